Background: an optimization exercise with open tools, aiming at small area and a short achievable clock period. Do not read the settings as production practice.
At most, simulation tests tie the RTL to the original design; equivalence was not proved.
Order is by start time. A run may have started before the one above it ended, and the first run may already hold edits.
The series may have gaps, and a smaller design here may also do less where the tests do not look.
Only the layout flow was run in runs 2 to 4, 7 and 9; the RTL was not checked for function there.
Power is estimated from default activity; no workload was simulated.

==> design.v <==
module Sync_FIFO
#(
	parameter data_width 		= 8		,	 
	parameter fifo_depth 		= 64		,	 
	parameter fifo_depth_bits	= 6			 
)
	(
		input  				clock			,
		input  				reset            	,
		input  				wr_req 			,
		input  [data_width-1:0] 	wr_data			,
		input  				rd_req            	,
		output reg [data_width-1:0]	rd_data			,
		output  			full            	,
		output  			empty            	,
		output  reg			overflow            	,
		input  				clear_overflow_request  ,
		output [fifo_depth_bits-1:0]	wr_index   		,
		output [fifo_depth_bits-1:0]	rd_index   
	);
	reg [data_width-1:0] memory [0:fifo_depth-1]			; 
	reg [fifo_depth_bits:0] 	wr_index_counter   		;  
	reg [fifo_depth_bits:0]  	rd_index_counter 		;
	wire full_sig  							;
	wire empty_sig 							;
	always @(posedge clock)
	begin
		if(reset == 1'b1) 
		begin
			wr_index_counter	<= {(fifo_depth_bits+1){1'b0}}	;
		end
		else if(wr_req == 1'b1 && full_sig == 1'b0) 
		begin
			memory[wr_index_counter[fifo_depth_bits-1:0]]	<=	wr_data		;
			wr_index_counter 	<=  wr_index_counter + 1'b1				;
		end 
	end 
	always @(posedge clock)
	begin
		if(reset == 1'b1)
		begin
			rd_index_counter	<= {(fifo_depth_bits+1){1'b0}}				;
			rd_data			<= {data_width{1'b0}}					;
		end	
		else if(rd_req == 1'b1 && empty_sig != 1'b1) 
		begin
			rd_data			<=	memory[rd_index_counter[fifo_depth_bits-1:0]]	;
			rd_index_counter	<=  rd_index_counter + 1'b1				; 
		end 
	end 
	assign full_sig 	= (wr_index_counter[fifo_depth_bits-1:0] == rd_index_counter[fifo_depth_bits-1:0]) && (wr_index_counter[fifo_depth_bits] != rd_index_counter[fifo_depth_bits]);
	assign empty_sig 	= (wr_index_counter == rd_index_counter)		;
	assign wr_index 	= wr_index_counter[fifo_depth_bits-1:0]			;
	assign rd_index 	= rd_index_counter[fifo_depth_bits-1:0]			;
	assign full 		= full_sig						;
	assign empty 		= empty_sig 						;
	always @(posedge clock)
	begin
		if(reset == 1'b1)  
			overflow <=	 1'b0 	;
		else if(clear_overflow_request == 1'b1)
			overflow <=	 1'b0 	;
		else if(full_sig == 1'b1 && wr_req == 1'b1) 
			overflow <=  1'b1	;
	end 
endmodule 
module I2C_Serial_Interface (clk, reset, SLAVE_ADDRESS_r,data_from_tx_fifo,tx_fifo_rd_en,control_reg,data_to_rx_fifo,rx_fifo_wr_en,i2c_sda_in,i2c_sda_out,i2c_scl,ref_clk_test, debug_port);
    	input   clk, reset;
	input [6:0]  	SLAVE_ADDRESS_r				;
	input [7:0] 	data_from_tx_fifo			;
	output 		tx_fifo_rd_en				;
	output reg [7:0]data_to_rx_fifo				;
	output		rx_fifo_wr_en				;
	 input [31:0] 	control_reg				;
    	input 	   	i2c_sda_in				;
    	output 	   	i2c_sda_out				;
    	output		i2c_scl					;
    	output 		ref_clk_test				;
    	output [47:0] debug_port				;
    	parameter IDLE	      			= 4'b0000	;
    	parameter I2C_START			= 4'b0001	;
    	parameter SEND_SLAVE_REG_ADDR_DATA 	= 4'b0010	;
    	parameter WAIT_STATE			= 4'b0011	;
    	parameter BUS_RELEASE			= 4'b0100	;
    	parameter ACK_CHECK		        = 4'b0101	;
    	parameter RD_DATA		        = 4'b0110	;
    	parameter RD_ACK_NACK			= 4'b0111	;
    	parameter STOP		       		= 4'b1000	;
    	reg [3:0] state						;
    	reg	  ref_clk					; 
	reg [7:0] ref_clk_counter				;
	wire 	  sda_in					;
	reg 	  release_bus					;
	reg       sda_change_flag				;
	reg 	  i2c_scl_cpy					;
	reg 	  sda_out					;
	wire [47:0] debug_port_ELA				;
	reg 		R_W_N					;
	reg 	[5:0]	BYTE_COUNT				;
	reg 		USE_REGISTER				;
	reg	[7:0] 	REGISTER				;
	reg 		USE_REPEATED_START			;
	reg		START					;
	reg 		TEST_OUT				;
	reg	[6:0] 	SLAVE_ADDRESS				;
	reg 		DEBUG_OUT				;
	reg	[7:0] 	RX_DATA					;
	 reg 		R_W_N_r					;
	 reg 	[5:0]	BYTE_COUNT_r				;
	 reg 		USE_REGISTER_r				;
	 reg	[7:0] 	REGISTER_r				;
	 reg 		USE_REPEATED_START_r			;
	 reg 	[7:0] 	Address_reg_data_I2C			;
	 reg  [2:0] 	shift_counter 				;
	 reg 	[1:0]	Addr_data_sel				; 
	 reg   		tx_fifo_rd_en_sig			; 
	 reg		tx_fifo_rd_en_sig_del			;
	 reg 		start_fsm				;
	 reg		clr_start_fsm				;
	 reg 	[2:0] 	dummy_counter				;
	 reg		ack_error				;
	 reg		Rd_data_flag				;
	 reg 		rx_fifo_wr_en_sig			;
	 reg		rx_fifo_wr_en_sig_del			;
	 reg 		BUSY					;
	always @ (posedge(clk))
	begin
		if (reset)
		begin
			ref_clk_counter <= 0			;
			ref_clk <= 1'b0				;
		end
		else if (ref_clk_counter < 125)
		begin
			ref_clk_counter <= ref_clk_counter + 1	;
			ref_clk <= 1'b0				;
		end
		else
		begin
			ref_clk_counter <= 0			;
			ref_clk <= 1				;
		end
	end
	assign ref_clk_test	=	ref_clk			;
	assign i2c_scl = i2c_scl_cpy				; 
	assign i2c_sda_out = sda_out				; 
	assign sda_in  = i2c_sda_in				; 
	always @(posedge clk)
	begin
		if(reset == 1'b1)
		begin
			START		<=	1'b0			;
			start_fsm	<=	1'b0			;
		end
		else
		begin
		START		<=	control_reg[17]		;
		if(clr_start_fsm == 1'b1)	
			start_fsm	<= 1'b0 		;
		else if((control_reg[17] && ~START) == 1'b1)	 
			start_fsm  <=  1'b1			;
		end
	end 
	always @(posedge clk)
	begin
		if(start_fsm == 1'b1)
		begin
			R_W_N				<=	control_reg[0]			;
			BYTE_COUNT			<=	control_reg[6:1]		;
			USE_REGISTER			<=	control_reg[7]			;
			REGISTER			<=	control_reg[15:8]		;
			USE_REPEATED_START		<=	control_reg[16]			;
			TEST_OUT			<=	control_reg[18]			;
			SLAVE_ADDRESS			<=	control_reg[25:19]		;
			DEBUG_OUT			<=	control_reg[31:26]		;
		end 
		else if(start_fsm == 1'b0)
		begin
			R_W_N				<=	1'b0				;
			BYTE_COUNT			<=	5'd0				;
			USE_REGISTER			<=	1'd0				;
			REGISTER			<=	8'd0				;
			USE_REPEATED_START		<=	1'b0				;
			TEST_OUT			<=	1'b0				;
			SLAVE_ADDRESS			<=	7'd0				;
			DEBUG_OUT			<=	13'd0				;
		end 
	end
	 always @(posedge clk)
	 begin
		if(reset == 1'b1)
			tx_fifo_rd_en_sig_del	<=	1'b0					;
		else
			tx_fifo_rd_en_sig_del	<=	tx_fifo_rd_en_sig			;
	 end 
	 assign tx_fifo_rd_en		=	tx_fifo_rd_en_sig & (~tx_fifo_rd_en_sig_del)	;
	always @(posedge clk)
	begin
		if(Addr_data_sel == 2'b00)									
			Address_reg_data_I2C	<=	{SLAVE_ADDRESS_r,1'b0}		; 
		else if(Addr_data_sel == 2'b01)								
			Address_reg_data_I2C	<=	{SLAVE_ADDRESS_r,1'b1}		; 
		else if(Addr_data_sel == 2'b10)
			Address_reg_data_I2C	<=	REGISTER_r			; 
		else 
			Address_reg_data_I2C	<=	data_from_tx_fifo		; 
	end 
	always @(posedge clk)
	begin
		if(reset == 1'b1)
			BUSY	<=	1'b0	;
		else if(start_fsm == 1'b1)
			BUSY	<=	1'b1	;
		else if(state == STOP && BYTE_COUNT_r == 6'd0)
			BUSY	<=	1'b0	;
	end 
   always @(posedge clk)
	begin
		if(reset==1'b1)
		begin
			i2c_scl_cpy						<= 1'b1							;
			sda_out							<= 1'b1							;
			R_W_N_r							<=	1'b0						;
			BYTE_COUNT_r						<=	5'd0						;
			USE_REGISTER_r						<=	1'd0						;
			REGISTER_r						<=	8'd0						;
			USE_REPEATED_START_r					<=	1'b0						;
			clr_start_fsm						<=	1'b0						;
			sda_change_flag						<=	1'b1						;
			sda_out								<= 1'b0						;
			Addr_data_sel						<=	2'b00						; 
			tx_fifo_rd_en_sig					<=	1'b0						;
			shift_counter						<=	3'b111						;
			ack_error						<=	1'b0						;
			rx_fifo_wr_en_sig					<=	1'b0						;
			Rd_data_flag						<=	1'b0						;
			state							<=	IDLE						;	
		end 
		else if(ref_clk == 1'b1 )
		begin
			case(state)
				IDLE:
				begin
					i2c_scl_cpy				<= 	1'b1						;	 
					sda_out					<= 	1'b1						;	 
					ack_error				<=	1'b0						;
					if(start_fsm == 1'b1 || Rd_data_flag == 1'b1)								 
					begin
						if(Rd_data_flag == 1'b1)
						begin
							state			<=	I2C_START					;	 
						end
						else
						begin
							R_W_N_r			<= R_W_N						;
							BYTE_COUNT_r		<= BYTE_COUNT						;
							USE_REGISTER_r		<= USE_REGISTER						;	
							REGISTER_r		<= REGISTER						;
							USE_REPEATED_START_r	<= USE_REPEATED_START					;
							state			<= I2C_START						;	
						end
					end 
					else
						state 				<=	IDLE						;
				end
				I2C_START:
				begin
					sda_change_flag				<=	1'b1						;	 
					sda_out					<= 1'b0							;	 
					shift_counter				<=	3'b111						;	 
					if(Rd_data_flag == 1'b1)			
						Addr_data_sel			<=	2'b01						;	 
					else			
					begin			
						clr_start_fsm			<=	1'b1						;	 
						Addr_data_sel			<=	2'b00						;	 
						if(R_W_N_r == 1'b0)			
							tx_fifo_rd_en_sig	<=	1'b1						;	 
					end 
					state	<=	SEND_SLAVE_REG_ADDR_DATA							;
				end
				SEND_SLAVE_REG_ADDR_DATA:
				begin
					tx_fifo_rd_en_sig			<=	1'b0						;	 
					if(sda_change_flag == 1'b1)
					begin
						shift_counter			<= 	shift_counter - 1'b1				;
						i2c_scl_cpy			<=	1'b0						;
						sda_out				<=	Address_reg_data_I2C[shift_counter]		;
						if(shift_counter == 3'b000)
						begin
							state			<=	WAIT_STATE					;
							if(Addr_data_sel == 2'b11)
								BYTE_COUNT_r	<=	BYTE_COUNT_r -1 				;
						end 
						else
							state			<=	SEND_SLAVE_REG_ADDR_DATA			;
							sda_change_flag		<= 	1'b0						;
					end
					else 
					begin
						sda_change_flag			<=	1'b1						;
						i2c_scl_cpy			<=	1'b1						;
						state				<=	SEND_SLAVE_REG_ADDR_DATA			;
					end
				end
				WAIT_STATE:												 
				begin
					i2c_scl_cpy				<=	1'b1						;
					state					<=	BUS_RELEASE					;
				end 
				BUS_RELEASE:												 
				begin
					i2c_scl_cpy				<=	1'b0						;
					sda_out					<=	1'b1						;							
					state					<=	ACK_CHECK					;
					if(Addr_data_sel == 2'b11 && BYTE_COUNT_r > 6'd0)
					begin
						tx_fifo_rd_en_sig		<=	1'b1 						; 
					end 
				end 
				ACK_CHECK:
				begin
					i2c_scl_cpy				<=	1'b1						;
					if(sda_in == 1'b0)
					begin
						sda_change_flag			<=	1'b1						;
						if(Addr_data_sel 	== 2'b00 && USE_REGISTER_r == 1'b1 )					 
						begin
							Addr_data_sel		<=  2'b10						;	 
							state			<=	SEND_SLAVE_REG_ADDR_DATA	;
						end 
						else if(Addr_data_sel != 2'b01 && R_W_N_r == 1'b0 && BYTE_COUNT_r > 6'd0)			 
						begin
							Addr_data_sel		<=  2'b11						;
							state			<=	SEND_SLAVE_REG_ADDR_DATA	;
						end 
						else if(Addr_data_sel != 2'b01 && R_W_N_r == 1'b0 && BYTE_COUNT_r == 6'd0)			 
						begin
							sda_out			<=	1'b0						;
							state			<=	STOP						;
						end 
						else if(R_W_N_r == 1'b1 && Rd_data_flag == 1'b0)						 
						begin
							Rd_data_flag		<=	1'b1						;
							sda_out			<=	1'b0						;
							state			<=	STOP						;
						end
						else
						begin												 
							Rd_data_flag		<=	1'b0						;
							sda_out			<=	1'b1						;
							state			<=	RD_DATA						;
						end 
					end 
					else
					begin
						ack_error			<=	1'b1						;
						state				<=	STOP						;
					end 
				end 
				RD_DATA:
				begin
					if(i2c_scl_cpy 		== 1'b1)
					begin
						sda_out				<=	1'b1						;
						i2c_scl_cpy			<=	1'b0						;
						state				<=	RD_DATA						;
					end
					else
					begin
						i2c_scl_cpy			<=	1'b1						;
						shift_counter			<= 	shift_counter - 1'b1				;
						RX_DATA[shift_counter]		<=	sda_in						;
						if(shift_counter == 3'b000)
						begin
							BYTE_COUNT_r		<=	BYTE_COUNT_r - 1'b1				;
							state			<=	RD_ACK_NACK					;
						end 
					end
				end 	
				RD_ACK_NACK:
				begin
					data_to_rx_fifo				<=	RX_DATA						;
					rx_fifo_wr_en_sig			<=	1'b1						;	 
					if(i2c_scl_cpy	==	1'b1)
					begin
						i2c_scl_cpy			<=	1'b0						;
						if(BYTE_COUNT_r > 6'd0)											
						begin
							sda_out			<=	1'b0						;	 
							state			<=	RD_ACK_NACK					;
						end 
						else
						begin
							sda_out			<=	1'b1						;	 
							state			<=	RD_ACK_NACK					;
						end
					end
					else	
					begin
						rx_fifo_wr_en_sig		<=	1'b0						;
						if(BYTE_COUNT_r > 6'd0)
						begin
							i2c_scl_cpy <= 1'b1								;
							state			<=	RD_DATA						;	 
						end 
						else
						begin
							i2c_scl_cpy <= 1'b1								;
							state			<=	STOP						;	 
						end
					end 
				end
				STOP:
				begin
					if(i2c_scl_cpy	== 1'b1)
					begin
						sda_out		 		<=	1'b0						;
						i2c_scl_cpy			<=	1'b0						;
						state 				<=	STOP						;
					end 
					else
					begin
						if(USE_REPEATED_START_r == 1'b1 && Rd_data_flag == 1'b1) 
						begin 	
							sda_out		 	<=	1'b1						;
							i2c_scl_cpy		<=	1'b1						;
							clr_start_fsm 		<=	1'b0						;
							state			<=	I2C_START					;
						end
						else
						begin
							sda_out		 	<=	1'b0						;
							i2c_scl_cpy		<=	1'b1						;
							clr_start_fsm 		<=	1'b0						;
							state			<=	IDLE						;
						end 
					end 
				end 
			endcase
		end
	end 
	always @(posedge clk)
	begin
		if(reset == 1'b1)
			rx_fifo_wr_en_sig_del	<=	1'b0			;
		else
			rx_fifo_wr_en_sig_del	<=	rx_fifo_wr_en_sig	;
	end 
	assign rx_fifo_wr_en	  = rx_fifo_wr_en_sig & ~rx_fifo_wr_en_sig_del	;
	assign debug_port_ELA = {4'd0,rx_fifo_wr_en,rx_fifo_wr_en_sig_del,BUSY,rx_fifo_wr_en_sig,data_to_rx_fifo,Rd_data_flag,data_from_tx_fifo,tx_fifo_rd_en_sig_del,tx_fifo_rd_en_sig,BYTE_COUNT_r,ack_error,start_fsm,sda_in,ref_clk,sda_out,i2c_scl_cpy,Addr_data_sel,state,shift_counter}	;
	assign debug_port	= debug_port_ELA	; 
endmodule
module I2C_Master (clk, reset, address, byteenable, chipselect, writedata, readdata, write, read,i2c_sda_in,i2c_sda_out,i2c_scl,ref_clk_test, debug_port);
    input   clk, reset;
    input             	read, write, chipselect	;
    input 	[1:0] 	address			;
    input 	[3:0]  	byteenable		;
    input 	[31:0] 	writedata		;
    output reg 	[31:0] 	readdata		;
    input 	       	i2c_sda_in		;
    output		i2c_sda_out		;
    output		i2c_scl			;
    output 		ref_clk_test		;
    output   	[14:0]  debug_port		;
    parameter ADDRESS           	= 2'b00	;
    parameter DATA              	= 2'b01	;
    parameter STATUS            	= 2'b10	;
    parameter CONTROL       		= 2'b11	;
    	reg [31:0] 	slave_address		;
    	reg  [31:0] 	tx_fifo_data_in		;
    	wire [31:0] 	tx_fifo_data_out	;
 	reg		tx_fifo_wr_req		;
	wire       	tx_fifo_rd_req		;
	wire		tx_fifo_full		;
	wire		tx_fifo_empty		;
	wire		tx_fifo_overflow	;
	wire		clr_tx_fifo_overflow	;
	wire [5:0] 	tx_fifo_wr_index	;
	wire [5:0] 	tx_fifo_rd_index	;
    	wire [31:0]	rx_fifo_data_in		;
	wire		rx_fifo_wr_req		;
	wire       	rx_fifo_rd_req		;
    	wire [7:0] 	rx_fifo_data_out	;
	wire		rx_fifo_full		;
	wire		rx_fifo_empty		;
	wire [5:0] 	rx_fifo_wr_index	;
	wire [5:0] 	rx_fifo_rd_index	;
	wire		rx_fifo_overflow	;
	wire		clr_rx_fifo_overflow	;
	wire[31:0] 	rx_tx_fifo_status		;
    	reg [31:0] 	rx_tx_fifo_status_service	;	 
    	reg [31:0] 	control_reg			;
	wire 		BUSY				;
	wire		ACK_ERROR			;
	reg 		chipselect_del			;
	wire		chipselect_rsg			;
	wire [47:0]  	debug_port_serial_interface	;
    always @ (*)
    begin
        if (read && chipselect)
            case (address)
                ADDRESS: 
                    readdata = slave_address		;
                DATA:
                    readdata = {24'b0, rx_fifo_data_out}	;
                STATUS: 
                    readdata = rx_tx_fifo_status	;
                CONTROL: 
                    readdata = control_reg		;
            endcase
        else
            readdata = 32'b0;
    end 
    always @ (posedge clk)
    begin
        if (reset)
        begin
    	    	slave_address 			<= 32'h0			;
    	    	tx_fifo_data_in	  		<= 32'h0			;
    	    	control_reg	  		<= 32'h0			;	
	 	tx_fifo_wr_req			<= 1'b0				; 
		rx_tx_fifo_status_service	<= 32'h0			; 
        end
        else
        begin
            if (write && chipselect)
            begin
                case (address)
                    ADDRESS: 
                        slave_address <= writedata				;
                    DATA:
			begin
                        	tx_fifo_data_in 	<= writedata		;
				tx_fifo_wr_req		<=	1'b1		;
			end 
                    STATUS: 
                        rx_tx_fifo_status_service 	<= writedata		;
                    CONTROL: 
                        control_reg 			<= writedata		;
                endcase
            end
	    else
	    begin
		tx_fifo_wr_req				<=	1'b0		; 
		rx_tx_fifo_status_service		<=	32'h00000000	; 
	    end 
        end
    end
	 always @(posedge clk)
	 begin
		if (reset)
			chipselect_del	<=	1'b0				;
		else
			chipselect_del	<=	chipselect			;
	 end 
	assign chipselect_rsg 		= chipselect & (~chipselect_del)	;	 
	assign rx_fifo_rd_req 		= ((chipselect_rsg == 1'b1)&& (read == 1'b1) && (address == DATA))?1'b1 :1'b0						; 
	assign clr_tx_fifo_overflow	= rx_tx_fifo_status_service[3]		;
	assign clr_rx_fifo_overflow	= rx_tx_fifo_status_service[0]		;
Sync_FIFO TX_FIFO_inst
(
	.clock(clk) 								,	 
	.reset(reset) 								,	 
	.wr_req(tx_fifo_wr_req) 						,	 
	.wr_data(tx_fifo_data_in[7:0])						,	 
	.rd_req(tx_fifo_rd_req) 						,	 
	.rd_data(tx_fifo_data_out[7:0]) 					,	 
	.full(tx_fifo_full) 							,	 
	.empty(tx_fifo_empty) 							,	 
	.overflow(tx_fifo_overflow) 						,	 
	.clear_overflow_request(clr_tx_fifo_overflow)				,	 
	.wr_index(tx_fifo_wr_index) 						,	 
	.rd_index(tx_fifo_rd_index) 							 
);
defparam TX_FIFO_inst.data_width = 8;
defparam TX_FIFO_inst.fifo_depth = 64;
defparam TX_FIFO_inst.fifo_depth_bits = 6;
Sync_FIFO RX_FIFO_inst
(
	.clock(clk) 								,	 
	.reset(reset) 								,	 
	.wr_req(rx_fifo_wr_req) 						,	 
	.wr_data(rx_fifo_data_in[7:0])						,	 
	.rd_req(rx_fifo_rd_req) 						,	 
	.rd_data(rx_fifo_data_out[7:0]) 					,	 
	.full(rx_fifo_full) 							,	 
	.empty(rx_fifo_empty) 							,	 
	.overflow(rx_fifo_overflow) 						,	 
	.clear_overflow_request(clr_rx_fifo_overflow)				,	 
	.wr_index(rx_fifo_wr_index) 						,	 
	.rd_index(rx_fifo_rd_index) 							 
);
defparam RX_FIFO_inst.data_width = 8;
defparam RX_FIFO_inst.fifo_depth = 64;
defparam RX_FIFO_inst.fifo_depth_bits = 6;
I2C_Serial_Interface I2C_Serial_Interface_inst
(
	.clk(clk) 								,	 
	.reset(reset) 								,	 
	.SLAVE_ADDRESS_r(slave_address[6:0])					,	 
	.data_from_tx_fifo(tx_fifo_data_out[7:0]) 				,	 
	.tx_fifo_rd_en(tx_fifo_rd_req) 						,	 
	.control_reg(control_reg) 						,	 
	.data_to_rx_fifo(rx_fifo_data_in[7:0]) 					,	 
	.rx_fifo_wr_en(rx_fifo_wr_req) 						,	 
	.i2c_sda_in(i2c_sda_in) 						,	 
	.i2c_sda_out(i2c_sda_out) 						,	 
	.i2c_scl(i2c_scl) 							,	 
	.ref_clk_test(ref_clk_test) 						,	 
	.debug_port(debug_port_serial_interface) 					 
);
assign ACK_ERROR 	= debug_port_serial_interface[14]	;
assign BUSY			= debug_port_serial_interface[41]	;
assign rx_tx_fifo_status  = {rx_fifo_rd_index,rx_fifo_wr_index,tx_fifo_rd_index,tx_fifo_wr_index,BUSY,ACK_ERROR,tx_fifo_empty,tx_fifo_full,tx_fifo_overflow,rx_fifo_empty,rx_fifo_full,rx_fifo_overflow}	;
assign debug_port = {rx_fifo_empty,rx_fifo_full,tx_fifo_full,rx_fifo_rd_index[2:0],rx_fifo_wr_index[2:0],tx_fifo_rd_index[2:0],tx_fifo_wr_index[2:0]}	;
endmodule
==> run.sh <==
#!/bin/bash
# synth_recipe.tcl (not shown) runs the flow's synth.tcl, then flattens the netlist and writes it again
# the make line also repeats each setting of config.mk as NAME=value (left out here)
make -C /OpenROAD-flow-scripts/flow DESIGN_CONFIG=/design/flow/config.mk WORK_HOME=/design/flow/orfs CLKGATE_MAP_FILE= SYNTH_SCRIPT=/design/flow/synth_recipe.tcl finish
==> config.mk <==
export PLATFORM = sky130hd
export DESIGN_NAME = I2C_Master
export DESIGN_NICKNAME = I2C_Master
export VERILOG_FILES = /design/flow/design.v
export SDC_FILE = /design/flow/constraint.sdc
export NUM_CORES = 4
export LEC_CHECK = 0
export CAP_MARGIN = 20
export CORE_MARGIN = 2
export CORE_UTILIZATION = 50
export PLACE_DENSITY = 0.65
export SLEW_MARGIN = 20
==> constraint.sdc <==
create_clock -name core_clock -period 4.5 [get_ports {clk}]
set_input_delay 0.9000 -clock core_clock [delete_from_list [all_inputs] [get_ports {clk}]]
set_output_delay 0.9000 -clock core_clock [all_outputs]
set_load 0.01 [all_outputs]
==> results of run 1 <==
## worst max-delay path, cell delays in order (launching register included)
cell and delay [ns]:
dfxtp_1 0.74, xor2_1 0.18, or2_2 0.35, nor3_1 0.30
mux4_2 0.29, nor2b_1 0.27, clkdlybuf4s50_1 0.61
## cells in the mapped netlist (all sizes together) (3+ instances only)
cell / number
a21oi: 131
o22ai: 13
o221ai: 11
a311oi: 6
a211o: 4
edfxtp: 1040
clkbuf: 108
or2: 13
and3: 10
a22oi: 126
nor3b: 5
or3b: 6
a31oi: 11
xnor2: 15
nand3b: 20
mux2i: 243
a2111oi: 3
a221oi: 11
mux4: 164
xor2: 29
nand4: 18
a41o: 3
nand2b: 11
mux2: 33
o211ai: 6
a211oi: 29
nand3: 70
nor3: 44
nor2: 273
nor4: 5
nor2b: 34
inv: 24
and4: 4
nand2: 228
or3: 6
dfxtp: 195
o21ai: 34
and2: 28
a22o: 8
buf: 99
ha: 13
or4: 4
## cell type report
class,count,area (sq um),share of cell area
Multi-Input combinational cell,1686,13400,0.239
Clock buffer,152,3180,0.0567
Timing Repair Buffer,198,1790,0.0319
Inverter,25,93.8,0.00168
Clock inverter,74,802,0.0143
Sequential cell,1235,35200,0.628
Tap cell,1287,1610,0.0287
## stage by stage
step | worst slack (ns) | std cells
floorplan | 1.34 | 3153
global placement | 0.723 | 4430
detailed placement | 0.707 | 4430
CTS | 0.132 | 4656
global route | 0.0862 | 4657
finish | 0.148 | 4657
## routing by layer
layer | track usage | vias to the layer above | part of all wire
li1 | - | 12400 | -
met1 | 0.326 | 14300 | 0.42
met2 | 0.370 | 1227 | 0.47
met3 | 0.0497 | 223 | 0.083
met4 | 0.0689 | 0 | 0.028
met5 | 0 | - | 0
## final timing paths
path,startpoint,endpoint,slack [ns],cells past startpoint
worst max register to register,RX_FIFO_inst.wr_index_counter[4],RX_FIFO_inst.memory[8][1],0.64,7
worst min register to register,rx_tx_fifo_status_service[0],RX_FIFO_inst.overflow,0.42,1
worst max-delay path,RX_FIFO_inst.wr_index_counter[4],readdata[2],0.15,6
worst min-delay path,rx_tx_fifo_status_service[0],RX_FIFO_inst.overflow,0.42,1
## power breakdown
| group | internal (mW) | switching (mW) |
|---|---|---|
| clock network | 5.75 | 4.33 |
| logic | 0.0718 | 0.146 |
| registers | 12.3 | 0.0187 |
## cells by family (layout without fill, tap and decap cells)
kind of cell,count (synthesis),in the layout
xor+xnor,44,44
buf+inv,232,449
compound gates,408,408
flops,1235,1235
mux,440,440
simple gates,781,781
fa+ha+maj,13,13
==> metrics.yaml, run 1 <==
power:
  pwr_density_cell_nw_per_um2: 403
  power_mw: 22.6
  irDropWorstVdd_uv: 368
  p_leak_nw: 17.2
timing:
  finalMaxSlewViolations: 0
  period_share: 0.967
  tightestPinTransition_ns: 0.948
  slew_headroom: 0.366
  fin_tns_setup_ns: 0
  worst_clock_skew_ns: 0.0595
  rsz0062_at_grt: "false"
  fmax_ghz: 0.230
  min_period_ns: 4.35
  fin_hold_ws_ns: 0.423
  finalSetupViolCount: 0
  finalHoldViolCount: 0
global_route:
  grt_use_total: 0.233
  grt_pass1_wl_um: 177000
  grt_max_degree: 98
  grt_pass1_vias: 27800
  antenna_found_initial: 2
  grt_overflow: 0
synth:
  synth_fa_ha_area_frac: 0.00328
  yosysUniqueCellTypes: 67
  ys_seq_elements: 1235
  synthXorXnorAreaFrac: 0.00807
  synth_area_leader_cell: "edfxtp_1"
  ys_warn_count: 3
  synth_top_family_by_area: "multiplexers"
  avgSynthCellArea_sq_um: 15.7
  ys_seq_area_frac: 0.708
  ys_async_sr_fraction: 0
  synth-edff-count: 1040
  synth_mux_area_frac: 0.131
  ys_top_cells_by_area: "edfxtp_1, dfxtp_1, mux4_2, mux2i_1, nor2_1"
  syn_nets: 3210
  synth_top_area_frac: 0.629
  yosys.area_share.simple: 0.0728
  synth_area_sq_um: 49600
  ys.flop_type: "edfxtp_1"
  synth_compound_area_frac: 0.0542
  netlist_instances: 3153
clock_network:
  cts_root_buf: "clkbuf_16"
  cts_tree: "built"
  cts_inserted_buffers: 121
  postCtsHoldBufs: 0
  cts.path.max_buffers: 3
  clk_pin_slew_ns: 0.06
  clock_latency_ns: 0.73
  htreeDepth: 3
  cts_resized: 0
  cts_setup_buffers: 0
  cts_sinks: 1235
detailed_routing:
  drt-total-wl_um: 120000
  drc: 0
  viasPerCell: 6.03
  wire_per_inst_um: 25.7
  dr.pass1.iters: 7
  drtIter0Drc: 3061
  postRouteAntennaNets: 0
  vias: 28100
die:
  core_area_sq_um: 98400
  chipHeight_um: 319
  rows: 115
  ios: 94
  start_util: 0.504
  die_w_um: 319
  dieArea_sq_um: 102000
place:
  globalplace.congestion: 0.879
  port-buffer-count: 89
  postPlaceCellArea_sq_um: 52000
  place_hpwl_um: 75700
worst_setup_path:
  crit_type: "reg -> out"
  cp-end-kind: "output port"
  path_max_fanout: 10
  critPathLaunchType: "register"
  arrival_ns: 3.45
  required_ns: 3.60
layout:
  fillerInstances: 7521
  final_cell_mix: "edfxtp_1, nor2_1, mux2i_1"
  final_nets: 3324
  fin_area_sq_um: 56000
  area_delta_synth_final_pct: 12.8
  utilization: 0.569
  drive_above_1_share: 0.157
  final_common_cell: "edfxtp_1"
  antenna_cells: 0
outcome:
  outcome: "no timing/DRC/antenna violations"
worst_hold_path:
  hold_class: "reg -> reg"
job:
  cap_violations: 0
==> run 2, diff against run 1 <==
==> design.v (replaced) <==
module Sync_FIFO
(
	input			clock,
	input			reset,
	input			wr_req,
	input	[7:0]		wr_data,
	input			rd_req,
	output reg [7:0]	rd_data,
	output reg		full,
	output reg		empty,
	output reg		overflow,
	input			clear_overflow_request,
	output reg [5:0]	wr_index,
	output reg [5:0]	rd_index
);
	reg [7:0] memory [0:63];
	wire push = wr_req & ~full;
	wire pop  = rd_req & ~empty;
	always @(posedge clock)
		if (push)
			memory[wr_index] <= wr_data;
	always @(posedge clock)
	begin
		if (reset)
		begin
			wr_index <= 6'd0;
			rd_index <= 6'd0;
			rd_data  <= 8'd0;
			full     <= 1'b0;
			empty    <= 1'b1;
		end
		else
		begin
			if (push)
				wr_index <= wr_index + 6'd1;
			if (pop)
			begin
				rd_index <= rd_index + 6'd1;
				rd_data  <= memory[rd_index];
			end
			if (push & ~pop)
			begin
				empty <= 1'b0;
				full  <= (wr_index + 6'd1 == rd_index);
			end
			if (pop & ~push)
			begin
				full  <= 1'b0;
				empty <= (rd_index + 6'd1 == wr_index);
			end
		end
	end
	always @(posedge clock)
	begin
		if (reset)
			overflow <= 1'b0;
		else if (clear_overflow_request)
			overflow <= 1'b0;
		else if (full & wr_req)
			overflow <= 1'b1;
	end
endmodule
module I2C_Serial_Interface
(
	input			clk,
	input			reset,
	input	[6:0]		SLAVE_ADDRESS_r,
	input	[7:0]		data_from_tx_fifo,
	output			tx_fifo_rd_en,
	input	[31:0]		control_reg,
	output reg [7:0]	RX_DATA,
	output			rx_fifo_wr_en,
	input			i2c_sda_in,
	output			i2c_sda_out,
	output			i2c_scl,
	output			ref_clk_test,
	output reg		BUSY,
	output reg		ack_error
);
	localparam IDLE				= 4'd0;
	localparam I2C_START			= 4'd1;
	localparam SEND_SLAVE_REG_ADDR_DATA	= 4'd2;
	localparam WAIT_STATE			= 4'd3;
	localparam BUS_RELEASE			= 4'd4;
	localparam ACK_CHECK			= 4'd5;
	localparam RD_DATA			= 4'd6;
	localparam RD_ACK_NACK			= 4'd7;
	localparam STOP				= 4'd8;
	reg [3:0]	state;
	reg		ref_clk;
	reg [6:0]	ref_clk_counter;
	reg		i2c_scl_cpy;
	reg		sda_out;
	reg		sda_change_flag;
	reg		START;
	reg		start_fsm;
	reg		clr_start_fsm;
	reg		R_W_N_r;
	reg [5:0]	BYTE_COUNT_r;
	reg		USE_REGISTER_r;
	reg [7:0]	REGISTER_r;
	reg		USE_REPEATED_START_r;
	reg [2:0]	shift_counter;
	reg [1:0]	Addr_data_sel;
	reg		tx_bit;		 
	reg		tx_fifo_rd_en_sig;
	reg		tx_fifo_rd_en_sig_del;
	reg		Rd_data_flag;
	reg		rx_fifo_wr_en_sig;
	reg		rx_fifo_wr_en_sig_del;
	wire pre_tick = (ref_clk_counter == 7'd125);
	always @(posedge clk)
	begin
		if (reset)
		begin
			ref_clk_counter	<= 7'd0;
			ref_clk		<= 1'b0;
		end
		else if (pre_tick)
		begin
			ref_clk_counter	<= 7'd0;
			ref_clk		<= 1'b1;
		end
		else
		begin
			ref_clk_counter	<= ref_clk_counter + 7'd1;
			ref_clk		<= 1'b0;
		end
	end
	assign ref_clk_test	= ref_clk;
	assign i2c_scl		= i2c_scl_cpy;
	assign i2c_sda_out	= sda_out;
	wire start_fsm_next = clr_start_fsm ? 1'b0 : ((control_reg[17] & ~START) ? 1'b1 : start_fsm);
	always @(posedge clk)
	begin
		if (reset)
		begin
			START		<= 1'b0;
			start_fsm	<= 1'b0;
		end
		else
		begin
			START		<= control_reg[17];
			start_fsm	<= start_fsm_next;
		end
	end
	wire load_cfg = ~reset & pre_tick & (state == IDLE) & ~Rd_data_flag & start_fsm_next;
	always @(posedge clk)
	begin
		if (load_cfg)
		begin
			R_W_N_r			<= start_fsm & control_reg[0];
			USE_REGISTER_r		<= start_fsm & control_reg[7];
			REGISTER_r		<= {8{start_fsm}} & control_reg[15:8];
			USE_REPEATED_START_r	<= start_fsm & control_reg[16];
		end
	end
	always @(posedge clk)
	begin
		if (reset)
			tx_fifo_rd_en_sig_del	<= 1'b0;
		else
			tx_fifo_rd_en_sig_del	<= tx_fifo_rd_en_sig;
	end
	assign tx_fifo_rd_en = tx_fifo_rd_en_sig & ~tx_fifo_rd_en_sig_del;
	reg [7:0] tx_byte;
	always @(*)
	begin
		case (Addr_data_sel)
			2'b00:   tx_byte = {SLAVE_ADDRESS_r, 1'b0};
			2'b01:   tx_byte = {SLAVE_ADDRESS_r, 1'b1};
			2'b10:   tx_byte = REGISTER_r;
			default: tx_byte = data_from_tx_fifo;
		endcase
	end
	always @(posedge clk)
		tx_bit <= tx_byte[shift_counter];
	always @(posedge clk)
	begin
		if (reset)
			BUSY <= 1'b0;
		else if (start_fsm)
			BUSY <= 1'b1;
		else if (state == STOP && BYTE_COUNT_r == 6'd0)
			BUSY <= 1'b0;
	end
	wire bc_nz = (BYTE_COUNT_r != 6'd0);
	always @(posedge clk)
	begin
		if (load_cfg)
			BYTE_COUNT_r <= {6{start_fsm}} & control_reg[6:1];
		else if (~reset & ref_clk)
		begin
			if ((state == SEND_SLAVE_REG_ADDR_DATA && sda_change_flag && shift_counter == 3'd0 && Addr_data_sel == 2'b11) ||
			    (state == RD_DATA && ~i2c_scl_cpy && shift_counter == 3'd0))
				BYTE_COUNT_r <= BYTE_COUNT_r - 6'd1;
		end
	end
	always @(posedge clk)
	begin
		if (reset)
		begin
			i2c_scl_cpy		<= 1'b1;
			sda_out			<= 1'b0;
			clr_start_fsm		<= 1'b0;
			sda_change_flag		<= 1'b1;
			Addr_data_sel		<= 2'b00;
			tx_fifo_rd_en_sig	<= 1'b0;
			shift_counter		<= 3'b111;
			ack_error		<= 1'b0;
			rx_fifo_wr_en_sig	<= 1'b0;
			Rd_data_flag		<= 1'b0;
			state			<= IDLE;
		end
		else if (ref_clk)
		begin
			case (state)
			IDLE:
			begin
				i2c_scl_cpy	<= 1'b1;
				sda_out		<= 1'b1;
				ack_error	<= 1'b0;
				if (start_fsm | Rd_data_flag)
					state	<= I2C_START;
			end
			I2C_START:
			begin
				sda_change_flag	<= 1'b1;
				sda_out		<= 1'b0;
				shift_counter	<= 3'b111;
				if (Rd_data_flag)
					Addr_data_sel	<= 2'b01;
				else
				begin
					clr_start_fsm	<= 1'b1;
					Addr_data_sel	<= 2'b00;
					if (~R_W_N_r)
						tx_fifo_rd_en_sig <= 1'b1;
				end
				state <= SEND_SLAVE_REG_ADDR_DATA;
			end
			SEND_SLAVE_REG_ADDR_DATA:
			begin
				tx_fifo_rd_en_sig <= 1'b0;
				if (sda_change_flag)
				begin
					shift_counter	<= shift_counter - 3'd1;
					i2c_scl_cpy	<= 1'b0;
					sda_out		<= tx_bit;
					sda_change_flag	<= 1'b0;
					if (shift_counter == 3'd0)
						state	<= WAIT_STATE;
				end
				else
				begin
					sda_change_flag	<= 1'b1;
					i2c_scl_cpy	<= 1'b1;
				end
			end
			WAIT_STATE:
			begin
				i2c_scl_cpy	<= 1'b1;
				state		<= BUS_RELEASE;
			end
			BUS_RELEASE:
			begin
				i2c_scl_cpy	<= 1'b0;
				sda_out		<= 1'b1;
				state		<= ACK_CHECK;
				if (Addr_data_sel == 2'b11 && bc_nz)
					tx_fifo_rd_en_sig <= 1'b1;
			end
			ACK_CHECK:
			begin
				i2c_scl_cpy	<= 1'b1;
				if (~i2c_sda_in)
				begin
					sda_change_flag	<= 1'b1;
					if (Addr_data_sel == 2'b00 && USE_REGISTER_r)
					begin
						Addr_data_sel	<= 2'b10;
						state		<= SEND_SLAVE_REG_ADDR_DATA;
					end
					else if (Addr_data_sel != 2'b01 && ~R_W_N_r && bc_nz)
					begin
						Addr_data_sel	<= 2'b11;
						state		<= SEND_SLAVE_REG_ADDR_DATA;
					end
					else if (Addr_data_sel != 2'b01 && ~R_W_N_r)
					begin
						sda_out		<= 1'b0;
						state		<= STOP;
					end
					else if (R_W_N_r && ~Rd_data_flag)
					begin
						Rd_data_flag	<= 1'b1;
						sda_out		<= 1'b0;
						state		<= STOP;
					end
					else
					begin
						Rd_data_flag	<= 1'b0;
						sda_out		<= 1'b1;
						state		<= RD_DATA;
					end
				end
				else
				begin
					ack_error	<= 1'b1;
					state		<= STOP;
				end
			end
			RD_DATA:
			begin
				if (i2c_scl_cpy)
				begin
					sda_out		<= 1'b1;
					i2c_scl_cpy	<= 1'b0;
				end
				else
				begin
					i2c_scl_cpy	<= 1'b1;
					shift_counter	<= shift_counter - 3'd1;
					if (shift_counter == 3'd0)
						state	<= RD_ACK_NACK;
				end
			end
			RD_ACK_NACK:
			begin
				if (i2c_scl_cpy)
				begin
					rx_fifo_wr_en_sig <= 1'b1;
					i2c_scl_cpy	<= 1'b0;
					sda_out		<= ~bc_nz;
				end
				else
				begin
					rx_fifo_wr_en_sig <= 1'b0;
					i2c_scl_cpy	<= 1'b1;
					state		<= bc_nz ? RD_DATA : STOP;
				end
			end
			STOP:
			begin
				if (i2c_scl_cpy)
				begin
					sda_out		<= 1'b0;
					i2c_scl_cpy	<= 1'b0;
				end
				else
				begin
					i2c_scl_cpy	<= 1'b1;
					clr_start_fsm	<= 1'b0;
					if (USE_REPEATED_START_r & Rd_data_flag)
					begin
						sda_out	<= 1'b1;
						state	<= I2C_START;
					end
					else
					begin
						sda_out	<= 1'b0;
						state	<= IDLE;
					end
				end
			end
			default: ;
			endcase
		end
	end
	always @(posedge clk)
		if (~reset & ref_clk & (state == RD_DATA) & ~i2c_scl_cpy)
			RX_DATA <= {RX_DATA[6:0], i2c_sda_in};
	always @(posedge clk)
	begin
		if (reset)
			rx_fifo_wr_en_sig_del	<= 1'b0;
		else
			rx_fifo_wr_en_sig_del	<= rx_fifo_wr_en_sig;
	end
	assign rx_fifo_wr_en = rx_fifo_wr_en_sig & ~rx_fifo_wr_en_sig_del;
endmodule
module I2C_Master (clk, reset, address, byteenable, chipselect, writedata, readdata, write, read, i2c_sda_in, i2c_sda_out, i2c_scl, ref_clk_test, debug_port);
	input		clk, reset;
	input		read, write, chipselect;
	input	[1:0]	address;
	input	[3:0]	byteenable;
	input	[31:0]	writedata;
	output reg [31:0] readdata;
	input		i2c_sda_in;
	output		i2c_sda_out;
	output		i2c_scl;
	output		ref_clk_test;
	output	[14:0]	debug_port;
	localparam ADDRESS	= 2'b00;
	localparam DATA		= 2'b01;
	localparam STATUS	= 2'b10;
	localparam CONTROL	= 2'b11;
	reg [31:0]	slave_address;
	reg [31:0]	control_reg;
	reg [7:0]	tx_fifo_data_in;
	reg		tx_fifo_wr_req;
	reg		clr_tx_fifo_overflow;
	reg		clr_rx_fifo_overflow;
	reg		chipselect_del;
	wire [7:0]	tx_fifo_data_out;
	wire		tx_fifo_rd_req;
	wire		tx_fifo_full, tx_fifo_empty, tx_fifo_overflow;
	wire [5:0]	tx_fifo_wr_index, tx_fifo_rd_index;
	wire [7:0]	rx_fifo_data_in;
	wire		rx_fifo_wr_req;
	wire		rx_fifo_rd_req;
	wire [7:0]	rx_fifo_data_out;
	wire		rx_fifo_full, rx_fifo_empty, rx_fifo_overflow;
	wire [5:0]	rx_fifo_wr_index, rx_fifo_rd_index;
	wire		BUSY, ACK_ERROR;
	wire [31:0]	status = {rx_fifo_rd_index, rx_fifo_wr_index, tx_fifo_rd_index, tx_fifo_wr_index,
				  BUSY, ACK_ERROR, tx_fifo_empty, tx_fifo_full, tx_fifo_overflow,
				  rx_fifo_empty, rx_fifo_full, rx_fifo_overflow};
	always @(*)
	begin
		if (read && chipselect)
			case (address)
				ADDRESS: readdata = slave_address;
				DATA:    readdata = {24'b0, rx_fifo_data_out};
				STATUS:  readdata = status;
				CONTROL: readdata = control_reg;
			endcase
		else
			readdata = 32'b0;
	end
	wire bus_write = write & chipselect;
	always @(posedge clk)
	begin
		if (reset)
		begin
			slave_address	<= 32'h0;
			control_reg	<= 32'h0;
		end
		else if (bus_write)
		begin
			if (address == ADDRESS)
				slave_address	<= writedata;
			if (address == CONTROL)
				control_reg	<= writedata;
		end
	end
	always @(posedge clk)
		if (bus_write && address == DATA)
			tx_fifo_data_in <= writedata[7:0];
	always @(posedge clk)
	begin
		if (reset)
		begin
			tx_fifo_wr_req		<= 1'b0;
			clr_tx_fifo_overflow	<= 1'b0;
			clr_rx_fifo_overflow	<= 1'b0;
		end
		else if (bus_write)
		begin
			if (address == DATA)
				tx_fifo_wr_req	<= 1'b1;
			if (address == STATUS)
			begin
				clr_tx_fifo_overflow	<= writedata[3];
				clr_rx_fifo_overflow	<= writedata[0];
			end
		end
		else
		begin
			tx_fifo_wr_req		<= 1'b0;
			clr_tx_fifo_overflow	<= 1'b0;
			clr_rx_fifo_overflow	<= 1'b0;
		end
	end
	always @(posedge clk)
	begin
		if (reset)
			chipselect_del	<= 1'b0;
		else
			chipselect_del	<= chipselect;
	end
	assign rx_fifo_rd_req = chipselect & ~chipselect_del & read & (address == DATA);
	Sync_FIFO TX_FIFO_inst
	(
		.clock(clk),
		.reset(reset),
		.wr_req(tx_fifo_wr_req),
		.wr_data(tx_fifo_data_in),
		.rd_req(tx_fifo_rd_req),
		.rd_data(tx_fifo_data_out),
		.full(tx_fifo_full),
		.empty(tx_fifo_empty),
		.overflow(tx_fifo_overflow),
		.clear_overflow_request(clr_tx_fifo_overflow),
		.wr_index(tx_fifo_wr_index),
		.rd_index(tx_fifo_rd_index)
	);
	Sync_FIFO RX_FIFO_inst
	(
		.clock(clk),
		.reset(reset),
		.wr_req(rx_fifo_wr_req),
		.wr_data(rx_fifo_data_in),
		.rd_req(rx_fifo_rd_req),
		.rd_data(rx_fifo_data_out),
		.full(rx_fifo_full),
		.empty(rx_fifo_empty),
		.overflow(rx_fifo_overflow),
		.clear_overflow_request(clr_rx_fifo_overflow),
		.wr_index(rx_fifo_wr_index),
		.rd_index(rx_fifo_rd_index)
	);
	I2C_Serial_Interface I2C_Serial_Interface_inst
	(
		.clk(clk),
		.reset(reset),
		.SLAVE_ADDRESS_r(slave_address[6:0]),
		.data_from_tx_fifo(tx_fifo_data_out),
		.tx_fifo_rd_en(tx_fifo_rd_req),
		.control_reg(control_reg),
		.RX_DATA(rx_fifo_data_in),
		.rx_fifo_wr_en(rx_fifo_wr_req),
		.i2c_sda_in(i2c_sda_in),
		.i2c_sda_out(i2c_sda_out),
		.i2c_scl(i2c_scl),
		.ref_clk_test(ref_clk_test),
		.BUSY(BUSY),
		.ack_error(ACK_ERROR)
	);
	assign debug_port = {rx_fifo_empty, rx_fifo_full, tx_fifo_full, rx_fifo_rd_index[2:0], rx_fifo_wr_index[2:0], tx_fifo_rd_index[2:0], tx_fifo_wr_index[2:0]};
endmodule
==> run 2 against run 1 <==
  * Area after synthesis decreased by 2.2%
  * Register-to-register slack better by 0.40 ns
  * Synthesized cell count down 6.8%
  * Largest cell class unchanged
  * Largest power group unchanged
==> metrics.yaml, run 2 <==
layout:
  final_cell_mix: "edfxtp_1, nor2_1, nand2_1"
  final_common_cell: "edfxtp_1"
  antenna_cells: 0  # unchanged
  area_delta_synth_final_pct: 12.1
  drive_above_1_share: 0.177  # +0.0202
  final_nets: 3071  # -7.6%
die:
  chipHeight_um: 316  # -1.1%
  ios: 94  # unchanged
  start_util: 0.503  # -0.00108
  dieArea_sq_um: 99600  # -2.2%
  rows: 114  # -0.87%
  die_w_um: 316  # -1.1%
  core_area_sq_um: 96400  # -2.0%
worst_setup_path:
  slowest_delay_ns: 0.59  # -0.15 ns
  endpoint: "readdata[20]"
  crit_cells: 5  # -1
  path_delay_family: "buffers and inverters"
  crit_top_cell: "clkdlybuf4s50_1"
  arrival_ns: 2.94  # -0.51 ns
  path_max_fanout: 21  # +11
  cp_cell_sequence: "clkdlybuf4s50_1 -> nand2_1 -> buf_4 -> nor2_1 -> clkdlybuf4s50_1"
  rr_endpoint: "RX_FIFO_inst.rd_data[2]"
  crit_buf_inv: 3  # +2
  critPathLaunchType: "primary input"
  required_ns: 3.60  # about the same
  rr_startpoint: "RX_FIFO_inst.rd_index[0]"
  cp-end-kind: "output port"
  regToRegSetupSlack_ns: 1.04  # +0.40 ns
  rr_worst_depth: 6  # -1
  crit_path_top_delay_cell: "clkdlybuf4s50_1"
  crit_type: "in -> out"
  cp-startpoint: "chipselect"
detailed_routing:
  postRouteAntennaNets: 0  # unchanged
  drc: 0  # unchanged
  drtIter0Drc: 3175  # +3.7%
  viasPerCell: 6.07  # +0.57%
  dr.pass1.iters: 8  # +1
  drt-total-wl_um: 112000  # -6.3%
  vias: 26600  # -5.3%
  wire_per_inst_um: 25.6  # -0.46%
timing:
  fmax_ghz: 0.261  # +13%
  finalSetupViolCount: 0  # unchanged
  period_share: 0.853  # -0.114
  finalMaxSlewViolations: 0  # unchanged
  rsz0062_at_grt: "false"
  min_period_ns: 3.84  # -0.515 ns
  fin_tns_setup_ns: 0  # unchanged
  setup_ws_ns: 0.663  # +0.515 ns
  fin_hold_ws_ns: 0.434  # +0.0103 ns
  tightestPinTransition_ns: 1.08  # +0.131 ns
  finalHoldViolCount: 0  # unchanged
  worst_clock_skew_ns: 0.0192  # -0.0403 ns
  slew_headroom: 0.280  # -0.0860
synth:
  ys_seq_elements: 1202  # -2.7%
  ys.flop_type: "edfxtp_1"
  yosys.area_share.simple: 0.0576  # -0.0152
  synth_compound_area_frac: 0.0568  # +0.00253
  synth-edff-count: 1057  # +1.6%
  avgSynthCellArea_sq_um: 16.5  # +4.9%
  synth_top_family_by_area: "multiplexers"
  synthXorXnorAreaFrac: 0.00776  # -0.000305
  ys_seq_area_frac: 0.714  # +0.00610
  synth_mux_area_frac: 0.140  # +0.00890
  synth_area_sq_um: 48500  # -2.2%
  synth_top_area_frac: 0.654  # +0.0249
  netlist_instances: 2939  # -6.8%
  yosysUniqueCellTypes: 64  # -4.5%
  ys_async_sr_fraction: 0  # unchanged
  syn_nets: 2997  # -6.6%
  ys_warn_count: 3  # unchanged
  yosysMostFrequentCell: "edfxtp_1"
  synth_area_leader_cell: "edfxtp_1"
  synth_top_cells_by_count: "edfxtp_1, nor2_1, nand2_1"
  ys_top_cells_by_area: "edfxtp_1, mux4_2, dfxtp_1, mux2i_1, mux2_2"
  synth_fa_ha_area_frac: 0.00361  # +0.000333
global_route:
  grt_pass1_wl_um: 168000  # -5.1%
  grt_use_total: 0.227  # -0.00591
  antenna_found_initial: 0  # -2
  grt_pass1_vias: 26500  # -4.7%
  grt_max_degree: 66  # -33%
  grt_overflow: 0  # unchanged
clock_network:
  htreeDepth: 3  # unchanged
  cts_root_buf: "clkbuf_16"
  cts_setup_buffers: 0  # unchanged
  cts_inserted_buffers: 114  # -5.8%
  postCtsHoldBufs: 0  # unchanged
  cts_resized: 0  # unchanged
  cts_tree: "built"
  cts_sinks: 1202  # -2.7%
  clock_latency_ns: 0.69  # -0.04 ns
  cts.path.max_buffers: 3  # unchanged
  clk_pin_slew_ns: 0.06  # about the same
power:
  p_leak_nw: 16.4  # -4.6%
  irDropWorstVdd_uv: 338  # -8.3%
  pwr_density_cell_nw_per_um2: 396  # -1.9%
  power_mw: 21.5  # -4.7%
place:
  port-buffer-count: 89  # unchanged
  globalplace.congestion: 0.881  # +0.28%
  place_hpwl_um: 72000  # -4.8%
  pre_cts_slack_ns: 0.701  # -0.00558 ns
job:
  cap_violations: 0  # unchanged
worst_hold_path:
  hold_class: "reg -> reg"
outcome:
  outcome: "no timing/DRC/antenna violations"
==> run 2: changes by cell type after synthesis, moves of 20 or more <==
cell | previous run | this run
a22oi_1 | 126 | 65
buf_4 | 40 | 17
dfxtp_1 | 195 | 145
mux2_2 | 33 | 82
mux2i_1 | 243 | 140
mux4_2 | 164 | 198
nand2_1 | 228 | 200
nand3_1 | 69 | 29
nor2_1 | 265 | 229
o22ai_1 | 13 | 33
==> run 2: logic make-up after synthesis <==
| family | after synthesis |
|---|---|
| compound gates | 413 |
| xor+xnor | 43 |
| fa+ha+maj | 14 |
| buf+inv | 226 |
| flops | 1202 |
| mux | 420 |
| simple gates | 621 |
==> run 2: layout make-up <==
type                            count  area [sq um]
Fill cell                        7289         42000
Sequential cell                  1202         34700
Multi-Input combinational cell   1511         12900
Clock buffer                      140          3010
Tap cell                         1276          1600
Timing Repair Buffer              161          1550
Clock inverter                     73           601
Inverter                           23          86.3
==> run 2: per-stage QoR <==
step           cell area (sq um)   util  instances
6_report                   54400  0.564       4386
3_5_place_dp               50800  0.527       4171
5_1_grt                    54400  0.564       4386
3_3_place_gp               50700  0.526       4167
2_1_floorplan              48500      -       2939
4_1_cts                    54400  0.564       4384
==> run 2: power by group <==
group          total [mW]  switching, mW  internal [mW]
Sequential           12.0         0.0157           12.0
Combinational       0.217          0.144         0.0733
Clock                9.29           4.04           5.24
==> run 2: layer usage <==
| layer | routed length (um) | GRT usage | up-vias |
|---|---|---|---|
| li1 | - | - | 11700 |
| met1 | 47500 | 0.329 | 13700 |
| met2 | 53000 | 0.354 | 1072 |
| met3 | 9550 | 0.0478 | 171 |
| met4 | 2380 | 0.0568 | 0 |
| met5 | 0 | 0 | - |
==> run 2: worst min path at each step <==
| stage | startpoint | to | slack, ns | cells past startpoint |
|---|---|---|---|---|
| 2_1_floorplan | clr_tx_fifo_overflow | TX_FIFO_inst.overflow | 0.40 | 1 |
| 3_3_place_gp | clr_tx_fifo_overflow | TX_FIFO_inst.overflow | 0.41 | 1 |
| 3_5_place_dp | clr_tx_fifo_overflow | TX_FIFO_inst.overflow | 0.43 | 1 |
| 4_1_cts | clr_tx_fifo_overflow | TX_FIFO_inst.overflow | 0.43 | 1 |
| 5_1_grt | clr_tx_fifo_overflow | TX_FIFO_inst.overflow | 0.46 | 1 |
| 6_report | clr_tx_fifo_overflow | TX_FIFO_inst.overflow | 0.43 | 1 |
==> run 3, diff against run 2 <==
--- a/config.mk
+++ b/config.mk
@@ -10,3 +10,4 @@
 export CORE_UTILIZATION = 50
 export PLACE_DENSITY = 0.65
+export SETUP_SLACK_MARGIN = 2.5
 export SLEW_MARGIN = 20
==> run 3 against run 2 <==
  * Count of clock-buffer cells in the layout decreased by 10
  * Worst hold slack got worse by 0.0034 ns
  * Sequential share of layout area decreased by 6.8 points
  * Combinational power increased by 47%
  * Largest power group unchanged
  * Design area increased by 12%
  * Maximum frequency increased by 29%
==> metrics.yaml, run 3 <==
global_route:
  grt_use_total: 0.255  # +0.0275
  grt_pass1_wl_um: 186000  # +11%
  grt_pass1_vias: 28100  # +6.0%
  antenna_found_initial: 0  # unchanged
  grt_overflow: 0  # unchanged
  grt_max_degree: 95  # +44%
timing:
  tightestPinTransition_ns: 1.07  # -0.0118 ns
  finalHoldViolCount: 0  # unchanged
  rsz0062_at_grt: "true"
  fin_tns_setup_ns: 0  # unchanged
  slew_headroom: 0.288  # +0.00884
  period_share: 0.660  # -0.192
  worst_clock_skew_ns: 0.0254  # +0.00626 ns
  finalMaxSlewViolations: 0  # unchanged
  setup_ws_ns: 1.53  # +0.866 ns
  min_period_ns: 2.97  # -0.866 ns
  fmax_ghz: 0.337  # +29%
  finalSetupViolCount: 0  # unchanged
  fin_hold_ws_ns: 0.430  # -0.00342 ns
layout:
  drive_above_1_share: 0.363  # +0.185
  final_cell_mix: "edfxtp_1, mux4_2, nand2_1"
  antenna_cells: 0  # unchanged
  final_common_cell: "edfxtp_1"
  area_delta_synth_final_pct: 25.9
  final_nets: 3331  # +8.5%
worst_setup_path:
  arrival_ns: 2.07  # -0.87 ns
  cp-startpoint: "address[0]"
  regToRegSetupSlack_ns: 1.86  # +0.82 ns
  path_max_fanout: 6  # -71%
  cp-end-kind: "output port"
  crit_type: "in -> out"
  critPathLaunchType: "primary input"
  required_ns: 3.60  # about the same
  crit_buf_inv: 5  # +2
  crit_path_top_delay_cell: "buf_2"
  slowest_delay_ns: 0.17  # -0.42 ns
  rr_startpoint: "TX_FIFO_inst.rd_index[0]"
  cp_cell_sequence: "buf_12 -> buf_12 -> nor2_4 -> buf_12 -> buf_16 -> a22oi_2 -> nor2_1 -> buf_2"
  crit_top_cell: "buf_12"
  path_delay_family: "buffers and inverters"
detailed_routing:
  viasPerCell: 6.16  # +1.5%
  drtIter0Drc: 3202  # +0.85%
  wire_per_inst_um: 27.9  # +9.0%
  drc: 0  # unchanged
  vias: 28600  # +7.6%
  dr.pass1.iters: 5  # -3
  drt-total-wl_um: 130000  # +16%
  postRouteAntennaNets: 0  # unchanged
clock_network:
  clock_latency_ns: 0.71  # +0.02 ns
  cts_root_buf: "clkbuf_16"
  htreeDepth: 3  # unchanged
  cts_tree: "built"
  cts_sinks: 1202  # unchanged
  cts_inserted_buffers: 117  # +2.6%
  clk_pin_slew_ns: 0.06  # about the same
  cts.path.max_buffers: 3  # unchanged
synth:
  synth_area_sq_um: 48500  # unchanged
  avgSynthCellArea_sq_um: 16.5  # unchanged
  synth_top_cells_by_count: "edfxtp_1, nor2_1, nand2_1"
  ys_seq_elements: 1202  # unchanged
  syn_nets: 2997  # unchanged
  ys.flop_type: "edfxtp_1"
  yosysUniqueCellTypes: 64  # unchanged
  ys_seq_area_frac: 0.714  # unchanged
  ys_async_sr_fraction: 0  # unchanged
  ys_top_cells_by_area: "edfxtp_1, mux4_2, dfxtp_1, mux2i_1, mux2_2"
  synth_area_leader_cell: "edfxtp_1"
  synth_top_area_frac: 0.654  # unchanged
  synth-edff-count: 1057  # unchanged
  netlist_instances: 2939  # unchanged
  ys_warn_count: 3  # unchanged
  yosysMostFrequentCell: "edfxtp_1"
die:
  chipHeight_um: 316  # unchanged
  ios: 94  # unchanged
  start_util: 0.503  # unchanged
  core_area_sq_um: 96400  # unchanged
  dieArea_sq_um: 99600  # unchanged
  rows: 114  # unchanged
  die_w_um: 316  # unchanged
worst_hold_path:
  min-delay-start: "clr_tx_fifo_overflow"
  hold_class: "reg -> reg"
place:
  pre_cts_slack_ns: 0.940  # +0.238 ns
  place_hpwl_um: 72200  # +0.22%
  port-buffer-count: 89  # unchanged
  globalplace.congestion: 0.896  # +1.7%
outcome:
  outcome: "no timing/DRC/antenna violations"
power:
  pwr_density_cell_nw_per_um2: 375  # -5.1%
  p_leak_nw: 19.0  # +16%
  irDropWorstVdd_uv: 313  # -7.2%
  power_mw: 22.9  # +6.5%
job:
  cap_violations: 0  # unchanged
run 3: changes by cell type in the layout (fill, tap and decap cells not counted), sizes merged:
| cell | change |
|---|---|
| inv | +6 |
| bufinv | +18 |
| clkinv | -10 |
| clkdlybuf4s50 | -52 |
| bufbuf | +3 |
| clkdlybuf4s15 | +1 |
| buf | +298 |
| clkinvlp | +5 |
| clkbuf | -4 |
run 3: cell type report:
type | instances | area (sq um)
multi-input combinational | 1511 | 15300
clock buffer | 130 | 2980
timing repair inverter | 1 | 6.26
inverter | 23 | 108
timing repair buffer | 417 | 5160
sequential | 1202 | 34800
fill | 6464 | 35300
clock inverter | 91 | 1200
tap | 1276 | 1600
run 3: worst reg2reg max path: cells and delay by family, from the launching register on:
family | cells | cell delay, ns
DFF | 1 | 0.38
muxes | 2 | 1.03
and+or+nand+nor | 1 | 0.07
AOI/OAI and AO/OA | 2 | 0.58
buffers and inverters | 3 | 0.44
run 3: what timing repair did:
item | CTS | global route
gates cloned | 19 | 5
setup endpoints to repair | 1196 | 1021
hold buffers | 0 | 0
buffers inserted | 157 | 81
endpoints found under the hold margin | 0 | 0
resized for setup | 797 | 152
pin swaps | 107 | 85
run 3: metrics by stage:
stage | std cells | instance area, sq um | utilization
after global placement | 4165 | 50900 | 0.527
after floorplan | 2939 | 48900 | -
after detailed placement | 4166 | 50900 | 0.528
after global routing | 4651 | 61100 | 0.634
final | 4651 | 61100 | 0.634
after CTS | 4563 | 59400 | 0.616
run 3: final timing paths:
check                       endpoint  cells after the start
max                     readdata[24]                      8
min reg2reg    TX_FIFO_inst.overflow                      1
max reg2reg  TX_FIFO_inst.rd_data[4]                      8
min            TX_FIFO_inst.overflow                      1
run 3: power by group:
group          total [mW]  switching, mW  internal (mW)
combinational       0.319          0.189          0.130
clock                10.6           4.26           6.33
sequential           12.0         0.0174           12.0
total                22.9           4.47           18.5
run 3: cells by family after synthesis:
| logic type | Yosys count | share of synthesized area |
|---|---|---|
| xor+xnor | 43 | 0.00776 |
| fa+ha+maj | 14 | 0.00361 |
| simple gates | 621 | 0.0576 |
| compound gates | 413 | 0.0568 |
| buf+inv | 226 | 0.0207 |
| mux | 420 | 0.140 |
| flops | 1202 | 0.714 |
run 3: layer usage:
| metal | global-route usage | vias up | wire (um) |
|---|---|---|---|
| met5 | 0 | - | 0 |
| met4 | 0.0874 | 0 | 4740 |
| met3 | 0.0397 | 260 | 10900 |
| met2 | 0.398 | 1333 | 61500 |
| met1 | 0.368 | 14800 | 52800 |
| li1 | - | 12200 | - |
==> run 4, diff against run 3 <==
--- a/config.mk
+++ b/config.mk
@@ -10,4 +10,4 @@
 export CORE_UTILIZATION = 50
 export PLACE_DENSITY = 0.65
-export SETUP_SLACK_MARGIN = 2.5
+export SETUP_SLACK_MARGIN = 1.5
 export SLEW_MARGIN = 20
==> run 4 against run 3 <==
  * Still clean on timing, DRC and antenna
  * Cell count is 5.4% lower
  * Sequential power barely moved
  * Register-to-register slack worse by 0.40 ns
  * Via count fell by 6.2%
  * Clock power fell by 7%
  * Core utilization shrank 6.2 points
  * Area after synthesis did not move
  * Critical endpoint is now TX_FIFO_inst.memory[14][0]
  * Largest cell class unchanged
  * Largest power group unchanged
==> metrics.yaml, run 4 <==
layout:
  finalNonFillerCells: 4401  # -5.4%
  antenna_cells: 0  # unchanged
  utilization: 0.571  # -0.0625
  final_nets: 3089  # -7.3%
  drive_above_1_share: 0.201  # -0.161
  area_delta_synth_final_pct: 13.5
  final_common_cell: "edfxtp_1"
  final_cell_mix: "edfxtp_1, nor2_1, nand2_1"
power:
  p_leak_nw: 16.8  # -11%
  irDropWorstVdd_uv: 317  # +0.97%
  pwr_density_cell_nw_per_um2: 401  # +6.9%
worst_setup_path:
  rr_startpoint: "TX_FIFO_inst.full"
  rr_worst_depth: 5  # -3
  path_max_fanout: 8  # +2
  rr_endpoint: "TX_FIFO_inst.memory[14][0]"
  cp_cell_sequence: "inv_1 -> nand2_1 -> clkinv_1 -> nand4b_1 -> nor2_1"
  arrival_ns: 3.36  # +1.29 ns
  crit_path_top_delay_cell: "nor2_1"
  cp-end-kind: "register"
  regToRegSetupSlack_ns: 1.46  # -0.40 ns
  required_ns: 4.82  # +1.22 ns
  path_delay_family: "simple AND/OR/NAND/NOR gates"
  crit_type: "reg -> reg"
  crit_buf_inv: 2  # -3
  slowest_delay_ns: 0.94  # +0.77 ns
  critPathLaunchType: "register"
clock_network:
  postCtsHoldBufs: 0  # unchanged
  cts_root_buf: "clkbuf_16"
  cts_tree: "built"
  htreeDepth: 3  # unchanged
  cts.path.max_buffers: 3  # unchanged
  clock_latency_ns: 0.71  # about the same
  cts_sinks: 1202  # unchanged
  cts_inserted_buffers: 117  # unchanged
  clk_pin_slew_ns: 0.06  # about the same
die:
  core_area_sq_um: 96400  # unchanged
  chipHeight_um: 316  # unchanged
  rows: 114  # unchanged
  dieArea_sq_um: 99600  # unchanged
  die_w_um: 316  # unchanged
  start_util: 0.503  # unchanged
  ios: 94  # unchanged
synth:
  ys_seq_area_frac: 0.714  # unchanged
  synth_top_cells_by_count: "edfxtp_1, nor2_1, nand2_1"
  ys_top_cells_by_area: "edfxtp_1, mux4_2, dfxtp_1, mux2i_1, mux2_2"
  ys_async_sr_fraction: 0  # unchanged
  yosysUniqueCellTypes: 64  # unchanged
  synth_area_sq_um: 48500  # unchanged
  synth_area_leader_cell: "edfxtp_1"
  syn_nets: 2997  # unchanged
  netlist_instances: 2939  # unchanged
  yosys.area_share.simple: 0.0576  # unchanged
  synthXorXnorAreaFrac: 0.00776  # unchanged
  synth_top_area_frac: 0.654  # unchanged
  synth_top_family_by_area: "multiplexers"
  ys_seq_elements: 1202  # unchanged
  synth_fa_ha_area_frac: 0.00361  # unchanged
  synth_mux_area_frac: 0.140  # unchanged
  ys_warn_count: 3  # unchanged
  synth-edff-count: 1057  # unchanged
  ys.flop_type: "edfxtp_1"
  avgSynthCellArea_sq_um: 16.5  # unchanged
  synth_compound_area_frac: 0.0568  # unchanged
  yosysMostFrequentCell: "edfxtp_1"
global_route:
  antenna_found_initial: 0  # unchanged
  grt_max_degree: 70  # -26%
  grt_pass1_vias: 26600  # -5.2%
  grt_use_total: 0.234  # -0.0201
  grt_overflow: 0  # unchanged
  grt_pass1_wl_um: 172000  # -7.6%
detailed_routing:
  postRouteAntennaNets: 0  # unchanged
  drc: 0  # unchanged
  vias: 26900  # -6.2%
  dr.pass1.iters: 5  # unchanged
  viasPerCell: 6.10  # -0.91%
  wire_per_inst_um: 26.5  # -5.3%
  drt-total-wl_um: 116000  # -10%
  drtIter0Drc: 3195  # -0.22%
timing:
  finalMaxSlewViolations: 0  # unchanged
  fin_tns_setup_ns: 0  # unchanged
  finalSetupViolCount: 0  # unchanged
  slew_headroom: 0.269  # -0.0198
  finalHoldViolCount: 0  # unchanged
  period_share: 0.677  # +0.0163
  fmax_ghz: 0.328  # -2.4%
  rsz0062_at_grt: "true"
  worst_clock_skew_ns: 0.0280  # +0.00252 ns
  fin_hold_ws_ns: 0.441  # +0.0102 ns
  min_period_ns: 3.04  # +0.0736 ns
  tightestPinTransition_ns: 1.09  # +0.0256 ns
outcome:
  outcome: "no timing/DRC/antenna violations"
worst_hold_path:
  min-delay-start: "clr_tx_fifo_overflow"
  hold_class: "reg -> reg"
  holdPathEnd: "TX_FIFO_inst.overflow"
  hold_depth: 1  # unchanged
place:
  place_hpwl_um: 71100  # -1.5%
  globalplace.congestion: 0.861  # -3.9%
  placed_cells: 4159  # -0.17%
  port-buffer-count: 89  # unchanged
job:
  cap_violations: 0  # unchanged
==> run 4: cell count changes in the layout (fill, tap and decap cells not counted), sizes merged <==
| cell | change |
|---|---|
| buf | -271 |
| bufbuf | -2 |
| bufinv | -12 |
| clkbuf | +10 |
| clkdlybuf4s15 | +3 |
| clkdlybuf4s50 | +15 |
| clkinv | +1 |
| clkinvlp | -6 |
| dlygate4sd2 | +16 |
| inv | -4 |
==> run 4: worst max-delay path by stage <==
stage | from | end | slack (ns) | cells past startpoint
4_1_cts | address[0] | readdata[5] | 1.48 | 6
5_1_grt | I2C_Serial_Interface_inst.rx_fifo_wr_en_sig | RX_FIFO_inst.memory[23][0] | 1.33 | 4
3_3_place_gp | chipselect | readdata[29] | 0.75 | 4
3_5_place_dp | chipselect | readdata[29] | 0.74 | 4
2_1_floorplan | address[1] | readdata[11] | 1.52 | 5
6_report | TX_FIFO_inst.full | TX_FIFO_inst.memory[14][0] | 1.46 | 5
==> run 4: cell families (layout without fill, tap and decap cells) <==
kind of cell / after synthesis / count (layout)
and+or+nand+nor: 621 / 621
AOI/OAI and AO/OA: 413 / 413
buffers and inverters: 226 / 412
DFF: 1202 / 1202
xor gates and xnor gates: 43 / 43
muxes: 420 / 420
adders and majority gates: 14 / 14
==> run 4: timing repair <==
item | CTS | global route
pin swaps | 7 | 1
gates resized for setup | 149 | 30
buffers inserted | 23 | 1
setup endpoints to repair | 57 | 117
cloned | 3 | 1
==> run 4: metrics by stage <==
| stage | area [sq um] | worst slack (ns) | power, mW |
|---|---|---|---|
| 2_1_floorplan | 48500 | 1.52 | 12.4 |
| 3_3_place_gp | 50600 | 0.752 | 12.5 |
| 3_5_place_dp | 50600 | 0.742 | 12.5 |
| 4_1_cts | 55000 | 1.48 | 22.2 |
| 5_1_grt | 55100 | 1.33 | 22.7 |
| 6_report | 55100 | 1.46 | 22.1 |
==> run 4: where the power goes <==
| part | internal [mW] | leakage (nW) | switching, mW |
|---|---|---|---|
| sequential | 12.0 | 10.7 | 0.0175 |
| combinational | 0.0951 | 4.26 | 0.160 |
| clock | 5.67 | 1.88 | 4.15 |
| total | 17.8 | 16.8 | 4.33 |
==> run 4: final cells by class <==
class | instances | area, sq um
timing repair buffer | 176 | 1810
clock inverter | 71 | 785
multi-input combinational | 1511 | 13100
sequential | 1202 | 34700
inverter | 23 | 86.3
fill | 7310 | 41400
tap | 1276 | 1600
clock buffer | 142 | 3040
==> run 4: metal layers <==
layer / vias to the layer above / global-route usage / routed length [um]
li1: 11700 / - / -
met1: 13900 / 0.334 / 49000
met2: 1074 / 0.368 / 54900
met3: 169 / 0.0516 / 10000
met4: 0 / 0.0643 / 2590
met5: - / 0 / 0
==> run 5, diff against run 4 <==
--- a/design.v
+++ b/design.v
@@ -17,7 +17,25 @@
 	wire push = wr_req & ~full;
 	wire pop  = rd_req & ~empty;
-	always @(posedge clock)
-		if (push)
-			memory[wr_index] <= wr_data;
+	wire [7:0] wr_hi = 8'd1 << wr_index[5:3];
+	wire [7:0] wr_lo = 8'd1 << wr_index[2:0];
+	wire [7:0] rd_hi = 8'd1 << rd_index[5:3];
+	wire [7:0] rd_lo = 8'd1 << rd_index[2:0];
+	reg  [7:0] rd_word;
+	integer k;
+	always @(*)
+	begin
+		rd_word = 8'd0;
+		for (k = 0; k < 64; k = k + 1)
+			rd_word = rd_word | (memory[k] & {8{rd_hi[k/8] & rd_lo[k%8]}});
+	end
+	genvar i;
+	generate
+		for (i = 0; i < 64; i = i + 1)
+		begin : row
+			always @(posedge clock)
+				if (push & wr_hi[i/8] & wr_lo[i%8])
+					memory[i] <= wr_data;
+		end
+	endgenerate
 	always @(posedge clock)
 	begin
@@ -37,5 +55,5 @@
 			begin
 				rd_index <= rd_index + 6'd1;
-				rd_data  <= memory[rd_index];
+				rd_data  <= rd_word;
 			end
 			if (push & ~pop)
@@ -152,6 +170,6 @@
 			R_W_N_r			<= start_fsm & control_reg[0];
 			USE_REGISTER_r		<= start_fsm & control_reg[7];
-			REGISTER_r		<= {8{start_fsm}} & control_reg[15:8];
-			USE_REPEATED_START_r	<= start_fsm & control_reg[16];
+			REGISTER_r		<= control_reg[15:8];
+			USE_REPEATED_START_r	<= control_reg[16];
 		end
 	end
@@ -417,16 +435,14 @@
 				  BUSY, ACK_ERROR, tx_fifo_empty, tx_fifo_full, tx_fifo_overflow,
 				  rx_fifo_empty, rx_fifo_full, rx_fifo_overflow};
+	wire rc = read & chipselect;
+	wire sel_address = rc & (address == ADDRESS);
+	wire sel_data    = rc & (address == DATA);
+	wire sel_status  = rc & (address == STATUS);
+	wire sel_control = rc & (address == CONTROL);
 	always @(*)
-	begin
-		if (read && chipselect)
-			case (address)
-				ADDRESS: readdata = slave_address;
-				DATA:    readdata = {24'b0, rx_fifo_data_out};
-				STATUS:  readdata = status;
-				CONTROL: readdata = control_reg;
-			endcase
-		else
-			readdata = 32'b0;
-	end
+		readdata = ({32{sel_address}} & slave_address)
+			 | ({32{sel_data}}    & {24'b0, rx_fifo_data_out})
+			 | ({32{sel_status}}  & status)
+			 | ({32{sel_control}} & control_reg);
 	wire bus_write = write & chipselect;
 	always @(posedge clk)
--- a/config.mk
+++ b/config.mk
@@ -8,6 +8,6 @@
 export CAP_MARGIN = 20
 export CORE_MARGIN = 2
-export CORE_UTILIZATION = 50
-export PLACE_DENSITY = 0.65
-export SETUP_SLACK_MARGIN = 1.5
+export CORE_UTILIZATION = 70
+export PLACE_DENSITY = 0.8
+export SETUP_SLACK_MARGIN = 1.8
 export SLEW_MARGIN = 20
==> run 5 against run 4 <==
  * Worst hold slack gained 0.0077 ns
  * Core utilization grew 27 points
  * First-iteration DRC count grew to 2.5 times the previous value
  * Still clean on timing, DRC and antenna
  * Sequential share of layout area shrank 2.7 points
  * Worst setup slack lost 0.092 ns
  * Total power shrank 1.3%
  * Clock skew grew 0.0061 ns
  * Synthesized cell count grew 17%
  * Count of clock-buffer cells in the layout grew 11
  * Die area shrank 28%
==> metrics.yaml, run 5 <==
worst_setup_path:
  rr_endpoint: "TX_FIFO_inst.rd_data[0]"
  regToRegSetupSlack_ns: 1.36  # -0.09 ns
  arrival_ns: 3.71  # +0.35 ns
  crit_type: "reg -> reg"
  cp-end-kind: "register"
  critPathLaunchType: "register"
  required_ns: 5.07  # +0.25 ns
  path_max_fanout: 12  # +4
  rr_worst_depth: 9  # +4
  rr_startpoint: "TX_FIFO_inst.rd_index[3]"
power:
  p_leak_nw: 18.8  # +12%
  pwr_density_cell_nw_per_um2: 378  # -5.8%
  power_mw: 21.8  # -1.3%
  irDropWorstVdd_uv: 334  # +5.6%
synth:
  ys_warn_count: 4  # +1
  ys_seq_area_frac: 0.716  # +0.00170
  ys.flop_type: "edfxtp_1"
  yosysMostFrequentCell: "edfxtp_1"
  avgSynthCellArea_sq_um: 14.0  # -15%
  ys_seq_elements: 1202  # unchanged
  ys_async_sr_fraction: 0  # unchanged
  yosysUniqueCellTypes: 77  # +20%
  synth-edff-count: 1057  # unchanged
  synth_top_area_frac: 0.656  # +0.00155
  synth_top_cells_by_count: "edfxtp_1, nor2_1, nand2_1"
  synth_area_sq_um: 48400  # -0.24%
  synth_area_leader_cell: "edfxtp_1"
  ys_top_cells_by_area: "edfxtp_1, dfxtp_1, a22oi_1, nor2_1, nand2_1"
  netlist_instances: 3448  # +17%
  syn_nets: 3525  # +18%
global_route:
  grt_pass1_wl_um: 253000  # +47%
  grt_overflow: 0  # unchanged
  grt_use_total: 0.511  # +0.277
  antenna_found_initial: 17  # +17
  grt_pass1_vias: 35200  # +32%
  grt_max_degree: 96  # +37%
timing:
  fin_tns_setup_ns: 0  # unchanged
  finalHoldViolCount: 0  # unchanged
  min_period_ns: 3.14  # +0.0918 ns
  finalMaxSlewViolations: 0  # unchanged
  period_share: 0.697  # +0.0204
  fmax_ghz: 0.319  # -2.9%
  slew_headroom: 0.281  # +0.0121
  rsz0062_at_grt: "true"
  tightestPinTransition_ns: 1.08  # -0.0142 ns
  worst_clock_skew_ns: 0.0341  # +0.00614 ns
  finalSetupViolCount: 0  # unchanged
die:
  start_util: 0.706  # +0.203
  ios: 94  # unchanged
  die_w_um: 267  # -15%
  rows: 96  # -16%
  chipHeight_um: 267  # -15%
  core_area_sq_um: 68600  # -29%
  dieArea_sq_um: 71300  # -28%
clock_network:
  cts_tree: "built"
  clk_pin_slew_ns: 0.07  # about the same
  cts_inserted_buffers: 113  # -3.4%
  cts_root_buf: "clkbuf_16"
  cts.path.max_buffers: 3  # unchanged
  htreeDepth: 3  # unchanged
  cts_sinks: 1202  # unchanged
  clock_latency_ns: 0.73  # +0.02 ns
layout:
  final_nets: 3847  # +25%
  fillerInstances: 3148  # -57%
  area_delta_synth_final_pct: 19.2
  drive_above_1_share: 0.237  # +0.0361
  final_common_cell: "edfxtp_1"
  final_cell_mix: "edfxtp_1, buf_4, nand2_1"
outcome:
  outcome: "no timing/DRC/antenna violations"
detailed_routing:
  drtIter0Drc: 8000  # +150%
  viasPerCell: 7.83  # +28%
  drc: 0  # unchanged
  vias: 37700  # +40%
  wire_per_inst_um: 39.0  # +47%
  postRouteAntennaNets: 0  # unchanged
  drt-total-wl_um: 188000  # +61%
  dr.pass1.iters: 9  # +4
job:
  cap_violations: 0  # unchanged
place:
  globalplace.congestion: 1.07  # +25%
  port-buffer-count: 89  # unchanged
  place_hpwl_um: 112000  # +58%
worst_hold_path:
  min-delay-start: "clr_rx_fifo_overflow"
  hold_depth: 1  # unchanged
  hold_class: "reg -> reg"
  holdPathEnd: "RX_FIFO_inst.overflow"
## run 5: cell count changes after synthesis, moves of 61 or more
cell     previous run  this run
nand3_1            29        96
nand2_1           200       261
mux4_2            198        15
nor2_1            229       342
a32oi_1             1        88
a22oi_1            65       202
## run 5: cell families after synthesis
kind of cell,share of synthesized area
xor gates and xnor gates,0.00832
muxes,0.0329
buffers and inverters,0.0243
AOI/OAI and AO/OA,0.108
DFF,0.716
adders and majority gates,0.00853
and+or+nand+nor,0.102
## run 5: per-stage QoR
stage	util	std cells	hold WS, ns	setup slack [ns]	cell area (sq um)
after floorplan	-	3448	0.401	1.81	48500
after global placement	0.742	4426	0.406	0.663	50900
after detailed placement	0.742	4428	0.424	0.522	50900
after CTS	0.819	4713	0.432	1.60	56200
after global routing	0.841	4799	0.473	1.37	57700
final	0.842	4811	0.448	1.36	57700
## run 5: timing repair
item	in CTS	in global routing
buffers inserted	65	81
setup endpoints to repair	542	561
pin swaps	26	49
hold buffers	0	0
gates resized for setup	431	206
gates cloned	8	2
## run 5: area by class of cell
type	instances	area (sq um)	area share
clock buffer	153	3040	0.0526
tap	931	1160	0.0202
sequential	1202	34800	0.602
antenna	13	32.5	0.000564
inverter	47	193	0.00334
timing repair buffer	428	4030	0.0698
clock inverter	59	558	0.00967
multi-input combinational	1978	13900	0.241
## run 5: worst max-delay path by stage
stage	cells after the start	slack, ns	startpoint	to
after floorplan	4	1.81	address[1]	readdata[6]
after global placement	7	0.66	address[0]	RX_FIFO_inst.rd_data[6]
after detailed placement	7	0.52	address[0]	RX_FIFO_inst.rd_data[6]
after CTS	4	1.60	I2C_Serial_Interface_inst.rx_fifo_wr_en_sig	RX_FIFO_inst.memory[19][6]
after global routing	9	1.37	TX_FIFO_inst.rd_index[3]	TX_FIFO_inst.rd_data[0]
final	9	1.36	TX_FIFO_inst.rd_index[3]	TX_FIFO_inst.rd_data[0]
## run 5: worst max-delay path: stages, from the launching register on
cell and delay [ns]:
dfxtp_4 0.42, buf_12 0.17, buf_4 0.19, and3_1 0.21, buf_4 0.19, and2_1 0.22, a221oi_1 0.56, nand3_1 0.27
a21oi_1 0.54, a311oi_1 0.18
## run 5: per-layer routing
layer | wire, um | track usage
met5 | 97 | 0
met2 | 79400 | 0.759
met1 | 53800 | 0.613
met3 | 31900 | 0.174
met4 | 22300 | 0.410
## run 5: report_power, final
| part | leakage (nW) | switching (mW) | internal, mW |
|---|---|---|---|
| Clock | 1.76 | 4.32 | 5.21 |
| Combinational | 6.38 | 0.178 | 0.102 |
| Sequential | 10.7 | 0.0188 | 12.0 |
==> run 6, diff against run 5 <==
--- a/design.v
+++ b/design.v
@@ -3,5 +3,6 @@
 	input			clock,
 	input			reset,
-	input			wr_req,
+	input			wr_req_next,	 
+	output reg		wr_req,		 
 	input	[7:0]		wr_data,
 	input			rd_req,
@@ -15,6 +16,12 @@
 );
 	reg [7:0] memory [0:63];
-	wire push = wr_req & ~full;
+	reg  push;
 	wire pop  = rd_req & ~empty;
+	wire full_next = (push & ~pop) ? (wr_index + 6'd1 == rd_index) : ((pop & ~push) ? 1'b0 : full);
+	always @(posedge clock)
+	begin
+		wr_req	<= ~reset & wr_req_next;
+		push	<= ~reset & wr_req_next & ~full_next;
+	end
 	wire [7:0] wr_hi = 8'd1 << wr_index[5:3];
 	wire [7:0] wr_lo = 8'd1 << wr_index[2:0];
@@ -57,14 +64,9 @@
 				rd_data  <= rd_word;
 			end
+			full <= full_next;
 			if (push & ~pop)
-			begin
 				empty <= 1'b0;
-				full  <= (wr_index + 6'd1 == rd_index);
-			end
 			if (pop & ~push)
-			begin
-				full  <= 1'b0;
 				empty <= (rd_index + 6'd1 == wr_index);
-			end
 		end
 	end
@@ -85,8 +87,8 @@
 	input	[6:0]		SLAVE_ADDRESS_r,
 	input	[7:0]		data_from_tx_fifo,
-	output			tx_fifo_rd_en,
+	output reg		tx_fifo_rd_en,
 	input	[31:0]		control_reg,
 	output reg [7:0]	RX_DATA,
-	output			rx_fifo_wr_en,
+	output			rx_fifo_wr_en_next,	 
 	input			i2c_sda_in,
 	output			i2c_sda_out,
@@ -123,8 +125,6 @@
 	reg		tx_bit;		 
 	reg		tx_fifo_rd_en_sig;
-	reg		tx_fifo_rd_en_sig_del;
 	reg		Rd_data_flag;
 	reg		rx_fifo_wr_en_sig;
-	reg		rx_fifo_wr_en_sig_del;
 	wire pre_tick = (ref_clk_counter == 7'd125);
 	always @(posedge clk)
@@ -174,12 +174,12 @@
 		end
 	end
+	wire tx_fifo_rd_en_sig_next =
+		~ref_clk ? tx_fifo_rd_en_sig :
+		(state == I2C_START) ? (tx_fifo_rd_en_sig | (~Rd_data_flag & ~R_W_N_r)) :
+		(state == SEND_SLAVE_REG_ADDR_DATA) ? 1'b0 :
+		(state == BUS_RELEASE) ? (tx_fifo_rd_en_sig | (Addr_data_sel == 2'b11 && BYTE_COUNT_r != 6'd0)) :
+		tx_fifo_rd_en_sig;
 	always @(posedge clk)
-	begin
-		if (reset)
-			tx_fifo_rd_en_sig_del	<= 1'b0;
-		else
-			tx_fifo_rd_en_sig_del	<= tx_fifo_rd_en_sig;
-	end
-	assign tx_fifo_rd_en = tx_fifo_rd_en_sig & ~tx_fifo_rd_en_sig_del;
+		tx_fifo_rd_en <= ~reset & tx_fifo_rd_en_sig_next & ~tx_fifo_rd_en_sig;
 	reg [7:0] tx_byte;
 	always @(*)
@@ -389,12 +389,6 @@
 		if (~reset & ref_clk & (state == RD_DATA) & ~i2c_scl_cpy)
 			RX_DATA <= {RX_DATA[6:0], i2c_sda_in};
-	always @(posedge clk)
-	begin
-		if (reset)
-			rx_fifo_wr_en_sig_del	<= 1'b0;
-		else
-			rx_fifo_wr_en_sig_del	<= rx_fifo_wr_en_sig;
-	end
-	assign rx_fifo_wr_en = rx_fifo_wr_en_sig & ~rx_fifo_wr_en_sig_del;
+	wire rx_fifo_wr_en_sig_next = (ref_clk & (state == RD_ACK_NACK)) ? i2c_scl_cpy : rx_fifo_wr_en_sig;
+	assign rx_fifo_wr_en_next = ~reset & rx_fifo_wr_en_sig_next & ~rx_fifo_wr_en_sig;
 endmodule
 module I2C_Master (clk, reset, address, byteenable, chipselect, writedata, readdata, write, read, i2c_sda_in, i2c_sda_out, i2c_scl, ref_clk_test, debug_port);
@@ -417,5 +411,7 @@
 	reg [31:0]	control_reg;
 	reg [7:0]	tx_fifo_data_in;
-	reg		tx_fifo_wr_req;
+	wire		tx_fifo_wr_req_next;
+	wire		tx_fifo_wr_req;
+	wire		rx_fifo_wr_req;
 	reg		clr_tx_fifo_overflow;
 	reg		clr_rx_fifo_overflow;
@@ -426,5 +422,5 @@
 	wire [5:0]	tx_fifo_wr_index, tx_fifo_rd_index;
 	wire [7:0]	rx_fifo_data_in;
-	wire		rx_fifo_wr_req;
+	wire		rx_fifo_wr_req_next;
 	wire		rx_fifo_rd_req;
 	wire [7:0]	rx_fifo_data_out;
@@ -464,9 +460,9 @@
 		if (bus_write && address == DATA)
 			tx_fifo_data_in <= writedata[7:0];
+	assign tx_fifo_wr_req_next = ~reset & bus_write & ((address == DATA) | tx_fifo_wr_req);
 	always @(posedge clk)
 	begin
 		if (reset)
 		begin
-			tx_fifo_wr_req		<= 1'b0;
 			clr_tx_fifo_overflow	<= 1'b0;
 			clr_rx_fifo_overflow	<= 1'b0;
@@ -474,6 +470,4 @@
 		else if (bus_write)
 		begin
-			if (address == DATA)
-				tx_fifo_wr_req	<= 1'b1;
 			if (address == STATUS)
 			begin
@@ -484,5 +478,4 @@
 		else
 		begin
-			tx_fifo_wr_req		<= 1'b0;
 			clr_tx_fifo_overflow	<= 1'b0;
 			clr_rx_fifo_overflow	<= 1'b0;
@@ -501,4 +494,5 @@
 		.clock(clk),
 		.reset(reset),
+		.wr_req_next(tx_fifo_wr_req_next),
 		.wr_req(tx_fifo_wr_req),
 		.wr_data(tx_fifo_data_in),
@@ -516,4 +510,5 @@
 		.clock(clk),
 		.reset(reset),
+		.wr_req_next(rx_fifo_wr_req_next),
 		.wr_req(rx_fifo_wr_req),
 		.wr_data(rx_fifo_data_in),
@@ -536,5 +531,5 @@
 		.control_reg(control_reg),
 		.RX_DATA(rx_fifo_data_in),
-		.rx_fifo_wr_en(rx_fifo_wr_req),
+		.rx_fifo_wr_en_next(rx_fifo_wr_req_next),
 		.i2c_sda_in(i2c_sda_in),
 		.i2c_sda_out(i2c_sda_out),
--- a/config.mk
+++ b/config.mk
@@ -8,6 +8,8 @@
 export CAP_MARGIN = 20
 export CORE_MARGIN = 2
-export CORE_UTILIZATION = 70
-export PLACE_DENSITY = 0.8
+export CORE_UTILIZATION = 50
+export CTS_BUF_LIST = sky130_fd_sc_hd__clkbuf_8
+export CTS_CLUSTER_SIZE = 30
+export PLACE_DENSITY = 0.65
 export SETUP_SLACK_MARGIN = 1.8
 export SLEW_MARGIN = 20
==> run 6 against run 5 <==
  * Sequential cell count rose by 2
  * Maximum frequency rose by 5.9%
  * Core utilization is 24 points lower
  * Wire length is 7.1% lower
  * Worst setup slack better by 0.18 ns
  * Clock skew up 0.038 ns
  * Via count down 6.7%
  * Register-to-register slack improved by 0.27 ns
==> metrics.yaml, run 6 <==
die:
  start_util: 0.503  # -0.203
  core_area_sq_um: 96400  # +41%
  dieArea_sq_um: 99500  # +40%
  chipHeight_um: 315  # +18%
  rows: 114  # +19%
  ios: 94  # unchanged
  die_w_um: 315  # +18%
synth:
  ys_seq_elements: 1204  # +0.17%
  ys_warn_count: 4  # unchanged
  synth_top_family_by_area: "compound AO/OA/AOI/OAI gates"
  synth_top_cells_by_count: "edfxtp_1, nor2_1, nand2_1"
  netlist_instances: 3440  # -0.23%
  synth-edff-count: 1057  # unchanged
  avgSynthCellArea_sq_um: 14.1  # +0.42%
  ys_async_sr_fraction: 0  # unchanged
  yosysMostFrequentCell: "edfxtp_1"
  ys.flop_type: "edfxtp_1"
  synth_area_leader_cell: "edfxtp_1"
  ys_seq_area_frac: 0.715  # about the same
  syn_nets: 3517  # -0.23%
  synth_area_sq_um: 48500  # +0.19%
  synth_compound_area_frac: 0.106  # -0.00242
  synth_mux_area_frac: 0.0313  # -0.00161
  synthXorXnorAreaFrac: 0.00885  # +0.000526
  ys_top_cells_by_area: "edfxtp_1, dfxtp_1, a32oi_1, nor2_1, a22oi_1"
  yosys.area_share.simple: 0.105  # +0.00329
  yosysUniqueCellTypes: 80  # +3.9%
  synth_top_area_frac: 0.654  # -0.00122
  synth_fa_ha_area_frac: 0.00851  # -0.0000158
worst_setup_path:
  crit_type: "reg -> out"
  regToRegSetupSlack_ns: 1.63  # +0.27 ns
  arrival_ns: 2.06  # -1.65 ns
  critPathLaunchType: "register"
  cp-startpoint: "RX_FIFO_inst.rd_data[5]"
  rr_worst_depth: 4  # -5
  rr_startpoint: "RX_FIFO_inst.push"
  slowest_delay_ns: 0.51  # -0.05 ns
  crit_path_top_delay_cell: "mux4_2"
  path_max_fanout: 2  # -10
  required_ns: 3.60  # -1.47 ns
  cp-end-kind: "output port"
  endpoint: "readdata[5]"
  cp_cell_sequence: "mux4_2 -> nor2b_4 -> buf_6"
  rr_endpoint: "RX_FIFO_inst.memory[18][4]"
clock_network:
  cts_inserted_buffers: 190  # +68%
  postCtsHoldBufs: 0  # unchanged
  cts_root_buf: "clkbuf_8"
  clock_latency_ns: 0.92  # +0.19 ns
  cts_sinks: 1204  # +0.17%
  clk_pin_slew_ns: 0.06  # about the same
  cts_tree: "built"
  cts.path.max_buffers: 3  # unchanged
  htreeDepth: 4  # +1
global_route:
  grt_pass1_vias: 32900  # -6.7%
  antenna_found_initial: 7  # -10
  grt_overflow: 0  # unchanged
  grt_use_total: 0.344  # -0.167
  grt_pass1_wl_um: 242000  # -4.7%
  grt_max_degree: 66  # -31%
layout:
  utilization: 0.598  # -0.244
  fillerInstances: 7521  # +140%
  multi_input_area_sq_um: 13900  # -0.49%
  area_delta_synth_final_pct: 18.8
  final_cell_mix: "edfxtp_1, buf_4, nand2_1"
  finalNonFillerCells: 5241  # +8.9%
  final_nets: 3882  # +0.91%
  drive_above_1_share: 0.241  # +0.00408
  final_common_cell: "edfxtp_1"
  seqCellArea_sq_um: 34800  # +0.12%
detailed_routing:
  dr.pass1.iters: 8  # -1
  postRouteAntennaNets: 0  # unchanged
  viasPerCell: 6.70  # -14%
  wire_per_inst_um: 33.2  # -15%
  vias: 35100  # -6.7%
  drtIter0Drc: 6179  # -23%
  drc: 0  # unchanged
  drt-total-wl_um: 174000  # -7.1%
place:
  placed_cells: 4765  # +7.6%
  port-buffer-count: 89  # unchanged
  place_hpwl_um: 110000  # -1.4%
  globalplace.congestion: 0.995  # -7.3%
  pre_cts_slack_ns: 0.580  # +0.0581 ns
timing:
  slew_headroom: 0.223  # -0.0574
  fin_tns_setup_ns: 0  # unchanged
  finalMaxSlewViolations: 0  # unchanged
  finalHoldViolCount: 0  # unchanged
  setup_ws_ns: 1.54  # +0.176 ns
  finalSetupViolCount: 0  # unchanged
  tightestPinTransition_ns: 1.16  # +0.0819 ns
  worst_clock_skew_ns: 0.0718  # +0.0377 ns
  fmax_ghz: 0.338  # +5.9%
  rsz0062_at_grt: "true"
  min_period_ns: 2.96  # -0.176 ns
  period_share: 0.658  # -0.0391
outcome:
  outcome: "no timing/DRC/antenna violations"
worst_hold_path:
  hold_class: "reg -> reg"
job:
  cap_violations: 0  # unchanged
run 6: cell count changes in the layout (fill, tap and decap cells not counted), sizes merged, moves of 27 or more:
cell and change:
clkbuf +50, nand3 +46, nor2 -27, inv +53, buf -28, clkinv +34
a22oi -58, a32oi +52
run 6: what timing repair did:
item | CTS | global route
cloned | 5 | 1
resized for setup | 455 | 137
pin swaps | 25 | 47
setup endpoints to repair | 178 | 329
setup buffers | 71 | 46
run 6: logic make-up after synthesis:
kind of cell,count (synthesis)
adder cells (fa/ha/maj),33
XOR/XNOR,49
AO/OA/AOI/OAI,693
multiplexers,132
buffers and inverters,272
flip-flops,1204
AND/OR/NAND/NOR,1057
run 6: worst min-delay path by stage:
stage,endpoint,depth (start not counted),slack (ns),startpoint
detailed placement,I2C_Serial_Interface_inst.tx_fifo_rd_en,1,0.42,I2C_Serial_Interface_inst.tx_fifo_rd_en_sig
CTS,RX_FIFO_inst.overflow,1,0.43,clr_rx_fifo_overflow
global route,I2C_Serial_Interface_inst.tx_fifo_rd_en,1,0.44,I2C_Serial_Interface_inst.tx_fifo_rd_en_sig
global placement,TX_FIFO_inst.overflow,1,0.41,clr_tx_fifo_overflow
finish,RX_FIFO_inst.overflow,1,0.42,clr_rx_fifo_overflow
floorplan,I2C_Serial_Interface_inst.tx_fifo_rd_en,1,0.39,I2C_Serial_Interface_inst.tx_fifo_rd_en_sig
run 6: cell type report:
cell class	count	area share
inverter	44	0.00319
timing repair buffer	400	0.0616
sequential	1204	0.604
clock buffer	206	0.0492
tap	1276	0.0277
antenna	6	0.000260
clock inverter	140	0.0135
multi-input combinational	1965	0.241
run 6: layer usage:
metal / GRT usage / routed length (um)
met3: 0.107 / 24500
met4: 0.181 / 11100
met5: 0 / 41
met2: 0.512 / 75800
met1: 0.456 / 62700
run 6: per-stage QoR:
step / hold WS, ns / cell area [sq um]
4_1_cts: 0.427 / 56700
2_1_floorplan: 0.394 / 48600
5_1_grt: 0.441 / 57600
3_5_place_dp: 0.415 / 51500
3_3_place_gp: 0.415 / 51400
6_report: 0.424 / 57600
run 6: critical path, delay by kind of cell (launching register included):
| kind | cells | cell delay (ns) |
|---|---|---|
| buf+inv | 1 | 0.11 |
| flops | 1 | 0.37 |
| mux | 1 | 0.51 |
| simple gates | 1 | 0.15 |
Power of run 6 is not shown: the default activity estimate is doubtful for this run.
==> run 7, diff against run 6 <==
--- a/design.v
+++ b/design.v
@@ -18,5 +18,10 @@
 	reg  push;
 	wire pop  = rd_req & ~empty;
-	wire full_next = (push & ~pop) ? (wr_index + 6'd1 == rd_index) : ((pop & ~push) ? 1'b0 : full);
+	wire [5:0] wr_inc = wr_index + 6'd1;
+	wire [5:0] rd_inc = rd_index + 6'd1;
+	wire fills    = (wr_inc == rd_index);	 
+	wire empties  = (rd_inc == wr_index);	 
+	wire full_next  = push ? (~pop & fills) : (~pop & full);
+	wire empty_next = pop ? (~push & empties) : (~push & empty);
 	always @(posedge clock)
 	begin
@@ -26,14 +31,4 @@
 	wire [7:0] wr_hi = 8'd1 << wr_index[5:3];
 	wire [7:0] wr_lo = 8'd1 << wr_index[2:0];
-	wire [7:0] rd_hi = 8'd1 << rd_index[5:3];
-	wire [7:0] rd_lo = 8'd1 << rd_index[2:0];
-	reg  [7:0] rd_word;
-	integer k;
-	always @(*)
-	begin
-		rd_word = 8'd0;
-		for (k = 0; k < 64; k = k + 1)
-			rd_word = rd_word | (memory[k] & {8{rd_hi[k/8] & rd_lo[k%8]}});
-	end
 	genvar i;
 	generate
@@ -58,15 +53,12 @@
 		begin
 			if (push)
-				wr_index <= wr_index + 6'd1;
+				wr_index <= wr_inc;
 			if (pop)
 			begin
-				rd_index <= rd_index + 6'd1;
-				rd_data  <= rd_word;
+				rd_index <= rd_inc;
+				rd_data  <= memory[rd_index];
 			end
-			full <= full_next;
-			if (push & ~pop)
-				empty <= 1'b0;
-			if (pop & ~push)
-				empty <= (rd_index + 6'd1 == wr_index);
+			full  <= full_next;
+			empty <= empty_next;
 		end
 	end
==> run 7 against run 6 <==
  * Design area up 2.1%
  * Still clean
  * Synthesized cell count is 2.3% higher
  * Wire length shrank 2.7%
  * Cell count increased by 2.6%
  * Die area is 0.16% higher
  * Global-route usage is 1.1 points lower
  * Sequential share of layout area shrank 1.3 points
  * Maximum frequency shrank 2.9%
  * Register-to-register slack got worse by 0.18 ns
  * Core utilization rose by 1.2 points
  * Via count increased by 2.2%
==> metrics.yaml, run 7 <==
timing:
  rsz0062_at_grt: "true"
  finalSetupViolCount: 0  # unchanged
  setup_ws_ns: 1.45  # -0.0873 ns
  slew_headroom: 0.199  # -0.0245
  tightestPinTransition_ns: 1.20  # +0.0366 ns
  fmax_ghz: 0.328  # -2.9%
  fin_hold_ws_ns: 0.407  # -0.0177 ns
  finalMaxSlewViolations: 0  # unchanged
  finalHoldViolCount: 0  # unchanged
  fin_tns_setup_ns: 0  # unchanged
  min_period_ns: 3.05  # +0.0873 ns
  period_share: 0.677  # +0.0194
  worst_clock_skew_ns: 0.0725  # +0.000660 ns
worst_setup_path:
  cp-end-kind: "register"
  crit_type: "reg -> reg"
  regToRegSetupSlack_ns: 1.45  # -0.18 ns
  rr_worst_depth: 11  # +7
  rr_endpoint: "TX_FIFO_inst.rd_data[5]"
  path_max_fanout: 6  # +4
  required_ns: 5.23  # +1.63 ns
  critPathLaunchType: "register"
  arrival_ns: 3.78  # +1.72 ns
  rr_startpoint: "TX_FIFO_inst.rd_index[0]"
clock_network:
  cts.path.max_buffers: 3  # unchanged
  cts_tree: "built"
  cts_root_buf: "clkbuf_8"
  cts_inserted_buffers: 190  # unchanged
  htreeDepth: 4  # unchanged
  clock_latency_ns: 0.90  # -0.02 ns
  cts_sinks: 1204  # unchanged
  clk_pin_slew_ns: 0.07  # about the same
worst_hold_path:
  holdPathEnd: "TX_FIFO_inst.wr_req"
  hold_class: "in -> reg"
  hold_depth: 4  # +3
  min-delay-start: "address[1]"
layout:
  fin_area_sq_um: 58900  # +2.1%
  area_delta_synth_final_pct: 21.1
  final_common_cell: "edfxtp_1"
  fillerInstances: 7215  # -4.1%
  final_cell_mix: "edfxtp_1, buf_4, nand2_1"
  drive_above_1_share: 0.247  # +0.00596
  final_nets: 4010  # +3.3%
global_route:
  grt_max_degree: 66  # unchanged
  grt_use_total: 0.333  # -0.0113
  antenna_found_initial: 3  # -4
  grt_pass1_vias: 33400  # +1.8%
  grt_pass1_wl_um: 237000  # -1.8%
  grt_overflow: 0  # unchanged
die:
  rows: 114  # unchanged
  chipHeight_um: 316  # about the same
  ios: 94  # unchanged
  die_w_um: 316  # about the same
  dieArea_sq_um: 99700  # +0.16%
  core_area_sq_um: 96600  # +0.15%
  start_util: 0.503  # about the same
detailed_routing:
  vias: 35900  # +2.2%
  viasPerCell: 6.68  # -0.39%
  drtIter0Drc: 6115  # -1.0%
  drt-total-wl_um: 170000  # -2.7%
  dr.pass1.iters: 10  # +2
  postRouteAntennaNets: 0  # unchanged
  wire_per_inst_um: 31.5  # -5.1%
  drc: 0  # unchanged
synth:
  ys_seq_elements: 1204  # unchanged
  synth_area_sq_um: 48600  # +0.16%
  ys_warn_count: 4  # unchanged
  synth_top_area_frac: 0.653  # -0.00106
  syn_nets: 3592  # +2.1%
  netlist_instances: 3520  # +2.3%
  ys.flop_type: "edfxtp_1"
  synth_top_cells_by_count: "edfxtp_1, nor2_1, nand2_1"
  synth-edff-count: 1057  # unchanged
  synth_area_leader_cell: "edfxtp_1"
  yosysMostFrequentCell: "edfxtp_1"
  ys_top_cells_by_area: "edfxtp_1, dfxtp_1, a32oi_1, nand3_1, a22oi_1"
  ys_async_sr_fraction: 0  # unchanged
  avgSynthCellArea_sq_um: 13.8  # -2.1%
  yosysUniqueCellTypes: 85  # +6.3%
  ys_seq_area_frac: 0.714  # -0.00116
place:
  port-buffer-count: 89  # unchanged
  pre_cts_slack_ns: 0.519  # -0.0612 ns
  globalplace.congestion: 1.03  # +3.9%
  place_hpwl_um: 106000  # -4.3%
  postPlaceCellArea_sq_um: 51300  # -0.28%
job:
  cap_violations: 0  # unchanged
outcome:
  outcome: "no timing/DRC/antenna violations"
==> run 7: changes by cell type after synthesis, moves of 23 or more <==
| cell | previous run | this run |
|---|---|---|
| clkbuf_1 | 138 | 161 |
| nor2_1 | 315 | 254 |
| inv_1 | 40 | 64 |
| mux2i_1 | 82 | 47 |
| mux2_2 | 38 | 1 |
| a222oi_1 | 5 | 32 |
| nand3_1 | 141 | 213 |
| nand4_1 | 70 | 95 |
==> run 7: worst max path at each step <==
stage,from,end,slack [ns],depth (start not counted)
2_1_floorplan,address[0],readdata[19],1.78,5
3_3_place_gp,address[0],readdata[9],0.56,7
3_5_place_dp,address[0],readdata[9],0.52,7
4_1_cts,RX_FIFO_inst.rd_index[0],readdata[26],1.55,4
5_1_grt,RX_FIFO_inst.rd_index[0],RX_FIFO_inst.rd_data[1],1.42,10
6_report,TX_FIFO_inst.rd_index[0],TX_FIFO_inst.rd_data[5],1.45,11
==> run 7: kinds of logic after synthesis <==
logic type | Yosys count | synth area share
xor+xnor | 48 | 0.00865
simple gates | 1130 | 0.117
compound gates | 735 | 0.113
buf+inv | 326 | 0.0300
fa+ha+maj | 28 | 0.00721
flops | 1204 | 0.714
mux | 49 | 0.0104
==> run 7: stage by stage <==
stage / instances / util
2_1_floorplan: 3520 / -
3_3_place_gp: 4790 / 0.531
3_5_place_dp: 4795 / 0.532
4_1_cts: 5290 / 0.595
5_1_grt: 5372 / 0.609
6_report: 5377 / 0.609
==> run 7: routing by layer <==
layer	global-route usage	wire length [um]	vias to the layer above
met2	0.494	73900	2910
met3	0.111	24100	612
li1	-	-	14700
met4	0.169	10200	2
met1	0.439	61300	17600
met5	0.00237	33	-
==> run 7: final cells by class <==
type	count	area (sq um)	area share
antenna	7	17.5	0.000298
clock buffer	200	2750	0.0468
clock inverter	148	686	0.0116
inverter	65	249	0.00423
multi-input combinational	1992	14200	0.241
sequential	1204	34800	0.591
tap	1276	1600	0.0271
timing repair buffer	485	4600	0.0782
==> run 7: critical path: stages (launching register included) <==
cell and delay, ns:
dfxtp_4 0.36, buf_6 0.13, ha_4 0.19, buf_4 0.14, buf_8 0.11, and4b_2 0.24, a32oi_4 0.25, nand4_1 0.34
or4_1 0.60, o311ai_1 0.25, buf_4 0.20, a31oi_1 0.08
==> run 7: timing repair <==
item                       CTS  global route
hold buffers                 0             0
setup endpoints to repair  246           361
pin swaps                  115           107
setup buffers              136            74
cloned                      11             3
gates resized for setup    584           168
Power of run 7 is not shown: the default activity estimate is doubtful for this run.
==> run 8, diff against run 7 <==
==> design.v: back to that of run 5 <==
--- a/config.mk
+++ b/config.mk
@@ -9,6 +9,4 @@
 export CORE_MARGIN = 2
 export CORE_UTILIZATION = 50
-export CTS_BUF_LIST = sky130_fd_sc_hd__clkbuf_8
-export CTS_CLUSTER_SIZE = 30
 export PLACE_DENSITY = 0.65
 export SETUP_SLACK_MARGIN = 1.8
==> run 8 against run 7 <==
  * Via count down 4.6%
  * Area after synthesis down 0.35%
  * Cell count down 4.9%
  * Clock skew down 0.030 ns
  * Worst setup slack better by 0.14 ns
  * Non-clock buffer count down 92
  * Core utilization down 0.94 points
  * Wire length up 0.62%
  * First-iteration DRC count down 11%
  * Largest cell class unchanged
==> metrics.yaml, run 8 <==
place:
  globalplace.congestion: 1.01  # -2.4%
  pre_cts_slack_ns: 0.433  # -0.0857 ns
  postPlaceCellArea_sq_um: 51400  # about the same
  place_hpwl_um: 110000  # +4.0%
  port-buffer-count: 89  # unchanged
global_route:
  antenna_found_initial: 4  # +1
  grt_overflow: 0  # unchanged
  grt_pass1_wl_um: 238000  # +0.22%
  grt_pass1_vias: 31900  # -4.5%
  grt_use_total: 0.339  # +0.00602
  grt_max_degree: 100  # +52%
power:
  comb_power_share: 0.014
  p_clk_frac: 0.435
  p_leak_nw: 18.6
  switching_share: 0.206
  pwr_density_cell_nw_per_um2: 378
  internal_power_mw: 17.3
  power_switching_mw: 4.49
  irDropWorstVdd_uv: 363
  pwr-share-seq: 0.551
detailed_routing:
  dr.pass1.iters: 6  # -4
  vias: 34300  # -4.6%
  viasPerCell: 6.70  # +0.27%
  drtIter0Drc: 5468  # -11%
  drc: 0  # unchanged
  drt-total-wl_um: 171000  # +0.62%
  postRouteAntennaNets: 0  # unchanged
  wire_per_inst_um: 33.3  # +5.8%
layout:
  drive_above_1_share: 0.224  # -0.0236
  final_common_cell: "edfxtp_1"
  fin_area_sq_um: 57800  # -1.8%
  area_delta_synth_final_pct: 19.3
  final_cell_mix: "edfxtp_1, nand2_1, buf_4"
  final_nets: 3817  # -4.8%
synth:
  ys_warn_count: 4  # unchanged
  synth_top_cells_by_count: "edfxtp_1, nor2_1, nand2_1"
  synth_compound_area_frac: 0.108  # -0.00477
  ys.flop_type: "edfxtp_1"
  netlist_instances: 3448  # -2.0%
  synth_fa_ha_area_frac: 0.00853  # +0.00132
  yosysUniqueCellTypes: 77  # -9.4%
  avgSynthCellArea_sq_um: 14.0  # +1.7%
  ys_seq_elements: 1202  # -0.17%
  synthXorXnorAreaFrac: 0.00832  # -0.000332
  syn_nets: 3525  # -1.9%
  ys_top_cells_by_area: "edfxtp_1, dfxtp_1, a22oi_1, nor2_1, nand2_1"
  yosys.area_share.simple: 0.102  # -0.0148
  synth_top_family_by_area: "compound AO/OA/AOI/OAI gates"
  synth_mux_area_frac: 0.0329  # +0.0225
  synth-edff-count: 1057  # unchanged
  synth_area_sq_um: 48400  # -0.35%
  ys_seq_area_frac: 0.716  # +0.00166
  yosysMostFrequentCell: "edfxtp_1"
  synth_area_leader_cell: "edfxtp_1"
  synth_top_area_frac: 0.656  # +0.00228
  ys_async_sr_fraction: 0  # unchanged
timing:
  fmax_ghz: 0.344  # +4.7%
  setup_ws_ns: 1.59  # +0.136 ns
  finalMaxSlewViolations: 0  # unchanged
  tightestPinTransition_ns: 1.02  # -0.179 ns
  period_share: 0.647  # -0.0303
  rsz0062_at_grt: "true"
  finalSetupViolCount: 0  # unchanged
  worst_clock_skew_ns: 0.0425  # -0.0300 ns
  fin_tns_setup_ns: 0  # unchanged
  finalHoldViolCount: 0  # unchanged
  min_period_ns: 2.91  # -0.136 ns
  slew_headroom: 0.318  # +0.120
outcome:
  outcome: "no timing/DRC/antenna violations"
clock_network:
  cts_sinks: 1202  # -0.17%
  clock_latency_ns: 0.74  # -0.16 ns
  cts_inserted_buffers: 118  # -38%
  cts.path.max_buffers: 3  # unchanged
  cts_tree: "built"
  cts_root_buf: "clkbuf_16"
  clk_pin_slew_ns: 0.06  # about the same
  postCtsHoldBufs: 0  # unchanged
  htreeDepth: 3  # -1
die:
  ios: 94  # unchanged
  dieArea_sq_um: 99300  # -0.34%
  die_w_um: 315  # -0.17%
  chipHeight_um: 315  # -0.17%
  rows: 114  # unchanged
  core_area_sq_um: 96300  # -0.30%
  start_util: 0.503  # about the same
worst_setup_path:
  crit_type: "in -> out"
  required_ns: 3.60  # -1.63 ns
  crit_path_top_delay_cell: "mux4_2"
  path_max_fanout: 5  # -1
  crit_top_cell: "buf_6"
  critPathLaunchType: "primary input"
  cp-end-kind: "output port"
  arrival_ns: 2.01  # -1.77 ns
  slowest_delay_ns: 0.53  # -0.07 ns
  cp_cell_sequence: "buf_16 -> buf_12 -> buf_6 -> mux4_2 -> nor2b_4 -> buf_6"
worst_hold_path:
  hold_class: "reg -> reg"
job:
  cap_violations: 0  # unchanged
[run 8: per-stage QoR]
stage | total power, mW | hold WS [ns] | cells | util
2_1_floorplan | 12.4 | 0.401 | 3448 | -
3_3_place_gp | 12.5 | 0.416 | 4771 | 0.533
3_5_place_dp | 12.5 | 0.415 | 4772 | 0.534
4_1_cts | 21.8 | 0.429 | 5067 | 0.589
5_1_grt | 22.3 | 0.452 | 5113 | 0.600
6_report | 21.8 | 0.426 | 5115 | 0.600
[run 8: cell families (layout without fill, tap and decap cells)]
logic type	Yosys count	in the layout
other cells	0	2
flops	1202	1202
fa+ha+maj	33	33
xor+xnor	46	46
simple gates	1039	1039
compound gates	724	724
mux	136	136
buf+inv	268	657
[run 8: final timing paths]
check	start	end	slack (ns)	cells past startpoint
hold / removal	clr_rx_fifo_overflow	RX_FIFO_inst.overflow	0.43	1
hold reg to reg	clr_rx_fifo_overflow	RX_FIFO_inst.overflow	0.43	1
setup / recovery	address[1]	readdata[5]	1.59	6
setup reg to reg	TX_FIFO_inst.full	TX_FIFO_inst.memory[4][5]	1.71	4
[run 8: power groups by stage]
stage / sequential [mW] / combinational, mW / clock, mW
after CTS: 12.0 / 0.286 / 9.50
after floorplan: 12.3 / 0.0968 / 0
after detailed placement: 12.3 / 0.224 / 0
final: 12.0 / 0.307 / 9.49
after global routing: 12.0 / 0.320 / 9.92
after global placement: 12.3 / 0.222 / 0
[run 8: critical path, delay by kind of cell]
family	cells	cell delay [ns]
mux	1	0.53
simple gates	1	0.15
buf+inv	4	0.42
[run 8: area by class of cell]
| class | instances | area, sq um |
|---|---|---|
| Tap cell | 1276 | 1600 |
| Sequential cell | 1202 | 34700 |
| Antenna cell | 2 | 5.00 |
| Timing Repair Buffer | 393 | 3750 |
| Fill cell | 7392 | 38500 |
| Clock inverter | 70 | 547 |
| Inverter | 47 | 184 |
| Multi-Input combinational cell | 1978 | 13900 |
| Clock buffer | 147 | 3080 |
[run 8: timing repair]
item,4_1_cts,5_1_grt
setup endpoints to repair,560,511
buffers inserted,70,46
gates cloned,8,0
pin swaps,35,62
gates resized for setup,418,177
[run 8: metal layers]
metal | track usage | part of all wire | vias up
met5 | 0 | 0.00016 | -
met4 | 0.181 | 0.069 | 4
met3 | 0.0804 | 0.12 | 562
met2 | 0.513 | 0.44 | 2716
met1 | 0.456 | 0.36 | 16900
li1 | - | - | 14000
==> run 9, diff against run 8 <==
==> design.v: back to that of run 7 <==
--- a/config.mk
+++ b/config.mk
@@ -10,4 +10,4 @@
 export CORE_UTILIZATION = 50
 export PLACE_DENSITY = 0.65
-export SETUP_SLACK_MARGIN = 1.8
+export SETUP_SLACK_MARGIN = 1.5
 export SLEW_MARGIN = 20
==> run 9 against run 8 <==
  * Critical path depth up 5
  * Die area up 0.34%
  * Global-route usage is 1.1 points lower
  * Maximum frequency decreased by 5.8%
  * Critical endpoint is now RX_FIFO_inst.rd_data[3]
  * Still clean on timing, DRC and antenna
  * Non-clock buffer count fell by 44
  * Wire length shrank 2.4%
  * Critical path type is now reg -> reg
  * Design area is 1.1% lower
==> metrics.yaml, run 9 <==
place:
  pre_cts_slack_ns: 0.465  # +0.0319 ns
  place_hpwl_um: 107000  # -2.3%
  globalplace.congestion: 0.998  # -1.1%
  postPlaceCellArea_sq_um: 51300  # about the same
  port-buffer-count: 89  # unchanged
global_route:
  grt_overflow: 0  # unchanged
  grt_max_degree: 72  # -28%
  grt_pass1_vias: 31800  # -0.31%
  grt_use_total: 0.328  # -0.0107
  antenna_found_initial: 2  # -2
  grt_pass1_wl_um: 234000  # -1.7%
synth:
  netlist_instances: 3520  # +2.1%
  ys_seq_area_frac: 0.714  # -0.00166
  ys_top_cells_by_area: "edfxtp_1, dfxtp_1, a32oi_1, nand3_1, a22oi_1"
  synth_area_leader_cell: "edfxtp_1"
  yosysMostFrequentCell: "edfxtp_1"
  ys_warn_count: 4  # unchanged
  yosysUniqueCellTypes: 85  # +10%
  syn_nets: 3592  # +1.9%
  synth_area_sq_um: 48600  # +0.35%
  synth_top_area_frac: 0.653  # -0.00228
  ys_seq_elements: 1204  # +0.17%
  synth_top_cells_by_count: "edfxtp_1, nor2_1, nand2_1"
  synth-edff-count: 1057  # unchanged
  ys.flop_type: "edfxtp_1"
  ys_async_sr_fraction: 0  # unchanged
  avgSynthCellArea_sq_um: 13.8  # -1.7%
clock_network:
  cts_root_buf: "clkbuf_16"
  cts_sinks: 1204  # +0.17%
  htreeDepth: 3  # unchanged
  clk_pin_slew_ns: 0.07  # about the same
  clock_latency_ns: 0.74  # about the same
  cts_tree: "built"
  cts.path.max_buffers: 3  # unchanged
  cts_inserted_buffers: 120  # +1.7%
  postCtsHoldBufs: 0  # unchanged
timing:
  finalSetupViolCount: 0  # unchanged
  period_share: 0.686  # +0.0395
  fin_tns_setup_ns: 0  # unchanged
  rsz0062_at_grt: "true"
  setup_ws_ns: 1.41  # -0.178 ns
  min_period_ns: 3.09  # +0.178 ns
  fmax_ghz: 0.324  # -5.8%
  finalMaxSlewViolations: 0  # unchanged
  finalHoldViolCount: 0  # unchanged
  fin_hold_ws_ns: 0.438  # +0.0116 ns
  tightestPinTransition_ns: 1.22  # +0.201 ns
  worst_clock_skew_ns: 0.0449  # +0.00244 ns
  slew_headroom: 0.184  # -0.135
die:
  die_w_um: 316  # +0.17%
  chipHeight_um: 316  # +0.17%
  ios: 94  # unchanged
  start_util: 0.503  # about the same
  rows: 114  # unchanged
  dieArea_sq_um: 99700  # +0.34%
  core_area_sq_um: 96600  # +0.30%
worst_setup_path:
  path_max_fanout: 11  # +6
  crit_cells: 11  # +5
  crit_top_cell: "buf_4"
  crit_type: "reg -> reg"
  crit_path_top_delay_cell: "a2111oi_2"
  rr_worst_depth: 11  # +7
  path_delay_family: "simple AND/OR/NAND/NOR gates"
  required_ns: 5.09  # +1.49 ns
  arrival_ns: 3.68  # +1.67 ns
  crit_buf_inv: 3  # -1
  slowest_delay_ns: 0.37  # -0.16 ns
  cp_cell_sequence: "inv_1 -> ha_4 -> buf_4 -> and3_4 -> and3_1 -> a2111oi_2 -> nand4_1 -> nor4_2 -> buf_4 -> nand3b_1 -> a32o_1"
  cp-end-kind: "register"
  critPathLaunchType: "register"
detailed_routing:
  drt-total-wl_um: 166000  # -2.4%
  vias: 34500  # +0.62%
  wire_per_inst_um: 32.6  # -2.2%
  postRouteAntennaNets: 0  # unchanged
  drc: 0  # unchanged
  dr.pass1.iters: 8  # +2
  drtIter0Drc: 5837  # +6.7%
  viasPerCell: 6.75  # +0.84%
worst_hold_path:
  hold_class: "reg -> reg"
  hold_depth: 1  # unchanged
layout:
  drive_above_1_share: 0.184  # -0.0402
  final_cell_mix: "edfxtp_1, nand2_1, buf_4"
  final_nets: 3803  # -0.37%
  area_delta_synth_final_pct: 17.6
  final_common_cell: "edfxtp_1"
  antenna_cells: 0  # -2
  fin_area_sq_um: 57100  # -1.1%
  fillerInstances: 7406  # +0.19%
job:
  cap_violations: 0  # unchanged
outcome:
  outcome: "no timing/DRC/antenna violations"
==> run 9: changes by cell type in the layout (fill, tap and decap cells not counted), moves of 26 or more <==
cell      change
mux2i_1      -35
nor2_4       -27
nand3_1     +119
mux2_2       -35
nor2_2       -51
a222oi_1     +27
and3_1       +31
a32oi_1      +42
nand4_1      +26
a22oi_1      -67
==> run 9: final cells by class <==
class / instances / area [sq um] / area share
clock inverters: 66 / 666 / 0.0117
inverters: 65 / 244 / 0.00427
multi-input cells: 1991 / 13500 / 0.237
repair buffers: 349 / 3120 / 0.0545
clock buffers: 153 / 3250 / 0.0569
well taps: 1276 / 1600 / 0.0279
flip-flops and latches: 1204 / 34700 / 0.608
==> run 9: routing by layer <==
metal / routed length (um) / up-vias / GRT usage
li1: - / 14300 / -
met1: 62300 / 17100 / 0.457
met2: 73800 / 2552 / 0.491
met3: 21100 / 512 / 0.0790
met4: 9280 / 2 / 0.151
met5: 11 / - / 0
==> run 9: final timing paths <==
path	from	end	slack (ns)
worst max-delay path	RX_FIFO_inst.rd_index[1]	RX_FIFO_inst.rd_data[3]	1.41
worst max register to register	RX_FIFO_inst.rd_index[1]	RX_FIFO_inst.rd_data[3]	1.41
worst min-delay path	clr_tx_fifo_overflow	TX_FIFO_inst.overflow	0.44
worst min register to register	clr_tx_fifo_overflow	TX_FIFO_inst.overflow	0.44
==> run 9: through the flow <==
step / std cells / utilization
after floorplan: 3520 / -
after global placement: 4796 / 0.531
after detailed placement: 4798 / 0.532
after CTS: 5061 / 0.583
after global routing: 5104 / 0.592
final: 5104 / 0.592
==> run 9: repair_timing <==
item                                    4_1_cts  5_1_grt
setup buffers                                39       37
gates resized for setup                     285      140
pin swaps                                    39       53
endpoints found under the setup margin       51       94
gates cloned                                  5        3
==> run 9: cell families after synthesis <==
kind of cell | synth area share
AOI/OAI and AO/OA | 0.113
adders and majority gates | 0.00721
and+or+nand+nor | 0.117
DFF | 0.714
muxes | 0.0104
xor gates and xnor gates | 0.00865
buffers and inverters | 0.0300
==> run 9: worst register-to-register path, delay by kind of cell, from the launching register on <==
kind                     cells  cell delay [ns]
AO/OA/AOI/OAI                2             0.63
adder cells (fa/ha/maj)      1             0.22
flip-flops                   1             0.35
buffers and inverters        3             0.50
AND/OR/NAND/NOR              5             1.24
Power of run 9 is not shown: the default activity estimate is doubtful for this run.
==> run 10, diff against run 9 <==
==> design.v: back to that of run 5 <==
--- a/config.mk
+++ b/config.mk
@@ -9,5 +9,8 @@
 export CORE_MARGIN = 2
 export CORE_UTILIZATION = 50
+export CTS_BUF_LIST = sky130_fd_sc_hd__clkbuf_16
+export CTS_CLUSTER_DIAMETER = 80
+export CTS_CLUSTER_SIZE = 30
 export PLACE_DENSITY = 0.65
-export SETUP_SLACK_MARGIN = 1.5
+export SETUP_SLACK_MARGIN = 1.8
 export SLEW_MARGIN = 20
==> run 10 against run 9 <==
  * First-iteration DRC count is 7.8% lower
  * Worst setup slack better by 0.17 ns
  * Clock skew up 0.028 ns
  * Wire length grew 1.2%
  * Count of clock-buffer cells in the layout decreased by 99
  * Critical path depth is 5 lower
  * Critical endpoint is now readdata[5]
==> metrics.yaml, run 10 <==
clock_network:
  clk_pin_slew_ns: 0.11  # +0.04 ns
  cts_root_buf: "clkbuf_16"
  cts_inserted_buffers: 52  # -57%
  postCtsHoldBufs: 0  # unchanged
  htreeDepth: 2  # -1
  cts.path.max_buffers: 3  # unchanged
  cts_sinks: 1202  # -0.17%
  clock_latency_ns: 0.73  # about the same
  cts_tree: "built"
detailed_routing:
  drt-total-wl_um: 168000  # +1.2%
  drtIter0Drc: 5380  # -7.8%
  drc: 0  # unchanged
  wire_per_inst_um: 33.8  # +3.7%
  postRouteAntennaNets: 0  # unchanged
  vias: 33700  # -2.4%
  viasPerCell: 6.76  # about the same
  dr.pass1.iters: 9  # +1
timing:
  min_period_ns: 2.92  # -0.168 ns
  worst_clock_skew_ns: 0.0733  # +0.0284 ns
  fin_hold_ws_ns: 0.437  # -0.000547 ns
  slew_headroom: 0.293  # +0.109
  fin_tns_setup_ns: 0  # unchanged
  period_share: 0.649  # -0.0374
  finalHoldViolCount: 0  # unchanged
  fmax_ghz: 0.342  # +5.8%
  tightestPinTransition_ns: 1.06  # -0.159 ns
  finalMaxSlewViolations: 0  # unchanged
  rsz0062_at_grt: "true"
  finalSetupViolCount: 0  # unchanged
layout:
  drive_above_1_share: 0.209  # +0.0256
  final_common_cell: "edfxtp_1"
  final_nets: 3750  # -1.4%
  final_cell_mix: "edfxtp_1, nand2_1, buf_4"
  fin_area_sq_um: 55800  # -2.4%
  utilization: 0.579  # -0.0123
  area_delta_synth_final_pct: 15.2
  finalNonFillerCells: 4982  # -2.4%
job:
  cap_violations: 0  # unchanged
die:
  ios: 94  # unchanged
  dieArea_sq_um: 99300  # -0.34%
  core_area_sq_um: 96300  # -0.30%
  die_w_um: 315  # -0.17%
  start_util: 0.503  # about the same
  rows: 114  # unchanged
  chipHeight_um: 315  # -0.17%
place:
  place_hpwl_um: 110000  # +2.3%
  placed_cells: 4772  # -0.54%
  globalplace.congestion: 1.01  # +1.1%
  postPlaceCellArea_sq_um: 51400  # about the same
  port-buffer-count: 89  # unchanged
synth:
  synth-edff-count: 1057  # unchanged
  synth_area_leader_cell: "edfxtp_1"
  ys_seq_elements: 1202  # -0.17%
  netlist_instances: 3448  # -2.0%
  syn_nets: 3525  # -1.9%
  ys.flop_type: "edfxtp_1"
  ys_async_sr_fraction: 0  # unchanged
  ys_top_cells_by_area: "edfxtp_1, dfxtp_1, a22oi_1, nor2_1, nand2_1"
  yosysMostFrequentCell: "edfxtp_1"
  synth_area_sq_um: 48400  # -0.35%
  ys_seq_area_frac: 0.716  # +0.00166
  synth_top_cells_by_count: "edfxtp_1, nor2_1, nand2_1"
  ys_warn_count: 4  # unchanged
  yosysUniqueCellTypes: 77  # -9.4%
  avgSynthCellArea_sq_um: 14.0  # +1.7%
  synth_top_area_frac: 0.656  # +0.00228
worst_setup_path:
  cp_cell_sequence: "buf_16 -> buf_12 -> buf_6 -> mux4_2 -> nor2b_4 -> buf_6"
  crit_type: "in -> out"
  required_ns: 3.60  # -1.49 ns
  crit_top_cell: "buf_6"
  cp-end-kind: "output port"
  path_delay_family: "multiplexers"
  arrival_ns: 2.02  # -1.66 ns
  critPathLaunchType: "primary input"
  crit_path_top_delay_cell: "mux4_2"
  slowest_delay_ns: 0.54  # +0.17 ns
  crit_buf_inv: 4  # +1
  path_max_fanout: 7  # -4
outcome:
  outcome: "no timing/DRC/antenna violations"
global_route:
  grt_use_total: 0.333  # +0.00511
  grt_overflow: 0  # unchanged
  grt_pass1_vias: 31100  # -2.3%
  grt_max_degree: 100  # +39%
  grt_pass1_wl_um: 233000  # about the same
  antenna_found_initial: 4  # +2
worst_hold_path:
  hold_class: "reg -> reg"
power:
  irDropWorstVdd_uv: 327
  p_leak_nw: 17.7
  pwr_density_cell_nw_per_um2: 328
## run 10: area by class of cell
cell class / count / area [sq um]
Antenna cell: 3 / 7.51
Clock buffer: 54 / 1350
Clock inverter: 30 / 314
Fill cell: 7562 / 40500
Inverter: 47 / 184
Multi-Input combinational cell: 1978 / 13800
Sequential cell: 1202 / 34800
Tap cell: 1276 / 1600
Timing Repair Buffer: 392 / 3740
## run 10: kinds of logic after synthesis
| group | share of synthesized area |
|---|---|
| AO/OA/AOI/OAI | 0.108 |
| XOR/XNOR | 0.00832 |
| adder cells (fa/ha/maj) | 0.00853 |
| buffers and inverters | 0.0243 |
| flip-flops | 0.716 |
| multiplexers | 0.0329 |
| AND/OR/NAND/NOR | 0.102 |
## run 10: worst paths after layout
path                                               startpoint  slack [ns]  depth (start not counted)                    endpoint
setup reg to reg  I2C_Serial_Interface_inst.rx_fifo_wr_en_sig        1.73                          4  RX_FIFO_inst.memory[44][3]
setup / recovery                                   address[1]        1.58                          6                 readdata[5]
hold / removal                           clr_tx_fifo_overflow        0.44                          1       TX_FIFO_inst.overflow
hold reg to reg                          clr_tx_fifo_overflow        0.44                          1       TX_FIFO_inst.overflow
## run 10: repair_timing
action	in CTS	in global routing
resized for setup	400	188
buffers inserted	71	45
setup endpoints to repair	522	510
cloned	6	0
pin swaps	24	56
## run 10: per-layer routing
layer / global-route usage / part of all wire
met5: 0.000484 / 0.00015
met4: 0.168 / 0.065
met3: 0.0787 / 0.13
met2: 0.510 / 0.45
met1: 0.448 / 0.36
## run 10: power by group
group / switching (mW) / internal, mW / leakage [nW]
Clock: 3.63 / 2.36 / 0.843
Combinational: 0.176 / 0.121 / 6.12
Sequential: 0.0165 / 12.0 / 10.7
Total: 3.82 / 14.5 / 17.7
## run 10: through the flow
| stage | worst slack (ns) | total power, mW |
|---|---|---|
| after floorplan | 1.81 | 12.4 |
| after global placement | 0.501 | 12.5 |
| after detailed placement | 0.433 | 12.5 |
| after CTS | 1.54 | 18.2 |
| after global routing | 1.57 | 18.6 |
| final | 1.58 | 18.3 |
==> run 11, diff against run 10 <==
--- a/config.mk
+++ b/config.mk
@@ -13,4 +13,4 @@
 export CTS_CLUSTER_SIZE = 30
 export PLACE_DENSITY = 0.65
-export SETUP_SLACK_MARGIN = 1.8
+export SETUP_SLACK_MARGIN = 2.0
 export SLEW_MARGIN = 20
==> run 11 against run 10 <==
  * Still clean on timing, DRC and antenna
  * Core utilization is 2.8 points higher
  * Sequential share of layout area fell by 2.8 points
  * Cell count increased by 2.0%
  * Worst setup slack better by 0.041 ns
  * Design area is 4.8% higher
  * Count of clock-buffer cells in the layout fell by 2
  * Sequential cell count unchanged
  * Non-clock buffer count is 106 higher
  * Global-route usage is 0.76 points higher
  * First-iteration DRC count grew 15%
  * Synthesized cell count unchanged
  * Critical path type unchanged
  * Highest routed layer unchanged
==> metrics.yaml, run 11 <==
clock_network:
  cts_root_buf: "clkbuf_16"
  htreeDepth: 2  # unchanged
  clock_latency_ns: 0.74  # about the same
  clk_pin_slew_ns: 0.11  # about the same
  cts.path.max_buffers: 3  # unchanged
  postCtsHoldBufs: 0  # unchanged
  cts_tree: "built"
  cts_inserted_buffers: 51  # -1.9%
  cts_sinks: 1202  # unchanged
detailed_routing:
  dr.pass1.iters: 6  # -3
  vias: 34600  # +3.0%
  postRouteAntennaNets: 0  # unchanged
  wire_per_inst_um: 34.2  # +1.0%
  drc: 0  # unchanged
  drt-total-wl_um: 174000  # +3.1%
  viasPerCell: 6.82  # +0.94%
  drtIter0Drc: 6183  # +15%
layout:
  final_cell_mix: "edfxtp_1, buf_4, nand2_1"
  final_common_cell: "edfxtp_1"
  area_delta_synth_final_pct: 20.8
  drive_above_1_share: 0.284  # +0.0749
  final_nets: 3856  # +2.8%
  finalNonFillerCells: 5081  # +2.0%
worst_hold_path:
  hold_class: "reg -> reg"
worst_setup_path:
  crit_buf_inv: 3  # -1
  cp_cell_sequence: "buf_16 -> buf_6 -> mux4_2 -> nor2b_4 -> buf_6"
  slowest_delay_ns: 0.57  # +0.03 ns
  path_delay_family: "multiplexers"
  required_ns: 3.60  # about the same
  cp-end-kind: "output port"
  arrival_ns: 1.98  # -0.04 ns
  crit_top_cell: "buf_6"
  critPathLaunchType: "primary input"
  path_max_fanout: 6  # -1
  crit_type: "in -> out"
  crit_path_top_delay_cell: "mux4_2"
synth:
  synth_top_area_frac: 0.656  # unchanged
  ys_warn_count: 4  # unchanged
  yosysMostFrequentCell: "edfxtp_1"
  avgSynthCellArea_sq_um: 14.0  # unchanged
  yosysUniqueCellTypes: 77  # unchanged
  synth_area_sq_um: 48400  # unchanged
  synth_area_leader_cell: "edfxtp_1"
  ys_seq_area_frac: 0.716  # unchanged
  ys_top_cells_by_area: "edfxtp_1, dfxtp_1, a22oi_1, nor2_1, nand2_1"
  synth-edff-count: 1057  # unchanged
  ys_seq_elements: 1202  # unchanged
  synth_top_cells_by_count: "edfxtp_1, nor2_1, nand2_1"
  ys.flop_type: "edfxtp_1"
  netlist_instances: 3448  # unchanged
  ys_async_sr_fraction: 0  # unchanged
  syn_nets: 3525  # unchanged
die:
  chipHeight_um: 315  # unchanged
  core_area_sq_um: 96300  # unchanged
  dieArea_sq_um: 99300  # unchanged
  die_w_um: 315  # unchanged
  rows: 114  # unchanged
  ios: 94  # unchanged
  start_util: 0.503  # unchanged
timing:
  slew_headroom: 0.257  # -0.0356
  rsz0062_at_grt: "true"
  worst_clock_skew_ns: 0.0698  # -0.00343 ns
  fmax_ghz: 0.347  # +1.4%
  fin_tns_setup_ns: 0  # unchanged
  finalSetupViolCount: 0  # unchanged
  tightestPinTransition_ns: 1.11  # +0.0534 ns
  finalMaxSlewViolations: 0  # unchanged
  finalHoldViolCount: 0  # unchanged
  period_share: 0.640  # -0.00918
  min_period_ns: 2.88  # -0.0413 ns
outcome:
  outcome: "no timing/DRC/antenna violations"
global_route:
  grt_pass1_vias: 32000  # +2.7%
  antenna_found_initial: 3  # -1
  grt_max_degree: 66  # -34%
  grt_overflow: 0  # unchanged
  grt.met3_usage: 0.0906  # +0.0119
  global_route.usage.met2: 0.516  # +0.00643
  grt_use_total: 0.341  # +0.00759
  top_usage_layer: "met2"
  use_met1: 0.454  # +0.00629
  grt_pass1_wl_um: 239000  # +2.5%
place:
  placed_cells: 4770  # -0.042%
  port-buffer-count: 89  # unchanged
  place_hpwl_um: 110000  # about the same
  globalplace.congestion: 1.03  # +1.8%
job:
  cap_violations: 0  # unchanged
[run 11: cell counts after synthesis]
No cell type changed its count.
[run 11: area by class of cell]
type	instances	area (sq um)
Sequential cell	1202	34800
Fill cell	7219	37800
Clock inverter	26	284
Antenna cell	1	2.50
Tap cell	1276	1600
Timing Repair Buffer	498	4820
Multi-Input combinational cell	1979	15500
Inverter	47	194
Clock buffer	52	1300
[run 11: timing repair]
| item | in CTS | in global routing |
|---|---|---|
| gates resized for setup | 730 | 276 |
| pin swaps | 102 | 156 |
| setup endpoints to repair | 857 | 430 |
| cloned | 11 | 2 |
| setup buffers | 137 | 82 |
[run 11: kinds of logic (layout without fill, tap and decap cells)]
kind of cell	after synthesis	count (layout)	share of synthesized area
DFF	1202	1202	0.716
and+or+nand+nor	1039	1040	0.102
AOI/OAI and AO/OA	724	724	0.108
buffers and inverters	268	623	0.0243
muxes	136	136	0.0329
xor gates and xnor gates	46	46	0.00832
adders and majority gates	33	33	0.00853
other	0	1	0
[run 11: per-stage QoR]
| stage | hold WS (ns) | util | setup WS, ns | instance area (sq um) |
|---|---|---|---|---|
| floorplan | 0.401 | - | 1.84 | 48600 |
| global placement | 0.419 | 0.533 | 0.663 | 51400 |
| detailed placement | 0.420 | 0.534 | 0.592 | 51400 |
| CTS | 0.436 | 0.586 | 1.58 | 56500 |
| global route | 0.446 | 0.607 | 1.60 | 58500 |
| finish | 0.437 | 0.607 | 1.62 | 58500 |
[run 11: metal layers]
metal	routed length [um]	up-vias
li1	-	14000
met1	62400	17200
met2	76400	2782
met3	23000	627
met4	11800	2
met5	9	-
[run 11: final timing paths]
check                                              start                       to  slack, ns  cells past startpoint
worst min-delay path                clr_tx_fifo_overflow    TX_FIFO_inst.overflow       0.44                      1
worst min register to register      clr_tx_fifo_overflow    TX_FIFO_inst.overflow       0.44                      1
worst max register to register  TX_FIFO_inst.rd_index[0]  TX_FIFO_inst.rd_data[5]       1.70                      9
worst max-delay path                          address[1]              readdata[2]       1.62                      5
Power of run 11 is not shown: the default activity estimate is doubtful for this run.
==> run 12, diff against run 11 <==
--- a/config.mk
+++ b/config.mk
@@ -10,7 +10,7 @@
 export CORE_UTILIZATION = 50
 export CTS_BUF_LIST = sky130_fd_sc_hd__clkbuf_16
-export CTS_CLUSTER_DIAMETER = 80
-export CTS_CLUSTER_SIZE = 30
+export CTS_CLUSTER_DIAMETER = 60
+export CTS_CLUSTER_SIZE = 24
 export PLACE_DENSITY = 0.65
-export SETUP_SLACK_MARGIN = 2.0
+export SETUP_SLACK_MARGIN = 1.8
 export SLEW_MARGIN = 20
==> run 12 against run 11 <==
  * Worst setup slack worse by 0.035 ns
  * Die area stayed put
  * Core utilization decreased by 1.7 points
  * Wire length fell by 1.9%
  * Sequential share of layout area rose by 1.7 points
  * Register-to-register slack hardly changed
  * Clock skew down 0.026 ns
  * Count of clock-buffer cells in the layout increased by 31
  * Worst hold slack got worse by 0.0096 ns
  * Cell count shrank 0.81%
  * Critical path type unchanged
  * Sequential cell count stayed put
==> metrics.yaml, run 12 <==
outcome:
  outcome: "no timing/DRC/antenna violations"
global_route:
  grt_overflow: 0  # unchanged
  antenna_found_initial: 3  # unchanged
  grt_use_total: 0.338  # -0.00352
  grt_pass1_vias: 31700  # -0.99%
  grt_pass1_wl_um: 236000  # -1.3%
  grt_max_degree: 100  # +52%
place:
  pre_cts_slack_ns: 0.433  # -0.159 ns
  placed_cells: 4772  # +0.042%
  place_hpwl_um: 110000  # about the same
  port-buffer-count: 89  # unchanged
  postPlaceCellArea_sq_um: 51400  # about the same
  globalplace.congestion: 1.01  # -1.7%
layout:
  area_delta_synth_final_pct: 17.3
  fillerInstances: 7467  # +3.4%
  final_common_cell: "edfxtp_1"
  final_nets: 3770  # -2.2%
  fin_area_sq_um: 56800  # -2.9%
  final_cell_mix: "edfxtp_1, nand2_1, buf_4"
  utilization: 0.590  # -0.0175
  drive_above_1_share: 0.218  # -0.0659
  finalNonFillerCells: 5040  # -0.81%
timing:
  fmax_ghz: 0.343  # -1.2%
  finalSetupViolCount: 0  # unchanged
  min_period_ns: 2.91  # +0.0345 ns
  tightestPinTransition_ns: 1.07  # -0.0445 ns
  rsz0062_at_grt: "true"
  fin_tns_setup_ns: 0  # unchanged
  period_share: 0.647  # +0.00767
  fin_hold_ws_ns: 0.427  # -0.00963 ns
  setup_ws_ns: 1.59  # -0.0345 ns
  finalHoldViolCount: 0  # unchanged
  worst_clock_skew_ns: 0.0438  # -0.0260 ns
  slew_headroom: 0.287  # +0.0296
  finalMaxSlewViolations: 0  # unchanged
worst_setup_path:
  cp_cell_sequence: "buf_16 -> buf_12 -> buf_6 -> mux4_2 -> nor2b_4 -> buf_6"
  arrival_ns: 2.01  # +0.03 ns
  crit_type: "in -> out"
  crit_path_top_delay_cell: "mux4_2"
  critPathLaunchType: "primary input"
  rr_worst_depth: 8  # -1
  cp-end-kind: "output port"
  slowest_delay_ns: 0.53  # -0.04 ns
  path_max_fanout: 5  # -1
  required_ns: 3.60  # about the same
  crit_top_cell: "buf_6"
die:
  core_area_sq_um: 96300  # unchanged
  dieArea_sq_um: 99300  # unchanged
  ios: 94  # unchanged
  start_util: 0.503  # unchanged
  chipHeight_um: 315  # unchanged
  rows: 114  # unchanged
  die_w_um: 315  # unchanged
synth:
  ys_top_cells_by_area: "edfxtp_1, dfxtp_1, a22oi_1, nor2_1, nand2_1"
  ys_seq_area_frac: 0.716  # unchanged
  netlist_instances: 3448  # unchanged
  avgSynthCellArea_sq_um: 14.0  # unchanged
  synth_top_cells_by_count: "edfxtp_1, nor2_1, nand2_1"
  synth_area_leader_cell: "edfxtp_1"
  ys_warn_count: 4  # unchanged
  yosysMostFrequentCell: "edfxtp_1"
  synth_top_area_frac: 0.656  # unchanged
  ys.flop_type: "edfxtp_1"
  yosysUniqueCellTypes: 77  # unchanged
  synth-edff-count: 1057  # unchanged
  syn_nets: 3525  # unchanged
  ys_async_sr_fraction: 0  # unchanged
  synth_area_sq_um: 48400  # unchanged
  ys_seq_elements: 1202  # unchanged
detailed_routing:
  drc: 0  # unchanged
  drt-total-wl_um: 170000  # -1.9%
  vias: 34000  # -1.9%
  drtIter0Drc: 5518  # -11%
  wire_per_inst_um: 33.8  # -1.1%
  viasPerCell: 6.74  # -1.1%
  postRouteAntennaNets: 0  # unchanged
  dr.pass1.iters: 7  # +1
clock_network:
  clock_latency_ns: 0.72  # -0.02 ns
  cts_tree: "built"
  cts_root_buf: "clkbuf_16"
  cts_inserted_buffers: 83  # +63%
  clk_pin_slew_ns: 0.08  # -0.03 ns
  postCtsHoldBufs: 0  # unchanged
  htreeDepth: 3  # +1
  cts_sinks: 1202  # unchanged
  cts.path.max_buffers: 3  # unchanged
worst_hold_path:
  hold_depth: 1  # unchanged
  hold_class: "reg -> reg"
power:
  power_mw: 20.4
  p_leak_nw: 18.2
  pwr_density_cell_nw_per_um2: 360
  irDropWorstVdd_uv: 337
job:
  cap_violations: 0  # unchanged
==> run 12: cell counts after synthesis <==
Identical to the previous run, type by type.
==> run 12: report_power, final <==
part / internal, mW / leakage (nW) / switching [mW]
Combinational: 0.121 / 6.06 / 0.175
Clock: 3.73 / 1.40 / 4.43
Sequential: 12.0 / 10.7 / 0.0171
==> run 12: worst max-delay path: cells and delay by family <==
family                 cells  cell delay, ns
multiplexers               1            0.53
buffers and inverters      4            0.43
AND/OR/NAND/NOR            1            0.15
==> run 12: path summary, 6_finish.rpt <==
kind,startpoint,to,slack [ns]
worst max-delay path,address[1],readdata[5],1.59
worst min-delay path,clr_rx_fifo_overflow,RX_FIFO_inst.overflow,0.43
worst max register to register,TX_FIFO_inst.rd_index[1],TX_FIFO_inst.rd_data[4],1.70
worst min register to register,clr_rx_fifo_overflow,RX_FIFO_inst.overflow,0.43
==> run 12: layer usage <==
layer	up-vias	GRT usage	part of all wire
met5	-	0	0.00015
met4	4	0.182	0.069
met3	577	0.0891	0.13
met2	2665	0.509	0.44
met1	16800	0.448	0.36
li1	13900	-	-
==> run 12: logic make-up (layout without fill, tap and decap cells) <==
group | count (synthesis) | in the layout | share of synthesized area
DFF | 1202 | 1202 | 0.716
and+or+nand+nor | 1039 | 1039 | 0.102
AOI/OAI and AO/OA | 724 | 724 | 0.108
buffers and inverters | 268 | 581 | 0.0243
muxes | 136 | 136 | 0.0329
xor gates and xnor gates | 46 | 46 | 0.00832
adders and majority gates | 33 | 33 | 0.00853
other | 0 | 3 | 0
==> run 12: final cells by class <==
type | instances | area, sq um | area share
clock buffer | 83 | 2080 | 0.0366
sequential | 1202 | 34800 | 0.612
multi-input combinational | 1978 | 13800 | 0.242
tap | 1276 | 1600 | 0.0281
timing repair buffer | 381 | 3590 | 0.0633
clock inverter | 70 | 816 | 0.0144
inverter | 47 | 180 | 0.00317
antenna | 3 | 7.51 | 0.000132
==> run 12: timing repair <==
item / CTS / global route
cloned: 8 / 1
endpoints found under the setup margin: 550 / 513
pin swaps: 26 / 55
resized for setup: 382 / 179
setup buffers: 68 / 33
==> run 13, diff against run 12 <==
--- a/config.mk
+++ b/config.mk
@@ -10,7 +10,7 @@
 export CORE_UTILIZATION = 50
 export CTS_BUF_LIST = sky130_fd_sc_hd__clkbuf_16
-export CTS_CLUSTER_DIAMETER = 60
-export CTS_CLUSTER_SIZE = 24
-export PLACE_DENSITY = 0.65
+export CTS_CLUSTER_DIAMETER = 70
+export CTS_CLUSTER_SIZE = 27
+export PLACE_DENSITY = 0.75
 export SETUP_SLACK_MARGIN = 1.8
 export SLEW_MARGIN = 20
==> run 13 against run 12 <==
  * Critical path type is now reg -> reg
  * Still clean on timing, DRC and antenna
  * Non-clock buffer count is 14 lower
  * Via count is 2.1% higher
  * Worst setup slack worse by 0.064 ns
  * Synthesized cell count stayed put
  * Sequential share of layout area is 0.66 points higher
  * Global-route usage is 1.1 points higher
==> metrics.yaml, run 13 <==
outcome:
  outcome: "no timing/DRC/antenna violations"
clock_network:
  cts.path.max_buffers: 3  # unchanged
  postCtsHoldBufs: 0  # unchanged
  cts_tree: "built"
  clock_latency_ns: 0.70  # -0.02 ns
  cts_inserted_buffers: 59  # -29%
  cts_root_buf: "clkbuf_16"
  htreeDepth: 2  # -1
  clk_pin_slew_ns: 0.09  # about the same
  cts_sinks: 1202  # unchanged
die:
  start_util: 0.503  # unchanged
  rows: 114  # unchanged
  chipHeight_um: 315  # unchanged
  core_area_sq_um: 96300  # unchanged
  die_w_um: 315  # unchanged
  ios: 94  # unchanged
  dieArea_sq_um: 99300  # unchanged
synth:
  ys.flop_type: "edfxtp_1"
  ys_seq_elements: 1202  # unchanged
  syn_nets: 3525  # unchanged
  avgSynthCellArea_sq_um: 14.0  # unchanged
  synth_top_cells_by_count: "edfxtp_1, nor2_1, nand2_1"
  synth_top_area_frac: 0.656  # unchanged
  synth_area_sq_um: 48400  # unchanged
  ys_seq_area_frac: 0.716  # unchanged
  synth_area_leader_cell: "edfxtp_1"
  netlist_instances: 3448  # unchanged
  ys_warn_count: 4  # unchanged
  ys_top_cells_by_area: "edfxtp_1, dfxtp_1, a22oi_1, nor2_1, nand2_1"
  yosysUniqueCellTypes: 77  # unchanged
  yosysMostFrequentCell: "edfxtp_1"
  synth-edff-count: 1057  # unchanged
  ys_async_sr_fraction: 0  # unchanged
detailed_routing:
  wire_per_inst_um: 35.4  # +4.8%
  postRouteAntennaNets: 0  # unchanged
  drc: 0  # unchanged
  route.met2.wl_um: 75800  # +0.17%
  top_layer: "met5"
  drt-met1-wl_um: 58700  # -4.2%
  met3_length_um: 26500  # +22%
  viasPerCell: 6.97  # +3.3%
  drt-total-wl_um: 176000  # +3.5%
  vias: 34700  # +2.1%
  dr.pass1.iters: 7  # unchanged
  drtIter0Drc: 6140  # +11%
global_route:
  grt_max_degree: 79  # -21%
  grt_pass1_wl_um: 242000  # +2.5%
  antenna_found_initial: 12  # +9
  grt_pass1_vias: 31900  # +0.83%
  grt_use_total: 0.348  # +0.0106
  grt_overflow: 0  # unchanged
timing:
  finalSetupViolCount: 0  # unchanged
  tightestPinTransition_ns: 1.14  # +0.0723 ns
  worst_clock_skew_ns: 0.0403  # -0.00357 ns
  setup_ws_ns: 1.52  # -0.0638 ns
  finalMaxSlewViolations: 0  # unchanged
  min_period_ns: 2.98  # +0.0638 ns
  finalHoldViolCount: 0  # unchanged
  slew_headroom: 0.236  # -0.0510
  fin_tns_setup_ns: 0  # unchanged
  rsz0062_at_grt: "true"
  period_share: 0.662  # +0.0142
  fmax_ghz: 0.336  # -2.1%
power:
  power_mw: 18.8  # -8.2%
  pwr_density_cell_nw_per_um2: 335  # -7.1%
  internal_power_mw: 14.8  # -6.8%
  switching_share: 0.214  # -0.0115
  pwr-share-seq: 0.639  # +0.052
  irDropWorstVdd_uv: 357  # +6.1%
  power_switching_mw: 4.02  # -13%
  comb_power_share: 0.018  # +0.004
  p_leak_nw: 17.7  # -2.4%
  p_clk_frac: 0.343  # -0.056
place:
  place_hpwl_um: 112000  # +2.2%
  port-buffer-count: 89  # unchanged
  pre_cts_slack_ns: 0.571  # +0.138 ns
  globalplace.congestion: 1.06  # +5.4%
layout:
  final_cell_mix: "edfxtp_1, nand2_1, buf_4"
  final_common_cell: "edfxtp_1"
  final_nets: 3732  # -1.0%
  area_delta_synth_final_pct: 15.9
  seqCellArea_sq_um: 34700  # -0.10%
  fillerInstances: 7332  # -1.8%
  drive_above_1_share: 0.212  # -0.00592
  multi_input_area_sq_um: 14200  # +3.2%
worst_hold_path:
  hold_class: "reg -> reg"
worst_setup_path:
  cp-end-kind: "register"
  path_max_fanout: 27  # +22
  arrival_ns: 3.51  # +1.50 ns
  required_ns: 5.03  # +1.43 ns
  crit_type: "reg -> reg"
  critPathLaunchType: "register"
job:
  cap_violations: 0  # unchanged
-- run 13: cell counts after synthesis --
No cell type changed its count.
-- run 13: logic make-up after synthesis --
logic type | after synthesis | share of synthesized area
AND/OR/NAND/NOR | 1039 | 0.102
buffers and inverters | 268 | 0.0243
XOR/XNOR | 46 | 0.00832
adder cells (fa/ha/maj) | 33 | 0.00853
flip-flops | 1202 | 0.716
multiplexers | 136 | 0.0329
AO/OA/AOI/OAI | 724 | 0.108
-- run 13: routing by layer --
metal  up-vias  GRT usage
met4        18      0.221
met5         -          0
li1      13800          -
met1     16900      0.437
met3       759      0.117
met2      3194      0.518
-- run 13: cell type report --
cell class | count | share of cell area
Tap cell | 1276 | 0.0284
Inverter | 47 | 0.00334
Antenna cell | 2 | 0.0000892
Sequential cell | 1202 | 0.619
Multi-Input combinational cell | 1978 | 0.253
Clock buffer | 59 | 0.0263
Timing Repair Buffer | 367 | 0.0620
Clock inverter | 48 | 0.00818
-- run 13: repair_timing --
item                       CTS  global route
pin swaps                   46            56
setup endpoints to repair  579           475
gates cloned                 9             0
setup buffers               71            30
resized for setup          487           162
-- run 13: worst paths after layout --
path	start	to	slack [ns]	cells after the start
max	RX_FIFO_inst.rd_index[4]	RX_FIFO_inst.rd_data[4]	1.52	7
min	clr_tx_fifo_overflow	TX_FIFO_inst.overflow	0.43	1
max reg2reg	RX_FIFO_inst.rd_index[4]	RX_FIFO_inst.rd_data[4]	1.52	7
min reg2reg	clr_tx_fifo_overflow	TX_FIFO_inst.overflow	0.43	1
-- run 13: through the flow --
stage | std cells | hold slack [ns] | utilization | instance area, sq um
after CTS | 4947 | 0.438 | 0.573 | 55100
after global placement | 4760 | 0.418 | 0.532 | 51200
final | 4979 | 0.434 | 0.583 | 56100
after global routing | 4977 | 0.447 | 0.583 | 56100
after detailed placement | 4760 | 0.424 | 0.532 | 51200
after floorplan | 3448 | 0.401 | - | 48500
-- run 13: power groups by stage --
stage / clock [mW] / combinational [mW] / sequential [mW]
final: 6.44 / 0.337 / 12.0
after global routing: 6.75 / 0.344 / 12.0
after CTS: 6.37 / 0.310 / 12.0
after detailed placement: 0 / 0.234 / 12.3
after global placement: 0 / 0.230 / 12.3
after floorplan: 0 / 0.0968 / 12.3
-- run 13: worst max-delay path, stage by stage, from the launching register on --
cell and delay, ns:
dfxtp_4 0.37, buf_16 0.19, inv_1 0.59, o21ai_0 0.31
a22oi_1 0.28, o2111ai_1 0.42, nor4_1 0.47, a211oi_1 0.15
==> run 14, diff against run 13 <==
==> design.v: back to that of run 6 <==
--- a/config.mk
+++ b/config.mk
@@ -10,7 +10,7 @@
 export CORE_UTILIZATION = 50
 export CTS_BUF_LIST = sky130_fd_sc_hd__clkbuf_16
-export CTS_CLUSTER_DIAMETER = 70
-export CTS_CLUSTER_SIZE = 27
-export PLACE_DENSITY = 0.75
+export CTS_CLUSTER_DIAMETER = 80
+export CTS_CLUSTER_SIZE = 30
+export PLACE_DENSITY = 0.65
 export SETUP_SLACK_MARGIN = 1.8
 export SLEW_MARGIN = 20
==> run 14 against run 13 <==
  * Cell count fell by 0.12%
  * Maximum frequency up 6.9%
  * Combinational power fell by 14%
  * Sequential power about the same
  * Worst hold slack got worse by 0.015 ns
  * Clock skew is 0.013 ns lower
  * Sequential share of layout area grew 0.49 points
  * First-iteration DRC count decreased by 4.6%
  * Count of clock-buffer cells in the layout is 6 lower
  * Wire length decreased by 2.9%
  * Highest routed layer unchanged
==> metrics.yaml, run 14 <==
place:
  port-buffer-count: 89  # unchanged
  postPlaceCellArea_sq_um: 51500  # +0.48%
  globalplace.congestion: 0.995  # -6.4%
  placed_cells: 4765  # +0.11%
  place_hpwl_um: 110000  # -1.7%
layout:
  drive_above_1_share: 0.212  # about the same
  area_delta_synth_final_pct: 15.1
  final_nets: 3743  # +0.29%
  final_common_cell: "edfxtp_1"
  fillerInstances: 7640  # +4.2%
  fin_area_sq_um: 55800  # -0.52%
  final_cell_mix: "edfxtp_1, nand2_1, buf_4"
  finalNonFillerCells: 4973  # -0.12%
worst_setup_path:
  critPathLaunchType: "register"
  arrival_ns: 3.37  # -0.14 ns
  required_ns: 5.08  # +0.05 ns
  rr_worst_depth: 8  # +1
  rr_startpoint: "RX_FIFO_inst.rd_index[2]"
  path_max_fanout: 28  # +3.7%
  regToRegSetupSlack_ns: 1.71  # +0.19 ns
  crit_type: "reg -> reg"
  cp-end-kind: "register"
  rr_endpoint: "RX_FIFO_inst.rd_data[3]"
global_route:
  grt_pass1_vias: 31200  # -2.4%
  grt_use_total: 0.336  # -0.0122
  antenna_found_initial: 5  # -7
  grt_pass1_wl_um: 236000  # -2.6%
  grt_overflow: 0  # unchanged
  grt_max_degree: 66  # -16%
synth:
  ys_warn_count: 4  # unchanged
  synth_area_sq_um: 48500  # +0.19%
  yosysUniqueCellTypes: 80  # +3.9%
  ys.flop_type: "edfxtp_1"
  ys_seq_area_frac: 0.715  # about the same
  synth-edff-count: 1057  # unchanged
  ys_async_sr_fraction: 0  # unchanged
  synth_top_cells_by_count: "edfxtp_1, nor2_1, nand2_1"
  ys_seq_elements: 1204  # +0.17%
  ys_top_cells_by_area: "edfxtp_1, dfxtp_1, a32oi_1, nor2_1, a22oi_1"
  synth_top_area_frac: 0.654  # -0.00122
  yosysMostFrequentCell: "edfxtp_1"
  syn_nets: 3517  # -0.23%
  avgSynthCellArea_sq_um: 14.1  # +0.42%
  synth_area_leader_cell: "edfxtp_1"
  netlist_instances: 3440  # -0.23%
timing:
  finalSetupViolCount: 0  # unchanged
  min_period_ns: 2.79  # -0.192 ns
  fin_tns_setup_ns: 0  # unchanged
  period_share: 0.619  # -0.0427
  finalHoldViolCount: 0  # unchanged
  tightestPinTransition_ns: 1.19  # +0.0527 ns
  rsz0062_at_grt: "true"
  fmax_ghz: 0.359  # +6.9%
  finalMaxSlewViolations: 0  # unchanged
  slew_headroom: 0.201  # -0.0353
  worst_clock_skew_ns: 0.0277  # -0.0125 ns
power:
  irDropWorstVdd_uv: 331  # -7.5%
  p_leak_nw: 17.8  # +0.49%
  pwr_density_cell_nw_per_um2: 328  # -2.0%
detailed_routing:
  wire_per_inst_um: 34.4  # -2.8%
  drtIter0Drc: 5858  # -4.6%
  vias: 34200  # -1.5%
  drc: 0  # unchanged
  postRouteAntennaNets: 0  # unchanged
  dr.pass1.iters: 6  # -1
  drt-total-wl_um: 171000  # -2.9%
  viasPerCell: 6.87  # -1.4%
clock_network:
  cts_tree: "built"
  postCtsHoldBufs: 0  # unchanged
  cts_inserted_buffers: 51  # -14%
  cts_root_buf: "clkbuf_16"
  clk_pin_slew_ns: 0.12  # +0.03 ns
  cts.path.max_buffers: 3  # unchanged
  cts_sinks: 1204  # +0.17%
  htreeDepth: 2  # unchanged
  clock_latency_ns: 0.71  # about the same
worst_hold_path:
  hold_depth: 1  # unchanged
  min-delay-start: "clr_rx_fifo_overflow"
  hold_class: "reg -> reg"
  holdPathEnd: "RX_FIFO_inst.overflow"
die:
  chipHeight_um: 315  # about the same
  ios: 94  # unchanged
  die_w_um: 315  # about the same
  dieArea_sq_um: 99500  # +0.18%
  start_util: 0.503  # about the same
  rows: 114  # unchanged
  core_area_sq_um: 96400  # +0.15%
job:
  cap_violations: 0  # unchanged
outcome:
  outcome: "no timing/DRC/antenna violations"
-- run 14: changes by cell type in the layout (fill, tap and decap cells not counted), moves of 8 or more --
cell,previous run,this run
a21oi_4,11,3
a22oi_1,188,132
a32oi_1,80,132
buf_4,220,247
buf_8,6,16
dfxtp_1,118,101
dfxtp_2,10,18
dfxtp_4,17,28
inv_1,60,43
nand2_1,258,248
nand3_1,89,134
nor2_2,95,82
nor2_4,34,18
o21ai_0,54,46
-- run 14: how the worst max path moves through the flow --
stage,to,from,cells after the start
3_5_place_dp,RX_FIFO_inst.rd_data[3],chipselect,9
3_3_place_gp,RX_FIFO_inst.rd_data[3],chipselect,9
4_1_cts,RX_FIFO_inst.memory[50][5],RX_FIFO_inst.push,4
2_1_floorplan,readdata[17],address[0],6
5_1_grt,RX_FIFO_inst.memory[17][1],RX_FIFO_inst.push,4
6_report,RX_FIFO_inst.rd_data[3],RX_FIFO_inst.rd_index[2],8
-- run 14: metrics by stage --
step	setup slack (ns)	power (mW)	utilization	hold WS, ns
6_report	1.71	18.3	0.579	0.419
5_1_grt	1.66	18.6	0.579	0.432
4_1_cts	1.61	18.3	0.567	0.412
3_5_place_dp	0.580	12.5	0.534	0.415
3_3_place_gp	0.608	12.5	0.533	0.415
2_1_floorplan	1.80	12.4	-	0.394
-- run 14: area by class of cell --
cell class,count,area (sq um),share of cell area
Sequential cell,1204,34800,0.624
Multi-Input combinational cell,1965,13800,0.248
Timing Repair Buffer,400,3750,0.0671
Tap cell,1276,1600,0.0286
Clock buffer,53,1330,0.0238
Clock inverter,28,317,0.00567
Inverter,44,184,0.00329
Antenna cell,3,7.51,0.000134
-- run 14: kinds of logic after synthesis --
kind of cell,Yosys count,share of synthesized area
flip-flops,1204,0.715
AND/OR/NAND/NOR,1057,0.105
AO/OA/AOI/OAI,693,0.106
buffers and inverters,272,0.0250
multiplexers,132,0.0313
XOR/XNOR,49,0.00885
adder cells (fa/ha/maj),33,0.00851
-- run 14: critical path, stage by stage, from the launching register on --
cell	delay (ns)
dfxtp_4	0.38
buf_12	0.13
nor2b_2	0.15
buf_4	0.27
and3_1	0.42
a32oi_1	0.43
nand4_1	0.23
nor4_2	0.51
a211oi_2	0.13
-- run 14: repair_timing --
| action | 4_1_cts | 5_1_grt |
|---|---|---|
| buffers inserted | 53 | 58 |
| endpoints found under the setup margin | 190 | 365 |
| hold endpoints to repair | 0 | 0 |
| pin swaps | 25 | 58 |
| cloned | 10 | 2 |
| gates resized for setup | 417 | 174 |
-- run 14: per-layer routing --
metal,routed length [um],global-route usage
met1,62400,0.461
met2,75400,0.504
met3,22700,0.0828
met4,10500,0.163
met5,41,0
-- run 14: report_power, final --
group	switching (mW)	internal, mW	leakage, nW
registers	0.0173	12.0	10.7
logic	0.174	0.117	6.27
clock network	3.60	2.41	0.824
total	3.80	14.5	17.8
==> run 15, diff against run 14 <==
--- a/config.mk
+++ b/config.mk
@@ -10,6 +10,6 @@
 export CORE_UTILIZATION = 50
 export CTS_BUF_LIST = sky130_fd_sc_hd__clkbuf_16
-export CTS_CLUSTER_DIAMETER = 80
-export CTS_CLUSTER_SIZE = 30
+export CTS_CLUSTER_DIAMETER = 60
+export CTS_CLUSTER_SIZE = 24
 export PLACE_DENSITY = 0.65
 export SETUP_SLACK_MARGIN = 1.8
==> run 15 against run 14 <==
  * Non-clock buffer count down 28
  * First-iteration DRC count up 4.5%
  * Combinational power about the same
  * Clock skew up 0.023 ns
  * Wire length up 0.49%
  * Sequential share of layout area down 1.2 points
  * Cell count up 1.1%
  * Via count up 0.38%
  * Critical endpoint is now RX_FIFO_inst.rd_data[2]
==> metrics.yaml, run 15 <==
die:
  die_w_um: 315  # unchanged
  start_util: 0.503  # unchanged
  dieArea_sq_um: 99500  # unchanged
  rows: 114  # unchanged
  chipHeight_um: 315  # unchanged
  core_area_sq_um: 96400  # unchanged
  ios: 94  # unchanged
layout:
  multi_input_area_sq_um: 13800  # -0.28%
  area_delta_synth_final_pct: 17.4
  seqCellArea_sq_um: 34800  # about the same
  utilization: 0.590  # +0.0114
  final_common_cell: "edfxtp_1"
  fillerInstances: 7520  # -1.6%
  final_cell_mix: "edfxtp_1, nand2_1, buf_4"
  drive_above_1_share: 0.219  # +0.00666
  fin_area_sq_um: 56900  # +2.0%
  final_nets: 3752  # +0.24%
detailed_routing:
  drc: 0  # unchanged
  drtIter0Drc: 6123  # +4.5%
  viasPerCell: 6.82  # -0.68%
  postRouteAntennaNets: 0  # unchanged
  wire_per_inst_um: 34.2  # -0.57%
  dr.pass1.iters: 8  # +2
  vias: 34300  # +0.38%
  drt-total-wl_um: 172000  # +0.49%
worst_setup_path:
  cp_cell_sequence: "buf_6 -> ha_1 -> nor3b_2 -> and2_0 -> a22oi_2 -> nand4_1 -> nor4_4 -> a311oi_1"
  crit_type: "reg -> reg"
  critPathLaunchType: "register"
  required_ns: 5.06  # -0.02 ns
  cp-end-kind: "register"
  crit_path_top_delay_cell: "nor4_4"
  arrival_ns: 3.39  # +0.02 ns
  path_max_fanout: 8  # -71%
  slowest_delay_ns: 0.53  # +0.02 ns
clock_network:
  cts_root_buf: "clkbuf_16"
  cts_inserted_buffers: 88  # +73%
  cts_sinks: 1204  # unchanged
  htreeDepth: 3  # +1
  cts.path.max_buffers: 3  # unchanged
  clock_latency_ns: 0.72  # about the same
  clk_pin_slew_ns: 0.09  # -0.03 ns
  cts_tree: "built"
global_route:
  grt_pass1_wl_um: 238000  # +0.84%
  grt_use_total: 0.339  # +0.00334
  grt_overflow: 0  # unchanged
  grt_pass1_vias: 31600  # +1.2%
  grt_max_degree: 66  # unchanged
  antenna_found_initial: 5  # unchanged
synth:
  synth_top_cells_by_count: "edfxtp_1, nor2_1, nand2_1"
  synth-edff-count: 1057  # unchanged
  ys_seq_elements: 1204  # unchanged
  ys_warn_count: 4  # unchanged
  ys_seq_area_frac: 0.715  # unchanged
  yosysUniqueCellTypes: 80  # unchanged
  syn_nets: 3517  # unchanged
  ys.flop_type: "edfxtp_1"
  yosysMostFrequentCell: "edfxtp_1"
  netlist_instances: 3440  # unchanged
  synth_area_sq_um: 48500  # unchanged
  ys_top_cells_by_area: "edfxtp_1, dfxtp_1, a32oi_1, nor2_1, a22oi_1"
  avgSynthCellArea_sq_um: 14.1  # unchanged
  ys_async_sr_fraction: 0  # unchanged
  synth_area_leader_cell: "edfxtp_1"
  synth_top_area_frac: 0.654  # unchanged
timing:
  slew_headroom: 0.166  # -0.0348
  worst_clock_skew_ns: 0.0503  # +0.0225 ns
  period_share: 0.630  # +0.0108
  tightestPinTransition_ns: 1.25  # +0.0520 ns
  fin_tns_setup_ns: 0  # unchanged
  setup_ws_ns: 1.67  # -0.0486 ns
  min_period_ns: 2.83  # +0.0486 ns
  fin_hold_ws_ns: 0.426  # +0.00738 ns
  finalMaxSlewViolations: 0  # unchanged
  finalSetupViolCount: 0  # unchanged
  finalHoldViolCount: 0  # unchanged
  rsz0062_at_grt: "true"
  fmax_ghz: 0.353  # -1.7%
power:
  p_leak_nw: 18.3  # +2.8%
  irDropWorstVdd_uv: 396  # +20%
  pwr_density_cell_nw_per_um2: 368  # +12%
place:
  port-buffer-count: 89  # unchanged
  pre_cts_slack_ns: 0.580  # unchanged
  postPlaceCellArea_sq_um: 51500  # unchanged
  place_hpwl_um: 110000  # unchanged
  globalplace.congestion: 0.995  # unchanged
job:
  cap_violations: 0  # unchanged
outcome:
  outcome: "no timing/DRC/antenna violations"
worst_hold_path:
  hold_class: "reg -> reg"
==> run 15: cell counts after synthesis <==
No cell type changed its count.
==> run 15: layer usage <==
layer	GRT usage	routed length [um]	vias up
met4	0.169	10700	10
li1	-	-	13900
met5	0	68	-
met3	0.0902	22900	592
met1	0.460	62600	17000
met2	0.508	75800	2807
==> run 15: through the flow <==
stage | instances | power [mW]
floorplan | 3440 | 12.4
global placement | 4759 | 12.5
detailed placement | 4765 | 12.5
CTS | 4983 | 20.9
global route | 5022 | 21.3
finish | 5026 | 20.9
==> run 15: worst paths after layout <==
check,start,end,slack [ns],cells after the start
worst max-delay path,RX_FIFO_inst.rd_index[0],RX_FIFO_inst.rd_data[2],1.67,8
worst min-delay path,clr_rx_fifo_overflow,RX_FIFO_inst.overflow,0.43,1
worst max register to register,RX_FIFO_inst.rd_index[0],RX_FIFO_inst.rd_data[2],1.67,8
worst min register to register,clr_rx_fifo_overflow,RX_FIFO_inst.overflow,0.43,1
==> run 15: final cells by class <==
type | instances | area share
multi-input combinational | 1965 | 0.242
clock inverter | 72 | 0.0153
sequential | 1204 | 0.611
inverter | 44 | 0.00323
tap | 1276 | 0.0280
timing repair buffer | 372 | 0.0604
clock buffer | 89 | 0.0391
antenna | 4 | 0.000176
==> run 15: cells by family after synthesis <==
group	share of synthesized area
flops	0.715
fa+ha+maj	0.00851
compound gates	0.106
mux	0.0313
simple gates	0.105
xor+xnor	0.00885
buf+inv	0.0250
==> run 15: worst max-delay path, delay by kind of cell, from the launching register on <==
| family | cells | cell delay [ns] |
|---|---|---|
| AOI/OAI and AO/OA | 2 | 0.53 |
| adders and majority gates | 1 | 0.21 |
| buffers and inverters | 1 | 0.14 |
| DFF | 1 | 0.32 |
| and+or+nand+nor | 4 | 1.49 |
==> run 15: power breakdown <==
part | switching [mW] | internal (mW)
combinational | 0.174 | 0.116
sequential | 0.0178 | 12.0
clock | 4.54 | 4.09
total | 4.73 | 16.2
==> run 15: what timing repair did <==
action | 4_1_cts | 5_1_grt
gates cloned | 9 | 0
resized for setup | 386 | 162
hold buffers | 0 | 0
buffers inserted | 48 | 39
endpoints found under the setup margin | 182 | 284
pin swaps | 27 | 55
==> run 16, diff against run 15 <==
--- a/design.v
+++ b/design.v
@@ -19,10 +19,12 @@
 	wire pop  = rd_req & ~empty;
 	wire full_next = (push & ~pop) ? (wr_index + 6'd1 == rd_index) : ((pop & ~push) ? 1'b0 : full);
+	reg  [7:0] push_hi;
+	wire [5:0] wr_index_next = push ? wr_index + 6'd1 : wr_index;
 	always @(posedge clock)
 	begin
 		wr_req	<= ~reset & wr_req_next;
 		push	<= ~reset & wr_req_next & ~full_next;
+		push_hi	<= {8{~reset & wr_req_next & ~full_next}} & (8'd1 << wr_index_next[5:3]);
 	end
-	wire [7:0] wr_hi = 8'd1 << wr_index[5:3];
 	wire [7:0] wr_lo = 8'd1 << wr_index[2:0];
 	wire [7:0] rd_hi = 8'd1 << rd_index[5:3];
@@ -41,5 +43,5 @@
 		begin : row
 			always @(posedge clock)
-				if (push & wr_hi[i/8] & wr_lo[i%8])
+				if (push_hi[i/8] & wr_lo[i%8])
 					memory[i] <= wr_data;
 		end
==> run 16 against run 15 <==
  * Still clean
  * Area after synthesis rose by 1.0%
  * Clock power fell by 5.6%
  * First-iteration DRC count shrank 6.9%
  * Design area shrank 1.2%
  * Via count decreased by 1.3%
  * Sequential power hardly changed
  * Clock skew fell by 0.017 ns
  * Largest power group unchanged
==> metrics.yaml, run 16 <==
detailed_routing:
  wire_per_inst_um: 34.5  # +0.80%
  viasPerCell: 6.84  # +0.15%
  dr.pass1.iters: 8  # unchanged
  drc: 0  # unchanged
  drtIter0Drc: 5700  # -6.9%
  vias: 33900  # -1.3%
  drt-total-wl_um: 171000  # -0.66%
  postRouteAntennaNets: 0  # unchanged
synth:
  synthXorXnorAreaFrac: 0.00876  # -0.0000904
  synth-edff-count: 1057  # unchanged
  avgSynthCellArea_sq_um: 14.2  # +0.45%
  synth_fa_ha_area_frac: 0.00843  # -0.0000869
  yosysUniqueCellTypes: 75  # -6.3%
  syn_nets: 3537  # +0.57%
  synth_area_sq_um: 49000  # +1.0%
  synth_top_family_by_area: "simple AND/OR/NAND/NOR gates"
  ys_warn_count: 4  # unchanged
  synth_top_area_frac: 0.648  # -0.00668
  yosysMostFrequentCell: "edfxtp_1"
  ys_async_sr_fraction: 0  # unchanged
  yosys.area_share.simple: 0.109  # +0.00370
  synth_mux_area_frac: 0.0277  # -0.00359
  ys_seq_elements: 1220  # +1.3%
  synth_top_cells_by_count: "edfxtp_1, nand2_1, a22oi_1"
  ys_seq_area_frac: 0.714  # -0.000766
  ys_top_cells_by_area: "edfxtp_1, dfxtp_1, a22oi_1, nand2_1, a32oi_1"
  netlist_instances: 3460  # +0.58%
  synth_compound_area_frac: 0.108  # +0.00267
  synth_area_leader_cell: "edfxtp_1"
  ys.flop_type: "edfxtp_1"
worst_setup_path:
  crit_top_cell: "buf_4"
  rr_startpoint: "TX_FIFO_inst.rd_index[5]"
  cp_cell_sequence: "buf_4 -> and2_1 -> buf_4 -> and3_1 -> a2111oi_4 -> nand3_1 -> or4_4 -> o31a_1"
  required_ns: 5.06  # about the same
  cp-end-kind: "register"
  path_max_fanout: 14  # +6
  slowest_delay_ns: 0.58  # +0.05 ns
  cp-startpoint: "TX_FIFO_inst.rd_index[5]"
  endpoint: "TX_FIFO_inst.rd_data[7]"
  crit_path_top_delay_cell: "or4_4"
  rr_worst_depth: 8  # unchanged
  arrival_ns: 3.36  # -0.03 ns
  rr_endpoint: "TX_FIFO_inst.rd_data[7]"
  regToRegSetupSlack_ns: 1.71  # +0.04 ns
  crit_type: "reg -> reg"
  critPathLaunchType: "register"
global_route:
  grt_max_degree: 66  # unchanged
  grt_pass1_vias: 31400  # -0.56%
  grt_pass1_wl_um: 238000  # about the same
  grt_overflow: 0  # unchanged
  grt_use_total: 0.336  # -0.00284
  antenna_found_initial: 5  # unchanged
timing:
  worst_clock_skew_ns: 0.0337  # -0.0165 ns
  finalHoldViolCount: 0  # unchanged
  slew_headroom: 0.246  # +0.0795
  tightestPinTransition_ns: 1.13  # -0.115 ns
  fmax_ghz: 0.358  # +1.5%
  min_period_ns: 2.79  # -0.0408 ns
  rsz0062_at_grt: "true"
  setup_ws_ns: 1.71  # +0.0408 ns
  period_share: 0.621  # -0.00908
  fin_tns_setup_ns: 0  # unchanged
  finalMaxSlewViolations: 0  # unchanged
  finalSetupViolCount: 0  # unchanged
clock_network:
  postCtsHoldBufs: 0  # unchanged
  clk_pin_slew_ns: 0.09  # about the same
  cts_tree: "built"
  htreeDepth: 3  # unchanged
  cts_inserted_buffers: 83  # -5.7%
  cts_root_buf: "clkbuf_16"
  cts_sinks: 1220  # +1.3%
  clock_latency_ns: 0.69  # -0.03 ns
  cts.path.max_buffers: 3  # unchanged
die:
  die_w_um: 317  # +0.51%
  ios: 94  # unchanged
  rows: 114  # unchanged
  dieArea_sq_um: 101000  # +1.0%
  chipHeight_um: 317  # +0.51%
  start_util: 0.506  # +0.00294
  core_area_sq_um: 96900  # +0.44%
place:
  port-buffer-count: 89  # unchanged
  globalplace.congestion: 1.02  # +2.2%
  place_hpwl_um: 111000  # +0.49%
  postPlaceCellArea_sq_um: 51600  # +0.14%
  pre_cts_slack_ns: 0.738  # +0.158 ns
layout:
  final_cell_mix: "edfxtp_1, nand2_1, a22oi_1"
  utilization: 0.581  # -0.00966
  drive_above_1_share: 0.175  # -0.0439
  area_delta_synth_final_pct: 14.8
  fin_area_sq_um: 56200  # -1.2%
  fillerInstances: 7510  # -0.13%
  final_common_cell: "edfxtp_1"
  final_nets: 3685  # -1.8%
power:
  irDropWorstVdd_uv: 355  # -10%
  p_leak_nw: 18.3  # +0.22%
  power_mw: 20.6  # -1.7%
  pwr_density_cell_nw_per_um2: 366  # -0.52%
outcome:
  outcome: "no timing/DRC/antenna violations"
worst_hold_path:
  hold_class: "reg -> reg"
  min-delay-start: "clr_rx_fifo_overflow"
job:
  cap_violations: 0  # unchanged
[run 16: repair_timing]
| item | 4_1_cts | 5_1_grt |
|---|---|---|
| setup endpoints to repair | 73 | 54 |
| gates resized for setup | 365 | 105 |
| pin swaps | 18 | 31 |
| cloned | 6 | 1 |
| buffers inserted | 51 | 18 |
[run 16: worst min path at each step]
| stage | to | slack [ns] | cells past startpoint |
|---|---|---|---|
| 6_report | RX_FIFO_inst.overflow | 0.43 | 1 |
| 5_1_grt | RX_FIFO_inst.overflow | 0.44 | 1 |
| 4_1_cts | TX_FIFO_inst.overflow | 0.43 | 1 |
| 3_5_place_dp | TX_FIFO_inst.overflow | 0.41 | 1 |
| 3_3_place_gp | RX_FIFO_inst.overflow | 0.42 | 1 |
| 2_1_floorplan | TX_FIFO_inst.overflow | 0.40 | 1 |
[run 16: where the power goes]
group          switching [mW]  internal, mW  total, mW  leakage, nW
registers              0.0183          12.1       12.2         10.8
logic                   0.165         0.104      0.268         6.08
clock network            4.37          3.77       8.14         1.42
[run 16: cell families after synthesis]
| logic type | Yosys count |
|---|---|
| flip-flops | 1220 |
| AND/OR/NAND/NOR | 1039 |
| AO/OA/AOI/OAI | 737 |
| buffers and inverters | 266 |
| multiplexers | 116 |
| XOR/XNOR | 49 |
| adder cells (fa/ha/maj) | 33 |
[run 16: through the flow]
stage	std cells	hold slack, ns
finish	4953	0.425
global route	4951	0.442
CTS	4932	0.430
detailed placement	4723	0.410
global placement	4723	0.416
floorplan	3460	0.401
[run 16: per-layer routing]
layer,up-vias,GRT usage,part of all wire
met3,600,0.0737,0.12
met5,-,0,0.00027
li1,13800,-,-
met4,8,0.182,0.071
met2,2652,0.517,0.44
met1,16800,0.449,0.36
[run 16: worst max-delay path, delay by kind of cell (launching register included)]
family	cells	cell delay [ns]
buf+inv	2	0.40
compound gates	2	0.74
simple gates	4	1.08
flops	1	0.45
[run 16: cell type report]
cell class                      count  area, sq um  share of cell area
Clock buffer                       85         2130              0.0378
Timing Repair Buffer              296         2830              0.0503
Inverter                           33          124             0.00220
Antenna cell                        2         5.00           0.0000890
Multi-Input combinational cell   1974        13700               0.244
Tap cell                         1276         1600              0.0284
Clock inverter                     67          734              0.0131
Sequential cell                  1220        35100               0.624
==> run 17, diff against run 16 <==
--- a/config.mk
+++ b/config.mk
@@ -10,6 +10,6 @@
 export CORE_UTILIZATION = 50
 export CTS_BUF_LIST = sky130_fd_sc_hd__clkbuf_16
-export CTS_CLUSTER_DIAMETER = 60
-export CTS_CLUSTER_SIZE = 24
+export CTS_CLUSTER_DIAMETER = 80
+export CTS_CLUSTER_SIZE = 30
 export PLACE_DENSITY = 0.65
 export SETUP_SLACK_MARGIN = 1.8
==> run 17 against run 16 <==
  * Maximum frequency is 0.15% lower
  * Worst hold slack improved by 0.0051 ns
  * Global-route usage rose by 0.070 points
  * Via count down 0.30%
  * Clock skew grew 0.019 ns
  * Non-clock buffer count grew 36
  * Count of clock-buffer cells in the layout is 31 lower
  * Area after synthesis did not move
  * Worst setup slack worse by 0.0043 ns
  * Critical endpoint is now RX_FIFO_inst.rd_data[5]
  * Largest power group unchanged
==> metrics.yaml, run 17 <==
timing:
  fin_tns_setup_ns: 0  # unchanged
  period_share: 0.622  # +0.000947
  setup_ws_ns: 1.70  # -0.00426 ns
  tightestPinTransition_ns: 1.18  # +0.0444 ns
  slew_headroom: 0.216  # -0.0296
  fmax_ghz: 0.357  # -0.15%
  rsz0062_at_grt: "true"
  worst_clock_skew_ns: 0.0525  # +0.0187 ns
  finalHoldViolCount: 0  # unchanged
  finalMaxSlewViolations: 0  # unchanged
  min_period_ns: 2.80  # +0.00426 ns
  finalSetupViolCount: 0  # unchanged
place:
  pre_cts_slack_ns: 0.738  # unchanged
  globalplace.congestion: 1.02  # unchanged
  postPlaceCellArea_sq_um: 51600  # unchanged
  port-buffer-count: 89  # unchanged
  placed_cells: 4723  # unchanged
  place_hpwl_um: 111000  # unchanged
synth:
  yosysUniqueCellTypes: 75  # unchanged
  synth_top_cells_by_count: "edfxtp_1, nand2_1, a22oi_1"
  yosysMostFrequentCell: "edfxtp_1"
  netlist_instances: 3460  # unchanged
  ys_seq_elements: 1220  # unchanged
  synth-edff-count: 1057  # unchanged
  synth_top_area_frac: 0.648  # unchanged
  avgSynthCellArea_sq_um: 14.2  # unchanged
  syn_nets: 3537  # unchanged
  ys_warn_count: 4  # unchanged
  ys.flop_type: "edfxtp_1"
  synth_area_sq_um: 49000  # unchanged
  ys_async_sr_fraction: 0  # unchanged
  ys_top_cells_by_area: "edfxtp_1, dfxtp_1, a22oi_1, nand2_1, a32oi_1"
  synth_area_leader_cell: "edfxtp_1"
  ys_seq_area_frac: 0.714  # unchanged
job:
  cap_violations: 0  # unchanged
die:
  die_w_um: 317  # unchanged
  core_area_sq_um: 96900  # unchanged
  start_util: 0.506  # unchanged
  rows: 114  # unchanged
  ios: 94  # unchanged
  chipHeight_um: 317  # unchanged
  dieArea_sq_um: 101000  # unchanged
layout:
  final_cell_mix: "edfxtp_1, nand2_1, a22oi_1"
  final_common_cell: "edfxtp_1"
  drive_above_1_share: 0.175  # -0.000433
  fin_area_sq_um: 55400  # -1.4%
  final_nets: 3690  # +0.14%
  area_delta_synth_final_pct: 13.1
  utilization: 0.572  # -0.00827
  finalNonFillerCells: 4925  # -0.57%
clock_network:
  clock_latency_ns: 0.70  # about the same
  clk_pin_slew_ns: 0.11  # +0.02 ns
  htreeDepth: 2  # -1
  cts_sinks: 1220  # unchanged
  cts.path.max_buffers: 3  # unchanged
  cts_root_buf: "clkbuf_16"
  postCtsHoldBufs: 0  # unchanged
  cts_inserted_buffers: 52  # -37%
  cts_tree: "built"
global_route:
  grt_overflow: 0  # unchanged
  grt_pass1_vias: 31200  # -0.63%
  grt_pass1_wl_um: 238000  # +0.14%
  antenna_found_initial: 5  # unchanged
  grt_max_degree: 66  # unchanged
  grt_use_total: 0.337  # +0.000697
detailed_routing:
  wire_per_inst_um: 34.9  # +1.2%
  dr.pass1.iters: 6  # -2
  vias: 33800  # -0.30%
  viasPerCell: 6.85  # +0.27%
  drtIter0Drc: 5915  # +3.8%
  postRouteAntennaNets: 0  # unchanged
  drt-total-wl_um: 172000  # +0.58%
  drc: 0  # unchanged
worst_setup_path:
  cp-end-kind: "register"
  arrival_ns: 3.38  # +0.02 ns
  crit_type: "reg -> reg"
  critPathLaunchType: "register"
  required_ns: 5.08  # +0.02 ns
  path_max_fanout: 21  # +7
worst_hold_path:
  hold_class: "reg -> reg"
power:
  irDropWorstVdd_uv: 318  # -11%
  p_leak_nw: 18.0  # -1.8%
  pwr_density_cell_nw_per_um2: 334  # -8.6%
outcome:
  outcome: "no timing/DRC/antenna violations"
## run 17: cell counts after synthesis
Identical to the previous run, type by type.
## run 17: critical path, stage by stage (launching register included)
cell and delay (ns):
dfxtp_4 0.36, buf_4 0.22, buf_6 0.22, and2_0 0.27, a22o_1 0.31, a22o_1 0.28, nor4_2 0.48, and4_4 0.39
a41oi_1 0.11
## run 17: path summary, 6_finish.rpt
| kind | startpoint | endpoint | slack (ns) | cells after the start |
|---|---|---|---|---|
| worst max-delay path | RX_FIFO_inst.rd_index[3] | RX_FIFO_inst.rd_data[5] | 1.70 | 8 |
| worst min register to register | clr_rx_fifo_overflow | RX_FIFO_inst.overflow | 0.43 | 1 |
| worst min-delay path | clr_rx_fifo_overflow | RX_FIFO_inst.overflow | 0.43 | 1 |
| worst max register to register | RX_FIFO_inst.rd_index[3] | RX_FIFO_inst.rd_data[5] | 1.70 | 8 |
## run 17: timing repair
item,in CTS,in global routing
gates cloned,6,1
gates resized for setup,393,125
pin swaps,24,38
endpoints found under the setup margin,83,72
setup buffers,80,25
## run 17: layout make-up
class                   count  area [sq um]
fillers                  7640         41400
diodes                      5          12.5
clock inverters            31           329
repair buffers            332          3140
flip-flops and latches   1220         35100
inverters                  33           124
well taps                1276          1600
multi-input cells        1974         13700
clock buffers              54          1350
## run 17: routing by layer
layer	global-route usage	routed length [um]	part of all wire	vias to the layer above
li1	-	-	-	13800
met1	0.452	62200	0.36	16800
met2	0.517	76800	0.45	2603
met3	0.0699	20600	0.12	604
met4	0.186	12200	0.071	2
met5	0	11	0.000064	-
## run 17: cells by family after synthesis
kind of cell | Yosys count | synth area share
buf+inv | 266 | 0.0232
flops | 1220 | 0.714
simple gates | 1039 | 0.109
mux | 116 | 0.0277
fa+ha+maj | 33 | 0.00843
xor+xnor | 49 | 0.00876
compound gates | 737 | 0.108
## run 17: where the power goes
part | leakage, nW | switching, mW | internal, mW | total, mW
combinational | 6.32 | 0.169 | 0.105 | 0.274
sequential | 10.9 | 0.0168 | 12.1 | 12.2
clock | 0.840 | 3.71 | 2.40 | 6.11
total | 18.0 | 3.89 | 14.6 | 18.5
## run 17: per-stage QoR
step | total power, mW | hold WS, ns
after floorplan | 12.5 | 0.401
after global placement | 12.7 | 0.416
after detailed placement | 12.7 | 0.410
after CTS | 18.5 | 0.432
after global routing | 18.9 | 0.446
final | 18.5 | 0.430
==> run 18, diff against run 17 <==
--- a/design.v
+++ b/design.v
@@ -28,6 +28,12 @@
 	end
 	wire [7:0] wr_lo = 8'd1 << wr_index[2:0];
-	wire [7:0] rd_hi = 8'd1 << rd_index[5:3];
-	wire [7:0] rd_lo = 8'd1 << rd_index[2:0];
+	reg  [7:0] rd_hi;
+	reg  [7:0] rd_lo;
+	wire [5:0] rd_index_next = reset ? 6'd0 : (pop ? rd_index + 6'd1 : rd_index);
+	always @(posedge clock)
+	begin
+		rd_hi <= 8'd1 << rd_index_next[5:3];
+		rd_lo <= 8'd1 << rd_index_next[2:0];
+	end
 	reg  [7:0] rd_word;
 	integer k;
--- a/config.mk
+++ b/config.mk
@@ -10,6 +10,6 @@
 export CORE_UTILIZATION = 50
 export CTS_BUF_LIST = sky130_fd_sc_hd__clkbuf_16
-export CTS_CLUSTER_DIAMETER = 80
-export CTS_CLUSTER_SIZE = 30
+export CTS_CLUSTER_DIAMETER = 70
+export CTS_CLUSTER_SIZE = 27
 export PLACE_DENSITY = 0.65
 export SETUP_SLACK_MARGIN = 1.8
==> run 18 against run 17 <==
  * Highest routed layer unchanged
  * Die area decreased by 0.70%
  * Still clean
  * Largest cell class unchanged
  * Critical path type unchanged
  * Non-clock buffer count decreased by 141
  * Sequential power about the same
==> metrics.yaml, run 18 <==
synth:
  netlist_instances: 3371  # -2.6%
  ys_async_sr_fraction: 0  # unchanged
  yosys.area_share.simple: 0.0919  # -0.0173
  ys.flop_type: "edfxtp_1"
  synth_top_cells_by_count: "edfxtp_1, a22oi_1, nand2_1"
  ys_warn_count: 4  # unchanged
  avgSynthCellArea_sq_um: 14.4  # +1.9%
  synth_area_leader_cell: "edfxtp_1"
  synth_compound_area_frac: 0.121  # +0.0122
  synth_top_area_frac: 0.652  # +0.00466
  ys_top_cells_by_area: "edfxtp_1, dfxtp_1, a22oi_1, a21oi_1, nand2_1"
  synth_top_family_by_area: "compound AO/OA/AOI/OAI gates"
  ys_seq_elements: 1252  # +2.6%
  synthXorXnorAreaFrac: 0.00987  # +0.00112
  yosysMostFrequentCell: "edfxtp_1"
  synth_mux_area_frac: 0.0145  # -0.0132
  synth_fa_ha_area_frac: 0.00591  # -0.00251
  yosysUniqueCellTypes: 79  # +5.3%
  syn_nets: 3438  # -2.8%
  synth_area_sq_um: 48700  # -0.71%
  ys_seq_area_frac: 0.733  # +0.0183
  synth-edff-count: 1057  # unchanged
timing:
  fmax_ghz: 0.357  # -0.16%
  period_share: 0.623  # +0.000973
  finalHoldViolCount: 0  # unchanged
  fin_tns_setup_ns: 0  # unchanged
  fin_hold_ws_ns: 0.449  # +0.0185 ns
  worst_clock_skew_ns: 0.0526  # +0.000117 ns
  slew_headroom: 0.257  # +0.0408
  tightestPinTransition_ns: 1.11  # -0.0613 ns
  min_period_ns: 2.80  # +0.00438 ns
  finalMaxSlewViolations: 0  # unchanged
  rsz0062_at_grt: "true"
  finalSetupViolCount: 0  # unchanged
detailed_routing:
  drt-total-wl_um: 157000  # -8.9%
  vias: 32100  # -4.9%
  postRouteAntennaNets: 0  # unchanged
  drtIter0Drc: 5907  # -0.14%
  dr.pass1.iters: 7  # +1
  drc: 0  # unchanged
  viasPerCell: 6.80  # -0.80%
  wire_per_inst_um: 33.2  # -5.0%
global_route:
  grt_max_degree: 66  # unchanged
  grt_overflow: 0  # unchanged
  grt_pass1_vias: 30800  # -1.2%
  antenna_found_initial: 7  # +2
  grt_use_total: 0.310  # -0.0271
  grt_pass1_wl_um: 221000  # -7.0%
clock_network:
  cts_inserted_buffers: 66  # +27%
  clk_pin_slew_ns: 0.09  # -0.02 ns
  cts.path.max_buffers: 3  # unchanged
  cts_tree: "built"
  postCtsHoldBufs: 0  # unchanged
  htreeDepth: 3  # +1
  clock_latency_ns: 0.68  # -0.02 ns
  cts_root_buf: "clkbuf_16"
  cts_sinks: 1252  # +2.6%
layout:
  fillerInstances: 7593  # -0.62%
  multi_input_area_sq_um: 12200  # -11%
  final_nets: 3460  # -6.2%
  final_cell_mix: "edfxtp_1, a22oi_1, nand2_1"
  utilization: 0.557  # -0.0159
  seqCellArea_sq_um: 35700  # +1.7%
  final_common_cell: "edfxtp_1"
  drive_above_1_share: 0.110  # -0.0647
  area_delta_synth_final_pct: 10.5
place:
  port-buffer-count: 89  # unchanged
  place_hpwl_um: 97600  # -12%
  globalplace.congestion: 0.937  # -7.9%
die:
  ios: 94  # unchanged
  die_w_um: 316  # -0.35%
  dieArea_sq_um: 99800  # -0.70%
  rows: 114  # unchanged
  core_area_sq_um: 96600  # -0.29%
  start_util: 0.504  # -0.00213
  chipHeight_um: 316  # -0.35%
power:
  p_leak_nw: 16.9  # -6.0%
  irDropWorstVdd_uv: 327  # +2.9%
  pwr_density_cell_nw_per_um2: 368  # +10%
job:
  cap_violations: 0  # unchanged
worst_setup_path:
  critPathLaunchType: "register"
  required_ns: 5.05  # -0.03 ns
  cp-end-kind: "register"
  crit_type: "reg -> reg"
  path_max_fanout: 12  # -43%
  regToRegSetupSlack_ns: 1.70  # about the same
  arrival_ns: 3.35  # -0.03 ns
outcome:
  outcome: "no timing/DRC/antenna violations"
worst_hold_path:
  hold_class: "reg -> reg"
==> run 18: cell types whose count changed after synthesis, moves of 38 or more <==
cell and change:
a32oi_1 -84, nand4_1 -39, a22oi_1 +82, a222oi_1 +53, mux2_2 -38, and3_1 -45, nor2_1 -45, nand3_1 +55
==> run 18: path summary, 6_finish.rpt <==
| kind | startpoint | endpoint | cells after the start |
|---|---|---|---|
| min | clr_tx_fifo_overflow | TX_FIFO_inst.overflow | 1 |
| max reg2reg | RX_FIFO_inst.rd_lo[0] | RX_FIFO_inst.rd_data[2] | 5 |
| min reg2reg | clr_tx_fifo_overflow | TX_FIFO_inst.overflow | 1 |
| max | RX_FIFO_inst.rd_lo[0] | RX_FIFO_inst.rd_data[2] | 5 |
==> run 18: power by group <==
group	total [mW]	switching, mW	internal [mW]
combinational	0.297	0.182	0.116
sequential	12.4	0.0183	12.4
clock	7.03	3.91	3.12
==> run 18: layout make-up <==
| class | count | share of cell area |
|---|---|---|
| Sequential cell | 1252 | 0.665 |
| Inverter | 53 | 0.00375 |
| Multi-Input combinational cell | 1829 | 0.227 |
| Clock inverter | 49 | 0.00868 |
| Timing Repair Buffer | 191 | 0.0348 |
| Antenna cell | 3 | 0.000140 |
| Clock buffer | 68 | 0.0317 |
| Tap cell | 1276 | 0.0297 |
==> run 18: repair_timing <==
item | 4_1_cts | 5_1_grt
endpoints found under the setup margin | 63 | 45
cloned | 7 | 2
setup buffers | 9 | 1
pin swaps | 13 | 20
resized for setup | 235 | 70
==> run 18: worst max-delay path: stages, from the launching register on <==
cell,delay [ns]
dfxtp_1,0.53
inv_1,0.63
o22ai_1,0.20
nor4_1,0.84
o211ai_1,0.19
o221a_2,0.30
==> run 18: metrics by stage <==
stage | std cells | instance area, sq um | power [mW] | worst slack [ns]
detailed placement | 4580 | 50800 | 12.9 | 0.699
global placement | 4580 | 50800 | 12.9 | 0.708
floorplan | 3371 | 48700 | 12.8 | 1.80
finish | 4721 | 53700 | 19.8 | 1.70
global route | 4720 | 53700 | 20.2 | 1.70
CTS | 4713 | 53400 | 19.7 | 1.68
==> run 18: routing by layer <==
layer | wire [um] | vias to the layer above | GRT usage
li1 | - | 13200 | -
met1 | 56900 | 16100 | 0.408
met2 | 72200 | 2328 | 0.487
met3 | 18300 | 448 | 0.0706
met4 | 9070 | 8 | 0.154
met5 | 51 | - | 0
==> run 18: kinds of logic (layout without fill, tap and decap cells) <==
logic type / after synthesis / after routing
xor+xnor: 54 / 54
fa+ha+maj: 23 / 23
flops: 1252 / 1252
compound gates: 815 / 815
buf+inv: 291 / 361
simple gates: 878 / 879
mux: 58 / 58
other cells: 0 / 3
==> run 19, diff against run 18 <==
--- a/config.mk
+++ b/config.mk
@@ -10,6 +10,6 @@
 export CORE_UTILIZATION = 50
 export CTS_BUF_LIST = sky130_fd_sc_hd__clkbuf_16
-export CTS_CLUSTER_DIAMETER = 70
-export CTS_CLUSTER_SIZE = 27
+export CTS_CLUSTER_DIAMETER = 60
+export CTS_CLUSTER_SIZE = 24
 export PLACE_DENSITY = 0.65
 export SETUP_SLACK_MARGIN = 1.8
==> run 19 against run 18 <==
  * Clock skew shrank 0.015 ns
  * Still clean
  * Design area grew 1.8%
  * Largest power group unchanged
  * Area after synthesis is the same
  * Worst setup slack lost 0.033 ns
==> metrics.yaml, run 19 <==
global_route:
  grt_overflow: 0  # unchanged
  grt_pass1_vias: 31100  # +0.99%
  antenna_found_initial: 5  # -2
  top_usage_layer: "met2"
  grt_max_degree: 66  # unchanged
  grt_pass1_wl_um: 223000  # +0.60%
  grt_use_total: 0.311  # +0.00150
  global_route.usage.met2: 0.486  # -0.000995
  use_met1: 0.411  # +0.00234
  grt.met3_usage: 0.0718  # +0.00125
power:
  p_leak_nw: 17.4  # +3.0%
  pwr_density_cell_nw_per_um2: 399  # +8.4%
  irDropWorstVdd_uv: 313  # -4.2%
worst_setup_path:
  cp-end-kind: "register"
  rr_endpoint: "RX_FIFO_inst.rd_data[0]"
  slowest_delay_ns: 0.83  # about the same
  endpoint: "RX_FIFO_inst.rd_data[0]"
  path_max_fanout: 10  # -2
  arrival_ns: 3.44  # +0.09 ns
  crit_type: "reg -> reg"
  cp-startpoint: "RX_FIFO_inst.rd_lo[6]"
  crit_path_top_delay_cell: "a2111oi_1"
  rr_worst_depth: 6  # +1
  regToRegSetupSlack_ns: 1.67  # -0.03 ns
  critPathLaunchType: "register"
  cp_cell_sequence: "buf_4 -> a22oi_1 -> nand2_1 -> a2111oi_1 -> o2111ai_1 -> o221a_2"
  rr_startpoint: "RX_FIFO_inst.rd_lo[6]"
  required_ns: 5.11  # +0.06 ns
synth:
  ys_seq_area_frac: 0.733  # unchanged
  synth_top_area_frac: 0.652  # unchanged
  ys.flop_type: "edfxtp_1"
  ys_seq_elements: 1252  # unchanged
  ys_top_cells_by_area: "edfxtp_1, dfxtp_1, a22oi_1, a21oi_1, nand2_1"
  syn_nets: 3438  # unchanged
  synth_mux_area_frac: 0.0145  # unchanged
  yosysUniqueCellTypes: 79  # unchanged
  synth-edff-count: 1057  # unchanged
  synth_top_family_by_area: "compound AO/OA/AOI/OAI gates"
  synth_compound_area_frac: 0.121  # unchanged
  netlist_instances: 3371  # unchanged
  yosysMostFrequentCell: "edfxtp_1"
  synthXorXnorAreaFrac: 0.00987  # unchanged
  synth_area_sq_um: 48700  # unchanged
  synth_fa_ha_area_frac: 0.00591  # unchanged
  ys_async_sr_fraction: 0  # unchanged
  yosys.area_share.simple: 0.0919  # unchanged
  synth_top_cells_by_count: "edfxtp_1, a22oi_1, nand2_1"
  avgSynthCellArea_sq_um: 14.4  # unchanged
  synth_area_leader_cell: "edfxtp_1"
  ys_warn_count: 4  # unchanged
outcome:
  outcome: "no timing/DRC/antenna violations"
timing:
  worst_clock_skew_ns: 0.0380  # -0.0146 ns
  finalSetupViolCount: 0  # unchanged
  slew_headroom: 0.239  # -0.0174
  period_share: 0.630  # +0.00727
  fmax_ghz: 0.353  # -1.2%
  finalMaxSlewViolations: 0  # unchanged
  fin_hold_ws_ns: 0.414  # -0.0346 ns
  finalHoldViolCount: 0  # unchanged
  tightestPinTransition_ns: 1.11  # -0.00273 ns
  fin_tns_setup_ns: 0  # unchanged
  setup_ws_ns: 1.67  # -0.0327 ns
  rsz0062_at_grt: "true"
  min_period_ns: 2.83  # +0.0327 ns
die:
  chipHeight_um: 316  # unchanged
  die_w_um: 316  # unchanged
  start_util: 0.504  # unchanged
  dieArea_sq_um: 99800  # unchanged
  rows: 114  # unchanged
  core_area_sq_um: 96600  # unchanged
  ios: 94  # unchanged
layout:
  multi_input_area_sq_um: 12000  # -1.7%
  final_cell_mix: "edfxtp_1, a22oi_1, nand2_1"
  area_delta_synth_final_pct: 12.5
  final_nets: 3482  # +0.64%
  drive_above_1_share: 0.121  # +0.0107
  final_common_cell: "edfxtp_1"
  seqCellArea_sq_um: 35700  # about the same
  fillerInstances: 7486  # -1.4%
place:
  globalplace.congestion: 0.937  # unchanged
  place_hpwl_um: 97600  # unchanged
  port-buffer-count: 89  # unchanged
  pre_cts_slack_ns: 0.699  # unchanged
clock_network:
  cts_tree: "built"
  htreeDepth: 3  # unchanged
  cts_root_buf: "clkbuf_16"
  cts.path.max_buffers: 3  # unchanged
  cts_inserted_buffers: 91  # +38%
  clk_pin_slew_ns: 0.10  # about the same
  clock_latency_ns: 0.71  # +0.03 ns
  cts_sinks: 1252  # unchanged
  postCtsHoldBufs: 0  # unchanged
detailed_routing:
  drtIter0Drc: 5812  # -1.6%
  dr.pass1.iters: 6  # -1
  viasPerCell: 6.78  # -0.30%
  drt-total-wl_um: 156000  # -0.22%
  drc: 0  # unchanged
  postRouteAntennaNets: 0  # unchanged
  vias: 32300  # +0.73%
  wire_per_inst_um: 32.7  # -1.2%
worst_hold_path:
  hold_class: "reg -> reg"
job:
  cap_violations: 0  # unchanged
run 19: cell types whose count changed in the layout (fill, tap and decap cells not counted), sizes merged:
cell	previous run	this run
bufinv	4	3
diode	3	1
buf	135	133
clkinvlp	1	5
clkbuf	70	96
clkinv	19	37
inv	78	84
run 19: metal layers:
metal / vias up / part of all wire
met2: 2389 / 0.46
met1: 16100 / 0.36
met5: - / 0.00017
met3: 506 / 0.12
li1: 13300 / -
met4: 4 / 0.062
run 19: cells by family after synthesis:
| kind of cell | after synthesis |
|---|---|
| flops | 1252 |
| xor+xnor | 54 |
| simple gates | 878 |
| fa+ha+maj | 23 |
| buf+inv | 291 |
| compound gates | 815 |
| mux | 58 |
run 19: what timing repair did:
action	4_1_cts	5_1_grt
setup endpoints to repair	74	39
resized for setup	242	21
buffers inserted	6	2
gates cloned	8	0
pin swaps	11	16
run 19: layout make-up:
class / instances / share of cell area
Sequential cell: 1252 / 0.653
Multi-Input combinational cell: 1829 / 0.219
Clock buffer: 95 / 0.0434
Timing Repair Buffer: 188 / 0.0335
Tap cell: 1276 / 0.0292
Clock inverter: 76 / 0.0182
Inverter: 53 / 0.00368
Antenna cell: 1 / 0.0000457
run 19: worst min path at each step:
stage                                                 from                                       to  slack [ns]  cells past startpoint
2_1_floorplan  I2C_Serial_Interface_inst.tx_fifo_rd_en_sig  I2C_Serial_Interface_inst.tx_fifo_rd_en        0.40                      1
3_3_place_gp                          clr_rx_fifo_overflow                    RX_FIFO_inst.overflow        0.41                      1
3_5_place_dp   I2C_Serial_Interface_inst.tx_fifo_rd_en_sig  I2C_Serial_Interface_inst.tx_fifo_rd_en        0.42                      1
4_1_cts                               clr_rx_fifo_overflow                    RX_FIFO_inst.overflow        0.40                      1
5_1_grt        I2C_Serial_Interface_inst.tx_fifo_rd_en_sig  I2C_Serial_Interface_inst.tx_fifo_rd_en        0.44                      1
6_report                              clr_rx_fifo_overflow                    RX_FIFO_inst.overflow        0.41                      1
run 19: critical path: cells and delay by family (launching register included):
kind                   cells  cell delay [ns]
AND/OR/NAND/NOR            1             0.08
buffers and inverters      1             0.31
flip-flops                 1             0.53
AO/OA/AOI/OAI              4             1.82
run 19: power breakdown:
group / switching (mW) / internal (mW)
clock: 4.73 / 4.37
sequential: 0.0173 / 12.4
combinational: 0.174 / 0.107
total: 4.92 / 16.9
run 19: per-stage QoR:
| step | instances | instance area (sq um) | utilization | total power [mW] |
|---|---|---|---|---|
| 2_1_floorplan | 3371 | 48700 | - | 12.8 |
| 3_3_place_gp | 4580 | 50800 | 0.526 | 12.9 |
| 3_5_place_dp | 4580 | 50800 | 0.526 | 12.9 |
| 4_1_cts | 4765 | 54600 | 0.566 | 21.8 |
| 5_1_grt | 4770 | 54700 | 0.567 | 22.3 |
| 6_report | 4770 | 54700 | 0.567 | 21.8 |
==> run 20, diff against run 19 <==
--- a/config.mk
+++ b/config.mk
@@ -10,7 +10,7 @@
 export CORE_UTILIZATION = 50
 export CTS_BUF_LIST = sky130_fd_sc_hd__clkbuf_16
-export CTS_CLUSTER_DIAMETER = 60
-export CTS_CLUSTER_SIZE = 24
+export CTS_CLUSTER_DIAMETER = 70
+export CTS_CLUSTER_SIZE = 27
 export PLACE_DENSITY = 0.65
-export SETUP_SLACK_MARGIN = 1.8
+export SETUP_SLACK_MARGIN = 1.7
 export SLEW_MARGIN = 20
==> run 20 against run 19 <==
  * Register-to-register slack worse by 0.04 ns
  * Largest power group unchanged
  * Largest cell class unchanged
  * Non-clock buffer count is 6 higher
  * Highest routed layer unchanged
  * Sequential power hardly changed
  * Critical endpoint is now RX_FIFO_inst.rd_data[3]
==> metrics.yaml, run 20 <==
layout:
  utilization: 0.551  # -0.0158
  area_delta_synth_final_pct: 9.33
  final_cell_mix: "edfxtp_1, a22oi_1, nand2_1"
  fin_area_sq_um: 53200  # -2.8%
  final_nets: 3457  # -0.72%
  drive_above_1_share: 0.0950  # -0.0255
  final_common_cell: "edfxtp_1"
  finalNonFillerCells: 4719  # -1.1%
power:
  comb_power_share: 0.014  # about the same
  power_mw: 19.2  # -12%
  irDropWorstVdd_uv: 350  # +12%
  pwr-share-seq: 0.648  # +0.078
  switching_share: 0.207  # -0.0179
  internal_power_mw: 15.2  # -9.9%
  power_switching_mw: 3.99  # -19%
  p_leak_nw: 16.8  # -3.6%
  pwr_density_cell_nw_per_um2: 361  # -9.4%
  p_clk_frac: 0.338  # -0.079
detailed_routing:
  viasPerCell: 6.75  # -0.36%
  wire_per_inst_um: 32.8  # +0.10%
  postRouteAntennaNets: 0  # unchanged
  dr.pass1.iters: 8  # +2
  met3_length_um: 18000  # -3.3%
  top_layer: "met5"
  drt-total-wl_um: 155000  # -0.97%
  drt-met1-wl_um: 57300  # +1.9%
  drtIter0Drc: 5301  # -8.8%
  drc: 0  # unchanged
  vias: 31900  # -1.4%
  route.met2.wl_um: 71300  # -0.37%
place:
  postPlaceCellArea_sq_um: 50900  # about the same
  placed_cells: 4584  # +0.087%
  place_hpwl_um: 97200  # -0.45%
  globalplace.congestion: 0.940  # +0.32%
  port-buffer-count: 89  # unchanged
die:
  die_w_um: 316  # unchanged
  chipHeight_um: 316  # unchanged
  core_area_sq_um: 96600  # unchanged
  rows: 114  # unchanged
  dieArea_sq_um: 99800  # unchanged
  start_util: 0.504  # unchanged
  ios: 94  # unchanged
timing:
  finalSetupViolCount: 0  # unchanged
  slew_headroom: 0.181  # -0.0588
  finalHoldViolCount: 0  # unchanged
  finalMaxSlewViolations: 0  # unchanged
  rsz0062_at_grt: "true"
  min_period_ns: 2.88  # +0.0423 ns
  tightestPinTransition_ns: 1.22  # +0.106 ns
  period_share: 0.639  # +0.00941
  fmax_ghz: 0.348  # -1.5%
  worst_clock_skew_ns: 0.0470  # +0.00898 ns
  fin_tns_setup_ns: 0  # unchanged
job:
  cap_violations: 0  # unchanged
clock_network:
  htreeDepth: 2  # -1
  cts.path.max_buffers: 3  # unchanged
  cts_sinks: 1252  # unchanged
  cts_tree: "built"
  cts_inserted_buffers: 60  # -34%
  cts_root_buf: "clkbuf_16"
  clock_latency_ns: 0.70  # about the same
  clk_pin_slew_ns: 0.10  # about the same
global_route:
  antenna_found_initial: 5  # unchanged
  grt_pass1_wl_um: 219000  # -1.9%
  grt_pass1_vias: 30500  # -2.0%
  grt_max_degree: 66  # unchanged
  grt_overflow: 0  # unchanged
  grt_use_total: 0.305  # -0.00672
outcome:
  outcome: "no timing/DRC/antenna violations"
worst_setup_path:
  path_max_fanout: 28  # +18
  required_ns: 5.09  # -0.02 ns
  rr_endpoint: "RX_FIFO_inst.rd_data[3]"
  rr_startpoint: "RX_FIFO_inst.rd_hi[6]"
  arrival_ns: 3.47  # +0.03 ns
  critPathLaunchType: "register"
  cp-end-kind: "register"
  rr_worst_depth: 5  # -1
  crit_type: "reg -> reg"
  regToRegSetupSlack_ns: 1.62  # -0.04 ns
  cp-startpoint: "RX_FIFO_inst.rd_hi[6]"
synth:
  synthXorXnorAreaFrac: 0.00987  # unchanged
  netlist_instances: 3371  # unchanged
  ys_seq_area_frac: 0.733  # unchanged
  synth_area_leader_cell: "edfxtp_1"
  yosys.area_share.simple: 0.0919  # unchanged
  synth_top_family_by_area: "compound AO/OA/AOI/OAI gates"
  ys_top_cells_by_area: "edfxtp_1, dfxtp_1, a22oi_1, a21oi_1, nand2_1"
  yosysMostFrequentCell: "edfxtp_1"
  synth_fa_ha_area_frac: 0.00591  # unchanged
  ys_warn_count: 4  # unchanged
  synth_top_cells_by_count: "edfxtp_1, a22oi_1, nand2_1"
  syn_nets: 3438  # unchanged
  ys_async_sr_fraction: 0  # unchanged
  synth-edff-count: 1057  # unchanged
  synth_top_area_frac: 0.652  # unchanged
  yosysUniqueCellTypes: 79  # unchanged
  synth_mux_area_frac: 0.0145  # unchanged
  ys.flop_type: "edfxtp_1"
  ys_seq_elements: 1252  # unchanged
  synth_area_sq_um: 48700  # unchanged
  avgSynthCellArea_sq_um: 14.4  # unchanged
  synth_compound_area_frac: 0.121  # unchanged
worst_hold_path:
  min-delay-start: "clr_tx_fifo_overflow"
  holdPathEnd: "TX_FIFO_inst.overflow"
  hold_class: "reg -> reg"
  hold_depth: 1  # unchanged
[run 20: worst max-delay path by stage]
stage	to	slack [ns]	cells after the start
after CTS	readdata[28]	1.69	6
after detailed placement	readdata[27]	0.69	6
after floorplan	I2C_Serial_Interface_inst.BYTE_COUNT_r[0]	1.73	6
after global routing	readdata[23]	1.66	6
after global placement	readdata[27]	0.72	6
final	RX_FIFO_inst.rd_data[3]	1.62	5
[run 20: power by group through the flow]
stage	combinational [mW]	clock (mW)	sequential, mW
2_1_floorplan	0.0990	0	12.7
3_3_place_gp	0.218	0	12.7
3_5_place_dp	0.225	0	12.7
4_1_cts	0.260	6.50	12.4
5_1_grt	0.283	6.91	12.5
6_report	0.269	6.51	12.5
[run 20: cell type report]
cell class | count | area (sq um)
Fill cell | 7651 | 43400
Sequential cell | 1252 | 35700
Multi-Input combinational cell | 1829 | 11900
Timing Repair Buffer | 194 | 1790
Tap cell | 1276 | 1600
Clock buffer | 61 | 1530
Clock inverter | 52 | 438
Inverter | 53 | 199
Antenna cell | 2 | 5.00
[run 20: cells by family (layout without fill, tap and decap cells)]
family,Yosys count,count (layout)
adders and majority gates,23,23
DFF,1252,1252
and+or+nand+nor,878,879
AOI/OAI and AO/OA,815,815
xor gates and xnor gates,54,54
buffers and inverters,291,360
muxes,58,58
other,0,2
[run 20: per-stage QoR]
stage          hold slack (ns)  worst slack [ns]
2_1_floorplan            0.400              1.73
3_3_place_gp             0.415             0.718
3_5_place_dp             0.422             0.692
4_1_cts                  0.423              1.69
5_1_grt                  0.438              1.66
6_report                 0.431              1.62
[run 20: what timing repair did]
action | CTS | global route
hold buffers | 0 | 0
gates resized for setup | 192 | 20
setup buffers | 11 | 4
gates cloned | 5 | 0
pin swaps | 5 | 4
setup endpoints to repair | 59 | 16
[run 20: critical path: stages (launching register included)]
cell,delay (ns)
dfxtp_2,0.60
a222oi_1,0.68
nor2_1,0.10
a2111oi_1,0.68
nand3_1,0.39
o221a_1,0.32
[run 20: layer usage]
metal  vias to the layer above  track usage
met5                         -      0.00473
met4                         6        0.135
met3                       403       0.0610
met2                      2261        0.478
met1                     16000        0.414
li1                      13200            -
==> run 21, diff against run 20 <==
--- a/design.v
+++ b/design.v
@@ -174,5 +174,12 @@
 	always @(posedge clk)
 	begin
-		if (load_cfg)
+		if (reset)
+		begin
+			R_W_N_r			<= 1'b0;
+			USE_REGISTER_r		<= 1'b0;
+			REGISTER_r		<= 8'd0;
+			USE_REPEATED_START_r	<= 1'b0;
+		end
+		else if (load_cfg)
 		begin
 			R_W_N_r			<= start_fsm & control_reg[0];
@@ -214,7 +221,9 @@
 	always @(posedge clk)
 	begin
-		if (load_cfg)
+		if (reset)
+			BYTE_COUNT_r <= 6'd0;
+		else if (load_cfg)
 			BYTE_COUNT_r <= {6{start_fsm}} & control_reg[6:1];
-		else if (~reset & ref_clk)
+		else if (ref_clk)
 		begin
 			if ((state == SEND_SLAVE_REG_ADDR_DATA && sda_change_flag && shift_counter == 3'd0 && Addr_data_sel == 2'b11) ||
--- a/config.mk
+++ b/config.mk
@@ -13,4 +13,4 @@
 export CTS_CLUSTER_SIZE = 27
 export PLACE_DENSITY = 0.65
-export SETUP_SLACK_MARGIN = 1.7
+export SETUP_SLACK_MARGIN = 1.8
 export SLEW_MARGIN = 20
==> run 21 against run 20 <==
  * Non-clock buffer count increased by 25
  * First-iteration DRC count increased by 0.85%
  * Design area increased by 0.72%
  * Wire length increased by 2.2%
  * Via count increased by 1.6%
  * Sequential power about the same
  * Clock power increased by 0.6%
  * Combinational power increased by 6%
  * Still clean
==> metrics.yaml, run 21 <==
synth:
  synth_fa_ha_area_frac: 0.00594  # +0.0000267
  avgSynthCellArea_sq_um: 14.3  # -1.3%
  ys_top_cells_by_area: "edfxtp_1, dfxtp_1, a22oi_1, a21oi_1, nand2_1"
  yosysMostFrequentCell: "edfxtp_1"
  netlist_instances: 3399  # +0.83%
  yosys.area_share.simple: 0.0901  # -0.00178
  synth_area_sq_um: 48400  # -0.45%
  yosysUniqueCellTypes: 74  # -6.3%
  synth_top_cells_by_count: "edfxtp_1, a22oi_1, nand2_1"
  ys_seq_area_frac: 0.732  # about the same
  ys_warn_count: 4  # unchanged
  syn_nets: 3466  # +0.81%
  synth_top_area_frac: 0.645  # -0.00759
  synthXorXnorAreaFrac: 0.0101  # +0.000225
  synth_area_leader_cell: "edfxtp_1"
  ys_seq_elements: 1252  # unchanged
  ys.flop_type: "edfxtp_1"
  synth-edff-count: 1040  # -1.6%
  synth_mux_area_frac: 0.0136  # -0.000864
  synth_compound_area_frac: 0.123  # +0.00204
  ys_async_sr_fraction: 0  # unchanged
  synth_top_family_by_area: "compound AO/OA/AOI/OAI gates"
power:
  p_leak_nw: 16.8  # about the same
  internal_power_mw: 15.1  # -0.63%
  comb_power_share: 0.015  # about the same
  switching_share: 0.214  # +0.00627
  power_mw: 19.3  # +0.16%
  pwr-share-seq: 0.645  # -0.003
  p_clk_frac: 0.340  # +0.002
  irDropWorstVdd_uv: 393  # +12%
  pwr_density_cell_nw_per_um2: 359  # -0.56%
  power_switching_mw: 4.11  # +3.2%
timing:
  fin_hold_ws_ns: 0.437  # +0.00686 ns
  tightestPinTransition_ns: 1.12  # -0.0943 ns
  slew_headroom: 0.244  # +0.0635
  min_period_ns: 2.80  # -0.0796 ns
  rsz0062_at_grt: "true"
  worst_clock_skew_ns: 0.0657  # +0.0187 ns
  period_share: 0.622  # -0.0177
  finalMaxSlewViolations: 0  # unchanged
  fin_tns_setup_ns: 0  # unchanged
  setup_ws_ns: 1.70  # +0.0796 ns
  finalSetupViolCount: 0  # unchanged
  finalHoldViolCount: 0  # unchanged
  fmax_ghz: 0.358  # +2.8%
layout:
  final_cell_mix: "edfxtp_1, a22oi_1, nand2_1"
  fin_area_sq_um: 53600  # +0.72%
  drive_above_1_share: 0.117  # +0.0224
  final_nets: 3510  # +1.5%
  area_delta_synth_final_pct: 10.6
  final_common_cell: "edfxtp_1"
  utilization: 0.557  # +0.00563
  finalNonFillerCells: 4769  # +1.1%
detailed_routing:
  wire_per_inst_um: 33.1  # +1.1%
  drtIter0Drc: 5346  # +0.85%
  viasPerCell: 6.79  # +0.58%
  drc: 0  # unchanged
  dr.pass1.iters: 9  # +1
  postRouteAntennaNets: 0  # unchanged
  drt-total-wl_um: 158000  # +2.2%
  vias: 32400  # +1.6%
worst_setup_path:
  rr_startpoint: "TX_FIFO_inst.rd_lo[5]"
  path_max_fanout: 2  # -93%
  rr_worst_depth: 7  # +2
  crit_buf_inv: 1  # +1
  regToRegSetupSlack_ns: 1.71  # +0.09 ns
  arrival_ns: 1.90  # -1.57 ns
  rr_endpoint: "TX_FIFO_inst.rd_data[5]"
  path_delay_family: "multiplexers"
  critPathLaunchType: "register"
  slowest_delay_ns: 0.52  # -0.16 ns
  cp-end-kind: "output port"
  crit_path_top_delay_cell: "mux4_2"
  cp_cell_sequence: "mux4_2 -> nor2b_1 -> buf_2"
  crit_type: "reg -> out"
  required_ns: 3.60  # -1.49 ns
clock_network:
  cts.path.max_buffers: 3  # unchanged
  cts_inserted_buffers: 60  # unchanged
  cts_sinks: 1252  # unchanged
  postCtsHoldBufs: 0  # unchanged
  clk_pin_slew_ns: 0.10  # about the same
  cts_root_buf: "clkbuf_16"
  cts_tree: "built"
  htreeDepth: 2  # unchanged
  clock_latency_ns: 0.73  # +0.03 ns
place:
  postPlaceCellArea_sq_um: 50800  # about the same
  globalplace.congestion: 0.972  # +3.4%
  pre_cts_slack_ns: 0.583  # -0.110 ns
  port-buffer-count: 89  # unchanged
  placed_cells: 4630  # +1.0%
  place_hpwl_um: 99600  # +2.5%
die:
  start_util: 0.503  # -0.000781
  chipHeight_um: 315  # -0.22%
  dieArea_sq_um: 99400  # -0.44%
  ios: 94  # unchanged
  rows: 114  # unchanged
  die_w_um: 315  # -0.22%
  core_area_sq_um: 96300  # -0.30%
global_route:
  antenna_found_initial: 6  # +1
  grt_max_degree: 72  # +9.1%
  grt_overflow: 0  # unchanged
  grt_pass1_vias: 30900  # +1.5%
  grt_use_total: 0.313  # +0.00778
  grt_pass1_wl_um: 223000  # +2.0%
outcome:
  outcome: "no timing/DRC/antenna violations"
worst_hold_path:
  hold_depth: 1  # unchanged
  min-delay-start: "clr_rx_fifo_overflow"
  hold_class: "reg -> reg"
  holdPathEnd: "RX_FIFO_inst.overflow"
job:
  cap_violations: 0  # unchanged
-- run 21: how the worst max path moves through the flow --
stage	start	slack (ns)	cells past startpoint	end
final	RX_FIFO_inst.rd_data[2]	1.70	3	readdata[2]
after CTS	RX_FIFO_inst.rd_data[2]	1.66	3	readdata[2]
after global routing	RX_FIFO_inst.rd_data[2]	1.68	3	readdata[2]
after floorplan	address[0]	1.80	6	readdata[21]
after global placement	chipselect	0.71	8	RX_FIFO_inst.rd_hi[5]
after detailed placement	chipselect	0.58	8	RX_FIFO_inst.rd_hi[4]
-- run 21: power groups by stage --
stage          combinational, mW  sequential (mW)  clock (mW)
3_5_place_dp               0.233             12.7           0
5_1_grt                    0.299             12.4        6.91
2_1_floorplan              0.116             12.7           0
4_1_cts                    0.273             12.4        6.55
6_report                   0.284             12.4        6.55
3_3_place_gp               0.226             12.7           0
-- run 21: area by class of cell --
| class | count | area (sq um) |
|---|---|---|
| Clock buffer | 60 | 1500 |
| Tap cell | 1276 | 1600 |
| Fill cell | 7641 | 42700 |
| Timing Repair Buffer | 219 | 2020 |
| Multi-Input combinational cell | 1850 | 12100 |
| Sequential cell | 1252 | 35600 |
| Antenna cell | 1 | 2.50 |
| Inverter | 60 | 249 |
| Clock inverter | 51 | 467 |
-- run 21: kinds of logic (layout without fill, tap and decap cells) --
group                      after synthesis  in the layout
DFF                                   1252           1252
and+or+nand+nor                        882            883
AOI/OAI and AO/OA                      836            836
buffers and inverters                  298            390
xor gates and xnor gates                55             55
muxes                                   53             53
adders and majority gates               23             23
other                                    0              1
-- run 21: routing by layer --
metal / wire length (um) / up-vias / global-route usage
met4: 6200 / 8 / 0.111
met1: 58700 / 16200 / 0.432
met3: 22000 / 375 / 0.0880
li1: - / 13300 / -
met2: 71200 / 2508 / 0.476
met5: 55 / - / 0
-- run 21: worst register-to-register path, stage by stage (launching register included) --
cell,delay [ns]
dfxtp_1,0.64
buf_6,0.37
clkinv_2,0.38
o22ai_1,0.50
nor4_1,0.14
and3_1,0.20
nand4_1,0.25
nor3b_1,0.23
-- run 21: timing repair --
item                       in CTS  in global routing
setup endpoints to repair     145                 56
setup buffers                  16                  4
pin swaps                      10                 14
resized for setup             279                 56
gates cloned                    6                  0

## separate check: timing with driven ports
No port has a modelled driver above. Below, the same layouts with a new extraction and two added sets of constraints. Step 1 assumes that a clkbuf_16 drives the clock port and a buf_2 every other input. Step 2 times the ports against the registers' clock, not the clock port: input delays grow and output delays shrink by t, the midpoint of the rising clock arrivals with the driver on. a / b / c = ideal ports / drivers / drivers and shift; a / b = the first two.
| run | t (ns) | slack for setup (ns) | worst setup path after step 2 |
|---|---|---|---|
| run 1 | 0.766 | 0.148 / 0.085 / 0.644 | register to register |
| run 2 | 0.750 | 0.663 / 0.638 / 0.638 | input to output |
| run 3 | 0.758 | 1.529 / 1.478 / 1.478 | input to output |
| run 4 | 0.774 | 1.456 / 1.448 / 1.260 | input to register |
| run 5 | 0.782 | 1.364 / 1.364 / 0.872 | input to register |
| run 6 | 0.959 | 1.540 / 1.471 / 0.962 | input to register |
| run 7 | 0.939 | 1.453 / 1.413 / 1.313 | input to register |
| run 8 | 0.792 | 1.589 / 1.402 / 1.232 | input to register |
| run 9 | 0.791 | 1.411 / 1.380 / 1.380 | input to output |
| run 10 | 0.769 | 1.580 / 1.496 / 1.250 | input to register |
| run 11 | 0.780 | 1.621 / 1.430 / 1.194 | input to register |
| run 12 | 0.776 | 1.586 / 1.408 / 1.287 | input to register |
| run 13 | 0.760 | 1.523 / 1.514 / 1.076 | input to register |
| run 14 | 0.776 | 1.715 / 1.503 / 1.073 | input to register |
| run 15 | 0.770 | 1.666 / 1.513 / 1.122 | input to register |
| run 16 | 0.743 | 1.707 / 1.523 / 1.215 | input to register |
| run 17 | 0.762 | 1.703 / 1.473 / 1.232 | input to register |
| run 18 | 0.732 | 1.698 / 1.421 / 1.249 | input to register |
| run 19 | 0.758 | 1.666 / 1.463 / 1.284 | input to register |
| run 20 | 0.749 | 1.623 / 1.480 / 1.272 | input to register |
| run 21 | 0.782 | 1.703 / 1.452 / 1.226 | input to register |
After both steps every run listed still meets setup and hold. For run 14, which loses most, drivers alone change the setup slack by -0.212 ns; drivers and shift together by -0.642 ns.
